From an optimization exercise on the open Yosys and OpenROAD flow, aimed at small area; shortcuts taken in it are not production practice. Where RTL was checked, it was by simulation tests only, not by an equivalence proof against the original. Order is by start time. A run may have started before the one above it ended, and the first run may already hold edits. Some runs may be left out. An edit can pass the tests and still lose a function that they never use. For runs 10 to 12 and 18, only the layout was checked, not whether the RTL still works. The clock cells of runs 7 to 22 come from the design's own scripts or RTL, not from TritonCTS. The flow treats the clock pin as an ideal source. Dropping or thinning the clock tree relies on that and would not hold on a real chip. Power and IR drop assume default switching activity.

<file path="flow/constraint.sdc">
create_clock -name core_clock -period 10.0 [get_ports {clk}]
set_input_delay 2.0000 -clock core_clock [delete_from_list [all_inputs] [get_ports {clk}]]
set_output_delay 2.0000 -clock core_clock [all_outputs]
set_load 0.01 [all_outputs]
</file>
<file path="flow/run.sh">
#!/bin/bash
# synth_recipe.tcl (not shown) runs the flow's synth.tcl, then flattens the netlist and writes it again
# the make line also repeats each setting of config.mk as NAME=value (left out here)
make -C /OpenROAD-flow-scripts/flow DESIGN_CONFIG=/design/flow/config.mk WORK_HOME=/design/flow/orfs CLKGATE_MAP_FILE= SYNTH_SCRIPT=/design/flow/synth_recipe.tcl finish
</file>
<file path="flow/design.v">
module TinyMIPS(
    input wire clk,
    input wire rst,
    input wire [15:0] data_fromRAM,
    output reg wrEn,
    output reg [7:0] addr_toRAM,
    output reg [15:0] data_toRAM
);
    reg [2:0] st, stN;
    reg [7:0] PC, PCN;
    reg [15:0] IW, IWN;
    reg [15:0] T1, T1N, T2, T2N;
    reg [15:0] RF [7:0];
    reg rfWe;
    reg [2:0] rfWa;
    reg [15:0] rfWd;
    always @(posedge clk or posedge rst) begin
        if (rst) begin
            st <= 3'd0;
            PC <= 8'd0;
            IW <= 16'd0;
            T1 <= 16'd0;
            T2 <= 16'd0;
        end else begin
            st <= stN;
            PC <= PCN;
            IW <= IWN;
            T1 <= T1N;
            T2 <= T2N;
        end
    end
    always @(posedge clk) begin
        if (rfWe)
            RF[rfWa] <= rfWd;
    end
    always @* begin
        wrEn = 1'b0;
        PCN = PC;
        IWN = IW;
        stN = st;
        addr_toRAM = 8'd0;
        data_toRAM = 16'd0;
        T1N = T1;
        T2N = T2;
        rfWe = 1'b0;
        rfWa = 3'd0;
        rfWd = 16'd0;
        case (st)
            3'd0: begin  
                addr_toRAM = PC;
                stN = 3'd1;
            end
            3'd1: begin  
                IWN = data_fromRAM;
                case (data_fromRAM[15:12])
                    4'b0000: begin  
                        T1N = RF[data_fromRAM[8:6]];
                        stN = 3'd2;
                    end
                    4'b0001: begin  
                        T1N = RF[data_fromRAM[8:6]];
                        stN = 3'd2;
                    end
                    4'b0010: begin  
                        T1N = RF[data_fromRAM[8:6]];
                        stN = 3'd2;
                    end
                    4'b0011: begin  
                        T1N = RF[data_fromRAM[8:6]];
                        stN = 3'd2;
                    end
                    4'b0100: begin  
                        T1N = RF[data_fromRAM[8:6]];
                        stN = 3'd2;
                    end
                    4'b0101: begin  
                        T1N = RF[data_fromRAM[8:6]];
                        stN = 3'd2;
                    end
                    4'b0110: begin  
                        rfWe = 1'b1; rfWa = data_fromRAM[11:9]; rfWd = RF[data_fromRAM[8:6]];
                        PCN = PC + 8'd1;
                        stN = 3'd0;
                    end
                    4'b0111: begin  
                        rfWe = 1'b1; rfWa = data_fromRAM[11:9]; rfWd = {7'd0, data_fromRAM[8:0]};
                        PCN = PC + 8'd1;
                        stN = 3'd0;
                    end
                    4'b1000: begin  
                        T1N = RF[data_fromRAM[11:9]];
                        stN = 3'd2;
                    end
                    4'b1001: begin  
                        T1N = RF[data_fromRAM[11:9]];
                        stN = 3'd2;
                    end
                    4'b1010: begin  
                        T1N = RF[data_fromRAM[11:9]];
                        stN = 3'd2;
                    end
                    default: stN = 3'd0;
                endcase
            end
            3'd2: begin  
                case (IW[15:12])
                    4'b0000: begin  
                        T1N = T1;
                        T2N = RF[IW[5:3]];
                        stN = 3'd3;
                    end
                    4'b0001: begin  
                        rfWe = 1'b1; rfWa = IW[11:9]; rfWd = T1 + {{10{IW[5]}}, IW[5:0]};
                        PCN = PC + 8'd1;
                        stN = 3'd0;
                    end
                    4'b0010: begin  
                        T1N = T1;
                        T2N = RF[IW[5:3]];
                        stN = 3'd3;
                    end
                    4'b0011: begin  
                        T1N = T1;
                        T2N = RF[IW[5:3]];
                        stN = 3'd3;
                    end
                    4'b0100: begin  
                        addr_toRAM = T1 + IW[5:0];
                        stN = 3'd3;
                    end
                    4'b0101: begin  
                        addr_toRAM = T1 + IW[5:0];
                        data_toRAM = RF[IW[11:9]];
                        wrEn = 1'b1;
                        PCN = PC + 8'd1;
                        stN = 3'd0;
                    end
                    4'b1000: begin  
                        T2N = RF[IW[8:6]];
                        stN = 3'd3;
                    end
                    4'b1001: begin  
                        T2N = RF[IW[8:6]];
                        stN = 3'd3;
                    end
                    4'b1010: begin  
                        T2N = RF[IW[8:6]];
                        stN = 3'd3;
                    end
                    default: stN = 3'd0;
                endcase
            end
            3'd3: begin  
                case (IW[15:12])
                    4'b0000: begin  
                        rfWe = 1'b1; rfWa = IW[11:9]; rfWd = T1 + T2;
                        PCN = PC + 8'd1;
                        stN = 3'd0;
                    end
                    4'b0010: begin  
                        rfWe = 1'b1; rfWa = IW[11:9]; rfWd = T1 * T2;
                        PCN = PC + 8'd1;
                        stN = 3'd0;
                    end
                    4'b0011: begin  
                        rfWe = 1'b1; rfWa = IW[11:9]; rfWd = (T2 < 32) ? (T1 >> T2) : (T1 << (T2 - 32));
                        PCN = PC + 8'd1;
                        stN = 3'd0;
                    end
                    4'b0100: begin  
                        rfWe = 1'b1; rfWa = IW[11:9]; rfWd = data_fromRAM;
                        PCN = PC + 8'd1;
                        stN = 3'd0;
                    end
                    4'b1000: begin  
                        PCN = (T1 == T2) ? (PC + {{2{IW[5]}}, IW[5:0]}) : (PC + 8'd1);
                        stN = 3'd0;
                    end
                    4'b1001: begin  
                        PCN = (T1 < T2) ? (PC + {{2{IW[5]}}, IW[5:0]}) : (PC + 8'd1);
                        stN = 3'd0;
                    end
                    4'b1010: begin  
                        PCN = (T1 > T2) ? (PC + {{2{IW[5]}}, IW[5:0]}) : (PC + 8'd1);
                        stN = 3'd0;
                    end
                    default: stN = 3'd0;
                endcase
            end
            default: stN = 3'd0;
        endcase
    end
endmodule
</file>
<file path="flow/config.mk">
export PLATFORM = sky130hd
export DESIGN_NAME = TinyMIPS
export DESIGN_NICKNAME = TinyMIPS
export VERILOG_FILES = /design/flow/design.v
export SDC_FILE = /design/flow/constraint.sdc
export NUM_CORES = 8
export LEC_CHECK = 0
export CAP_MARGIN = 20
export CORE_MARGIN = 2
export CORE_UTILIZATION = 40
export SLEW_MARGIN = 20
</file>
==> results of run 1 <==
-- final timing paths --
check	end	slack, ns	cells past startpoint
max	RF[7][14]	2.65	20
min	IW[0]	0.57	1
max reg2reg	RF[7][14]	2.65	20
min reg2reg	IW[0]	0.57	1
max in group asynchronous	T2[1]	7.32	3
min in group asynchronous	IW[9]	2.09	3
-- final cells by class --
| cell class | instances | share of cell area |
|---|---|---|
| Multi-Input combinational cell | 1326 | 0.624 |
| Timing Repair Buffer | 79 | 0.0319 |
| Tap cell | 664 | 0.0390 |
| Clock inverter | 13 | 0.00905 |
| Inverter | 149 | 0.0263 |
| Clock buffer | 19 | 0.0208 |
| Sequential cell | 186 | 0.249 |
-- cell usage after synthesis, types with 11 or more instances --
cell,count,area share
mux4_2,181,0.21
nand2_1,174,0.033
inv_1,146,0.028
edfxtp_1,128,0.20
ha_1,105,0.067
clkbuf_1,97,0.019
o21ai_0,97,0.025
nor2_1,83,0.016
fa_1,82,0.083
mux2i_1,63,0.032
and2_1,60,0.019
dfrtp_1,58,0.074
a21oi_1,56,0.014
xnor2_1,56,0.025
mux2_2,52,0.030
o211ai_1,25,0.0095
nor3_1,21,0.0053
buf_2,20,0.0051
xor2_1,20,0.0089
a21o_1,17,0.0065
a22oi_1,15,0.0057
buf_1,14,0.0027
nand3_1,14,0.0036
a211oi_1,12,0.0046
a31oi_1,12,0.0038
o22ai_1,12,0.0038
a22o_1,11,0.0049
nand2b_1,11,0.0035
-- cell families (layout without fill, tap and decap cells) --
logic type / count (synthesis) / in the layout / share of synthesized area
and+or+nand+nor: 424 / 424 / 0.102
AOI/OAI and AO/OA: 342 / 342 / 0.117
muxes: 296 / 296 / 0.269
buffers and inverters: 285 / 260 / 0.0574
adders and majority gates: 187 / 187 / 0.150
DFF: 186 / 186 / 0.269
xor gates and xnor gates: 77 / 77 / 0.0350
-- per-layer routing --
metal  vias up  track usage
met4         0       0.0867
met1      7679        0.348
met5         -            0
met3       128       0.0518
met2       780        0.391
li1       6608            -
-- metrics by stage --
step,hold slack (ns),util,cells,cell area (um^2)
floorplan,0.512,-,1797,19700
global placement,0.555,0.423,2404,20600
detailed placement,0.550,0.424,2404,20600
CTS,0.569,0.437,2436,21300
global route,0.602,0.437,2436,21300
finish,0.567,0.437,2436,21300
-- registers in the layout, indices dropped and copies added (netlist names) --
name / flops
st: 2
IW: 16
T2: 16
RF: 128
PC: 8
T1: 16
==> flow_summary.toml, run 1 <==
[cells_and_area]
area_delta_synth_final_pct = 8.20
n_fill_cell = 4514
final_common_cell = "mux4_2"
seq_area_um2 = 5300
drive_above_1_share = 0.187
multi_input_area_um2 = 13300
nets = 1964
layout_common_cells = "mux4_2, nand2_1, inv_1"
diodes = 0

[clock_tree]
clk_pin_slew_ns = 0.08
cts-root-buf = "clkbuf_16"
cts_setup_buffers = 0
ctsHoldBuffers = 0
cts_resized = 0
cts_tree = "built"
cts-htree-levels = 4
cts_buffer_depth = 2
cts_buffers = 17
clk_latency_ns = 0.47
cts.sinks = 186

[synthesis]
synth_area_um2 = 19700
synth_ff_type = "edfxtp_1"
ys_async_sr_fraction = 0.312
ys_seq_area_frac = 0.269
yosysWarnings = 1
syn_nets = 2002
yosys.cell_types.count = 79
synth_area_per_cell_um2 = 10.9
syn_inst = 1797
synth_edf_count = 128
ys_seq_elements = 186

[worst_setup_path]
r2r-start = "T1[5]"
crit_family = "adder cells"
critPathKind = "reg2reg"
critPathMaxStageDelay_ns = 0.91
path_buf_inv = 3
start_kind = "flop"
path_common_cell = "fa_1"
crit_arrival_ns = 7.51
critPathRequiredTime_ns = 10.16
crit_chain = "ha_1 > xnor2_1 > ha_1 > a31oi_1 > fa_1 > fa_1 > fa_1 > inv_1 > fa_1 > inv_1 > fa_1 > inv_1 > ha_1 > and3_1 > a2111oi_0 > nand2_1 > o311a_1 > xor2_1 > a221oi_1 > o221ai_1"
cp_slowest_cell = "dfrtp_1"
cp-startpoint = "T1[5]"
cp-end-kind = "flop"
crit_path_max_fanout = 24

[flow_run]
maxCapViolCount = 0

[sta]
min_period_over_period = 0.735
fmax_mhz = 136
hold_viol_final = 0
max_slew_margin = 0.237
finalClockSkew_ns = 0.0202
tightest_slew_ns = 1.14
worst_slack_ns = 2.65
rsz0062_at_grt = "false"
finalCriticalPeriod_ns = 7.35
tns_ns = 0
maxSlewViolCount = 0
setup_viol = 0

[floorplan]
ios = 43
die_area_um2 = 51000
die_h_um = 226
core_um2 = 48700
start_util = 0.404
die_width_um = 226
core.rowCount = 81

[drt]
drtIter0Drc = 1791
first_pass_iters = 6
num_vias = 15195
wl_met3_mm = 6.08
wl_met1_mm = 25.9
drt.antenna.violating_nets = 0
dr.max_layer_used = "met4"
wire_per_inst_um = 25.6
routed_wl_mm = 62.5
wl_met2_mm = 28.6
drcViolationCount = 0
via_per_inst = 6.24

[place]
port_buffers = 42
pre_cts_ws_ns = 2.78
place.gp.congestion = 0.938
place_hpwl_mm = 43.2

[global_route]
grt_pass1_vias = 15382
grt_max_degree = 59
grt_pass1_wl_mm = 95.6
grt_usage = 0.251
overflow = 0
antenna_found_initial = 0

[hold_path]
min-delay-start = "IW[0]"
hp-class = "reg2reg"

[outcome]
status = "finished clean"
Power of run 1 is left out: the tool's default activity adds up to more than one toggle a clock period on the data nets, which glitch-free logic cannot reach.
==> run 2, diff against run 1 <==
==> flow/design.v (replaced) <==
module TinyMIPS(
    input wire clk,
    input wire rst,
    input wire [15:0] data_fromRAM,
    output wire wrEn,
    output wire [7:0] addr_toRAM,
    output wire [15:0] data_toRAM
);
    localparam S_WAIT = 3'd0, S_EX = 3'd1, S_PCUP = 3'd2, S_LDW = 3'd3,
               S_LDR = 3'd4, S_STW = 3'd5, S_LDX = 3'd6, S_STX = 3'd7;
    reg [3:0] ph;
    reg [2:0] st;
    reg [2:0] k;
    reg [7:0] AR;
    reg [15:0] T;
    reg [2:0] Ah;
    reg c1, c2, tdel, d0, d1;
    reg [3:0] n;
    reg zf, lf, neq, taken;
    reg [15:0] R [0:7];
    wire [15:0] I = data_fromRAM;
    wire [3:0] op = I[15:12];
    wire [2:0] fB = I[8:6];
    wire [2:0] fC = I[5:3];
    wire ex   = (st == S_EX);
    wire pcup = (st == S_PCUP);
    wire ldw  = (st == S_LDW);
    wire ldr  = (st == S_LDR);
    wire stw  = (st == S_STW);
    wire ldx  = (st == S_LDX);
    wire stx  = (st == S_STX);
    wire oADD = ex && op == 4'd0;
    wire oADDI= ex && op == 4'd1;
    wire oMUL = ex && op == 4'd2;
    wire oSRL = ex && op == 4'd3;
    wire oLD  = ex && op == 4'd4;
    wire oST  = ex && op == 4'd5;
    wire oCP  = ex && op == 4'd6;
    wire oCPI = ex && op == 4'd7;
    wire oBR  = ex && (op == 4'd8 || op == 4'd9 || op == 4'd10);
    wire oHLT = ex && op >= 4'd11;
    wire t0 = (ph == 4'd0);
    wire t15 = (ph == 4'd15);
    wire lo8 = ~ph[3];
    wire cA = (fC == Ah);
    wire bA = (fB == Ah);
    wire useA = oBR | oST | stx | stw | (oMUL & ((k != 3'd0) | cA));
    wire [2:0] selP = useA ? Ah : fB;
    wire useC = oADD | oSRL | (oMUL & ~cA);
    wire [2:0] selQ = useC ? fC : fB;
    wire P = R[selP][0];
    wire Q = R[selQ][0];
    wire dm = I[ph];
    wire sx6 = (ph >= 4'd5) ? I[5] : dm;
    wire zx6 = (ph < 4'd6) & dm;
    wire zx9 = (ph < 4'd9) & dm;
    wire mcopy = (oMUL | oSRL) & (k == 3'd0);
    wire ldst = oLD | oST;
    wire exch = ldx | stx;
    reg Tin;
    always @* begin
        if (mcopy) Tin = P;
        else if (ldst | exch) Tin = s1;
        else if (oBR) Tin = sx6;
        else Tin = T[0];
    end
    wire Tm = mcopy ? P : T[0];
    wire [3:0] s = oSRL ? (lf ? n : ~n) : {k, 1'b0};
    reg tap;
    always @* begin
        case (s)
            4'd0: tap = Tm;
            4'd1: tap = T[15];
            4'd2: tap = T[14];
            4'd3: tap = T[13];
            4'd4: tap = T[12];
            4'd5: tap = T[11];
            4'd6: tap = T[10];
            4'd7: tap = T[9];
            4'd8: tap = T[8];
            4'd9: tap = T[7];
            4'd10: tap = T[6];
            4'd11: tap = T[5];
            4'd12: tap = T[4];
            4'd13: tap = T[3];
            4'd14: tap = T[2];
            default: tap = T[1];
        endcase
    end
    wire D = (cA & bA) ? Tm : Q;
    wire kmatch = (ph[3:1] == k);
    wire d0n = (kmatch & ~ph[0]) ? D : (t0 ? 1'b0 : d0);
    wire d1n = (kmatch &  ph[0]) ? D : (t0 ? 1'b0 : d1);
    wire term0 = d0n & tap;
    wire term1 = d1n & tdel;
    reg a1, b1, ci1;
    always @* begin
        a1 = P; b1 = Q;
        if (oADDI) b1 = sx6;
        if (oBR) b1 = ~Q;
        if (ldst) begin a1 = Q; b1 = zx6; end
        if (exch | pcup) begin a1 = AR[0]; b1 = pcup & taken & T[0]; end
        if (oMUL) begin a1 = (k != 3'd0) & P; b1 = term0; end
        if (t0) ci1 = oBR | (pcup & ~taken);
        else if (exch & (ph == 4'd8)) ci1 = 1'b1;
        else ci1 = c1;
    end
    wire s1 = a1 ^ b1 ^ ci1;
    wire co1 = (a1 & b1) | (ci1 & (a1 ^ b1));
    wire ci2 = t0 ? 1'b0 : c2;
    wire s2 = s1 ^ term1 ^ ci2;
    wire co2 = (s1 & term1) | (ci2 & (s1 ^ term1));
    wire [4:0] tn = {1'b0, ph} + {1'b0, n};
    wire srl_bit = zf ? 1'b0 : (lf ? ((ph >= n) & tap) : (~tn[4] & tdel));
    wire swap = oST | stx | stw;
    reg wen, wdat;
    always @* begin
        wen = 1'b0; wdat = s1;
        if (oADD | oADDI) wen = 1'b1;
        if (oCP) begin wen = 1'b1; wdat = P; end
        if (oCPI) begin wen = 1'b1; wdat = zx9; end
        if (oMUL) begin wen = 1'b1; wdat = s2; end
        if (oSRL & (k == 3'd1)) begin wen = 1'b1; wdat = srl_bit; end
        if ((ldw & ~t0) | (ldr & t0)) begin wen = 1'b1; wdat = dm; end
        if (swap) begin wen = 1'b1; wdat = R[0][0]; end
    end
    integer i;
    always @(posedge clk) begin
        for (i = 0; i < 8; i = i + 1) begin
            if (i == 0)
                R[0] <= {swap ? P : (wen & (Ah == 3'd0)) ? wdat : R[0][0], R[0][15:1]};
            else
                R[i] <= {(wen & (Ah == i)) ? wdat : R[i][0], R[i][15:1]};
        end
        T <= {Tin, T[15:1]};
        c1 <= co1;
        c2 <= co2;
        tdel <= tap;
        d0 <= d0n;
        d1 <= d1n;
        if (oSRL & (k == 3'd0)) begin
            if (ph < 4'd4) n <= {Q, n[3:1]};
            if (ph == 4'd4) zf <= Q;
            else if (ph >= 4'd6) zf <= zf | Q;
            if (ph == 4'd5) lf <= Q;
        end
        if (oBR) neq <= (t0 ? 1'b0 : neq) | (P ^ Q);
    end
    wire arsh = ((pcup | ldr | stw) & lo8) | exch;
    wire arin = pcup ? s1 : T[8];
    wire ne_all = neq | (P ^ Q);
    wire cond = (op == 4'd8) ? ~ne_all : (op == 4'd9) ? ~co1 : (co1 & ne_all);
    always @(posedge clk or posedge rst) begin
        if (rst) begin
            ph <= 4'd14;
            st <= S_WAIT;
            k <= 3'd0;
            AR <= 8'd0;
            Ah <= 3'd0;
            taken <= 1'b0;
        end else begin
            ph <= ph + 4'd1;
            if (arsh) AR <= {arin, AR[7:1]};
            if (ph == 4'd7 && oLD) st <= S_LDX;
            if (ph == 4'd7 && oST) st <= S_STX;
            if (t15) begin
                if (st != S_EX && st != S_LDW && st != S_LDX && st != S_STX) Ah <= I[11:9];
                taken <= oBR & cond;
                case (st)
                    S_EX: begin
                        if ((oMUL & (k != 3'd7)) | (oSRL & (k == 3'd0))) k <= k + 3'd1;
                        else if (oHLT) k <= 3'd0;
                        else begin
                            k <= 3'd0;
                            st <= S_PCUP;
                        end
                    end
                    S_LDX: st <= S_LDW;
                    S_STX: st <= S_STW;
                    S_LDW: st <= S_LDR;
                    default: st <= S_EX;
                endcase
            end
        end
    end
    assign addr_toRAM = AR;
    assign wrEn = stw & t0;
    assign data_toRAM = R[0];
endmodule
==> run 2 against run 1 <==
Net effect:
- setup slack lost 0.43 ns
- clock skew shrank 0.012 ns
- sequential share of layout area rose by 25 points
- fmax down 5.5%
- global-route usage fell by 7.9 points
- first-iteration DRC count decreased by 80%
- via count fell by 72%
- final cell count is 66% lower
- critical path depth is 2 lower
- flip-flop and latch count decreased by 8
- synthesized cell count down 69%
- wire length decreased by 79%
- critical path type is now in2reg
==> flow_summary.toml, run 2 <==
[sta]
hold_viol_final = 0
fmax_mhz = 128
rsz0062_at_grt = "false"
finalCriticalPeriod_ns = 7.78
max_slew_margin = 0.365
tns_ns = 0
timing.hold.ws_ns = 0.323
min_period_over_period = 0.778
worst_slack_ns = 2.22
maxSlewViolCount = 0
tightest_slew_ns = 0.938
finalClockSkew_ns = 0.00835
setup_viol = 0

[clock_tree]
cts-htree-levels = 4
cts_resized = 0
cts.sinks = 178
cts_buffer_depth = 2
cts_buffers = 17
cts_setup_buffers = 0
ctsHoldBuffers = 0
clk_pin_slew_ns = 0.07
clk_latency_ns = 0.42
cts_tree = "built"
cts-root-buf = "clkbuf_16"

[synthesis]
synth_top_area_frac = 0.470
synth_edf_count = 7
ys_seq_elements = 178
syn_inst = 561
synth_area_per_cell_um2 = 11.3
ys_async_sr_fraction = 0.124
synth_most_common_cell = "dfxtp_1"
synth_ff_type = "dfxtp_1"
synthTopCellsByCount = "dfxtp_1, nand2_1, a21oi_1, nor2_1, inv_1"
synth_area_leader_cell = "dfxtp_1"
synth_area_leaders = "dfxtp_1, dfrtp_1, edfxtp_1"
yosysWarnings = 2
syn_nets = 597
ys_seq_area_frac = 0.591
yosys.cell_types.count = 72
synth_area_um2 = 6340

[worst_setup_path]
crit_path_max_fanout = 10
critPathRequiredTime_ns = 10.36
cp-end-kind = "flop"
critPathMaxStageDelay_ns = 0.84
crit_arrival_ns = 8.14
crit_chain = "clkdlybuf4s50_1 > or4b_4 > nor2_2 > nand4_1 > o311ai_4 > mux2_1 > mux4_2 > a211o_1 > a311oi_1 > nor2_1 > a31o_1 > fa_1 > inv_1 > fa_1 > a21oi_1 > a21oi_1 > o311ai_1 > o22a_1"
cp_slowest_cell = "o311ai_1"
critPathKind = "in2reg"
start_kind = "input pin"

[hold_path]
hp-class = "reg2reg"

[floorplan]
core_um2 = 15700
die_h_um = 130
start_util = 0.403
ios = 43
die_width_um = 130
die_area_um2 = 16900
core.rowCount = 46

[cells_and_area]
diodes = 0
largest_reg_flops = 128
largestRegisters = "R x128, T x16, AR x8"
final_area_um2 = 7540
area_delta_synth_final_pct = 19.0
largest-register = "R"
drive_above_1_share = 0.101
final_common_cell = "dfxtp_1"
n_fill_cell = 1409
layout_common_cells = "dfxtp_1, nand2_1, clkdlybuf4s50_1"
nets = 636

[global_route]
grt_max_degree = 23
grt_pass1_wl_mm = 22.1
antenna_found_initial = 0
grt_pass1_vias = 4180
grt_usage = 0.172
overflow = 0

[drt]
num_vias = 4290
drt.antenna.violating_nets = 0
routed_wl_mm = 13.4
wire_per_inst_um = 16.1
drcViolationCount = 0
first_pass_iters = 6
via_per_inst = 5.17
drtIter0Drc = 351

[power]
leakage_nw = 3.03
power.total_mw = 1.64
p_per_area_nw_per_um2 = 218
ir_worst_vdd_mv = 0.213

[flow_run]
maxCapViolCount = 0

[place]
port_buffers = 42
dpl_cell_area_um2 = 6930
pre_cts_ws_ns = 1.82
place_hpwl_mm = 9.59
place.gp.congestion = 0.934

[outcome]
status = "finished clean"
run 2: where the power goes:
group          switching, mW  internal, mW  leakage [nW]  total, mW
clock network          0.293         0.363         0.286      0.657
logic                 0.0805        0.0777          1.17      0.158
registers             0.0386         0.790          1.58      0.829
run 2: stage by stage:
stage,utilization,instances
floorplan,-,561
global placement,0.441,797
detailed placement,0.441,797
CTS,0.480,829
global route,0.480,829
finish,0.480,829
run 2: routing by layer:
metal / global-route usage / vias up / routed length (um)
li1: - / 2060 / -
met1: 0.229 / 2094 / 6240
met2: 0.260 / 106 / 6200
met3: 0.0472 / 30 / 595
met4: 0.0791 / 0 / 338
met5: 0 / - / 0
run 2: cell families (layout without fill, tap and decap cells):
logic type | count (synthesis) | in the layout | synth area share
AO/OA/AOI/OAI | 114 | 114 | 0.126
XOR/XNOR | 14 | 14 | 0.0193
adder cells (fa/ha/maj) | 18 | 18 | 0.0379
buffers and inverters | 44 | 96 | 0.0290
flip-flops | 178 | 178 | 0.591
multiplexers | 35 | 35 | 0.0701
AND/OR/NAND/NOR | 158 | 158 | 0.127
run 2: path summary, 6_finish.rpt:
kind | start | end | slack, ns | depth (start not counted)
worst min register to register | R[7][4] | R[7][3] | 0.32 | 0
worst min-delay path | R[7][4] | R[7][3] | 0.32 | 0
max in group asynchronous | rst | ph[0] | 7.38 | 2
worst max-delay path | data_fromRAM[15] | R[7][15] | 2.22 | 18
worst max register to register | st[1] | R[7][15] | 3.74 | 17
min in group asynchronous | rst | Ah[0] | 2.07 | 2
run 2: worst max-delay path: cells and delay by family:
family	cells	cell delay, ns
and+or+nand+nor	4	1.25
AOI/OAI and AO/OA	8	2.27
buffers and inverters	2	0.60
adders and majority gates	2	1.05
muxes	2	0.93
run 2: layout make-up:
| type | count | area, um^2 | area share |
|---|---|---|---|
| clock buffer | 18 | 439 | 0.0582 |
| clock inverter | 14 | 170 | 0.0226 |
| inverter | 21 | 78.8 | 0.0105 |
| multi-input combinational | 339 | 2410 | 0.319 |
| sequential | 178 | 3750 | 0.497 |
| tap | 216 | 270 | 0.0358 |
| timing repair buffer | 43 | 428 | 0.0567 |
==> run 3, diff against run 2 <==
--- a/flow/config.mk
+++ b/flow/config.mk
@@ -9,3 +9,4 @@
 export CORE_MARGIN = 2
 export CORE_UTILIZATION = 40
+export CTS_BUF_LIST = sky130_fd_sc_hd__clkbuf_8
 export SLEW_MARGIN = 20
==> run 3 against run 2 <==
Net effect:
- still clean on timing, DRC and antenna
- design area fell by 2.5%
- sequential power barely moved
- total power fell by 10%
- register-to-register slack got worse by 0.03 ns
- clock-buffer cell count did not move
- combinational power barely moved
- critical path depth did not move
- clock power fell by 26%
- final cell count did not move
- critical path type unchanged
==> flow_summary.toml, run 3 <==
[outcome]
status = "finished clean"

[synthesis]
synth-xor-area-share = 0.0193
yosys.cell_types.count = 72
synth_area_um2 = 6340
synthTopCellsByCount = "dfxtp_1, nand2_1, a21oi_1, nor2_1, inv_1"
synth_compound_area_frac = 0.126
ys_seq_elements = 178
synth-simple-area-share = 0.127
synth_fa_ha_area_frac = 0.0379
syn_inst = 561
synth_ff_type = "dfxtp_1"
synth_top_family_by_area = "simple AND/OR/NAND/NOR gates"
synthMuxAreaShare = 0.0701
synth_area_leaders = "dfxtp_1, dfrtp_1, edfxtp_1"
ys_seq_area_frac = 0.591
synth_top_area_frac = 0.470
yosysWarnings = 2
syn_nets = 597
synth_area_per_cell_um2 = 11.3
ys_async_sr_fraction = 0.124
synth_area_leader_cell = "dfxtp_1"
synth_most_common_cell = "dfxtp_1"
synth_edf_count = 7

[flow_run]
maxCapViolCount = 0

[drt]
first_pass_iters = 4
drt.antenna.violating_nets = 0
drtIter0Drc = 332
wire_per_inst_um = 16.0
via_per_inst = 5.13
routed_wl_mm = 13.3
drcViolationCount = 0
num_vias = 4252

[worst_setup_path]
cp_slowest_cell = "o311ai_1"
r2r-start = "st[1]"
cp-end-kind = "flop"
reg2reg_depth = 17
crit_chain = "clkdlybuf4s50_1 > or4b_4 > nor2_2 > nand4_1 > o311ai_4 > mux2_1 > mux4_2 > a211o_1 > a311oi_1 > nor2_1 > a31o_1 > fa_1 > inv_1 > fa_1 > a21oi_1 > a21oi_1 > o311ai_1 > o22a_1"
path_buf_inv = 2
start_kind = "input pin"
crit_family = "compound AO/OA/AOI/OAI gates"
critPathRequiredTime_ns = 10.39
critPathKind = "in2reg"
crit_arrival_ns = 8.16
reg2reg_slack_ns = 3.71
critPathMaxStageDelay_ns = 0.86
rr_endpoint = "R[7][15]"
crit_path_max_fanout = 10
cp_num_cells = 18

[clock_tree]
clk_latency_ns = 0.44
clk_pin_slew_ns = 0.09
cts_resized = 0
cts_setup_buffers = 0
cts_buffers = 17
cts.sinks = 178
ctsHoldBuffers = 0
cts-root-buf = "clkbuf_8"
cts-htree-levels = 4
cts_buffer_depth = 2
cts_tree = "built"

[global_route]
grt_pass1_wl_mm = 22.0
grt_usage = 0.169
overflow = 0
antenna_found_initial = 0
grt_pass1_vias = 4163
grt_max_degree = 23

[power]
p_per_area_nw_per_um2 = 201
ir_worst_vdd_mv = 0.182
leakage_nw = 2.95

[sta]
rsz0062_at_grt = "false"
max_slew_margin = 0.350
tns_ns = 0
tightest_slew_ns = 0.960
worst_slack_ns = 2.23
min_period_over_period = 0.777
setup_viol = 0
maxSlewViolCount = 0
finalClockSkew_ns = 0.0104
finalCriticalPeriod_ns = 7.77
hold_viol_final = 0
fmax_mhz = 129

[cells_and_area]
largestRegisters = "R x128, T x16, AR x8"
largest_reg_flops = 128
final_area_um2 = 7350
nets = 636
layout_common_cells = "dfxtp_1, nand2_1, clkdlybuf4s50_1"
final_common_cell = "dfxtp_1"
area_delta_synth_final_pct = 15.9
largest-register = "R"
final_util = 0.468
diodes = 0
layoutNonFillerInstCount = 829
drive_above_1_share = 0.101
n_fill_cell = 1447

[place]
port_buffers = 42
pre_cts_ws_ns = 1.82
place.gp.congestion = 0.934
placed_cells = 797
dpl_cell_area_um2 = 6930
place_hpwl_mm = 9.59

[floorplan]
core.rowCount = 46
die_area_um2 = 16900
start_util = 0.403
die_width_um = 130
ios = 43
core_um2 = 15700
die_h_um = 130

[hold_path]
min-delay-start = "R[7][4]"
hold_path_depth = 0
hold_end = "R[7][3]"
hp-class = "reg2reg"
==> run 3: cell counts after synthesis <==
No cell type changed its count.
==> run 3: cell type report <==
type / count / area [um^2] / share of cell area
Sequential cell: 178 / 3750 / 0.510
Multi-Input combinational cell: 339 / 2410 / 0.328
Timing Repair Buffer: 43 / 428 / 0.0582
Tap cell: 216 / 270 / 0.0368
Clock buffer: 18 / 248 / 0.0337
Clock inverter: 14 / 170 / 0.0231
Inverter: 21 / 78.8 / 0.0107
==> run 3: kinds of logic after synthesis <==
family | Yosys count
flops | 178
simple gates | 158
compound gates | 114
buf+inv | 44
mux | 35
fa+ha+maj | 18
xor+xnor | 14
==> run 3: metrics by stage <==
step	total power [mW]	hold WS, ns
4_1_cts	1.49	0.327
5_1_grt	1.54	0.324
6_report	1.48	0.326
2_1_floorplan	0.932	0.310
3_3_place_gp	0.999	0.313
3_5_place_dp	1.00	0.312
==> run 3: worst max path at each step <==
stage                                start       end  slack (ns)
after global placement    data_fromRAM[15]  R[6][15]        2.00
after floorplan           data_fromRAM[15]  R[1][15]        2.98
final                     data_fromRAM[15]  R[7][15]        2.23
after CTS                 data_fromRAM[15]  R[7][15]        2.29
after detailed placement  data_fromRAM[15]  R[7][15]        1.82
after global routing      data_fromRAM[12]  R[7][15]        1.70
==> run 3: metal layers <==
metal / vias up / global-route usage / share of wire / wire length (um)
met3: 27 / 0.0447 / 0.047 / 620
met1: 2062 / 0.228 / 0.47 / 6290
li1: 2060 / - / - / -
met2: 103 / 0.258 / 0.46 / 6110
met5: - / 0 / 0 / 0
met4: 0 / 0.0734 / 0.021 / 276
==> run 3: where the power goes <==
group	leakage, nW	internal, mW	switching [mW]
Combinational	1.17	0.0778	0.0809
Sequential	1.58	0.789	0.0388
Clock	0.199	0.217	0.272
==> run 4, diff against run 3 <==
==> flow/flow/run.sh (new file) <==
#!/bin/bash
# Standard ORFS layout with two changes: ports are buffered with the smallest
# buffer, and the clock tree is built from clkbuf_8 cells without dummy loads.
set -euo pipefail
export BUFFER_PORTS_ARGS="-buffer_cell sky130_fd_sc_hd__buf_1"
export CTS_ARGS="-sink_clustering_enable -repair_clock_nets -dont_use_dummy_load -buf_list sky130_fd_sc_hd__clkbuf_8"
bash standard.sh > standard_sh.log 2>&1
==> flow/standard.sh (new file) <==
#!/bin/bash
# synth_recipe.tcl (not shown) runs the flow's synth.tcl, then flattens the netlist and writes it again
# the make line also repeats each setting of config.mk as NAME=value (left out here)
make -C /OpenROAD-flow-scripts/flow DESIGN_CONFIG=/design/flow/config.mk WORK_HOME=/design/flow/orfs CLKGATE_MAP_FILE= SYNTH_SCRIPT=/design/flow/synth_recipe.tcl "${@:-finish}"
--- a/flow/config.mk
+++ b/flow/config.mk
@@ -9,4 +9,3 @@
 export CORE_MARGIN = 2
 export CORE_UTILIZATION = 40
-export CTS_BUF_LIST = sky130_fd_sc_hd__clkbuf_8
 export SLEW_MARGIN = 20
removed: flow/run.sh
==> run 4 against run 3 <==
Net effect:
- clock skew grew 0.017 ns
- synthesized cell count unchanged
- fmax increased by 4.4%
- first-iteration DRC count shrank 13%
- setup slack better by 0.33 ns
- core utilization down 2.8 points
- wire length up 1.6%
- global-route usage increased by 0.067 points
- total power is 10% lower
- still clean
==> flow_summary.toml, run 4 <==
[outcome]
status = "finished clean"

[drt]
first_pass_iters = 5
drcViolationCount = 0
drt.antenna.violating_nets = 0
num_vias = 4241
via_per_inst = 5.21
drtIter0Drc = 289
wire_per_inst_um = 16.6
routed_wl_mm = 13.5

[worst_setup_path]
critPathKind = "in2reg"
cp_slowest_cell = "o311ai_1"
crit_path_max_fanout = 16
crit_chain = "buf_1 > nand2_1 > a22oi_1 > o31ai_1 > nor2_1 > mux2i_1 > mux2i_1 > a221o_1 > o31ai_1 > a211o_1 > a31o_1 > fa_1 > inv_1 > fa_1 > a21oi_1 > a21oi_1 > o311ai_1 > o22a_1"
path_buf_inv = 2
cp-end-kind = "flop"
critPathRequiredTime_ns = 10.37
crit_family = "compound AO/OA/AOI/OAI gates"
critPathMaxStageDelay_ns = 0.82
crit_arrival_ns = 7.82
start_kind = "input pin"

[synthesis]
synth_area_um2 = 6340
synth_most_common_cell = "dfxtp_1"
synth_area_per_cell_um2 = 11.3
ys_seq_elements = 178
synth_edf_count = 7
yosys.cell_types.count = 72
syn_nets = 597
synth_area_leaders = "dfxtp_1, dfrtp_1, edfxtp_1"
ys_async_sr_fraction = 0.124
synth_ff_type = "dfxtp_1"
syn_inst = 561
synth_area_leader_cell = "dfxtp_1"
ys_seq_area_frac = 0.591
synthTopCellsByCount = "dfxtp_1, nand2_1, a21oi_1, nor2_1, inv_1"
synth_top_area_frac = 0.470
yosysWarnings = 2

[cells_and_area]
final_common_cell = "dfxtp_1"
n_fill_cell = 1501
layout_common_cells = "dfxtp_1, nand2_1, buf_1"
nets = 636
largest-register = "R"
largestRegisters = "R x128, T x16, AR x8"
diodes = 0
drive_above_1_share = 0.0786
largest_reg_flops = 128
area_delta_synth_final_pct = 8.90
final_area_um2 = 6900

[floorplan]
start_util = 0.403
die_h_um = 130
die_width_um = 130
ios = 43
core_um2 = 15700
core.rowCount = 46
die_area_um2 = 16900

[hold_path]
hp-class = "reg2reg"

[power]
power.total_mw = 1.33
ir_worst_vdd_mv = 0.127
p_per_area_nw_per_um2 = 192
leakage_nw = 2.76

[clock_tree]
cts_buffer_depth = 2
clk_pin_slew_ns = 0.09
cts_buffers = 17
cts-htree-levels = 4
cts_tree = "built"
cts_setup_buffers = 0
clk_latency_ns = 0.44
cts_resized = 0
cts-root-buf = "clkbuf_8"
ctsHoldBuffers = 0
cts.sinks = 178

[place]
pre_cts_ws_ns = 2.20
place_hpwl_mm = 9.78
place.gp.congestion = 0.905
port_buffers = 42
dpl_cell_area_um2 = 6670

[sta]
min_period_over_period = 0.745
tightest_slew_ns = 0.917
tns_ns = 0
fmax_mhz = 134
max_slew_margin = 0.379
finalClockSkew_ns = 0.0273
maxSlewViolCount = 0
worst_slack_ns = 2.55
setup_viol = 0
rsz0062_at_grt = "false"
hold_viol_final = 0
finalCriticalPeriod_ns = 7.45
timing.hold.ws_ns = 0.299

[global_route]
busiest_layer = "met2"
antenna_found_initial = 0
use_met3 = 0.0426
grt_pass1_vias = 4227
met2_usage = 0.269
grt_max_degree = 23
overflow = 0
grtUsageMet1 = 0.225
grt_pass1_wl_mm = 21.9
grt_usage = 0.170

[flow_run]
maxCapViolCount = 0
## run 4: layer usage
metal / vias to the layer above / wire [um]
met5: - / 0
met2: 91 / 6440
met4: 0 / 207
met1: 2093 / 6350
li1: 2039 / -
met3: 18 / 510
## run 4: through the flow
step | instances | util
after floorplan | 561 | -
after global placement | 797 | 0.425
after detailed placement | 797 | 0.425
after CTS | 814 | 0.439
after global routing | 814 | 0.439
final | 814 | 0.439
## run 4: cell type report
cell class,instances,area [um^2],area share
clock buffer,17,234,0.0339
inverter,21,78.8,0.0114
multi-input combinational,339,2410,0.349
sequential,178,3750,0.543
tap,216,270,0.0391
timing repair buffer,43,165,0.0239
## run 4: path summary, 6_finish.rpt
path                       cells after the start       end  slack (ns)             start
max in group asynchronous                      2      k[2]        7.78               rst
setup reg to reg                              17  R[1][15]        3.70             st[1]
hold reg to reg                                0   R[6][6]        0.30           R[6][7]
min in group asynchronous                      2     Ah[0]        1.68               rst
setup / recovery                              18  R[1][15]        2.55  data_fromRAM[12]
hold / removal                                 0   R[6][6]        0.30           R[6][7]
## run 4: cells by family (layout without fill, tap and decap cells)
logic type      after synthesis  count (layout)  share of synthesized area
compound gates              114             114                      0.126
mux                          35              35                     0.0701
xor+xnor                     14              14                     0.0193
simple gates                158             158                      0.127
fa+ha+maj                    18              18                     0.0379
buf+inv                      44              81                     0.0290
flops                       178             178                      0.591
## run 4: report_power, final
group / switching, mW / internal [mW]
Combinational: 0.0812 / 0.0586
Clock: 0.208 / 0.150
Sequential: 0.0390 / 0.790
Total: 0.328 / 0.999
==> run 5, diff against run 4 <==
==> flow/design.v (replaced) <==
module TinyMIPS(
    input wire clk,
    input wire rst,
    input wire [15:0] data_fromRAM,
    output wire wrEn,
    output wire [7:0] addr_toRAM,
    output wire [15:0] data_toRAM
);
    localparam S_WAIT = 3'd0, S_PCUP = 3'd1, S_LDR = 3'd2, S_STW = 3'd3,
               S_EX = 3'd4, S_LDW = 3'd5, S_LDX = 3'd6, S_STX = 3'd7;
    reg [3:0] ph;       
    reg [2:0] st;
    reg [2:0] k;        
    reg [7:0] AR;       
    reg [15:0] T;       
    reg [2:0] Ah;       
    reg c1, c2;         
    reg tdel;           
    reg d0, d1;         
    reg [3:0] n;        
    reg fz;             
    reg fl;             
    reg sp;             
    reg [15:0] R [0:7];
    wire [15:0] I = data_fromRAM;
    wire [3:0] op = I[15:12];
    wire [2:0] fB = I[8:6];
    wire [2:0] fC = I[5:3];
    wire g1   = ~st[2];
    wire ex   = (st == S_EX);
    wire pcup = (st == S_PCUP);
    wire wait0= (st == S_WAIT);
    wire ldw  = (st == S_LDW);
    wire ldr  = (st == S_LDR);
    wire stw  = (st == S_STW);
    wire exch = st[2] & st[1];
    wire swst = st[1] & st[0];
    wire oADD = ex & (op == 4'd0);
    wire oADDI= ex & (op == 4'd1);
    wire oMUL = ex & (op == 4'd2);
    wire oSRL = ex & (op == 4'd3);
    wire oLD  = ex & (op == 4'd4);
    wire oST  = ex & (op == 4'd5);
    wire oCP  = ex & (op == 4'd6);
    wire oCPI = ex & (op == 4'd7);
    wire oBR  = ex & (op[3:2] == 2'b10) & (op[1:0] != 2'b11);
    wire oHLT = ex & ((op[3:2] == 2'b11) | (op == 4'd11));
    wire t0 = (ph == 4'd0);
    wire t15 = (ph == 4'd15);
    wire k0 = (k == 3'd0);
    wire cA = (fC == Ah);
    wire bA = (fB == Ah);
    wire useA = oBR | oST | swst | (oMUL & (~k0 | cA));
    wire [2:0] selP = useA ? Ah : fB;
    wire useC = oADD | oSRL | (oMUL & ~cA);
    wire [2:0] selQ = useC ? fC : fB;
    wire P = R[selP][0];
    wire Q = R[selQ][0];
    wire dm = I[ph];
    wire sx6 = (ph >= 4'd5) ? I[5] : dm;
    wire zx6 = (ph < 4'd6) & dm;
    wire zx9 = (ph < 4'd9) & dm;
    wire mcopy = (oMUL & k0) | (oSRL & ~sp);
    wire Tm = mcopy ? P : T[0];
    reg tap;
    always @* begin
        case (k)
            3'd0: tap = Tm;
            3'd1: tap = T[14];
            3'd2: tap = T[12];
            3'd3: tap = T[10];
            3'd4: tap = T[8];
            3'd5: tap = T[6];
            3'd6: tap = T[4];
            default: tap = T[2];
        endcase
    end
    wire D = (cA & bA) ? Tm : Q;
    wire nz = (n == 4'd0);
    wire lft = fl | nz;
    wire sv = ~fz & oSRL;
    wire cap0v = oMUL ? D : (sv & lft & ~n[0]);
    wire cap1v = oMUL ? D : (sv & lft &  n[0]);
    wire pre0 = sv & ~lft & ~n[0];
    wire pre1 = sv & ~lft &  n[0];
    wire kmatch = (oMUL | oSRL) & (ph[3:1] == k);
    wire d0n = (kmatch & ~ph[0]) ? cap0v : t0 ? pre0 : d0;
    wire d1n = (kmatch &  ph[0]) ? cap1v : t0 ? pre1 : d1;
    wire term0 = d0n & tap;
    wire term1 = d1n & tdel;
    wire ldst = oLD | oST;
    wire a1 = ((oADD | oADDI | oBR | oCP | (oMUL & ~k0)) & P) | (ldst & Q) | ((exch | pcup) & AR[0]);
    wire b1 = (oADD & Q) | (oBR & ~Q) | (oADDI & sx6) | (ldst & zx6) | (oCPI & zx9) |
              ((ldw | ldr) & dm) | ((oMUL | oSRL) & term0) | (pcup & fl & T[0]);
    wire ci1 = t0 ? (oBR | (pcup & ~fl)) : ((exch & (ph == 4'd8)) | c1);
    wire s1 = a1 ^ b1 ^ ci1;
    wire co1 = (a1 & b1) | (ci1 & (a1 ^ b1));
    wire ci2 = ~t0 & c2;
    wire s2 = s1 ^ term1 ^ ci2;
    wire co2 = (s1 & term1) | (ci2 & (s1 ^ term1));
    wire Tin = mcopy ? P : (ldst | exch) ? s1 : oBR ? sx6 : T[0];
    wire swap = oST | swst;
    wire wen = oADD | oADDI | oCP | oCPI | oMUL | (oSRL & sp) | (ldw & ~t0) | (ldr & t0);
    wire wdat = swap ? R[0][0] : s2;
    integer i;
    always @(posedge clk) begin
        R[0] <= {swap ? P : (wen & (Ah == 3'd0)) ? wdat : R[0][0], R[0][15:1]};
        for (i = 1; i < 8; i = i + 1)
            R[i] <= {((wen | swap) & (Ah == i[2:0])) ? wdat : R[i][0], R[i][15:1]};
        T <= {Tin, T[15:1]};
        c1 <= co1;
        c2 <= co2;
        tdel <= tap;
        d0 <= d0n;
        d1 <= d1n;
        if (oSRL & ~sp) begin
            if (ph < 4'd4) n <= {Q, n[3:1]};
            if (ph == 4'd4) fz <= Q;
            else if (ph >= 4'd6) fz <= fz | Q;
            if (ph == 4'd5) fl <= Q;
        end
        if (oBR) fz <= ~t0 & fz | (P ^ Q);
        if (ex & t15 & ~(oSRL & ~sp)) fl <= oBR & cond;
        if (ex & t15) sp <= oSRL & ~sp;
        if (t15 & g1) Ah <= I[11:9];
        if (arsh) AR <= {arin, AR[7:1]};
        if (oSRL & ~sp & ph[3]) k <= lft ? n[3:1] : (~n[3:1] + {2'b00, ~n[0]});
        else if (ex & t15) begin
            if (oMUL & (k != 3'd7)) k <= k + 3'd1;
            else k <= 3'd0;
        end
    end
    wire ne_all = fz | (P ^ Q);
    wire cond = (op[1:0] == 2'd0) ? ~ne_all : (op[1:0] == 2'd1) ? ~co1 : (co1 & ne_all);
    wire arsh = (g1 & ~ph[3]) | exch;
    wire arin = pcup ? s1 : ~wait0 & T[8];
    always @(posedge clk or posedge rst) begin
        if (rst) begin
            ph <= 4'd0;
            st <= S_WAIT;
        end else begin
            ph <= ph + 4'd1;
            if (ph == 4'd7 && oLD) st <= S_LDX;
            if (ph == 4'd7 && oST) st <= S_STX;
            if (t15) begin
                case (st)
                    S_EX: if (~oHLT & ~(oMUL & (k != 3'd7)) & ~(oSRL & ~sp)) st <= S_PCUP;
                    S_LDX: st <= S_LDW;
                    S_STX: st <= S_STW;
                    S_LDW: st <= S_LDR;
                    default: st <= S_EX;
                endcase
            end
        end
    end
    assign addr_toRAM = AR;
    assign wrEn = stw & t0;
    assign data_toRAM = R[0];
endmodule
==> run 5 against run 4 <==
Net effect:
- register-to-register slack improved by 0.99 ns
- still clean on timing, DRC and antenna
- clock power is 2% lower
- total power shrank 3.1%
- die area shrank 2.4%
- synthesized area is 2.5% lower
- non-clock buffer count shrank 1
- clock skew up 0.011 ns
- sequential share of layout area increased by 2.3 points
- largest cell class unchanged
==> flow_summary.toml, run 5 <==
[power]
power.net_switching_mw = 0.317
ir_worst_vdd_mv = 0.104
power_frac_comb = 0.112
internal-power_mw = 0.969
p_per_area_nw_per_um2 = 192
power_frac_seq = 0.615
clkPwrFrac = 0.273
leakage_nw = 2.59
switching_share = 0.247

[global_route]
grt_usage = 0.165
use_met3 = 0.0392
overflow = 0
grt_pass1_vias = 3836
grt_max_degree = 20
grtUsageMet1 = 0.227
busiest_layer = "met2"
grt_pass1_wl_mm = 20.5
met2_usage = 0.252
antenna_found_initial = 0

[synthesis]
synth_most_common_cell = "dfxtp_1"
yosysWarnings = 2
synth-xor-area-share = 0.0170
ys_seq_elements = 177
synth_top_family_by_area = "compound AO/OA/AOI/OAI gates"
yosys.cell_types.count = 80
synth_ff_type = "dfxtp_1"
synth-simple-area-share = 0.124
syn_nets = 552
ys_seq_area_frac = 0.613
synth_area_um2 = 6180
ys_async_sr_fraction = 0.0395
synthTopCellsByCount = "dfxtp_1, nand2_1, nor2_1"
synth_area_leader_cell = "dfxtp_1"
synthMuxAreaShare = 0.0549
synth_top_area_frac = 0.483
synth_area_per_cell_um2 = 11.9
synth_fa_ha_area_frac = 0.0308
synth_edf_count = 21
synth_area_leaders = "dfxtp_1, edfxtp_1, dfrtp_1"
syn_inst = 520
synth_compound_area_frac = 0.129

[worst_setup_path]
r2r-start = "st[1]"
cp-end-kind = "flop"
crit_arrival_ns = 6.73
critPathKind = "in2reg"
crit_path_max_fanout = 17
cp-startpoint = "data_fromRAM[12]"
critPathRequiredTime_ns = 10.35
start_kind = "input pin"

[clock_tree]
cts.sinks = 177
cts-htree-levels = 4
clk_pin_slew_ns = 0.10
cts_setup_buffers = 0
cts_tree = "built"
cts_buffer_depth = 2
cts_resized = 0
ctsHoldBuffers = 0
clk_latency_ns = 0.44
cts-root-buf = "clkbuf_8"
cts_buffers = 17

[drt]
num_vias = 3969
drcViolationCount = 0
first_pass_iters = 5
drtIter0Drc = 256
via_per_inst = 5.33
drt.antenna.violating_nets = 0
wire_per_inst_um = 17.1
routed_wl_mm = 12.8

[cells_and_area]
largestRegisters = "R x128, T x16, AR x8"
drive_above_1_share = 0.0987
largest_reg_flops = 128
layout_common_cells = "dfxtp_1, buf_1, nand2_1, nor2_1, inv_1"
nets = 591
final_common_cell = "dfxtp_1"
diodes = 0
n_fill_cell = 1400
seq_area_um2 = 3790
final_area_um2 = 6700
area_delta_synth_final_pct = 8.40
multi_input_area_um2 = 2200
largest-register = "R"

[floorplan]
die_area_um2 = 16500
core.rowCount = 45
ios = 43
die_h_um = 128
core_um2 = 15100
start_util = 0.408
die_width_um = 128

[sta]
rsz0062_at_grt = "false"
finalClockSkew_ns = 0.0380
worst_slack_ns = 3.62
hold_viol_final = 0
setup_viol = 0
maxSlewViolCount = 0
tns_ns = 0
fmax_mhz = 157
finalCriticalPeriod_ns = 6.38
max_slew_margin = 0.421
tightest_slew_ns = 0.844
min_period_over_period = 0.638

[place]
dpl_cell_area_um2 = 6470
pre_cts_ws_ns = 3.29
port_buffers = 42
place.gp.congestion = 0.899
place_hpwl_mm = 9.47

[hold_path]
min-delay-start = "R[5][6]"
hp-class = "reg2reg"

[flow_run]
maxCapViolCount = 0

[outcome]
status = "finished clean"
-- run 5: cell count changes in the layout (fill, tap and decap cells not counted), sizes merged, moves of 5 or more --
cell    previous run  this run
nor3b              6         1
dfrtp             19         7
edfxtp             7        21
o211ai             1         6
mux2i             14         9
mux2              15         9
nor3               8        13
o22a               7         0
a21oi             29        18
nand2             52        35
nor2b             10         4
nor2              30        35
-- run 5: power by group through the flow --
stage / clock, mW / sequential, mW / combinational, mW
5_1_grt: 0.395 / 0.797 / 0.156
3_3_place_gp: 0 / 0.806 / 0.141
2_1_floorplan: 0 / 0.800 / 0.105
3_5_place_dp: 0 / 0.807 / 0.142
6_report: 0.351 / 0.791 / 0.143
4_1_cts: 0.369 / 0.792 / 0.143
-- run 5: per-stage QoR --
step	cells	hold WS [ns]	power, mW	utilization
after floorplan	520	0.310	0.905	-
after global placement	728	0.311	0.947	0.427
after detailed placement	728	0.312	0.949	0.427
after CTS	745	0.304	1.30	0.442
after global routing	745	0.310	1.35	0.442
final	745	0.306	1.29	0.442
-- run 5: layout make-up --
type	count	area share
clock buffers	17	0.0349
inverters	23	0.0129
multi-input cells	298	0.328
flip-flops and latches	177	0.565
well taps	188	0.0351
repair buffers	42	0.0235
-- run 5: critical path: stages --
cell and delay (ns):
buf_1 0.56, nor2b_1 0.15, nand3_1 0.26, a2bb2oi_1 0.41
nand3_1 0.23, a221oi_4 0.34, a22oi_4 0.12, a211oi_1 0.23
o21ai_1 0.12, o31a_1 0.26, fa_1 0.54, fa_1 0.55
o21ai_0 0.66, mux2_2 0.29
-- run 5: layer usage --
| layer | share of wire | vias to the layer above |
|---|---|---|
| met1 | 0.46 | 1932 |
| met5 | 0 | - |
| li1 | - | 1922 |
| met3 | 0.061 | 16 |
| met2 | 0.47 | 99 |
| met4 | 0.012 | 0 |
-- run 5: worst paths after layout --
check                           endpoint  slack (ns)  cells after the start
worst min register to register   R[5][5]        0.31                      0
worst max register to register  R[4][15]        4.69                     13
worst min-delay path             R[5][5]        0.31                      0
worst max-delay path            R[4][15]        3.62                     14
max in group asynchronous          ph[1]        8.32                      2
min in group asynchronous          st[2]        1.47                      2
-- run 5: logic make-up after synthesis --
family	after synthesis
AND/OR/NAND/NOR	146
XOR/XNOR	12
flip-flops	177
adder cells (fa/ha/maj)	14
buffers and inverters	45
multiplexers	24
AO/OA/AOI/OAI	102
==> run 6, diff against run 5 <==
--- a/flow/config.mk
+++ b/flow/config.mk
@@ -6,4 +6,5 @@
 export NUM_CORES = 8
 export LEC_CHECK = 0
+export ABC_AREA = 1
 export CAP_MARGIN = 20
 export CORE_MARGIN = 2
==> run 6 against run 5 <==
Net effect:
- still clean
- critical path depth increased by 15
- sequential power is 8.6% lower
- non-clock buffer count is the same
- synthesized cell count grew 7.5%
- flip-flop and latch count is the same
- total power fell by 12%
- via count shrank 3.5%
- wire length fell by 4.0%
- clock-buffer cell count is the same
- highest routed layer unchanged
==> flow_summary.toml, run 6 <==
[power]
switching_share = 0.214
leakage_nw = 2.67
clkPwrFrac = 0.313
power_frac_seq = 0.639
power.net_switching_mw = 0.242
p_per_area_nw_per_um2 = 176
power_frac_comb = 0.048
ir_worst_vdd_mv = 0.107
internal-power_mw = 0.889

[clock_tree]
clk_pin_slew_ns = 0.10
cts-root-buf = "clkbuf_8"
cts-htree-levels = 4
cts.sinks = 177
ctsHoldBuffers = 0
cts_setup_buffers = 0
cts_tree = "built"
clk_latency_ns = 0.45
cts_resized = 0
cts_buffer_depth = 2
cts_buffers = 17

[cells_and_area]
final_common_cell = "dfxtp_1"
drive_above_1_share = 0.0852
area_delta_synth_final_pct = 10.1
diodes = 0
largestRegisters = "R x128, T x16, AR x8"
nets = 644
n_fill_cell = 1395
multi_input_area_um2 = 1750
largest-register = "R"
layout_common_cells = "dfxtp_1, nand2_1, inv_1"
seq_area_um2 = 3790
largest_reg_flops = 128

[drt]
first_pass_iters = 5
wire_per_inst_um = 15.4
num_vias = 3830
drt.antenna.violating_nets = 0
via_per_inst = 4.82
drcViolationCount = 0
drtIter0Drc = 236
routed_wl_mm = 12.3

[synthesis]
yosysWarnings = 2
synth_area_per_cell_um2 = 10.4
synth_edf_count = 21
synthMuxAreaShare = 0
synth-simple-area-share = 0.157
synth_fa_ha_area_frac = 0.0326
ys_seq_elements = 177
synth_area_leaders = "dfxtp_1, edfxtp_1, nand2_1"
yosys.cell_types.count = 45
synth_area_um2 = 5830
ys_seq_area_frac = 0.650
syn_nets = 591
synth_area_leader_cell = "dfxtp_1"
ys_async_sr_fraction = 0.0395
synth_top_area_frac = 0.512
syn_inst = 559
synth_compound_area_frac = 0.0926
synth-xor-area-share = 0.0178
synth_ff_type = "dfxtp_1"
synth_top_family_by_area = "simple AND/OR/NAND/NOR gates"
synth_most_common_cell = "dfxtp_1"
synthTopCellsByCount = "dfxtp_1, nand2_1, inv_1"

[sta]
maxSlewViolCount = 0
max_slew_margin = 0.458
tns_ns = 0
finalCriticalPeriod_ns = 5.81
finalClockSkew_ns = 0.0408
rsz0062_at_grt = "false"
min_period_over_period = 0.581
hold_viol_final = 0
worst_slack_ns = 4.19
tightest_slew_ns = 0.793
fmax_mhz = 172
setup_viol = 0

[worst_setup_path]
critPathKind = "in2reg"
critPathMaxStageDelay_ns = 0.60
cp_slowest_cell = "fa_1"
path_common_cell = "nand2_1"
start_kind = "input pin"
reg2reg_depth = 30
cp-end-kind = "flop"
crit_path_max_fanout = 8
crit_arrival_ns = 6.12
critPathRequiredTime_ns = 10.31

[floorplan]
core.rowCount = 44
ios = 43
start_util = 0.405
die_width_um = 125
die_area_um2 = 15500
core_um2 = 14400
die_h_um = 125

[outcome]
status = "finished clean"

[place]
place.gp.congestion = 0.916
port_buffers = 42
place_hpwl_mm = 9.11
pre_cts_ws_ns = 3.79

[global_route]
grt_pass1_vias = 3897
grt_pass1_wl_mm = 20.1
grt_max_degree = 19
grt_usage = 0.167
antenna_found_initial = 0
overflow = 0

[hold_path]
hold_path_depth = 0
hp-class = "reg2reg"

[flow_run]
maxCapViolCount = 0
[run 6: cell types whose count changed in the layout (fill, tap and decap cells not counted), sizes merged, moves of 5 or more]
cell / delta
a22oi: -7
inv: +45
mux2: -9
mux2i: -9
mux4: -6
nand2: +57
nand2b: -11
nand3: +24
nor2: +10
o21ai: +19
or3: -5
[run 6: kinds of logic (layout without fill, tap and decap cells)]
| logic type | count (synthesis) | after routing |
|---|---|---|
| flip-flops | 177 | 177 |
| buffers and inverters | 76 | 127 |
| AO/OA/AOI/OAI | 86 | 86 |
| adder cells (fa/ha/maj) | 14 | 14 |
| XOR/XNOR | 11 | 11 |
| AND/OR/NAND/NOR | 195 | 195 |
[run 6: power groups by stage]
stage / sequential, mW / clock (mW) / combinational, mW
2_1_floorplan: 0.738 / 0 / 0.0378
5_1_grt: 0.723 / 0.395 / 0.0603
6_report: 0.723 / 0.354 / 0.0540
4_1_cts: 0.723 / 0.370 / 0.0536
3_3_place_gp: 0.739 / 0 / 0.0531
3_5_place_dp: 0.739 / 0 / 0.0534
[run 6: final cells by class]
| type | count | share of cell area |
|---|---|---|
| clock buffers | 17 | 0.0365 |
| multi-input cells | 306 | 0.273 |
| well taps | 184 | 0.0359 |
| flip-flops and latches | 177 | 0.591 |
| inverters | 68 | 0.0398 |
| repair buffers | 42 | 0.0246 |
[run 6: layer usage]
metal  up-vias  global-route usage  wire length (um)
li1       1927                   -                 -
met1      1796               0.231              6230
met2        97               0.257              5320
met3        10              0.0395               594
met4         0              0.0582               116
met5         -                   0                 0
[run 6: metrics by stage]
stage,utilization,cell area [um^2],power [mW],hold WS (ns),instances
after floorplan,-,5830,0.776,0.310,559
after global placement,0.430,6180,0.792,0.310,777
after detailed placement,0.430,6180,0.792,0.312,777
after CTS,0.446,6410,1.15,0.306,794
after global routing,0.446,6410,1.18,0.310,794
final,0.446,6410,1.13,0.299,794
[run 6: worst paths after layout]
check	startpoint	to	slack (ns)
max	data_fromRAM[12]	R[0][15]	4.19
min	R[2][9]	R[2][8]	0.30
max reg2reg	k[0]	R[0][15]	5.27
min reg2reg	R[2][9]	R[2][8]	0.30
max in group asynchronous	rst	st[2]	8.33
min in group asynchronous	rst	st[0]	1.44
[run 6: critical path: cells and delay by family]
family | cells | cell delay (ns)
AO/OA/AOI/OAI | 4 | 0.73
adder cells (fa/ha/maj) | 2 | 1.14
AND/OR/NAND/NOR | 20 | 1.93
buffers and inverters | 3 | 0.33
==> run 7, diff against run 6 <==
==> flow/flow/run.sh (replaced) <==
#!/bin/bash
# Standard ORFS layout (standard.sh) with two changes:
#  - ports are buffered with the smallest buffer (buf_1);
#  - the clock tree is a small two-level inverter tree built by
#    flow/cts_manual.tcl in place of TritonCTS (sourced through PRE_CTS_TCL,
#    so the rest of ORFS's CTS step - legalisation, timing repair - still runs).
set -euo pipefail
here=$(pwd)
export BUFFER_PORTS_ARGS="-buffer_cell sky130_fd_sc_hd__buf_1"
export PRE_CTS_TCL="$here/flow/cts_manual.tcl"
bash standard.sh > standard_sh.log 2>&1
==> flow/flow/cts_manual.tcl (new file) <==
# Sourced by ORFS's cts.tcl before CTS (PRE_CTS_TCL).  Replaces TritonCTS with a
# small two-level inverter tree: the clock port drives NROOT root inverters, each
# root drives NLEAF/NROOT leaf inverters, and each leaf drives one compact group
# of flip-flops.  Two inversions keep the clock polarity.
rename clock_tree_synthesis tritoncts_unused
proc clock_tree_synthesis {args} {
  set nroot 2
  set nleaf 8
  set root_cell sky130_fd_sc_hd__inv_12
  set leaf_cell sky130_fd_sc_hd__inv_8
  set db [ord::get_db]
  set block [ord::get_db_block]
  set clk_port_net [$block findNet clk]
  set sinks {}
  foreach it [$clk_port_net getITerms] {
    set inst [$it getInst]
    set xy [$inst getLocation]
    lappend sinks [list [lindex $xy 0] [lindex $xy 1] $it]
  }
  set n [llength $sinks]
  puts "manual CTS: $n sinks, $nroot roots, $nleaf leaves"
  # split by x into nroot columns, then each column by y into leaves
  set sinks [lsort -integer -index 0 $sinks]
  set per_root [expr {$nleaf / $nroot}]
  set groups {}
  for {set r 0} {$r < $nroot} {incr r} {
    set lo [expr {($r * $n) / $nroot}]
    set hi [expr {(($r + 1) * $n) / $nroot - 1}]
    set col [lsort -integer -index 1 [lrange $sinks $lo $hi]]
    set m [llength $col]
    set leaves {}
    for {set l 0} {$l < $per_root} {incr l} {
      set a [expr {($l * $m) / $per_root}]
      set b [expr {(($l + 1) * $m) / $per_root - 1}]
      lappend leaves [lrange $col $a $b]
    }
    lappend groups $leaves
  }
  set rm [$db findMaster $root_cell]
  set lm [$db findMaster $leaf_cell]
  for {set r 0} {$r < $nroot} {incr r} {
    set rnet [odb::dbNet_create $block "clknet_root_$r"]
    $rnet setSigType CLOCK
    set rinst [odb::dbInst_create $block $rm "clkinv_root_$r"]
    [$rinst findITerm A] connect $clk_port_net
    [$rinst findITerm Y] connect $rnet
    set rx 0; set ry 0; set rc 0
    set l 0
    foreach grp [lindex $groups $r] {
      set lnet [odb::dbNet_create $block "clknet_leaf_${r}_$l"]
      $lnet setSigType CLOCK
      set linst [odb::dbInst_create $block $lm "clkinv_leaf_${r}_$l"]
      [$linst findITerm A] connect $rnet
      [$linst findITerm Y] connect $lnet
      set sx 0; set sy 0
      foreach s $grp {
        set it [lindex $s 2]
        $it disconnect
        $it connect $lnet
        incr sx [lindex $s 0]; incr sy [lindex $s 1]
      }
      set k [llength $grp]
      set cx [expr {$sx / $k}]; set cy [expr {$sy / $k}]
      $linst setLocation $cx $cy
      $linst setPlacementStatus PLACED
      incr rx $cx; incr ry $cy; incr rc
      puts "  leaf ${r}_$l: $k sinks at $cx $cy"
      incr l
    }
    $rinst setLocation [expr {$rx / $rc}] [expr {$ry / $rc}]
    $rinst setPlacementStatus PLACED
  }
  set_propagated_clock [all_clocks]
}
==> run 7 against run 6 <==
Net effect:
- still clean
- register-to-register slack lost 0.04 ns
- critical path depth is the same
- synthesized area is the same
- design area shrank 1.7%
- clock skew shrank 0.026 ns
- synthesized cell count is the same
- largest power group unchanged
- highest routed layer unchanged
==> flow_summary.toml, run 7 <==
[outcome]
status = "finished clean"

[cells_and_area]
area_delta_synth_final_pct = 8.20
multi_input_area_um2 = 1750
largest_reg_flops = 128
n_fill_cell = 1402
layout_common_cells = "dfxtp_1, nand2_1, inv_1"
largest-register = "R"
drive_above_1_share = 0.0746
nets = 637
final_common_cell = "dfxtp_1"
seq_area_um2 = 3790
diodes = 0
largestRegisters = "R x128, T x16, AR x8"

[power]
clkPwrFrac = 0.255
switching_share = 0.249
internal-power_mw = 0.783
power_frac_seq = 0.693
power.total_mw = 1.04
power.net_switching_mw = 0.259
p_per_area_nw_per_um2 = 165
ir_worst_vdd_mv = 0.123
leakage_nw = 2.61
power_frac_comb = 0.052

[synthesis]
synth_most_common_cell = "dfxtp_1"
synth_ff_type = "dfxtp_1"
synth_area_um2 = 5830
yosysWarnings = 2
synthTopCellsByCount = "dfxtp_1, nand2_1, inv_1"
synth_area_leader_cell = "dfxtp_1"
syn_inst = 559
ys_seq_area_frac = 0.650
yosys.cell_types.count = 45
synth_top_area_frac = 0.512
synth_area_per_cell_um2 = 10.4
syn_nets = 591
synth_area_leaders = "dfxtp_1, edfxtp_1, nand2_1"
ys_seq_elements = 177
synth_edf_count = 21
ys_async_sr_fraction = 0.0395

[sta]
hold_viol_final = 0
tightest_slew_ns = 0.793
rsz0062_at_grt = "false"
maxSlewViolCount = 0
min_period_over_period = 0.610
fmax_mhz = 164
timing.hold.ws_ns = 0.325
tns_ns = 0
finalClockSkew_ns = 0.0147
max_slew_margin = 0.458
finalCriticalPeriod_ns = 6.10
setup_viol = 0

[worst_setup_path]
reg2reg_slack_ns = 5.23
start_kind = "input pin"
critPathRequiredTime_ns = 10.03
critPathKind = "in2reg"
cp-end-kind = "flop"
critPathMaxStageDelay_ns = 0.59
path_common_cell = "nand2_1"
cp_slowest_cell = "fa_1"
reg2reg_depth = 30
crit_path_max_fanout = 8
crit_arrival_ns = 6.13
rr_endpoint = "R[0][15]"
r2r-start = "k[0]"

[drt]
wire_per_inst_um = 15.3
first_pass_iters = 5
drcViolationCount = 0
via_per_inst = 4.81
num_vias = 3785
drt.antenna.violating_nets = 0
drtIter0Drc = 235
routed_wl_mm = 12.0

[floorplan]
start_util = 0.405
die_area_um2 = 15500
ios = 43
core.rowCount = 44
core_um2 = 14400
die_width_um = 125
die_h_um = 125

[clock_tree]
cts_setup_buffers = 0
cts_resized = 0
clk_pin_slew_ns = 0.10
clk_latency_ns = 0.15
ctsHoldBuffers = 0

[flow_run]
maxCapViolCount = 0

[hold_path]
hold_path_depth = 0
hold_end = "R[1][14]"
hp-class = "reg2reg"
min-delay-start = "R[1][15]"

[global_route]
grt_max_degree = 24
overflow = 0
grt_usage = 0.154
grt_pass1_vias = 3808
grt_pass1_wl_mm = 19.8
antenna_found_initial = 0

[place]
port_buffers = 42
place.gp.congestion = 0.916
place_hpwl_mm = 9.11
==> run 7: cell count changes in the layout (fill, tap and decap cells not counted) <==
cell / change
inv_8: +8
clkbuf_8: -17
inv_12: +2
==> run 7: metal layers <==
layer | GRT usage | vias to the layer above | share of wire | routed length, um
li1 | - | 1920 | - | -
met1 | 0.233 | 1768 | 0.52 | 6260
met2 | 0.249 | 83 | 0.43 | 5160
met3 | 0.0120 | 14 | 0.037 | 448
met4 | 0.0212 | 0 | 0.015 | 175
met5 | 0 | - | 0 | 0
==> run 7: worst max-delay path, delay by kind of cell <==
| family | cells | cell delay [ns] |
|---|---|---|
| AND/OR/NAND/NOR | 20 | 1.92 |
| adder cells (fa/ha/maj) | 2 | 1.13 |
| AO/OA/AOI/OAI | 4 | 0.73 |
| buffers and inverters | 3 | 0.34 |
==> run 7: power groups by stage <==
stage / Clock, mW / Sequential [mW] / Combinational [mW]
6_report: 0.266 / 0.723 / 0.0538
5_1_grt: 0.303 / 0.723 / 0.0603
4_1_cts: 0.279 / 0.723 / 0.0536
3_5_place_dp: 0 / 0.739 / 0.0534
3_3_place_gp: 0 / 0.739 / 0.0531
2_1_floorplan: 0 / 0.738 / 0.0378
==> run 7: cells by family after synthesis <==
group,share of synthesized area
AND/OR/NAND/NOR,0.157
flip-flops,0.650
AO/OA/AOI/OAI,0.0926
buffers and inverters,0.0494
adder cells (fa/ha/maj),0.0326
XOR/XNOR,0.0178
==> run 7: cell type report <==
type	instances	share of cell area
repair buffers	42	0.0250
well taps	184	0.0365
inverters	78	0.0599
flip-flops and latches	177	0.601
multi-input cells	306	0.277
==> run 7: per-stage QoR <==
stage / cells / setup WS [ns] / instance area, um^2 / util
6_report: 787 / 3.90 / 6300 / 0.439
5_1_grt: 787 / 3.45 / 6300 / 0.439
4_1_cts: 787 / 3.93 / 6300 / 0.439
3_5_place_dp: 777 / 3.79 / 6180 / 0.430
3_3_place_gp: 777 / 3.79 / 6180 / 0.430
2_1_floorplan: 559 / 4.68 / 5830 / -
==> run 7: how the worst max path moves through the flow <==
stage               slack (ns)              from  cells after the start        to
finish                    3.90  data_fromRAM[12]                     29  R[0][15]
global route              3.45  data_fromRAM[12]                     29  R[0][15]
CTS                       3.93  data_fromRAM[12]                     29  R[0][15]
detailed placement        3.79  data_fromRAM[12]                     29  R[0][15]
global placement          3.79  data_fromRAM[12]                     29  R[0][15]
floorplan                 4.68  data_fromRAM[15]                     26  R[0][15]
==> run 8, diff against run 7 <==
--- a/flow/design.v
+++ b/flow/design.v
@@ -18,5 +18,5 @@
     reg tdel;           
     reg d0, d1;         
-    reg [3:0] n;        
+    reg n0;             
     reg fz;             
     reg fl;             
@@ -77,11 +77,10 @@
     end
     wire D = (cA & bA) ? Tm : Q;
-    wire nz = (n == 4'd0);
-    wire lft = fl | nz;
+    wire nz = (k == 3'd0) & ~n0;
     wire sv = ~fz & oSRL;
-    wire cap0v = oMUL ? D : (sv & lft & ~n[0]);
-    wire cap1v = oMUL ? D : (sv & lft &  n[0]);
-    wire pre0 = sv & ~lft & ~n[0];
-    wire pre1 = sv & ~lft &  n[0];
+    wire cap0v = oMUL ? D : (sv & fl & ~n0);
+    wire cap1v = oMUL ? D : (sv & fl &  n0);
+    wire pre0 = sv & ~fl & ~n0;
+    wire pre1 = sv & ~fl &  n0;
     wire kmatch = (oMUL | oSRL) & (ph[3:1] == k);
     wire d0n = (kmatch & ~ph[0]) ? cap0v : t0 ? pre0 : d0;
@@ -115,8 +114,8 @@
         d1 <= d1n;
         if (oSRL & ~sp) begin
-            if (ph < 4'd4) n <= {Q, n[3:1]};
             if (ph == 4'd4) fz <= Q;
             else if (ph >= 4'd6) fz <= fz | Q;
             if (ph == 4'd5) fl <= Q;
+            if (ph == 4'd14) fl <= fl | nz;
         end
         if (oBR) fz <= ~t0 & fz | (P ^ Q);
@@ -125,6 +124,7 @@
         if (t15 & g1) Ah <= I[11:9];
         if (arsh) AR <= {arin, AR[7:1]};
-        if (oSRL & ~sp & ph[3]) k <= lft ? n[3:1] : (~n[3:1] + {2'b00, ~n[0]});
-        else if (ex & t15) begin
+        if (oSRL & ~sp & (ph < 4'd4)) {k, n0} <= {Q, k, n0} >> 1;
+        else if (oSRL & ~sp & (ph == 4'd14)) k <= (fl | nz) ? k : (~k + {2'b00, ~n0});
+        else if (ex & t15 & ~(oSRL & ~sp)) begin
             if (oMUL & (k != 3'd7)) k <= k + 3'd1;
             else k <= 3'd0;
==> flow/flow/run.sh (replaced) <==
#!/bin/bash
# The standard ORFS layout (standard.sh) with three changes:
#  - synthesis maps logic with an area-oriented ABC script (flow/synth_area.tcl,
#    flow/area.abc); registers are mapped before ABC, exactly as in the
#    standard synthesis;
#  - ports are buffered with the smallest buffer (buf_1);
#  - the clock tree is a small two-level inverter tree built by
#    flow/cts_manual.tcl in place of TritonCTS (sourced through PRE_CTS_TCL,
#    so the rest of ORFS's CTS step - legalisation, timing repair - still runs).
# Each make step's full output is in orfs/logs; make's own output is in
# standard_sh.log.
set -euo pipefail
here=$(pwd)
export FLOW_SYNTH_TCL="$here/synth_recipe.tcl"
export AREA_ABC_SCRIPT="$here/flow/area.abc"
export BUFFER_PORTS_ARGS="-buffer_cell sky130_fd_sc_hd__buf_1"
export PRE_CTS_TCL="$here/flow/cts_manual.tcl"
sed "s#SYNTH_SCRIPT=[^ ]*#SYNTH_SCRIPT=$here/flow/synth_area.tcl#" standard.sh > standard_area.sh
grep -q "SYNTH_SCRIPT=$here/flow/synth_area.tcl" standard_area.sh
bash standard_area.sh > standard_sh.log 2>&1
==> flow/flow/area.abc (new file) <==
&get -n
&st
&syn2
&dch -f
&nf -R 1000 -p
&put
==> flow/flow/synth_area.tcl (new file) <==
# The standard synthesis (synth_recipe.tcl, which runs ORFS's synth.tcl), with
# one change: ABC maps the logic with flow/area.abc, an area-oriented script,
# instead of ORFS's delay-oriented one.  Flip-flops are mapped before ABC runs,
# so the registers (names, count, cell types) are the standard synthesis's.
proc abc {args} {
  set i [lsearch -exact $args -script]
  if {$i >= 0} {
    set args [lreplace $args $i [expr {$i + 1}] -script $::env(AREA_ABC_SCRIPT)]
  }
  yosys abc {*}$args
}
source $::env(FLOW_SYNTH_TCL)
--- a/flow/config.mk
+++ b/flow/config.mk
@@ -6,5 +6,4 @@
 export NUM_CORES = 8
 export LEC_CHECK = 0
-export ABC_AREA = 1
 export CAP_MARGIN = 20
 export CORE_MARGIN = 2
==> run 8 against run 7 <==
Net effect:
- synthesized cell count down 24%
- fmax down 16%
- first-iteration DRC count up 5.1%
- largest power group unchanged
- still clean on timing, DRC and antenna
- clock skew up 0.012 ns
- total power up 7.8%
- die area down 7.0%
- sequential share of layout area up 2.5 points
- final cell count down 17%
- largest cell class unchanged
==> flow_summary.toml, run 8 <==
[sta]
setup_viol = 0
tightest_slew_ns = 0.777
max_slew_margin = 0.478
hold_viol_final = 0
finalClockSkew_ns = 0.0269
tns_ns = 0
maxSlewViolCount = 0
timing.hold.ws_ns = 0.303
finalCriticalPeriod_ns = 7.27
rsz0062_at_grt = "false"
min_period_over_period = 0.727
fmax_mhz = 138

[worst_setup_path]
critPathRequiredTime_ns = 10.03
crit_family = "multiplexers"
crit_chain = "buf_1 > nand2b_1 > nand2b_1 > a21oi_1 > nor2_1 > nand2_1 > mux2i_1 > mux4_2 > mux2i_1 > a21oi_1 > o21ai_0 > a31oi_1 > a221oi_1 > fa_1 > fa_1 > a21oi_1 > mux2_1"
path_buf_inv = 1
crit_path_max_fanout = 16
cp_slowest_cell = "fa_1"
critPathKind = "in2reg"
crit_arrival_ns = 7.29
start_kind = "input pin"
path_common_cell = "a21oi_1"
critPathMaxStageDelay_ns = 0.59
cp-end-kind = "flop"

[power]
leakage_nw = 2.20
ir_worst_vdd_mv = 0.141
p_per_area_nw_per_um2 = 190

[place]
place.gp.congestion = 0.880
dpl_cell_area_um2 = 5790
placed_cells = 645
port_buffers = 42
place_hpwl_mm = 7.39

[drt]
routed_wl_mm = 10.2
drt.antenna.violating_nets = 0
first_pass_iters = 4
num_vias = 3249
wire_per_inst_um = 15.5
via_per_inst = 4.96
drcViolationCount = 0
drtIter0Drc = 247

[cells_and_area]
final_common_cell = "dfxtp_1"
nets = 514
largest-register = "R"
final_area_um2 = 5910
diodes = 0
largest_reg_flops = 128
largestRegisters = "R x128, T x16, AR x8"
final_util = 0.448
layoutNonFillerInstCount = 655
layout_common_cells = "dfxtp_1, buf_1, nand2_1"
n_fill_cell = 1250
drive_above_1_share = 0.0334
area_delta_synth_final_pct = 9.40

[flow_run]
maxCapViolCount = 0

[synthesis]
synth-simple-area-share = 0.105
syn_inst = 426
ys_async_sr_fraction = 0.0402
syn_nets = 459
synth_edf_count = 18
synth_most_common_cell = "dfxtp_1"
synth_fa_ha_area_frac = 0.0375
synth_area_um2 = 5400
synth_compound_area_frac = 0.0857
synth_top_family_by_area = "simple AND/OR/NAND/NOR gates"
synth_ff_type = "dfxtp_1"
synth_top_area_frac = 0.552
ys_seq_elements = 174
synth_area_leader_cell = "dfxtp_1"
synthTopCellsByCount = "dfxtp_1, nand2_1, o21ai_0"
yosys.cell_types.count = 44
synthMuxAreaShare = 0.0561
ys_seq_area_frac = 0.685
synth_area_per_cell_um2 = 12.7
yosysWarnings = 2
synth_area_leaders = "dfxtp_1, edfxtp_1, dfrtp_1"
synth-xor-area-share = 0.0211

[global_route]
overflow = 0
antenna_found_initial = 0
grt_pass1_wl_mm = 16.4
grt_usage = 0.140
grt_pass1_vias = 3234
grt_max_degree = 23

[clock_tree]
ctsHoldBuffers = 0
cts_setup_buffers = 0
cts_resized = 0
clk_latency_ns = 0.16
clk_pin_slew_ns = 0.12

[floorplan]
ios = 43
die_width_um = 120
core_um2 = 13200
die_h_um = 120
die_area_um2 = 14400
core.rowCount = 42
start_util = 0.410

[outcome]
status = "finished clean"

[hold_path]
hp-class = "reg2reg"
[run 8: cell families after synthesis]
group | after synthesis
XOR/XNOR | 13
multiplexers | 23
AND/OR/NAND/NOR | 113
buffers and inverters | 14
adder cells (fa/ha/maj) | 15
flip-flops | 174
AO/OA/AOI/OAI | 74
[run 8: per-stage QoR]
step                      power [mW]  setup slack, ns
final                           1.12             2.73
after global routing            1.17             2.22
after CTS                       1.13             2.73
after detailed placement       0.874             2.59
after global placement         0.874             2.78
after floorplan                0.838             3.54
[run 8: path summary, 6_finish.rpt]
path	startpoint	endpoint	slack, ns	depth (start not counted)
setup / recovery	data_fromRAM[13]	R[7][15]	2.73	17
hold / removal	R[2][2]	R[2][1]	0.30	0
setup reg to reg	st[2]	R[7][15]	3.83	18
hold reg to reg	R[2][2]	R[2][1]	0.30	0
max in group asynchronous	rst	ph[1]	8.14	2
min in group asynchronous	rst	st[1]	1.70	2
[run 8: worst register-to-register path, cell delays in order, from the launching register on]
cell      delay [ns]
dfrtp_1         0.56
nor2b_1         0.30
nand2b_1        0.16
nor3_1          0.42
nand2b_1        0.33
a21oi_1         0.20
nor2_1          0.07
nand2_1         0.15
mux2i_1         0.42
mux4_2          0.55
mux2i_1         0.40
a21oi_1         0.16
o21ai_0         0.23
a31oi_1         0.16
a221oi_1        0.35
fa_1            0.55
fa_1            0.59
a21oi_1         0.15
mux2_1          0.32
[run 8: final cells by class]
type | count | area, um^2 | share of cell area
Timing Repair Buffer | 43 | 165 | 0.0279
Multi-Input combinational cell | 238 | 1650 | 0.279
Inverter | 24 | 175 | 0.0296
Sequential cell | 174 | 3700 | 0.626
Tap cell | 176 | 220 | 0.0373
[run 8: layer usage]
layer | wire length (um) | global-route usage
met4 | 449 | 0.0566
met2 | 4670 | 0.234
met3 | 421 | 0.00896
met1 | 4650 | 0.189
met5 | 0 | 0
[run 8: report_power, final]
| part | internal (mW) | switching, mW |
|---|---|---|
| Sequential | 0.746 | 0.0201 |
| Clock | 0.0443 | 0.220 |
| Combinational | 0.0351 | 0.0578 |
==> run 9, diff against run 8 <==
--- a/flow/flow/cts_manual.tcl
+++ b/flow/flow/cts_manual.tcl
@@ -4,4 +4,18 @@
 # of flip-flops.  Two inversions keep the clock polarity.
 rename clock_tree_synthesis tritoncts_unused
+proc bisect {pts parts} {
+  if {$parts <= 1} { return [list $pts] }
+  set xs {}; set ys {}
+  foreach p $pts { lappend xs [lindex $p 0]; lappend ys [lindex $p 1] }
+  set xs [lsort -integer $xs]; set ys [lsort -integer $ys]
+  set w [expr {[lindex $xs end] - [lindex $xs 0]}]
+  set h [expr {[lindex $ys end] - [lindex $ys 0]}]
+  set idx [expr {$w >= $h ? 0 : 1}]
+  set pts [lsort -integer -index $idx $pts]
+  set a [expr {$parts / 2}]
+  set cut [expr {([llength $pts] * $a) / $parts}]
+  return [concat [bisect [lrange $pts 0 [expr {$cut - 1}]] $a] \
+                 [bisect [lrange $pts $cut end] [expr {$parts - $a}]]]
+}
 proc clock_tree_synthesis {args} {
   set nroot 2
@@ -9,4 +23,5 @@
   set root_cell sky130_fd_sc_hd__inv_12
   set leaf_cell sky130_fd_sc_hd__inv_8
+  set big_leaf_cell sky130_fd_sc_hd__inv_12
   set db [ord::get_db]
   set block [ord::get_db_block]
@@ -20,20 +35,10 @@
   set n [llength $sinks]
   puts "manual CTS: $n sinks, $nroot roots, $nleaf leaves"
-  # split by x into nroot columns, then each column by y into leaves
-  set sinks [lsort -integer -index 0 $sinks]
+  # recursive bisection by count, always across the longer side of the
+  # group's bounding box, so that the groups come out compact
   set per_root [expr {$nleaf / $nroot}]
   set groups {}
-  for {set r 0} {$r < $nroot} {incr r} {
-    set lo [expr {($r * $n) / $nroot}]
-    set hi [expr {(($r + 1) * $n) / $nroot - 1}]
-    set col [lsort -integer -index 1 [lrange $sinks $lo $hi]]
-    set m [llength $col]
-    set leaves {}
-    for {set l 0} {$l < $per_root} {incr l} {
-      set a [expr {($l * $m) / $per_root}]
-      set b [expr {(($l + 1) * $m) / $per_root - 1}]
-      lappend leaves [lrange $col $a $b]
-    }
-    lappend groups $leaves
+  foreach half [bisect $sinks $nroot] {
+    lappend groups [bisect $half $per_root]
   }
   set rm [$db findMaster $root_cell]
@@ -54,16 +59,24 @@
       [$linst findITerm Y] connect $lnet
       set sx 0; set sy 0
+      set x0 1e9; set y0 1e9; set x1 -1e9; set y1 -1e9
       foreach s $grp {
         set it [lindex $s 2]
         $it disconnect
         $it connect $lnet
-        incr sx [lindex $s 0]; incr sy [lindex $s 1]
+        set px [lindex $s 0]; set py [lindex $s 1]
+        incr sx $px; incr sy $py
+        set x0 [expr {min($x0, $px)}]; set x1 [expr {max($x1, $px)}]
+        set y0 [expr {min($y0, $py)}]; set y1 [expr {max($y1, $py)}]
       }
       set k [llength $grp]
+      # a group spread over a large box has long wires: give it a stronger driver
+      if {($x1 - $x0) + ($y1 - $y0) > 60000} {
+        $linst swapMaster [$db findMaster $big_leaf_cell]
+      }
       set cx [expr {$sx / $k}]; set cy [expr {$sy / $k}]
       $linst setLocation $cx $cy
       $linst setPlacementStatus PLACED
       incr rx $cx; incr ry $cy; incr rc
-      puts "  leaf ${r}_$l: $k sinks at $cx $cy"
+      puts "  leaf ${r}_$l: $k sinks at $cx $cy, box [expr {($x1 - $x0) / 1000.0}] x [expr {($y1 - $y0) / 1000.0}] um, [[$linst getMaster] getName]"
       incr l
     }
==> run 9 against run 8 <==
Net effect:
- clock power grew 4%
- setup slack lost 0.0091 ns
- first-iteration DRC count unchanged
- clock skew decreased by 0.0050 ns
- critical endpoint unchanged
- die area is the same
- hold slack improved by 0.014 ns
- sequential share of layout area decreased by 0.16 points
- design area is 0.25% higher
- global-route usage unchanged
- register-to-register slack hardly changed
- fmax shrank 0.13%
- synthesized area stayed put
==> flow_summary.toml, run 9 <==
[synthesis]
syn_inst = 426
synth_area_per_cell_um2 = 12.7
synth_area_um2 = 5400
synth_edf_count = 18
ys_seq_area_frac = 0.685
ys_seq_elements = 174
synth_most_common_cell = "dfxtp_1"
yosys.cell_types.count = 44
synth_area_leader_cell = "dfxtp_1"
synth_area_leaders = "dfxtp_1, edfxtp_1, dfrtp_1"
syn_nets = 459
ys_async_sr_fraction = 0.0402
yosysWarnings = 2
synth_ff_type = "dfxtp_1"
synthTopCellsByCount = "dfxtp_1, nand2_1, o21ai_0"
synth_top_area_frac = 0.552

[floorplan]
ios = 43
die_h_um = 120
core_um2 = 13200
die_area_um2 = 14400
core.rowCount = 42
start_util = 0.410
die_width_um = 120

[sta]
fmax_mhz = 137
hold_viol_final = 0
finalClockSkew_ns = 0.0219
finalCriticalPeriod_ns = 7.28
max_slew_margin = 0.471
maxSlewViolCount = 0
rsz0062_at_grt = "false"
tightest_slew_ns = 0.787
tns_ns = 0
min_period_over_period = 0.728
setup_viol = 0

[power]
ir_worst_vdd_mv = 0.143
leakage_nw = 2.21
p_per_area_nw_per_um2 = 191

[cells_and_area]
nets = 514
diodes = 0
final_util = 0.449
drive_above_1_share = 0.0334
largest_reg_flops = 128
largestRegisters = "R x128, T x16, AR x8"
layout_common_cells = "dfxtp_1, buf_1, nand2_1"
area_delta_synth_final_pct = 9.68
largest-register = "R"
final_common_cell = "dfxtp_1"

[worst_setup_path]
cp-end-kind = "flop"
critPathKind = "in2reg"
r2r-start = "st[2]"
crit_path_max_fanout = 16
crit_arrival_ns = 7.30
rr_endpoint = "R[7][15]"
start_kind = "input pin"
cp-startpoint = "data_fromRAM[13]"
reg2reg_depth = 18
worstSetupEndpoint = "R[7][15]"
reg2reg_slack_ns = 3.84
critPathRequiredTime_ns = 10.03

[clock_tree]
ctsHoldBuffers = 0
cts_setup_buffers = 0
clk_latency_ns = 0.15
clk_pin_slew_ns = 0.09
cts_resized = 0

[drt]
num_vias = 3236
drt.antenna.violating_nets = 0
routed_wl_mm = 10.2
wire_per_inst_um = 15.5
via_per_inst = 4.94
drtIter0Drc = 247
drcViolationCount = 0
first_pass_iters = 4

[global_route]
grt_pass1_wl_mm = 16.4
antenna_found_initial = 0
grt_max_degree = 23
grt_pass1_vias = 3217
grt_usage = 0.140
overflow = 0

[place]
port_buffers = 42
place_hpwl_mm = 7.39
place.gp.congestion = 0.880

[outcome]
status = "finished clean"

[hold_path]
hp-class = "reg2reg"

[flow_run]
maxCapViolCount = 0
[run 9: final cells by class]
cell class	instances	area (um^2)
tap	176	220
timing repair buffer	43	165
fill	1245	7270
multi-input combinational	238	1650
inverter	24	190
sequential	174	3700
[run 9: worst min path at each step]
stage             start  slack, ns       end  cells after the start
2_1_floorplan   R[1][1]       0.31   R[1][0]                      0
3_3_place_gp    R[1][3]       0.31   R[1][2]                      0
3_5_place_dp   R[1][15]       0.31  R[1][14]                      0
4_1_cts         R[5][2]       0.31   R[5][1]                      0
5_1_grt         R[5][2]       0.32   R[5][1]                      0
6_report        R[5][2]       0.32   R[5][1]                      0
[run 9: routing by layer]
metal | GRT usage | vias to the layer above | wire (um)
met5 | 0 | - | 0
met4 | 0.0559 | 0 | 424
met3 | 0.0137 | 27 | 393
li1 | - | 1615 | -
met2 | 0.233 | 83 | 4690
met1 | 0.187 | 1511 | 4670
[run 9: worst max-delay path: stages]
cell	delay, ns
buf_1	0.47
nand2b_1	0.21
nand2b_1	0.35
a21oi_1	0.20
nor2_1	0.07
nand2_1	0.15
mux2i_1	0.41
mux4_2	0.55
mux2i_1	0.40
a21oi_1	0.16
o21ai_0	0.23
a31oi_1	0.15
a221oi_1	0.35
fa_1	0.55
fa_1	0.59
a21oi_1	0.15
mux2_1	0.32
[run 9: report_power, final]
part / internal, mW / switching [mW]
clock network: 0.0483 / 0.227
logic: 0.0350 / 0.0579
registers: 0.746 / 0.0201
total: 0.829 / 0.305
[run 9: logic make-up after synthesis]
group,count (synthesis),share of synthesized area
adder cells (fa/ha/maj),15,0.0375
multiplexers,23,0.0561
AND/OR/NAND/NOR,113,0.105
flip-flops,174,0.685
buffers and inverters,14,0.00973
AO/OA/AOI/OAI,74,0.0857
XOR/XNOR,13,0.0211
[run 9: metrics by stage]
stage	instances	hold slack (ns)	area, um^2	setup WS, ns	total power [mW]
2_1_floorplan	426	0.310	5400	3.54	0.838
3_3_place_gp	645	0.310	5790	2.78	0.874
3_5_place_dp	645	0.312	5790	2.59	0.874
4_1_cts	655	0.314	5920	2.73	1.15
5_1_grt	655	0.315	5920	2.22	1.19
6_report	655	0.317	5920	2.72	1.13
==> run 10, diff against run 9 <==
--- a/flow/design.v
+++ b/flow/design.v
@@ -113,22 +113,20 @@
         d0 <= d0n;
         d1 <= d1n;
-        if (oSRL & ~sp) begin
-            if (ph == 4'd4) fz <= Q;
-            else if (ph >= 4'd6) fz <= fz | Q;
-            if (ph == 4'd5) fl <= Q;
-            if (ph == 4'd14) fl <= fl | nz;
-        end
-        if (oBR) fz <= ~t0 & fz | (P ^ Q);
-        if (ex & t15 & ~(oSRL & ~sp)) fl <= oBR & cond;
+        if (oBR | srl0) fz <= (~t0 & fz) | (oBR ? (P ^ Q) : (Q & (ph[3] | (ph[2] & (ph[1] | ~ph[0])))));
+        if (srl0 & (ph == 4'd5)) fl <= Q | nz;
+        else if (ex & t15 & ~srl0) fl <= oBR & cond;
         if (ex & t15) sp <= oSRL & ~sp;
         if (t15 & g1) Ah <= I[11:9];
         if (arsh) AR <= {arin, AR[7:1]};
-        if (oSRL & ~sp & (ph < 4'd4)) {k, n0} <= {Q, k, n0} >> 1;
-        else if (oSRL & ~sp & (ph == 4'd14)) k <= (fl | nz) ? k : (~k + {2'b00, ~n0});
-        else if (ex & t15 & ~(oSRL & ~sp)) begin
-            if (oMUL & (k != 3'd7)) k <= k + 3'd1;
-            else k <= 3'd0;
-        end
+        if (kshift) {k, n0} <= {Q, k, n0} >> 1;
+        else if (kadd) k <= kx + {2'b00, kcin};
     end
+    wire srl0 = oSRL & ~sp;
+    wire kshift = srl0 & (ph < 4'd4);
+    wire kinv = srl0 & ~(fl | nz);
+    wire kclr = ~srl0 & ~(oMUL & (k != 3'd7));
+    wire kadd = (srl0 & (ph == 4'd14)) | (ex & t15 & ~srl0);
+    wire [2:0] kx = kclr ? 3'd0 : kinv ? ~k : k;
+    wire kcin = srl0 ? (kinv & ~n0) : ~kclr;
     wire ne_all = fz | (P ^ Q);
     wire cond = (op[1:0] == 2'd0) ? ~ne_all : (op[1:0] == 2'd1) ? ~co1 : (co1 & ne_all);
==> run 10 against run 9 <==
Net effect:
- final cell count decreased by 2.1%
- synthesized cell count is 3.3% lower
- combinational power down 1%
- synthesized area down 1.6%
- global-route usage grew 0.64 points
- die area fell by 1.5%
- hold slack better by 0.0038 ns
- sequential power grew 2%
- total power rose by 1.4%
- clock power hardly changed
- critical endpoint is now R[0][15]
- fmax decreased by 5.6%
- wire length increased by 3.7%
==> flow_summary.toml, run 10 <==
[floorplan]
die_area_um2 = 14200
ios = 43
core_um2 = 13100
die_width_um = 119
core.rowCount = 42
start_util = 0.406
die_h_um = 119

[global_route]
grt_pass1_vias = 3082
antenna_found_initial = 0
grt_pass1_wl_mm = 16.7
overflow = 0
grt_usage = 0.146
grt_max_degree = 23

[synthesis]
synth_ff_type = "dfxtp_1"
yosys.cell_types.count = 46
synth_top_area_frac = 0.561
synth_area_leader_cell = "dfxtp_1"
synth_most_common_cell = "dfxtp_1"
ys_seq_area_frac = 0.696
ys_seq_elements = 174
synth_edf_count = 18
yosysWarnings = 2
synth_area_per_cell_um2 = 12.9
syn_inst = 412
synth_area_leaders = "dfxtp_1, edfxtp_1, dfrtp_1"
synthTopCellsByCount = "dfxtp_1, nor2_1, nand2_1"
synth_area_um2 = 5320
syn_nets = 439
ys_async_sr_fraction = 0.0402

[drt]
via_per_inst = 4.97
num_vias = 3187
drt.antenna.violating_nets = 0
first_pass_iters = 4
drtIter0Drc = 190
routed_wl_mm = 10.6
drcViolationCount = 0
wire_per_inst_um = 16.5

[power]
power_frac_comb = 0.080
power_frac_seq = 0.679
p_per_area_nw_per_um2 = 197
switching_share = 0.270
internal-power_mw = 0.839
clkPwrFrac = 0.241
ir_worst_vdd_mv = 0.127
power.net_switching_mw = 0.311
leakage_nw = 2.23

[sta]
min_period_over_period = 0.771
fmax_mhz = 130
maxSlewViolCount = 0
tns_ns = 0
tightest_slew_ns = 0.747
finalClockSkew_ns = 0.0151
finalCriticalPeriod_ns = 7.71
rsz0062_at_grt = "false"
hold_viol_final = 0
max_slew_margin = 0.498
setup_viol = 0

[cells_and_area]
largest-register = "R"
nets = 494
diodes = 0
final_common_cell = "dfxtp_1"
layout_common_cells = "dfxtp_1, buf_1, nor2_1"
n_fill_cell = 1246
area_delta_synth_final_pct = 9.93
seq_area_um2 = 3700
final_area_um2 = 5840
largest_reg_flops = 128
largestRegisters = "R x128, T x16, AR x8"
multi_input_area_um2 = 1580
drive_above_1_share = 0.0323

[worst_setup_path]
start_kind = "input pin"
cp_num_cells = 20
cp_slowest_cell = "or4_1"
critPathMaxStageDelay_ns = 0.70
crit_family = "compound AO/OA/AOI/OAI gates"
cp-end-kind = "flop"
reg2reg_depth = 20
path_buf_inv = 1
crit_chain = "buf_1 > or4_1 > nor2_1 > o21ai_0 > nand3_1 > mux2i_1 > mux2_1 > a211oi_1 > a21oi_1 > mux2i_1 > mux2i_1 > nand2_1 > a31oi_1 > and3b_1 > a2111oi_0 > fa_1 > fa_1 > a21oi_1 > mux2i_1 > a21oi_1"
critPathRequiredTime_ns = 10.07
crit_path_max_fanout = 8
crit_arrival_ns = 7.77
critPathKind = "in2reg"
path_common_cell = "mux2i_1"

[place]
port_buffers = 42
place_hpwl_mm = 7.68
place.gp.congestion = 0.903
dpl_cell_area_um2 = 5700

[clock_tree]
ctsHoldBuffers = 0
cts_setup_buffers = 0
clk_latency_ns = 0.14
cts_resized = 0
clk_pin_slew_ns = 0.08

[hold_path]
hp-class = "reg2reg"
hold_path_depth = 0

[outcome]
status = "finished clean"

[flow_run]
maxCapViolCount = 0
[run 10: changes by cell type after synthesis, sizes merged, moves of 5 or more]
cell | before | now
mux2i | 10 | 15
nor3 | 13 | 8
nand2 | 28 | 23
ha | 13 | 7
nor2 | 20 | 31
a21oi | 20 | 15
o21ai | 21 | 16
[run 10: cell families (layout without fill, tap and decap cells)]
group	count (synthesis)	count (layout)	synth area share
DFF	174	174	0.696
buffers and inverters	10	63	0.00706
and+or+nand+nor	111	111	0.104
xor gates and xnor gates	15	15	0.0247
muxes	30	30	0.0685
adders and majority gates	9	9	0.0240
AOI/OAI and AO/OA	63	63	0.0758
[run 10: per-stage QoR]
stage	total power [mW]	utilization	instances	hold slack [ns]	setup slack, ns
after global placement	0.887	0.436	631	0.310	2.50
after floorplan	0.845	-	412	0.310	3.13
after CTS	1.17	0.447	641	0.323	2.32
final	1.15	0.447	641	0.321	2.29
after detailed placement	0.889	0.436	631	0.312	2.20
after global routing	1.20	0.447	641	0.331	1.83
[run 10: final cells by class]
type / instances / share of cell area
inverters: 20 / 0.0308
multi-input cells: 228 / 0.270
flip-flops and latches: 174 / 0.633
well taps: 176 / 0.0377
repair buffers: 43 / 0.0283
[run 10: power by group through the flow]
stage	registers (mW)	clock network, mW	logic [mW]
after global routing	0.787	0.314	0.102
after detailed placement	0.797	0	0.0919
after global placement	0.797	0	0.0902
after CTS	0.782	0.291	0.0925
after floorplan	0.794	0	0.0510
final	0.781	0.277	0.0918
[run 10: routing by layer]
metal / GRT usage / vias to the layer above / part of all wire
li1: - / 1570 / -
met1: 0.202 / 1549 / 0.47
met2: 0.247 / 56 / 0.47
met3: 0.0153 / 12 / 0.033
met4: 0.0342 / 0 / 0.020
met5: 0 / - / 0
[run 10: path summary, 6_finish.rpt]
check                            startpoint        to  slack [ns]
setup / recovery           data_fromRAM[15]  R[0][15]        2.29
hold / removal                        T[13]     T[12]        0.32
setup reg to reg                      st[1]  R[0][15]        3.59
hold reg to reg                       T[13]     T[12]        0.32
max in group asynchronous               rst     ph[2]        8.12
min in group asynchronous               rst     ph[3]        1.71
==> run 11, diff against run 10 <==
--- a/flow/design.v
+++ b/flow/design.v
@@ -83,5 +83,5 @@
     wire pre0 = sv & ~fl & ~n0;
     wire pre1 = sv & ~fl &  n0;
-    wire kmatch = (oMUL | oSRL) & (ph[3:1] == k);
+    wire kmatch = (ph[3:1] == k);
     wire d0n = (kmatch & ~ph[0]) ? cap0v : t0 ? pre0 : d0;
     wire d1n = (kmatch &  ph[0]) ? cap1v : t0 ? pre1 : d1;
@@ -100,5 +100,5 @@
     wire Tin = mcopy ? P : (ldst | exch) ? s1 : oBR ? sx6 : T[0];
     wire swap = oST | swst;
-    wire wen = oADD | oADDI | oCP | oCPI | oMUL | (oSRL & sp) | (ldw & ~t0) | (ldr & t0);
+    wire wen = oADD | oADDI | oCP | oCPI | oMUL | (oSRL & sp) | ldw | (ldr & t0);
     wire wdat = swap ? R[0][0] : s2;
     integer i;
@@ -116,17 +116,17 @@
         if (srl0 & (ph == 4'd5)) fl <= Q | nz;
         else if (ex & t15 & ~srl0) fl <= oBR & cond;
-        if (ex & t15) sp <= oSRL & ~sp;
+        if (ex & t15) sp <= srl0;
         if (t15 & g1) Ah <= I[11:9];
         if (arsh) AR <= {arin, AR[7:1]};
-        if (kshift) {k, n0} <= {Q, k, n0} >> 1;
+        if (g1) k <= 3'd0;
+        else if (kshift) {k, n0} <= {Q, k, n0} >> 1;
         else if (kadd) k <= kx + {2'b00, kcin};
     end
     wire srl0 = oSRL & ~sp;
     wire kshift = srl0 & (ph < 4'd4);
-    wire kinv = srl0 & ~(fl | nz);
-    wire kclr = ~srl0 & ~(oMUL & (k != 3'd7));
-    wire kadd = (srl0 & (ph == 4'd14)) | (ex & t15 & ~srl0);
-    wire [2:0] kx = kclr ? 3'd0 : kinv ? ~k : k;
-    wire kcin = srl0 ? (kinv & ~n0) : ~kclr;
+    wire kinv = srl0 & ~fl;
+    wire kadd = (srl0 & (ph == 4'd14)) | (oMUL & t15);
+    wire [2:0] kx = kinv ? ~k : k;
+    wire kcin = ~srl0 | (kinv & ~n0);
     wire ne_all = fz | (P ^ Q);
     wire cond = (op[1:0] == 2'd0) ? ~ne_all : (op[1:0] == 2'd1) ? ~co1 : (co1 & ne_all);
==> run 11 against run 10 <==
Net effect:
- fmax rose by 4.8%
- still clean
- synthesized area fell by 0.38%
- via count fell by 0.60%
- first-iteration DRC count rose by 5.3%
- clock power rose by 2%
- sequential power barely moved
- critical path depth rose by 1
- register-to-register slack improved by 0.50 ns
- synthesized cell count fell by 0.73%
- critical path type unchanged
- flip-flop and latch count did not move
==> flow_summary.toml, run 11 <==
[clock_tree]
ctsHoldBuffers = 0
cts_setup_buffers = 0
clk_pin_slew_ns = 0.09
clk_latency_ns = 0.15
cts_resized = 0

[worst_setup_path]
reg2reg_depth = 23
cp-end-kind = "flop"
worstSetupEndpoint = "R[2][15]"
cp-startpoint = "data_fromRAM[13]"
reg2reg_slack_ns = 4.09
rr_endpoint = "R[2][15]"
crit_path_max_fanout = 16
start_kind = "input pin"
r2r-start = "st[0]"
crit_arrival_ns = 7.38
critPathRequiredTime_ns = 10.02
critPathKind = "in2reg"

[floorplan]
core_um2 = 13100
start_util = 0.405
ios = 43
die_area_um2 = 14200
core.rowCount = 42
die_width_um = 119
die_h_um = 119

[global_route]
grt_pass1_vias = 3028
grt_usage = 0.138
grt_max_degree = 23
grt_pass1_wl_mm = 16.1
overflow = 0
antenna_found_initial = 0

[synthesis]
synth_most_common_cell = "dfxtp_1"
ys_seq_area_frac = 0.693
synth-xor-area-share = 0.0265
synth_area_leader_cell = "dfxtp_1"
yosysWarnings = 2
synth_area_um2 = 5300
synth_compound_area_frac = 0.0787
synthTopCellsByCount = "dfxtp_1, nand2_1, nor2_1"
synth-simple-area-share = 0.0990
synth_top_family_by_area = "simple AND/OR/NAND/NOR gates"
synth_edf_count = 15
ys_seq_elements = 174
synth_ff_type = "dfxtp_1"
yosys.cell_types.count = 46
synth_top_area_frac = 0.575
synthMuxAreaShare = 0.0721
syn_inst = 409
syn_nets = 436
synth_fa_ha_area_frac = 0.0241
ys_async_sr_fraction = 0.0402
synth_area_leaders = "dfxtp_1, edfxtp_1, dfrtp_1"
synth_area_per_cell_um2 = 12.9

[place]
place_hpwl_mm = 7.13
port_buffers = 42
pre_cts_ws_ns = 2.54
dpl_cell_area_um2 = 5680
place.gp.congestion = 0.872

[cells_and_area]
nets = 491
largest_reg_flops = 128
final_area_um2 = 5830
drive_above_1_share = 0.0390
diodes = 0
layout_common_cells = "dfxtp_1, buf_1, nand2_1"
largest-register = "R"
area_delta_synth_final_pct = 10.1
largestRegisters = "R x128, T x16, AR x8"
final_common_cell = "dfxtp_1"

[sta]
fmax_mhz = 136
setup_viol = 0
finalClockSkew_ns = 0.0213
tns_ns = 0
min_period_over_period = 0.736
tightest_slew_ns = 0.698
rsz0062_at_grt = "false"
finalCriticalPeriod_ns = 7.36
maxSlewViolCount = 0
hold_viol_final = 0
worst_slack_ns = 2.64
max_slew_margin = 0.531

[drt]
num_vias = 3168
routed_wl_mm = 9.96
drt.antenna.violating_nets = 0
wire_per_inst_um = 15.6
drcViolationCount = 0
via_per_inst = 4.97
first_pass_iters = 4
drtIter0Drc = 200

[power]
p_per_area_nw_per_um2 = 199
ir_worst_vdd_mv = 0.130
power.total_mw = 1.16
leakage_nw = 2.23

[hold_path]
hp-class = "reg2reg"
min-delay-start = "R[3][7]"

[flow_run]
maxCapViolCount = 0

[outcome]
status = "finished clean"
run 11: changes by cell type in the layout (fill, tap and decap cells not counted), sizes merged, moves of 3 or more:
cell,delta
mux2i,-5
nand3,+3
nand2,+7
a21oi,+4
nand3b,-3
edfxtp,-3
o211a,+3
dfxtp,+3
o22ai,-4
nor2,-10
mux4,+3
run 11: cells by family after synthesis:
family                   after synthesis
flip-flops                           174
adder cells (fa/ha/maj)                9
buffers and inverters                 10
AND/OR/NAND/NOR                      107
multiplexers                          28
XOR/XNOR                              16
AO/OA/AOI/OAI                         65
run 11: final cells by class:
| cell class | count | area [um^2] |
|---|---|---|
| fill | 1251 | 7260 |
| sequential | 174 | 3670 |
| multi-input combinational | 225 | 1590 |
| tap | 176 | 220 |
| inverter | 20 | 185 |
| timing repair buffer | 43 | 165 |
run 11: worst min-delay path by stage:
| stage | endpoint | slack [ns] | cells after the start |
|---|---|---|---|
| after floorplan | R[1][0] | 0.31 | 0 |
| after global placement | R[2][6] | 0.31 | 0 |
| after detailed placement | R[5][9] | 0.31 | 0 |
| after CTS | R[3][6] | 0.31 | 0 |
| after global routing | R[1][12] | 0.32 | 0 |
| final | R[3][6] | 0.31 | 0 |
run 11: stage by stage:
step                cells  utilization  hold WS [ns]
finish                638        0.445         0.309
global route          638        0.445         0.320
CTS                   638        0.445         0.310
detailed placement    628        0.434         0.312
global placement      628        0.434         0.311
floorplan             409            -         0.310
run 11: routing by layer:
metal	vias up	track usage	wire length, um	share of wire
li1	1553	-	-	-
met1	1516	0.212	5060	0.51
met2	83	0.212	4170	0.42
met3	16	0.0168	528	0.053
met4	0	0.0246	199	0.020
met5	-	0	0	0
run 11: worst max-delay path, cell delays in order:
cell	delay, ns
buf_1	0.46
nand2b_1	0.26
nor2_1	0.09
a21oi_1	0.40
nand3_1	0.26
mux2_1	0.42
mux4_2	0.44
mux2i_1	0.37
nand2_1	0.09
o21ai_0	0.11
mux2i_1	0.09
and2_0	0.18
o21ai_0	0.15
o21ai_0	0.12
nand4_1	0.11
nand2_1	0.06
a21oi_1	0.17
fa_1	0.51
fa_1	0.60
a21oi_1	0.16
mux2_1	0.35
run 11: power by group:
part | switching, mW | total, mW | internal [mW]
sequential | 0.0256 | 0.778 | 0.753
clock | 0.231 | 0.283 | 0.0510
combinational | 0.0633 | 0.102 | 0.0386
==> run 12, diff against run 11 <==
==> flow/flow/area.abc (replaced) <==
&get -n
&st
&syn2
&dch -f
&nf -R 1000 -p -C 32 -E 50
&put
==> run 12 against run 11 <==
Net effect:
- sequential power about the same
- register-to-register slack got worse by 0.23 ns
- clock skew about the same
- via count increased by 0.28%
- die area decreased by 0.28%
- flip-flop and latch count unchanged
- largest power group unchanged
==> flow_summary.toml, run 12 <==
[worst_setup_path]
crit_arrival_ns = 7.54
reg2reg_depth = 22
crit_path_max_fanout = 16
cp_slowest_cell = "fa_1"
cp-end-kind = "flop"
critPathRequiredTime_ns = 10.02
critPathMaxStageDelay_ns = 0.60
critPathKind = "in2reg"
start_kind = "input pin"
crit_chain = "buf_1 > nand2b_1 > nor2_1 > a21oi_1 > nand3_1 > mux2i_1 > mux4_2 > mux2i_1 > nand2_1 > o21ai_0 > mux2_1 > nor2_1 > o21ai_0 > o21ai_0 > nand4_1 > nand3_1 > a21oi_1 > fa_1 > fa_1 > a21oi_1 > mux2_1"

[place]
port_buffers = 42
place.gp.congestion = 0.938
placed_cells = 620
place_hpwl_mm = 7.12

[sta]
tns_ns = 0
finalClockSkew_ns = 0.0213
min_period_over_period = 0.752
max_slew_margin = 0.294
setup_viol = 0
tightest_slew_ns = 1.05
rsz0062_at_grt = "false"
maxSlewViolCount = 0
hold_viol_final = 0
fmax_mhz = 133
finalCriticalPeriod_ns = 7.52

[synthesis]
ys_seq_elements = 174
synth_ff_type = "dfxtp_1"
yosys.cell_types.count = 40
ys_seq_area_frac = 0.695
yosysWarnings = 2
synthTopCellsByCount = "dfxtp_1, nand2_1, nor2_1"
syn_inst = 405
synth_most_common_cell = "dfxtp_1"
syn_nets = 432
synth_area_um2 = 5280
synth_edf_count = 15
synth_area_per_cell_um2 = 13.0
ys_async_sr_fraction = 0.0402
synth_area_leader_cell = "dfxtp_1"
synth_area_leaders = "dfxtp_1, edfxtp_1, mux4_2"
synth_top_area_frac = 0.576

[drt]
drtIter0Drc = 213
first_pass_iters = 4
drcViolationCount = 0
via_per_inst = 5.04
routed_wl_mm = 10.0
wire_per_inst_um = 15.9
drt.antenna.violating_nets = 0
num_vias = 3177

[clock_tree]
cts_setup_buffers = 0
cts_resized = 0
ctsHoldBuffers = 0
clk_latency_ns = 0.15
clk_pin_slew_ns = 0.09

[floorplan]
die_width_um = 119
ios = 43
core_um2 = 12800
die_h_um = 119
core.rowCount = 41
die_area_um2 = 14100
start_util = 0.413

[cells_and_area]
final_util = 0.454
final_common_cell = "dfxtp_1"
largest-register = "R"
layoutNonFillerInstCount = 630
area_delta_synth_final_pct = 9.90
diodes = 0
layout_common_cells = "dfxtp_1, buf_1, nand2_1"
largestRegisters = "R x128, T x16, AR x8"
nets = 487
drive_above_1_share = 0.0459
largest_reg_flops = 128

[global_route]
overflow = 0
grt_usage = 0.141
grt_pass1_vias = 3036
antenna_found_initial = 0
grt_max_degree = 23
grt_pass1_wl_mm = 16.4

[outcome]
status = "finished clean"

[hold_path]
hp-class = "reg2reg"
hold_path_depth = 0

[flow_run]
maxCapViolCount = 0

[power]
ir_worst_vdd_mv = 0.145
leakage_nw = 2.18
p_per_area_nw_per_um2 = 198
==> run 12: cell count changes after synthesis, sizes merged, moves of 3 or more <==
cell / previous run / this run
a21oi: 19 / 14
a31oi: 2 / 6
nor2: 21 / 28
o211ai: 5 / 2
mux4: 7 / 10
==> run 12: routing by layer <==
layer  part of all wire  GRT usage
met3              0.045     0.0144
met5                  0          0
met2               0.46      0.226
met1               0.46      0.202
met4              0.027     0.0394
==> run 12: metrics by stage <==
step	power (mW)	hold slack, ns	setup slack [ns]	area (um^2)
detailed placement	0.887	0.312	2.39	5660
floorplan	0.847	0.310	3.62	5280
global placement	0.886	0.310	2.65	5660
finish	1.15	0.322	2.48	5800
global route	1.21	0.334	1.98	5800
CTS	1.16	0.326	2.55	5800
==> run 12: area by class of cell <==
cell class / count / area (um^2)
inverter: 20 / 180
sequential: 174 / 3670
multi-input combinational: 221 / 1580
timing repair buffer: 43 / 165
tap: 172 / 215
fill: 1183 / 6970
==> run 12: kinds of logic (layout without fill, tap and decap cells) <==
logic type | after synthesis | count (layout) | synth area share
compound gates | 62 | 62 | 0.0739
xor+xnor | 16 | 16 | 0.0265
fa+ha+maj | 9 | 9 | 0.0242
buf+inv | 10 | 63 | 0.00711
flops | 174 | 174 | 0.695
mux | 28 | 28 | 0.0791
simple gates | 106 | 106 | 0.0945
==> run 12: path summary, 6_finish.rpt <==
path / from / endpoint / slack [ns]
max: data_fromRAM[13] / R[7][15] / 2.48
min in group asynchronous: rst / st[1] / 1.70
max reg2reg: st[2] / R[7][15] / 3.86
min reg2reg: T[1] / T[0] / 0.32
min: T[1] / T[0] / 0.32
max in group asynchronous: rst / st[0] / 8.14
==> run 12: critical path: cells and delay by family <==
family / cells / cell delay (ns)
buffers and inverters: 1 / 0.51
adders and majority gates: 2 / 1.11
and+or+nand+nor: 7 / 0.93
AOI/OAI and AO/OA: 6 / 1.12
muxes: 5 / 1.85
==> run 12: report_power, final <==
| part | internal (mW) | switching [mW] | total [mW] |
|---|---|---|---|
| Combinational | 0.0376 | 0.0588 | 0.0964 |
| Sequential | 0.750 | 0.0255 | 0.775 |
| Clock | 0.0497 | 0.228 | 0.277 |
==> run 13, diff against run 12 <==
--- a/flow/design.v
+++ b/flow/design.v
@@ -116,5 +116,6 @@
         if (srl0 & (ph == 4'd5)) fl <= Q | nz;
         else if (ex & t15 & ~srl0) fl <= oBR & cond;
-        if (ex & t15) sp <= srl0;
+        if (g1) sp <= 1'b0;
+        else if (ex & t15) sp <= srl0;
         if (t15 & g1) Ah <= I[11:9];
         if (arsh) AR <= {arin, AR[7:1]};
==> run 13 against run 12 <==
Net effect:
- largest power group unchanged
- setup slack improved by 0.46 ns
- hold slack improved by 0.0052 ns
- design area fell by 0.43%
- flip-flop and latch count did not move
- synthesized area fell by 0.47%
- wire length rose by 2.6%
- final cell count fell by 1.7%
- register-to-register slack improved by 0.19 ns
- via count fell by 2.2%
- core utilization barely moved
- clock power barely moved
- total power fell by 8.6%
==> flow_summary.toml, run 13 <==
[outcome]
status = "finished clean"

[sta]
finalCriticalPeriod_ns = 7.07
rsz0062_at_grt = "false"
finalClockSkew_ns = 0.0215
max_slew_margin = 0.534
tightest_slew_ns = 0.694
fmax_mhz = 142
maxSlewViolCount = 0
tns_ns = 0
timing.hold.ws_ns = 0.328
setup_viol = 0
hold_viol_final = 0
min_period_over_period = 0.707

[global_route]
use_met3 = 0.0101
overflow = 0
antenna_found_initial = 0
busiest_layer = "met2"
met2_usage = 0.242
grtUsageMet1 = 0.200
grt_pass1_vias = 3041
grt_max_degree = 23
grt_pass1_wl_mm = 16.4
grt_usage = 0.143

[synthesis]
synthTopCellsByCount = "dfxtp_1, nand2_1, nor2_1"
syn_inst = 394
synth_area_leaders = "dfxtp_1, edfxtp_1, mux4_2"
synth_most_common_cell = "dfxtp_1"
yosysWarnings = 2
synth_area_um2 = 5260
synth_top_area_frac = 0.583
ys_seq_elements = 174
synth_area_leader_cell = "dfxtp_1"
synth_area_per_cell_um2 = 13.3
ys_seq_area_frac = 0.696
synth_ff_type = "dfxtp_1"
synth-simple-area-share = 0.0900
synth_compound_area_frac = 0.0764
synth_top_family_by_area = "simple AND/OR/NAND/NOR gates"
synthMuxAreaShare = 0.0788
synth_edf_count = 14
ys_async_sr_fraction = 0.0402
yosys.cell_types.count = 49
synth_fa_ha_area_frac = 0.0243
syn_nets = 421
synth-xor-area-share = 0.0267

[cells_and_area]
drive_above_1_share = 0.0470
largest_reg_flops = 128
layout_common_cells = "dfxtp_1, buf_1, nand2_1"
diodes = 0
final_common_cell = "dfxtp_1"
nets = 476
area_delta_synth_final_pct = 9.95
n_fill_cell = 1223
largest-register = "R"
largestRegisters = "R x128, T x16, AR x8"

[power]
power_frac_comb = 0.042
power_frac_seq = 0.692
switching_share = 0.251
ir_worst_vdd_mv = 0.140
clkPwrFrac = 0.267
power.net_switching_mw = 0.263
leakage_nw = 2.19
p_per_area_nw_per_um2 = 182
internal-power_mw = 0.787

[flow_run]
maxCapViolCount = 0

[hold_path]
hp-class = "reg2reg"
hold_path_depth = 0
min-delay-start = "T[5]"
hold_end = "T[4]"

[floorplan]
start_util = 0.413
die_area_um2 = 14100
die_h_um = 119
core_um2 = 12700
core.rowCount = 41
ios = 43
die_width_um = 119

[worst_setup_path]
critPathMaxStageDelay_ns = 0.57
crit_chain = "buf_1 > a21oi_1 > and4_1 > nand3b_1 > mux2i_1 > mux4_2 > mux2i_1 > nand2_1 > o21ai_0 > mux2i_1 > nor2_1 > a21oi_1 > a31o_1 > a41oi_1 > fa_1 > fa_1 > a21oi_1 > mux2_1"
crit_path_max_fanout = 14
cp_slowest_cell = "fa_1"
critPathKind = "in2reg"
r2r-start = "st[2]"
start_kind = "input pin"
reg2reg_depth = 19
rr_endpoint = "R[3][15]"
reg2reg_slack_ns = 4.05
crit_arrival_ns = 7.09
critPathRequiredTime_ns = 10.03
cp-end-kind = "flop"

[drt]
routed_wl_mm = 10.3
drt.antenna.violating_nets = 0
drcViolationCount = 0
first_pass_iters = 5
wire_per_inst_um = 16.6
num_vias = 3106
drtIter0Drc = 183
via_per_inst = 5.02

[clock_tree]
ctsHoldBuffers = 0
cts_setup_buffers = 0
cts_resized = 0
clk_pin_slew_ns = 0.10
clk_latency_ns = 0.15

[place]
place.gp.congestion = 0.866
place_hpwl_mm = 7.34
port_buffers = 42
## run 13: changes by cell type in the layout (fill, tap and decap cells not counted), moves of 3 or more
cell / before / now
mux2_1: 10 / 7
mux2i_1: 8 / 11
nand3_1: 11 / 7
nor2_1: 28 / 20
o21ai_0: 18 / 13
## run 13: layer usage
layer,vias to the layer above,routed length [um]
li1,1518,-
met2,63,4950
met3,16,363
met4,0,253
met5,-,0
met1,1509,4690
## run 13: kinds of logic after synthesis
family / count (synthesis)
flops: 174
simple gates: 95
compound gates: 61
mux: 28
xor+xnor: 16
buf+inv: 11
fa+ha+maj: 9
## run 13: worst max-delay path, delay by kind of cell
family                     cells  cell delay [ns]
muxes                          5             1.69
adders and majority gates      2             1.09
AOI/OAI and AO/OA              6             1.00
and+or+nand+nor                4             0.87
buffers and inverters          1             0.43
## run 13: per-stage QoR
stage,std cells,power (mW),worst slack (ns),utilization,instance area [um^2]
floorplan,394,0.768,3.54,-,5260
global placement,609,0.786,2.91,0.443,5640
detailed placement,609,0.786,2.74,0.443,5640
CTS,619,1.06,2.90,0.454,5780
global route,619,1.09,2.46,0.454,5780
finish,619,1.05,2.93,0.454,5780
## run 13: how the worst max path moves through the flow
stage	startpoint	end	slack, ns	cells past startpoint
floorplan	data_fromRAM[15]	R[2][15]	3.54	18
global placement	data_fromRAM[13]	R[3][15]	2.91	18
detailed placement	data_fromRAM[13]	R[3][15]	2.74	18
CTS	data_fromRAM[13]	R[3][15]	2.90	18
global route	data_fromRAM[13]	R[3][15]	2.46	18
finish	data_fromRAM[13]	R[3][15]	2.93	18
## run 13: final cells by class
cell class	instances	area, um^2	share of cell area
sequential	174	3660	0.633
timing repair buffer	43	165	0.0286
tap	172	215	0.0372
inverter	21	184	0.0318
multi-input combinational	209	1560	0.269
## run 13: power groups by stage
stage | Clock (mW) | Combinational [mW] | Sequential [mW]
after floorplan | 0 | 0.0282 | 0.740
after global placement | 0 | 0.0433 | 0.743
after detailed placement | 0 | 0.0437 | 0.742
after CTS | 0.290 | 0.0439 | 0.727
after global routing | 0.314 | 0.0488 | 0.728
final | 0.280 | 0.0436 | 0.727
==> run 14, diff against run 13 <==
--- a/flow/config.mk
+++ b/flow/config.mk
@@ -8,4 +8,4 @@
 export CAP_MARGIN = 20
 export CORE_MARGIN = 2
-export CORE_UTILIZATION = 40
+export CORE_UTILIZATION = 75
 export SLEW_MARGIN = 20
==> run 14 against run 13 <==
Net effect:
- highest routed layer unchanged
- sequential power is essentially flat
- largest power group unchanged
- critical endpoint is now R[1][15]
- final cell count decreased by 12%
- die area is 45% lower
- flip-flop and latch count unchanged
- fmax decreased by 8.4%
- critical path type unchanged
==> flow_summary.toml, run 14 <==
[clock_tree]
clk_latency_ns = 0.15
clk_pin_slew_ns = 0.10
cts_setup_buffers = 0
ctsHoldBuffers = 0
cts_resized = 0

[drt]
wire_per_inst_um = 23.2
routed_wl_mm = 12.6
drcViolationCount = 0
drt.antenna.violating_nets = 0
num_vias = 3522
via_per_inst = 6.49
drtIter0Drc = 535
first_pass_iters = 8

[synthesis]
synth_edf_count = 14
synth_area_um2 = 5260
synth_area_leaders = "dfxtp_1, edfxtp_1, mux4_2"
ys_async_sr_fraction = 0.0402
yosysWarnings = 2
syn_nets = 421
synth_area_per_cell_um2 = 13.3
ys_seq_area_frac = 0.696
synth_area_leader_cell = "dfxtp_1"
syn_inst = 394
synth_ff_type = "dfxtp_1"
synth_most_common_cell = "dfxtp_1"
ys_seq_elements = 174
synthTopCellsByCount = "dfxtp_1, nand2_1, nor2_1"
synth_top_area_frac = 0.583
yosys.cell_types.count = 49

[worst_setup_path]
critPathRequiredTime_ns = 10.08
crit_family = "multiplexers"
cp-end-kind = "flop"
crit_arrival_ns = 7.79
critPathKind = "in2reg"
path_buf_inv = 1
cp_slowest_cell = "fa_1"
crit_path_max_fanout = 14
start_kind = "input pin"
crit_chain = "buf_1 > a21oi_1 > and4_1 > nand3b_1 > mux2i_1 > mux4_2 > mux2i_1 > nand2_1 > o21ai_0 > mux2i_1 > nor2_1 > a21oi_1 > a31o_1 > a41oi_1 > fa_1 > fa_1 > a21oi_1 > mux2_1"
critPathMaxStageDelay_ns = 0.56

[place]
pre_cts_ws_ns = 2.54
port_buffers = 42
place.gp.congestion = 0.906
place_hpwl_mm = 7.96

[floorplan]
die_h_um = 87.7
ios = 43
die_width_um = 87.7
core.rowCount = 30
die_area_um2 = 7690
core_um2 = 6790
start_util = 0.774

[cells_and_area]
drive_above_1_share = 0.0470
layout_common_cells = "dfxtp_1, buf_1, nand2_1"
final_common_cell = "dfxtp_1"
largest-register = "R"
largestRegisters = "R x128, T x16, AR x8"
largest_reg_flops = 128
nets = 476
area_delta_synth_final_pct = 7.95
diodes = 0

[outcome]
status = "finished clean"

[power]
ir_worst_vdd_mv = 0.265
leakage_nw = 2.19
p_per_area_nw_per_um2 = 185

[sta]
setup_viol = 0
worst_slack_ns = 2.29
max_slew_margin = 0.450
finalClockSkew_ns = 0.0165
tns_ns = 0
hold_viol_final = 0
min_period_over_period = 0.771
finalCriticalPeriod_ns = 7.71
rsz0062_at_grt = "false"
tightest_slew_ns = 0.802
fmax_mhz = 130
maxSlewViolCount = 0

[hold_path]
hp-class = "reg2reg"

[flow_run]
maxCapViolCount = 0

[global_route]
antenna_found_initial = 1
grt_pass1_vias = 3523
grt_usage = 0.337
grt_pass1_wl_mm = 19.4
overflow = 0
grt_max_degree = 23
## run 14: stage by stage
step	total power [mW]	hold WS (ns)	util	area, um^2	std cells
final	1.05	0.321	0.835	5670	543
after global routing	1.08	0.331	0.835	5670	543
after CTS	1.05	0.324	0.835	5670	543
after detailed placement	0.788	0.312	0.816	5540	533
after global placement	0.784	0.310	0.816	5540	533
after floorplan	0.768	0.310	-	5260	394
## run 14: routing by layer
metal | up-vias | track usage | routed length [um]
met5 | - | 0 | 0
met4 | 0 | 0.161 | 826
met3 | 96 | 0.0688 | 1400
met2 | 317 | 0.550 | 5890
met1 | 1602 | 0.434 | 4500
li1 | 1507 | - | -
## run 14: where the power goes
part | internal, mW | leakage, nW | switching [mW]
clock network | 0.0471 | 0.0655 | 0.225
logic | 0.0179 | 0.658 | 0.0313
registers | 0.719 | 1.46 | 0.00897
total | 0.784 | 2.19 | 0.266
## run 14: worst paths after layout
check	start	slack (ns)	cells past startpoint	endpoint
max in group asynchronous	rst	8.13	2	st[2]
worst max-delay path	data_fromRAM[13]	2.29	18	R[1][15]
worst max register to register	st[2]	3.38	19	R[1][15]
worst min-delay path	T[1]	0.32	0	T[0]
min in group asynchronous	rst	1.70	2	ph[1]
worst min register to register	T[1]	0.32	0	T[0]
## run 14: worst register-to-register path, delay by kind of cell, from the launching register on
kind	cells	cell delay, ns
and+or+nand+nor	6	1.53
AOI/OAI and AO/OA	6	1.50
DFF	1	0.70
adders and majority gates	2	1.09
muxes	5	1.72
## run 14: final cells by class
cell class / instances / area [um^2]
Fill cell: 309 / 1120
Timing Repair Buffer: 43 / 165
Tap cell: 96 / 120
Multi-Input combinational cell: 209 / 1560
Sequential cell: 174 / 3660
Inverter: 21 / 174
## run 14: cells by family after synthesis
logic type / Yosys count / share of synthesized area
AOI/OAI and AO/OA: 61 / 0.0764
and+or+nand+nor: 95 / 0.0900
DFF: 174 / 0.696
buffers and inverters: 11 / 0.00786
muxes: 28 / 0.0788
xor gates and xnor gates: 16 / 0.0267
adders and majority gates: 9 / 0.0243
==> run 15, diff against run 14 <==
--- a/flow/config.mk
+++ b/flow/config.mk
@@ -8,4 +8,4 @@
 export CAP_MARGIN = 20
 export CORE_MARGIN = 2
-export CORE_UTILIZATION = 75
+export CORE_UTILIZATION = 60
 export SLEW_MARGIN = 20
==> run 15 against run 14 <==
Net effect:
- via count down 9.6%
- synthesized cell count is the same
- global-route usage shrank 11 points
- combinational power fell by 9.6%
- hold slack got worse by 0.0039 ns
- fmax increased by 8.0%
- register-to-register slack improved by 0.58 ns
- first-iteration DRC count is 68% lower
- flip-flop and latch count stayed put
- clock power barely moved
- wire length shrank 18%
- clock skew rose by 0.0058 ns
- critical endpoint is now R[4][15]
- largest power group unchanged
- highest routed layer unchanged
==> flow_summary.toml, run 15 <==
[drt]
wire_per_inst_um = 18.7
first_pass_iters = 5
routed_wl_mm = 10.4
drt.antenna.violating_nets = 0
num_vias = 3185
drtIter0Drc = 172
drcViolationCount = 0
via_per_inst = 5.74

[synthesis]
synth_ff_type = "dfxtp_1"
ys_async_sr_fraction = 0.0402
syn_nets = 421
yosys.cell_types.count = 49
synth_area_leaders = "dfxtp_1, edfxtp_1, mux4_2"
synthTopCellsByCount = "dfxtp_1, nand2_1, nor2_1"
yosysWarnings = 2
synth_edf_count = 14
synth_top_area_frac = 0.583
synth_area_per_cell_um2 = 13.3
syn_inst = 394
synth_area_leader_cell = "dfxtp_1"
ys_seq_area_frac = 0.696
ys_seq_elements = 174
synth_most_common_cell = "dfxtp_1"
synth_area_um2 = 5260

[clock_tree]
clk_pin_slew_ns = 0.10
cts_resized = 0
cts_setup_buffers = 0
ctsHoldBuffers = 0
clk_latency_ns = 0.15

[sta]
fmax_mhz = 140
setup_viol = 0
tns_ns = 0
maxSlewViolCount = 0
finalCriticalPeriod_ns = 7.14
max_slew_margin = 0.502
finalClockSkew_ns = 0.0223
min_period_over_period = 0.714
tightest_slew_ns = 0.742
timing.hold.ws_ns = 0.317
hold_viol_final = 0
rsz0062_at_grt = "false"

[power]
internal-power_mw = 0.786
switching_share = 0.246
clkPwrFrac = 0.259
ir_worst_vdd_mv = 0.173
leakage_nw = 2.19
power.net_switching_mw = 0.256
power_frac_comb = 0.043
p_per_area_nw_per_um2 = 183
power_frac_seq = 0.698
power.total_mw = 1.04

[worst_setup_path]
cp-end-kind = "flop"
rr_endpoint = "R[4][15]"
r2r-start = "st[2]"
reg2reg_depth = 19
worstSetupEndpoint = "R[4][15]"
critPathRequiredTime_ns = 10.03
crit_arrival_ns = 7.17
critPathKind = "in2reg"
reg2reg_slack_ns = 3.96
start_kind = "input pin"
cp-startpoint = "data_fromRAM[13]"
crit_path_max_fanout = 14

[cells_and_area]
drive_above_1_share = 0.0470
area_delta_synth_final_pct = 8.33
layoutNonFillerInstCount = 555
layout_common_cells = "dfxtp_1, buf_1, nand2_1"
largest_reg_flops = 128
nets = 476
largestRegisters = "R x128, T x16, AR x8"
largest-register = "R"
diodes = 0
final_util = 0.663
n_fill_cell = 641
final_common_cell = "dfxtp_1"

[place]
placed_cells = 545
port_buffers = 42
place.gp.congestion = 0.897
place_hpwl_mm = 7.38

[flow_run]
maxCapViolCount = 0

[global_route]
grt_pass1_vias = 3118
antenna_found_initial = 0
grt_max_degree = 23
grt_usage = 0.223
overflow = 0
grt_pass1_wl_mm = 17.0

[floorplan]
start_util = 0.612
core.rowCount = 34
die_area_um2 = 9520
die_h_um = 97.6
core_um2 = 8590
die_width_um = 97.6
ios = 43

[hold_path]
hp-class = "reg2reg"

[outcome]
status = "finished clean"
-- run 15: cell counts after synthesis --
No cell type changed its count.
-- run 15: power groups by stage --
stage	Sequential [mW]	Clock, mW	Combinational (mW)
2_1_floorplan	0.740	0	0.0282
3_3_place_gp	0.742	0	0.0432
3_5_place_dp	0.743	0	0.0441
4_1_cts	0.727	0.281	0.0443
5_1_grt	0.729	0.303	0.0492
6_report	0.727	0.270	0.0445
-- run 15: final cells by class --
class / count / area [um^2] / share of cell area
well taps: 108 / 135 / 0.0237
repair buffers: 43 / 165 / 0.0290
flip-flops and latches: 174 / 3660 / 0.642
inverters: 21 / 179 / 0.0314
multi-input cells: 209 / 1560 / 0.273
-- run 15: worst min-delay path by stage --
stage	startpoint	end	slack (ns)	cells past startpoint
finish	T[7]	T[6]	0.32	0
global route	R[2][5]	R[2][4]	0.32	0
CTS	T[15]	T[14]	0.32	0
detailed placement	R[5][7]	R[5][6]	0.31	0
global placement	T[9]	T[8]	0.31	0
floorplan	R[1][1]	R[1][0]	0.31	0
-- run 15: cells by family after synthesis --
logic type / share of synthesized area
xor gates and xnor gates: 0.0267
adders and majority gates: 0.0243
muxes: 0.0788
AOI/OAI and AO/OA: 0.0764
buffers and inverters: 0.00786
DFF: 0.696
and+or+nand+nor: 0.0900
-- run 15: metal layers --
metal  wire, um  up-vias  track usage
met2       5040      111        0.375
met3        621       21       0.0281
met4        254        0       0.0491
li1           -     1516            -
met1       4470     1537        0.313
met5          0        -            0
-- run 15: worst max-delay path, cell delays in order --
cell and delay (ns):
buf_1 0.42, a21oi_1 0.16, and4_1 0.35, nand3b_1 0.29, mux2i_1 0.34, mux4_2 0.54
mux2i_1 0.38, nand2_1 0.12, o21ai_0 0.13, mux2i_1 0.15, nor2_1 0.11, a21oi_1 0.05
a31o_1 0.23, a41oi_1 0.26, fa_1 0.52, fa_1 0.60, a21oi_1 0.15, mux2_1 0.35
-- run 15: stage by stage --
stage | setup slack, ns | cell area [um^2]
CTS | 2.86 | 5690
global placement | 2.97 | 5560
finish | 2.86 | 5690
floorplan | 3.54 | 5260
global route | 2.45 | 5690
detailed placement | 2.71 | 5560
==> run 16, diff against run 15 <==
--- a/flow/design.v
+++ b/flow/design.v
@@ -18,5 +18,5 @@
     reg tdel;           
     reg d0, d1;         
-    reg n0;             
+    reg n0b;            
     reg fz;             
     reg fl;             
@@ -49,9 +49,8 @@
     wire t15 = (ph == 4'd15);
     wire k0 = (k == 3'd0);
-    wire cA = (fC == Ah);
-    wire bA = (fB == Ah);
-    wire useA = oBR | oST | swst | (oMUL & (~k0 | cA));
+    wire k7 = (k == 3'd7);
+    wire useA = oBR | oST | swst | (oMUL & ~k0);
     wire [2:0] selP = useA ? Ah : fB;
-    wire useC = oADD | oSRL | (oMUL & ~cA);
+    wire useC = oADD | oSRL | oMUL;
     wire [2:0] selQ = useC ? fC : fB;
     wire P = R[selP][0];
@@ -66,16 +65,17 @@
     always @* begin
         case (k)
-            3'd0: tap = Tm;
-            3'd1: tap = T[14];
-            3'd2: tap = T[12];
-            3'd3: tap = T[10];
-            3'd4: tap = T[8];
-            3'd5: tap = T[6];
-            3'd6: tap = T[4];
-            default: tap = T[2];
+            3'd0: tap = T[2];
+            3'd1: tap = T[4];
+            3'd2: tap = T[6];
+            3'd3: tap = T[8];
+            3'd4: tap = T[10];
+            3'd5: tap = T[12];
+            3'd6: tap = T[14];
+            default: tap = Tm;
         endcase
     end
-    wire D = (cA & bA) ? Tm : Q;
-    wire nz = (k == 3'd0) & ~n0;
+    wire D = Q;
+    wire n0 = ~n0b;
+    wire nz = k7 & n0b;
     wire sv = ~fz & oSRL;
     wire cap0v = oMUL ? D : (sv & fl & ~n0);
@@ -83,5 +83,5 @@
     wire pre0 = sv & ~fl & ~n0;
     wire pre1 = sv & ~fl &  n0;
-    wire kmatch = (ph[3:1] == k);
+    wire kmatch = (ph[3:1] == ~k);
     wire d0n = (kmatch & ~ph[0]) ? cap0v : t0 ? pre0 : d0;
     wire d1n = (kmatch &  ph[0]) ? cap1v : t0 ? pre1 : d1;
@@ -89,5 +89,5 @@
     wire term1 = d1n & tdel;
     wire ldst = oLD | oST;
-    wire a1 = ((oADD | oADDI | oBR | oCP | (oMUL & ~k0)) & P) | (ldst & Q) | ((exch | pcup) & AR[0]);
+    wire a1 = ((oADD | oADDI | oBR | oCP | (oMUL & ~k0 & ~kmatch)) & P) | ((ldst | (oMUL & k0 & ~kmatch)) & Q) | ((exch | pcup) & AR[0]);
     wire b1 = (oADD & Q) | (oBR & ~Q) | (oADDI & sx6) | (ldst & zx6) | (oCPI & zx9) |
               ((ldw | ldr) & dm) | ((oMUL | oSRL) & term0) | (pcup & fl & T[0]);
@@ -121,13 +121,11 @@
         if (arsh) AR <= {arin, AR[7:1]};
         if (g1) k <= 3'd0;
-        else if (kshift) {k, n0} <= {Q, k, n0} >> 1;
-        else if (kadd) k <= kx + {2'b00, kcin};
+        else if (kshift) {k, n0b} <= {~Q, k};
+        else if (kadd) k <= oMUL ? ky : ~ky;
     end
     wire srl0 = oSRL & ~sp;
     wire kshift = srl0 & (ph < 4'd4);
-    wire kinv = srl0 & ~fl;
-    wire kadd = (srl0 & (ph == 4'd14)) | (oMUL & t15);
-    wire [2:0] kx = kinv ? ~k : k;
-    wire kcin = ~srl0 | (kinv & ~n0);
+    wire kadd = (srl0 & ~fl & (ph == 4'd14)) | (oMUL & t15);
+    wire [2:0] ky = k + {2'b00, oMUL | n0b};
     wire ne_all = fz | (P ^ Q);
     wire cond = (op[1:0] == 2'd0) ? ~ne_all : (op[1:0] == 2'd1) ? ~co1 : (co1 & ne_all);
@@ -144,5 +142,5 @@
             if (t15) begin
                 case (st)
-                    S_EX: if (~oHLT & ~(oMUL & (k != 3'd7)) & ~(oSRL & ~sp)) st <= S_PCUP;
+                    S_EX: if (~oHLT & ~(oMUL & ~k7) & ~(oSRL & ~sp)) st <= S_PCUP;
                     S_LDX: st <= S_LDW;
                     S_STX: st <= S_STW;
--- a/flow/config.mk
+++ b/flow/config.mk
@@ -8,4 +8,4 @@
 export CAP_MARGIN = 20
 export CORE_MARGIN = 2
-export CORE_UTILIZATION = 60
+export CORE_UTILIZATION = 40
 export SLEW_MARGIN = 20
==> run 16 against run 15 <==
Net effect:
- hold slack got worse by 0.0030 ns
- still clean
- core utilization fell by 21 points
- clock skew fell by 0.0053 ns
- wire length fell by 7.8%
- critical path type unchanged
- highest routed layer unchanged
- clock power rose by 3%
- largest cell class unchanged
==> flow_summary.toml, run 16 <==
[synthesis]
synth_area_per_cell_um2 = 13.3
synth_most_common_cell = "dfxtp_1"
ys_async_sr_fraction = 0.0402
ys_seq_elements = 174
yosysWarnings = 2
synth_edf_count = 14
synth_top_area_frac = 0.588
syn_nets = 419
synth_ff_type = "dfxtp_1"
synth_area_leader_cell = "dfxtp_1"
ys_seq_area_frac = 0.703
yosys.cell_types.count = 43
synth_area_um2 = 5210
synth_area_leaders = "dfxtp_1, edfxtp_1, mux4_2"
syn_inst = 392
synthTopCellsByCount = "dfxtp_1, nand2_1, nor2_1"

[cells_and_area]
drive_above_1_share = 0.0472
largest_reg_flops = 128
largestRegisters = "R x128, T x16, AR x8"
layoutNonFillerInstCount = 617
nets = 474
final_common_cell = "dfxtp_1"
diodes = 0
largest-register = "R"
final_area_um2 = 5730
layout_common_cells = "dfxtp_1, buf_1, nand2_1"
area_delta_synth_final_pct = 10.1
final_util = 0.453

[drt]
drtIter0Drc = 154
routed_wl_mm = 9.58
wire_per_inst_um = 15.5
via_per_inst = 4.92
first_pass_iters = 5
drt.antenna.violating_nets = 0
num_vias = 3038
drcViolationCount = 0

[clock_tree]
clk_latency_ns = 0.14
cts_setup_buffers = 0
clk_pin_slew_ns = 0.09
ctsHoldBuffers = 0
cts_resized = 0

[power]
ir_worst_vdd_mv = 0.138
p_per_area_nw_per_um2 = 196
power.total_mw = 1.12
leakage_nw = 2.18

[global_route]
overflow = 0
antenna_found_initial = 0
grt_usage = 0.138
grt_max_degree = 23
grt_pass1_vias = 3042
grt_pass1_wl_mm = 15.8

[worst_setup_path]
critPathKind = "in2reg"
cp-end-kind = "flop"
path_buf_inv = 1
critPathRequiredTime_ns = 10.08
crit_arrival_ns = 7.33
crit_chain = "buf_1 > nand2b_1 > nand2b_1 > nor2_1 > nor3_1 > mux2i_1 > mux4_2 > mux2i_1 > nand2_1 > o21ai_0 > a21oi_1 > a41oi_1 > fa_1 > fa_1 > o21ai_0 > mux2_1 > nor2_1 > a21oi_1"
crit_family = "multiplexers"
crit_path_max_fanout = 11
critPathMaxStageDelay_ns = 0.57
start_kind = "input pin"
cp_slowest_cell = "o21ai_0"

[floorplan]
start_util = 0.411
die_h_um = 118
core.rowCount = 41
die_area_um2 = 13900
core_um2 = 12700
die_width_um = 118
ios = 43

[sta]
finalClockSkew_ns = 0.0170
fmax_mhz = 138
finalCriticalPeriod_ns = 7.25
hold_viol_final = 0
tightest_slew_ns = 0.941
max_slew_margin = 0.366
worst_slack_ns = 2.75
rsz0062_at_grt = "false"
timing.hold.ws_ns = 0.314
maxSlewViolCount = 0
min_period_over_period = 0.725
tns_ns = 0
setup_viol = 0

[hold_path]
hp-class = "reg2reg"

[place]
place.gp.congestion = 0.887
placed_cells = 607
pre_cts_ws_ns = 2.58
port_buffers = 42
dpl_cell_area_um2 = 5590
place_hpwl_mm = 7.02

[outcome]
status = "finished clean"

[flow_run]
maxCapViolCount = 0
## run 16: cell count changes in the layout (fill, tap and decap cells not counted), moves of 4 or more
cell      before  now
nor2b_1        1    5
o21ai_0       13   19
xor2_1        11    5
nand2b_1       5    9
and3_1         1    5
a21oi_1       15   19
## run 16: layout make-up
class                      instances  area (um^2)
fill                            1188         6940
sequential                       174         3660
multi-input combinational        208         1510
tap                              172          215
inverter                          20          185
timing repair buffer              43          165
## run 16: kinds of logic (layout without fill, tap and decap cells)
| family | after synthesis | count (layout) | synth area share |
|---|---|---|---|
| buffers and inverters | 10 | 63 | 0.00721 |
| and+or+nand+nor | 99 | 99 | 0.0949 |
| adders and majority gates | 9 | 9 | 0.0245 |
| DFF | 174 | 174 | 0.703 |
| muxes | 29 | 29 | 0.0820 |
| xor gates and xnor gates | 9 | 9 | 0.0151 |
| AOI/OAI and AO/OA | 62 | 62 | 0.0735 |
## run 16: routing by layer
layer | share of wire | vias to the layer above | GRT usage
li1 | - | 1487 | -
met1 | 0.47 | 1467 | 0.189
met2 | 0.47 | 68 | 0.236
met3 | 0.037 | 16 | 0.0170
met4 | 0.022 | 0 | 0.0279
met5 | 0 | - | 0
## run 16: worst paths after layout
path | cells past startpoint | from | endpoint | slack, ns
max in group asynchronous | 2 | rst | ph[1] | 8.13
max reg2reg | 17 | st[2] | R[0][15] | 3.65
min in group asynchronous | 2 | rst | st[0] | 1.71
min | 0 | R[5][1] | R[5][0] | 0.31
max | 18 | data_fromRAM[12] | R[0][15] | 2.75
min reg2reg | 0 | R[5][1] | R[5][0] | 0.31
## run 16: worst reg2reg max path: stages, from the launching register on
cell and delay, ns:
dfrtp_1 0.75, nor3b_1 0.63, nand3b_1 0.24, o21ai_0 0.56, nor3_1 0.24, mux2i_1 0.33
mux4_2 0.54, mux2i_1 0.36, nand2_1 0.13, o21ai_0 0.10, a21oi_1 0.12, a41oi_1 0.28
fa_1 0.53, fa_1 0.49, o21ai_0 0.57, mux2_1 0.23, nor2_1 0.04, a21oi_1 0.14
## run 16: where the power goes
part	leakage [nW]	internal (mW)	switching [mW]	total, mW
logic	0.650	0.0299	0.0458	0.0758
clock network	0.0692	0.0512	0.227	0.278
registers	1.46	0.747	0.0223	0.769
total	2.18	0.828	0.295	1.12
==> run 17, diff against run 16 <==
--- a/flow/design.v
+++ b/flow/design.v
@@ -92,5 +92,5 @@
     wire b1 = (oADD & Q) | (oBR & ~Q) | (oADDI & sx6) | (ldst & zx6) | (oCPI & zx9) |
               ((ldw | ldr) & dm) | ((oMUL | oSRL) & term0) | (pcup & fl & T[0]);
-    wire ci1 = t0 ? (oBR | (pcup & ~fl)) : ((exch & (ph == 4'd8)) | c1);
+    wire ci1 = t0 ? (oBR | (pcup & ~fl)) : c1;
     wire s1 = a1 ^ b1 ^ ci1;
     wire co1 = (a1 & b1) | (ci1 & (a1 ^ b1));
@@ -108,5 +108,5 @@
             R[i] <= {((wen | swap) & (Ah == i[2:0])) ? wdat : R[i][0], R[i][15:1]};
         T <= {Tin, T[15:1]};
-        c1 <= co1;
+        c1 <= co1 | (ldst & (ph == 4'd7));    
         c2 <= co2;
         tdel <= tap;
@@ -126,5 +126,5 @@
     wire srl0 = oSRL & ~sp;
     wire kshift = srl0 & (ph < 4'd4);
-    wire kadd = (srl0 & ~fl & (ph == 4'd14)) | (oMUL & t15);
+    wire kadd = (srl0 & ~(Q | nz) & (ph == 4'd5)) | (oMUL & t15);
     wire [2:0] ky = k + {2'b00, oMUL | n0b};
     wire ne_all = fz | (P ^ Q);
==> run 17 against run 16 <==
Net effect:
- still clean on timing, DRC and antenna
- clock skew up 0.0039 ns
- wire length fell by 0.57%
- first-iteration DRC count grew 14%
- register-to-register slack worse by 0.05 ns
- clock power is essentially flat
- hold slack got worse by 0.0044 ns
- synthesized area is 0.79% lower
- die area is 0.77% lower
- largest power group unchanged
==> flow_summary.toml, run 17 <==
[outcome]
status = "finished clean"

[power]
leakage_nw = 2.20
power.net_switching_mw = 0.295
power_frac_comb = 0.067
ir_worst_vdd_mv = 0.121
internal-power_mw = 0.828
switching_share = 0.263
p_per_area_nw_per_um2 = 197
clkPwrFrac = 0.248
power_frac_seq = 0.685

[sta]
min_period_over_period = 0.701
tightest_slew_ns = 0.773
max_slew_margin = 0.481
tns_ns = 0
finalClockSkew_ns = 0.0209
worst_slack_ns = 2.99
rsz0062_at_grt = "false"
fmax_mhz = 143
setup_viol = 0
hold_viol_final = 0
maxSlewViolCount = 0
finalCriticalPeriod_ns = 7.01

[synthesis]
synthTopCellsByCount = "dfxtp_1, nand2_1, nor2_1"
syn_nets = 411
synth_ff_type = "dfxtp_1"
synth_top_area_frac = 0.593
synth_area_leader_cell = "dfxtp_1"
syn_inst = 386
synth_edf_count = 14
ys_seq_area_frac = 0.708
synth_area_leaders = "dfxtp_1, edfxtp_1, mux4_2"
synth_area_per_cell_um2 = 13.4
ys_seq_elements = 174
synth_most_common_cell = "dfxtp_1"
yosys.cell_types.count = 46
ys_async_sr_fraction = 0.0402
yosysWarnings = 2
synth_area_um2 = 5160

[cells_and_area]
final_area_um2 = 5690
nets = 466
final_common_cell = "dfxtp_1"
area_delta_synth_final_pct = 10.2
largestRegisters = "R x128, T x16, AR x8"
layout_common_cells = "dfxtp_1, buf_1, nand2_1"
drive_above_1_share = 0.0478
largest_reg_flops = 128
diodes = 0
n_fill_cell = 1178
largest-register = "R"

[drt]
num_vias = 2996
first_pass_iters = 4
drt.antenna.violating_nets = 0
via_per_inst = 4.90
drtIter0Drc = 175
wl_met1_mm = 4.26
routed_wl_mm = 9.52
drcViolationCount = 0
wl_met2_mm = 4.68
dr.max_layer_used = "met4"
wl_met3_um = 367
wire_per_inst_um = 15.6

[flow_run]
maxCapViolCount = 0

[clock_tree]
clk_pin_slew_ns = 0.09
cts_resized = 0
ctsHoldBuffers = 0
clk_latency_ns = 0.15
cts_setup_buffers = 0

[worst_setup_path]
path_common_cell = "o21ai_0"
cp_slowest_cell = "mux4_2"
critPathKind = "in2reg"
critPathMaxStageDelay_ns = 0.54
crit_path_max_fanout = 12
start_kind = "input pin"
critPathRequiredTime_ns = 10.07
cp-end-kind = "flop"
crit_chain = "buf_1 > nand2b_1 > o21ai_0 > or3_1 > mux2i_1 > mux4_2 > mux2i_1 > nand2_1 > o21ai_0 > a21oi_1 > nand4b_1 > nand3_1 > a41oi_1 > fa_1 > fa_1 > o21ai_0 > mux2_1"
crit_arrival_ns = 7.08

[place]
place.gp.congestion = 0.876
place_hpwl_mm = 7.02
dpl_cell_area_um2 = 5550
port_buffers = 42
pre_cts_ws_ns = 2.82

[floorplan]
core.rowCount = 41
core_um2 = 12600
ios = 43
die_h_um = 118
die_area_um2 = 13800
start_util = 0.409
die_width_um = 118

[global_route]
overflow = 0
antenna_found_initial = 0
grt_usage = 0.136
grt_pass1_vias = 3001
grt_pass1_wl_mm = 15.6
grt_max_degree = 23

[hold_path]
hp-class = "reg2reg"
## run 17: worst max-delay path, delay by kind of cell
kind	cells	cell delay, ns
AO/OA/AOI/OAI	5	1.44
adder cells (fa/ha/maj)	2	1.03
buffers and inverters	1	0.38
multiplexers	4	1.45
AND/OR/NAND/NOR	5	0.77
## run 17: routing by layer
| layer | GRT usage | vias to the layer above |
|---|---|---|
| met5 | 0 | - |
| met4 | 0.0361 | 0 |
| met3 | 0.0145 | 21 |
| met2 | 0.240 | 76 |
| met1 | 0.178 | 1433 |
| li1 | - | 1466 |
## run 17: cell families (layout without fill, tap and decap cells)
group,after synthesis,count (layout),synth area share
and+or+nand+nor,98,98,0.0937
muxes,28,28,0.0804
DFF,174,174,0.708
buffers and inverters,10,63,0.00727
AOI/OAI and AO/OA,59,59,0.0734
adders and majority gates,7,7,0.0199
xor gates and xnor gates,10,10,0.0170
## run 17: power by group through the flow
stage          sequential, mW  clock (mW)  combinational (mW)
2_1_floorplan           0.782           0              0.0441
3_3_place_gp            0.786           0              0.0760
3_5_place_dp            0.786           0              0.0757
4_1_cts                 0.771       0.294              0.0759
5_1_grt                 0.775       0.316              0.0838
6_report                0.770       0.278              0.0751
## run 17: cell type report
cell class              instances  area, um^2  area share
well taps                     172         215      0.0378
multi-input cells             202        1470       0.258
inverters                      20         185      0.0325
flip-flops and latches        174        3660       0.643
repair buffers                 43         165      0.0290
## run 17: worst paths after layout
path / slack [ns] / startpoint / cells past startpoint / end
max: 2.99 / data_fromRAM[12] / 17 / R[5][15]
min: 0.31 / R[4][1] / 0 / R[4][0]
max reg2reg: 3.60 / st[2] / 17 / R[5][15]
min reg2reg: 0.31 / R[4][1] / 0 / R[4][0]
max in group asynchronous: 8.13 / rst / 2 / st[0]
min in group asynchronous: 1.70 / rst / 2 / ph[3]
## run 17: per-stage QoR
stage | util | hold slack (ns) | power [mW] | std cells
floorplan | - | 0.310 | 0.826 | 386
global placement | 0.439 | 0.310 | 0.862 | 601
global route | 0.451 | 0.321 | 1.17 | 611
CTS | 0.451 | 0.314 | 1.14 | 611
finish | 0.451 | 0.309 | 1.12 | 611
detailed placement | 0.439 | 0.312 | 0.861 | 601
==> run 18, diff against run 17 <==
--- a/flow/design.v
+++ b/flow/design.v
@@ -50,7 +50,7 @@
     wire k0 = (k == 3'd0);
     wire k7 = (k == 3'd7);
-    wire useA = oBR | oST | swst | (oMUL & ~k0);
+    wire useA = ~ex | op[3] | (op[2:0] == 3'b101) | ((op[2:0] == 3'b010) & ~k0);
     wire [2:0] selP = useA ? Ah : fB;
-    wire useC = oADD | oSRL | oMUL;
+    wire useC = ~op[3] & ~op[2];
     wire [2:0] selQ = useC ? fC : fB;
     wire P = R[selP][0];
@@ -98,5 +98,5 @@
     wire s2 = s1 ^ term1 ^ ci2;
     wire co2 = (s1 & term1) | (ci2 & (s1 ^ term1));
-    wire Tin = mcopy ? P : (ldst | exch) ? s1 : oBR ? sx6 : T[0];
+    wire Tin = exch ? s1 : ~ex ? T[0] : op[3] ? sx6 : (op[2] & ~op[1]) ? s1 : Tm;
     wire swap = oST | swst;
     wire wen = oADD | oADDI | oCP | oCPI | oMUL | (oSRL & sp) | ldw | (ldr & t0);
--- a/flow/flow/cts_manual.tcl
+++ b/flow/flow/cts_manual.tcl
@@ -24,4 +24,5 @@
   set leaf_cell sky130_fd_sc_hd__inv_8
   set big_leaf_cell sky130_fd_sc_hd__inv_12
+  set slew_limit 0.100
   set db [ord::get_db]
   set block [ord::get_db_block]
@@ -70,13 +71,9 @@
       }
       set k [llength $grp]
-      # a group spread over a large box has long wires: give it a stronger driver
-      if {($x1 - $x0) + ($y1 - $y0) > 60000} {
-        $linst swapMaster [$db findMaster $big_leaf_cell]
-      }
       set cx [expr {$sx / $k}]; set cy [expr {$sy / $k}]
       $linst setLocation $cx $cy
       $linst setPlacementStatus PLACED
       incr rx $cx; incr ry $cy; incr rc
-      puts "  leaf ${r}_$l: $k sinks at $cx $cy, box [expr {($x1 - $x0) / 1000.0}] x [expr {($y1 - $y0) / 1000.0}] um, [[$linst getMaster] getName]"
+      puts "  leaf ${r}_$l: $k sinks at $cx $cy, box [expr {($x1 - $x0) / 1000.0}] x [expr {($y1 - $y0) / 1000.0}] um"
       incr l
     }
@@ -85,3 +82,19 @@
   }
   set_propagated_clock [all_clocks]
+  # a leaf whose flip-flop clock pins see a slow edge (estimated from the
+  # placement) gets the stronger inverter
+  estimate_parasitics -placement
+  foreach net [get_nets clknet_leaf_*] {
+    set worst 0
+    foreach pin [get_pins -of_objects $net -filter "direction==input"] {
+      set sl [get_property $pin slew_max]
+      if {$sl > $worst} { set worst $sl }
+    }
+    set name [get_full_name $net]
+    set inst [$block findInst [string map {clknet_leaf_ clkinv_leaf_} $name]]
+    if {$worst > $slew_limit} {
+      $inst swapMaster [$db findMaster $big_leaf_cell]
+    }
+    puts "  $name: estimated slew [format %.3f $worst] ns, [[$inst getMaster] getName]"
+  }
 }
==> run 18 against run 17 <==
Net effect:
- still clean on timing, DRC and antenna
- setup slack better by 0.0046 ns
- final cell count up 2.0%
- clock power increased by 3%
- clock skew increased by 0.0070 ns
- synthesized cell count up 2.8%
- die area rose by 0.47%
- first-iteration DRC count up 1.1%
- combinational power increased by 37%
- total power up 4.2%
- sequential power is 2% higher
- via count increased by 4.6%
- critical endpoint is now R[1][15]
- largest cell class unchanged
==> flow_summary.toml, run 18 <==
[worst_setup_path]
cp-end-kind = "flop"
critPathKind = "in2reg"
r2r-start = "st[2]"
start_kind = "input pin"
crit_path_max_fanout = 11
reg2reg_depth = 14
rr_endpoint = "R[1][15]"
critPathRequiredTime_ns = 10.02
crit_arrival_ns = 7.02
reg2reg_slack_ns = 4.24

[synthesis]
synth_area_per_cell_um2 = 13.1
synth_area_leaders = "dfxtp_1, edfxtp_1, mux4_2"
ys_seq_elements = 174
synth_most_common_cell = "dfxtp_1"
ys_seq_area_frac = 0.705
synthTopCellsByCount = "dfxtp_1, nand2_1, nor2_1"
syn_inst = 397
syn_nets = 422
yosys.cell_types.count = 45
yosysWarnings = 2
synth_ff_type = "dfxtp_1"
synth_edf_count = 14
ys_async_sr_fraction = 0.0402
synth_top_area_frac = 0.590
synth_area_leader_cell = "dfxtp_1"
synth_area_um2 = 5190

[floorplan]
die_width_um = 118
ios = 43
start_util = 0.411
die_area_um2 = 13900
die_h_um = 118
core_um2 = 12600
core.rowCount = 41

[clock_tree]
ctsHoldBuffers = 0
cts_setup_buffers = 0
clk_latency_ns = 0.15
cts_resized = 0
clk_pin_slew_ns = 0.10

[sta]
finalClockSkew_ns = 0.0278
setup_viol = 0
fmax_mhz = 143
tns_ns = 0
tightest_slew_ns = 0.766
min_period_over_period = 0.700
finalCriticalPeriod_ns = 7.00
maxSlewViolCount = 0
worst_slack_ns = 3.00
rsz0062_at_grt = "false"
hold_viol_final = 0
max_slew_margin = 0.489

[global_route]
antenna_found_initial = 0
grt_pass1_wl_mm = 16.5
grt_usage = 0.145
grt_max_degree = 23
grt_pass1_vias = 3056
overflow = 0

[cells_and_area]
layout_common_cells = "dfxtp_1, buf_1, nand2_1"
final_common_cell = "dfxtp_1"
largest_reg_flops = 128
final_area_um2 = 5730
nets = 478
n_fill_cell = 1190
largest-register = "R"
drive_above_1_share = 0.0466
area_delta_synth_final_pct = 10.3
diodes = 0
largestRegisters = "R x128, T x16, AR x8"

[drt]
drcViolationCount = 0
drtIter0Drc = 177
first_pass_iters = 5
num_vias = 3133
routed_wl_mm = 10.1
drt.antenna.violating_nets = 0
wire_per_inst_um = 16.2
via_per_inst = 5.03

[power]
ir_worst_vdd_mv = 0.0943
p_per_area_nw_per_um2 = 204
leakage_nw = 2.15

[place]
dpl_cell_area_um2 = 5580
pre_cts_ws_ns = 2.79
place_hpwl_mm = 7.20
place.gp.congestion = 0.888
port_buffers = 42

[outcome]
status = "finished clean"

[hold_path]
hp-class = "reg2reg"
hold_end = "R[5][2]"
min-delay-start = "R[5][3]"
hold_path_depth = 0

[flow_run]
maxCapViolCount = 0
run 18: worst max path at each step:
stage | from | to | slack, ns
after floorplan | data_fromRAM[15] | R[3][15] | 3.72
after global placement | data_fromRAM[12] | R[2][15] | 3.05
after detailed placement | data_fromRAM[12] | R[1][15] | 2.79
after CTS | data_fromRAM[12] | R[1][15] | 2.96
after global routing | data_fromRAM[12] | R[4][15] | 2.59
final | data_fromRAM[12] | R[1][15] | 3.00
run 18: cell families (layout without fill, tap and decap cells):
kind of cell,count (synthesis),after routing,synth area share
buffers and inverters,7,61,0.00506
xor gates and xnor gates,10,10,0.0169
adders and majority gates,7,7,0.0198
muxes,26,26,0.0735
AOI/OAI and AO/OA,70,70,0.0829
DFF,174,174,0.705
and+or+nand+nor,103,103,0.0969
run 18: worst max-delay path, stage by stage:
cell	delay (ns)
buf_1	0.35
nand2b_1	0.24
nor3_1	0.07
a211oi_1	0.52
mux2i_1	0.40
mux4_2	0.54
mux2i_1	0.40
a21o_1	0.19
a21oi_1	0.08
a2111oi_0	0.56
fa_1	0.59
fa_1	0.60
a21oi_1	0.15
mux2_1	0.34
run 18: final cells by class:
class | instances | area (um^2) | area share
flip-flops and latches | 174 | 3660 | 0.639
repair buffers | 44 | 173 | 0.0302
inverters | 17 | 174 | 0.0304
multi-input cells | 216 | 1510 | 0.263
well taps | 172 | 215 | 0.0376
run 18: per-layer routing:
metal | routed length (um) | GRT usage
met4 | 138 | 0.0218
met3 | 633 | 0.0228
met2 | 4260 | 0.221
met1 | 5050 | 0.221
met5 | 0 | 0
run 18: through the flow:
| step | util | hold WS [ns] | power (mW) | instances |
|---|---|---|---|---|
| 6_report | 0.454 | 0.309 | 1.17 | 623 |
| 5_1_grt | 0.454 | 0.323 | 1.23 | 623 |
| 4_1_cts | 0.454 | 0.316 | 1.18 | 623 |
| 3_5_place_dp | 0.442 | 0.312 | 0.902 | 613 |
| 3_3_place_gp | 0.442 | 0.311 | 0.899 | 613 |
| 2_1_floorplan | - | 0.310 | 0.857 | 397 |
run 18: power by group:
group	total (mW)	internal [mW]	switching [mW]
Sequential	0.782	0.755	0.0271
Combinational	0.103	0.0406	0.0626
Clock	0.285	0.0512	0.234
Total	1.17	0.847	0.324
==> run 19, diff against run 18 <==
--- a/flow/design.v
+++ b/flow/design.v
@@ -50,7 +50,7 @@
     wire k0 = (k == 3'd0);
     wire k7 = (k == 3'd7);
-    wire useA = ~ex | op[3] | (op[2:0] == 3'b101) | ((op[2:0] == 3'b010) & ~k0);
+    wire useA = oBR | oST | swst | (oMUL & ~k0);
     wire [2:0] selP = useA ? Ah : fB;
-    wire useC = ~op[3] & ~op[2];
+    wire useC = oADD | oSRL | oMUL;
     wire [2:0] selQ = useC ? fC : fB;
     wire P = R[selP][0];
@@ -98,5 +98,5 @@
     wire s2 = s1 ^ term1 ^ ci2;
     wire co2 = (s1 & term1) | (ci2 & (s1 ^ term1));
-    wire Tin = exch ? s1 : ~ex ? T[0] : op[3] ? sx6 : (op[2] & ~op[1]) ? s1 : Tm;
+    wire Tin = mcopy ? P : (ldst | exch) ? s1 : oBR ? sx6 : T[0];
     wire swap = oST | swst;
     wire wen = oADD | oADDI | oCP | oCPI | oMUL | (oSRL & sp) | ldw | (ldr & t0);
--- a/flow/flow/cts_manual.tcl
+++ b/flow/flow/cts_manual.tcl
@@ -20,8 +20,8 @@
 proc clock_tree_synthesis {args} {
   set nroot 2
-  set nleaf 8
-  set root_cell sky130_fd_sc_hd__inv_12
-  set leaf_cell sky130_fd_sc_hd__inv_8
-  set big_leaf_cell sky130_fd_sc_hd__inv_12
+  set nleaf 6
+  set root_cell sky130_fd_sc_hd__inv_8
+  set leaf_cell sky130_fd_sc_hd__inv_12
+  set big_leaf_cell sky130_fd_sc_hd__inv_16
   set slew_limit 0.100
   set db [ord::get_db]
==> run 19 against run 18 <==
Net effect:
- still clean
- register-to-register slack got worse by 0.65 ns
- clock power decreased by 7.0%
- combinational power decreased by 27%
- hold slack improved by 0.016 ns
- fmax decreased by 0.38%
- synthesized cell count decreased by 2.8%
- wire length decreased by 5.3%
- final cell count decreased by 2.2%
- largest power group unchanged
==> flow_summary.toml, run 19 <==
[clock_tree]
clk_pin_slew_ns = 0.10
cts_setup_buffers = 0
clk_latency_ns = 0.16
ctsHoldBuffers = 0
cts_resized = 0

[drt]
dr.max_layer_used = "met4"
drcViolationCount = 0
num_vias = 2976
wl_met2_mm = 4.64
wl_met1_mm = 4.28
first_pass_iters = 4
routed_wl_mm = 9.54
wire_per_inst_um = 15.7
via_per_inst = 4.89
drtIter0Drc = 167
wl_met3_um = 357
drt.antenna.violating_nets = 0

[synthesis]
synth_ff_type = "dfxtp_1"
syn_inst = 386
ys_seq_area_frac = 0.708
synth_area_leaders = "dfxtp_1, edfxtp_1, mux4_2"
synth_most_common_cell = "dfxtp_1"
ys_seq_elements = 174
yosys.cell_types.count = 46
synth_area_leader_cell = "dfxtp_1"
synthTopCellsByCount = "dfxtp_1, nand2_1, nor2_1"
synth_area_per_cell_um2 = 13.4
synth_top_area_frac = 0.593
synth_area_um2 = 5160
syn_nets = 411
ys_async_sr_fraction = 0.0402
yosysWarnings = 2
synth_edf_count = 14

[worst_setup_path]
critPathRequiredTime_ns = 10.10
rr_endpoint = "R[2][15]"
reg2reg_depth = 17
critPathKind = "in2reg"
reg2reg_slack_ns = 3.59
crit_arrival_ns = 7.13
path_common_cell = "o21ai_0"
path_buf_inv = 1
cp_slowest_cell = "mux4_2"
crit_path_max_fanout = 14
start_kind = "input pin"
crit_chain = "buf_1 > nand2b_1 > o21ai_0 > or3_1 > mux2i_1 > mux4_2 > mux2i_1 > nand2_1 > o21ai_0 > a21oi_1 > nand4b_1 > nand3_1 > a41oi_1 > fa_1 > fa_1 > o21ai_0 > mux2_1"
crit_family = "multiplexers"
critPathMaxStageDelay_ns = 0.54
cp-end-kind = "flop"
r2r-start = "st[2]"

[floorplan]
die_width_um = 118
start_util = 0.409
die_h_um = 118
core.rowCount = 41
die_area_um2 = 13800
core_um2 = 12600
ios = 43

[flow_run]
maxCapViolCount = 0

[sta]
tightest_slew_ns = 0.792
finalClockSkew_ns = 0.0106
setup_viol = 0
rsz0062_at_grt = "false"
timing.hold.ws_ns = 0.325
maxSlewViolCount = 0
hold_viol_final = 0
fmax_mhz = 142
max_slew_margin = 0.468
min_period_over_period = 0.703
finalCriticalPeriod_ns = 7.03
tns_ns = 0

[hold_path]
hold_end = "R[7][1]"
hold_path_depth = 0
hp-class = "reg2reg"
min-delay-start = "R[7][2]"

[global_route]
overflow = 0
grt_max_degree = 30
grt_usage = 0.136
grt_pass1_vias = 2960
antenna_found_initial = 0
grt_pass1_wl_mm = 15.5

[power]
ir_worst_vdd_mv = 0.179
p_per_area_nw_per_um2 = 196
power.total_mw = 1.11
leakage_nw = 2.19

[place]
placed_cells = 601
port_buffers = 42
place_hpwl_mm = 7.02
place.gp.congestion = 0.876

[cells_and_area]
area_delta_synth_final_pct = 9.84
largest_reg_flops = 128
n_fill_cell = 1178
largest-register = "R"
final_common_cell = "dfxtp_1"
diodes = 0
nets = 464
drive_above_1_share = 0.0435
largestRegisters = "R x128, T x16, AR x8"
layout_common_cells = "dfxtp_1, buf_1, nand2_1"
layoutNonFillerInstCount = 609

[outcome]
status = "finished clean"
## run 19: cells by family (layout without fill, tap and decap cells)
| group | after synthesis | count (layout) | synth area share |
|---|---|---|---|
| flip-flops | 174 | 174 | 0.708 |
| XOR/XNOR | 10 | 10 | 0.0170 |
| adder cells (fa/ha/maj) | 7 | 7 | 0.0199 |
| multiplexers | 28 | 28 | 0.0804 |
| AND/OR/NAND/NOR | 98 | 98 | 0.0937 |
| buffers and inverters | 10 | 61 | 0.00727 |
| AO/OA/AOI/OAI | 59 | 59 | 0.0734 |
## run 19: area by class of cell
class                           count  area (um^2)  area share
Multi-Input combinational cell    202         1470       0.259
Inverter                           18          165      0.0291
Sequential cell                   174         3660       0.645
Tap cell                          172          215      0.0379
Timing Repair Buffer               43          165      0.0291
## run 19: worst max path at each step
stage / startpoint / to / slack [ns] / cells past startpoint
final: data_fromRAM[13] / R[2][15] / 2.97 / 17
after global routing: data_fromRAM[12] / R[2][15] / 2.34 / 17
after CTS: data_fromRAM[12] / R[2][15] / 2.96 / 17
after detailed placement: data_fromRAM[12] / R[2][15] / 2.82 / 17
after global placement: data_fromRAM[12] / R[2][15] / 2.94 / 17
after floorplan: data_fromRAM[14] / R[2][15] / 3.70 / 19
## run 19: per-layer routing
layer / up-vias / global-route usage
met2: 65 / 0.239
met4: 0 / 0.0377
met5: - / 0
met3: 23 / 0.0150
met1: 1421 / 0.177
li1: 1467 / -
## run 19: where the power goes
group | internal (mW) | switching (mW) | total [mW]
registers | 0.747 | 0.0222 | 0.769
clock network | 0.0437 | 0.221 | 0.265
logic | 0.0294 | 0.0460 | 0.0755
## run 19: worst reg2reg max path, cell delays in order (launching register included)
cell	delay (ns)
dfrtp_1	0.71
nor3b_1	0.71
nand3_1	0.30
o21ai_0	0.56
or3_1	0.29
mux2i_1	0.34
mux4_2	0.54
mux2i_1	0.35
nand2_1	0.14
o21ai_0	0.09
a21oi_1	0.10
nand4b_1	0.09
nand3_1	0.09
a41oi_1	0.23
fa_1	0.52
fa_1	0.52
o21ai_0	0.53
mux2_1	0.24
## run 19: stage by stage
step	worst slack, ns	area [um^2]	util
floorplan	3.70	5160	-
global placement	2.94	5550	0.439
detailed placement	2.82	5550	0.439
CTS	2.96	5670	0.450
global route	2.34	5670	0.450
finish	2.97	5670	0.450
==> run 20, diff against run 19 <==
--- a/flow/flow/cts_manual.tcl
+++ b/flow/flow/cts_manual.tcl
@@ -1,6 +1,11 @@
 # Sourced by ORFS's cts.tcl before CTS (PRE_CTS_TCL).  Replaces TritonCTS with a
-# small two-level inverter tree: the clock port drives NROOT root inverters, each
-# root drives NLEAF/NROOT leaf inverters, and each leaf drives one compact group
-# of flip-flops.  Two inversions keep the clock polarity.
+# small two-level inverter tree: the clock port drives nroot root inverters, each
+# root drives nleaf/nroot leaf inverters, and each leaf drives one compact group
+# of flip-flops (groups of equal size, from recursive bisection of the placed
+# flip-flops).  Two inversions keep the clock polarity, and every flip-flop is
+# two inverters from the clock port.  A leaf whose flip-flops would see a clock
+# edge slower than slew_limit (estimated from the placement) gets a bigger
+# inverter.  ORFS's cts.tcl then legalises the placement and repairs timing as
+# usual.
 rename clock_tree_synthesis tritoncts_unused
 proc bisect {pts parts} {
==> run 20 against run 19 <==
Net effect:
- clock skew did not move
- synthesized area is the same
- critical path depth stayed put
- global-route usage unchanged
- still clean on timing, DRC and antenna
- sequential share of layout area unchanged
- fmax stayed put
- largest cell class unchanged
==> flow_summary.toml, run 20 <==
[outcome]
status = "finished clean"

[hold_path]
hp-class = "reg2reg"

[synthesis]
synth-xor-area-share = 0.0170
synth_area_leaders = "dfxtp_1, edfxtp_1, mux4_2"
synth_area_um2 = 5160
synth_top_area_frac = 0.593
yosysWarnings = 2
synth_top_family_by_area = "simple AND/OR/NAND/NOR gates"
ys_seq_elements = 174
synth_edf_count = 14
synth_area_leader_cell = "dfxtp_1"
synth_area_per_cell_um2 = 13.4
yosys.cell_types.count = 46
syn_nets = 411
synth_fa_ha_area_frac = 0.0199
synth_compound_area_frac = 0.0734
ys_seq_area_frac = 0.708
syn_inst = 386
synth-simple-area-share = 0.0938
ys_async_sr_fraction = 0.0402
synthMuxAreaShare = 0.0804
synth_ff_type = "dfxtp_1"
synth_most_common_cell = "dfxtp_1"
synthTopCellsByCount = "dfxtp_1, nand2_1, nor2_1"

[sta]
setup_viol = 0
finalCriticalPeriod_ns = 7.03
tns_ns = 0
max_slew_margin = 0.468
hold_viol_final = 0
timing.hold.ws_ns = 0.325
rsz0062_at_grt = "false"
min_period_over_period = 0.703
tightest_slew_ns = 0.792
finalClockSkew_ns = 0.0106
fmax_mhz = 142
maxSlewViolCount = 0

[cells_and_area]
largest-register = "R"
layout_common_cells = "dfxtp_1, buf_1, nand2_1"
layoutNonFillerInstCount = 609
n_fill_cell = 1178
area_delta_synth_final_pct = 9.84
final_util = 0.450
largestRegisters = "R x128, T x16, AR x8"
largest_reg_flops = 128
multi_input_area_um2 = 1470
drive_above_1_share = 0.0435
final_common_cell = "dfxtp_1"
nets = 464
diodes = 0
seq_area_um2 = 3660

[power]
power.total_mw = 1.11
ir_worst_vdd_mv = 0.179
leakage_nw = 2.19
p_per_area_nw_per_um2 = 196

[floorplan]
core_um2 = 12600
core.rowCount = 41
die_h_um = 118
start_util = 0.409
die_width_um = 118
ios = 43
die_area_um2 = 13800

[global_route]
grt_pass1_vias = 2960
grt_max_degree = 30
overflow = 0
grt_pass1_wl_mm = 15.5
grt_usage = 0.136
antenna_found_initial = 0

[flow_run]
maxCapViolCount = 0

[drt]
wire_per_inst_um = 15.7
num_vias = 2976
drtIter0Drc = 167
drt.antenna.violating_nets = 0
routed_wl_mm = 9.54
drcViolationCount = 0
via_per_inst = 4.89
first_pass_iters = 4

[clock_tree]
ctsHoldBuffers = 0
clk_latency_ns = 0.16
cts_setup_buffers = 0
cts_resized = 0
clk_pin_slew_ns = 0.10

[worst_setup_path]
critPathKind = "in2reg"
start_kind = "input pin"
crit_arrival_ns = 7.13
crit_path_max_fanout = 14
critPathRequiredTime_ns = 10.10
cp-end-kind = "flop"

[place]
place.gp.congestion = 0.876
placed_cells = 601
place_hpwl_mm = 7.02
port_buffers = 42
## run 20: cell counts in the layout (fill, tap and decap cells not counted)
Identical to the previous run, type by type.
## run 20: kinds of logic after synthesis
logic type	count (synthesis)
DFF	174
and+or+nand+nor	98
AOI/OAI and AO/OA	59
muxes	28
xor gates and xnor gates	10
buffers and inverters	10
adders and majority gates	7
## run 20: stage by stage
step | instance area, um^2 | setup WS, ns
finish | 5670 | 2.97
global route | 5670 | 2.34
CTS | 5670 | 2.96
detailed placement | 5550 | 2.82
global placement | 5550 | 2.94
floorplan | 5160 | 3.70
## run 20: cell type report
class,instances,share of cell area
sequential,174,0.645
timing repair buffer,43,0.0291
inverter,18,0.0291
tap,172,0.0379
multi-input combinational,202,0.259
## run 20: layer usage
metal  vias to the layer above  track usage  routed length (um)
met2                        65        0.239                4640
met3                        23       0.0150                 357
met1                      1421        0.177                4280
li1                       1467            -                   -
met4                         0       0.0377                 257
met5                         -            0                   0
## run 20: worst paths after layout
path,from,to,slack [ns],cells after the start
worst max-delay path,data_fromRAM[13],R[2][15],2.97,17
worst max register to register,st[2],R[2][15],3.59,17
max in group asynchronous,rst,ph[1],8.15,2
worst min-delay path,R[7][2],R[7][1],0.33,0
worst min register to register,R[7][2],R[7][1],0.33,0
min in group asynchronous,rst,st[2],1.69,2
## run 20: worst max-delay path, stage by stage
cell and delay [ns]:
buf_1 0.42, nand2b_1 0.22, o21ai_0 0.22, or3_1 0.51, mux2i_1 0.31, mux4_2 0.54
mux2i_1 0.35, nand2_1 0.14, o21ai_0 0.09, a21oi_1 0.10, nand4b_1 0.09, nand3_1 0.09
a41oi_1 0.23, fa_1 0.52, fa_1 0.52, o21ai_0 0.53, mux2_1 0.24
## run 20: power breakdown
| part | internal [mW] | total (mW) | switching [mW] |
|---|---|---|---|
| clock network | 0.0437 | 0.265 | 0.221 |
| registers | 0.747 | 0.769 | 0.0222 |
| logic | 0.0294 | 0.0755 | 0.0460 |
==> run 21, diff against run 20 <==
--- a/flow/config.mk
+++ b/flow/config.mk
@@ -9,3 +9,4 @@
 export CORE_MARGIN = 2
 export CORE_UTILIZATION = 40
+export PLACE_DENSITY = 0.8
 export SLEW_MARGIN = 20
==> run 21 against run 20 <==
Net effect:
- still clean
- core utilization fell by 0.060 points
- wire length barely moved
- combinational power fell by 0.7%
- die area did not move
- final cell count fell by 0.16%
- critical path type unchanged
- highest routed layer unchanged
==> flow_summary.toml, run 21 <==
[hold_path]
hp-class = "reg2reg"

[clock_tree]
cts_resized = 0
ctsHoldBuffers = 0
clk_pin_slew_ns = 0.09
cts_setup_buffers = 0
clk_latency_ns = 0.16

[synthesis]
ys_async_sr_fraction = 0.0402
yosysWarnings = 2
synthTopCellsByCount = "dfxtp_1, nand2_1, nor2_1"
ys_seq_elements = 174
ys_seq_area_frac = 0.708
synth_most_common_cell = "dfxtp_1"
synth_edf_count = 14
syn_nets = 411
synth_ff_type = "dfxtp_1"
synth_area_leader_cell = "dfxtp_1"
synth_area_leaders = "dfxtp_1, edfxtp_1, mux4_2"
synth_area_per_cell_um2 = 13.4
yosys.cell_types.count = 46
synth_top_area_frac = 0.593
synth_area_um2 = 5160
syn_inst = 386

[worst_setup_path]
crit_chain = "buf_1 > nand2b_1 > o21ai_0 > or3_1 > mux2i_1 > mux4_2 > mux2i_1 > nand2_1 > o21ai_0 > a21oi_1 > nand4b_1 > nand3_1 > a41oi_1 > fa_1 > fa_1 > o21ai_0 > mux2_1"
cp_slowest_cell = "mux4_2"
critPathKind = "in2reg"
start_kind = "input pin"
crit_path_max_fanout = 12
crit_arrival_ns = 7.25
critPathMaxStageDelay_ns = 0.54
path_common_cell = "o21ai_0"
cp-end-kind = "flop"
critPathRequiredTime_ns = 10.10

[cells_and_area]
layout_common_cells = "dfxtp_1, buf_1, nand2_1"
drive_above_1_share = 0.0413
nets = 463
largest-register = "R"
layoutNonFillerInstCount = 608
final_area_um2 = 5670
final_util = 0.449
final_common_cell = "dfxtp_1"
diodes = 0
largestRegisters = "R x128, T x16, AR x8"
n_fill_cell = 1191
seq_area_um2 = 3660
largest_reg_flops = 128
multi_input_area_um2 = 1470
area_delta_synth_final_pct = 9.69

[drt]
first_pass_iters = 4
drcViolationCount = 0
num_vias = 2992
routed_wl_mm = 9.54
drtIter0Drc = 225
via_per_inst = 4.92
wire_per_inst_um = 15.7
drt.antenna.violating_nets = 0

[power]
power.total_mw = 1.11
power_frac_comb = 0.068
power_frac_seq = 0.695
power.net_switching_mw = 0.288
clkPwrFrac = 0.238
leakage_nw = 2.18
internal-power_mw = 0.820
p_per_area_nw_per_um2 = 196
ir_worst_vdd_mv = 0.146
switching_share = 0.260

[global_route]
grt_pass1_wl_mm = 15.6
grt_pass1_vias = 3000
antenna_found_initial = 0
grt_usage = 0.138
grt_max_degree = 30
overflow = 0

[sta]
worst_slack_ns = 2.84
max_slew_margin = 0.325
rsz0062_at_grt = "false"
tns_ns = 0
hold_viol_final = 0
min_period_over_period = 0.716
fmax_mhz = 140
setup_viol = 0
finalCriticalPeriod_ns = 7.16
finalClockSkew_ns = 0.00729
maxSlewViolCount = 0
tightest_slew_ns = 1.01
timing.hold.ws_ns = 0.332

[place]
place_hpwl_mm = 7.00
place.gp.congestion = 0.849
placed_cells = 600
dpl_cell_area_um2 = 5540
port_buffers = 42
pre_cts_ws_ns = 2.66

[floorplan]
core_um2 = 12600
start_util = 0.409
die_h_um = 118
die_area_um2 = 13800
ios = 43
die_width_um = 118
core.rowCount = 41

[outcome]
status = "finished clean"

[flow_run]
maxCapViolCount = 0
==> run 21: cells by family after synthesis <==
| group | synth area share |
|---|---|
| flip-flops | 0.708 |
| AND/OR/NAND/NOR | 0.0937 |
| AO/OA/AOI/OAI | 0.0734 |
| multiplexers | 0.0804 |
| XOR/XNOR | 0.0170 |
| buffers and inverters | 0.00727 |
| adder cells (fa/ha/maj) | 0.0199 |
==> run 21: layout make-up <==
type / instances / share of cell area
well taps: 172 / 0.0380
repair buffers: 42 / 0.0278
multi-input cells: 202 / 0.259
flip-flops and latches: 174 / 0.646
inverters: 18 / 0.0292
==> run 21: path summary, 6_finish.rpt <==
kind                       slack (ns)             start  cells after the start        to
setup / recovery                 2.84  data_fromRAM[12]                     17  R[1][15]
hold / removal                   0.33           R[5][3]                      0   R[5][2]
setup reg to reg                 3.41             st[2]                     17  R[1][15]
hold reg to reg                  0.33           R[5][3]                      0   R[5][2]
max in group asynchronous        8.14               rst                      2     ph[3]
min in group asynchronous        1.70               rst                      2     st[2]
==> run 21: power by group through the flow <==
stage               clock [mW]  combinational, mW  sequential, mW
finish                   0.263             0.0750           0.769
global route             0.302             0.0837           0.775
CTS                      0.274             0.0755           0.771
detailed placement           0             0.0752           0.785
global placement             0             0.0749           0.784
floorplan                    0             0.0441           0.782
==> run 21: worst max-delay path: cells and delay by family <==
family | cells | cell delay (ns)
and+or+nand+nor | 5 | 0.76
muxes | 4 | 1.51
AOI/OAI and AO/OA | 5 | 1.52
buffers and inverters | 1 | 0.39
adders and majority gates | 2 | 1.05
==> run 21: metal layers <==
metal / up-vias / routed length (um) / GRT usage
li1: 1472 / - / -
met1: 1441 / 4460 / 0.186
met2: 68 / 4560 / 0.242
met3: 11 / 392 / 0.0179
met4: 0 / 125 / 0.0173
met5: - / 0 / 0
==> run 22, diff against run 21 <==
--- a/flow/config.mk
+++ b/flow/config.mk
@@ -8,5 +8,5 @@
 export CAP_MARGIN = 20
 export CORE_MARGIN = 2
-export CORE_UTILIZATION = 40
+export CORE_UTILIZATION = 60
 export PLACE_DENSITY = 0.8
 export SLEW_MARGIN = 20
==> run 22 against run 21 <==
Net effect:
- still clean
- hold slack improved by 0.00058 ns
- setup slack got worse by 0.22 ns
- die area fell by 32%
- sequential share of layout area rose by 0.88 points
- flip-flop and latch count did not move
- design area fell by 1.3%
- critical endpoint is now R[4][15]
- largest cell class unchanged
- largest power group unchanged
==> flow_summary.toml, run 22 <==
[outcome]
status = "finished clean"

[power]
p_per_area_nw_per_um2 = 200
ir_worst_vdd_mv = 0.205
power.total_mw = 1.12
leakage_nw = 2.19

[drt]
dr.max_layer_used = "met4"
drt.antenna.violating_nets = 0
routed_wl_mm = 10.5
num_vias = 3075
wl_met2_mm = 5.40
first_pass_iters = 5
wl_met3_um = 697
wl_met1_mm = 4.20
drcViolationCount = 0
wire_per_inst_um = 19.4
via_per_inst = 5.67
drtIter0Drc = 147

[floorplan]
core_um2 = 8300
die_h_um = 96.8
die_width_um = 96.8
start_util = 0.622
die_area_um2 = 9370
ios = 43
core.rowCount = 33

[place]
place.gp.congestion = 0.914
place_hpwl_mm = 7.58
port_buffers = 42
dpl_cell_area_um2 = 5460

[sta]
hold_viol_final = 0
finalCriticalPeriod_ns = 7.38
min_period_over_period = 0.738
maxSlewViolCount = 0
setup_viol = 0
max_slew_margin = 0.432
tightest_slew_ns = 0.843
timing.hold.ws_ns = 0.332
finalClockSkew_ns = 0.00923
fmax_mhz = 136
rsz0062_at_grt = "false"
tns_ns = 0

[clock_tree]
cts_setup_buffers = 0
ctsHoldBuffers = 0
clk_pin_slew_ns = 0.10
clk_latency_ns = 0.16
cts_resized = 0

[cells_and_area]
nets = 464
final_util = 0.673
seq_area_um2 = 3660
drive_above_1_share = 0.0435
final_area_um2 = 5590
final_common_cell = "dfxtp_1"
largest_reg_flops = 128
largestRegisters = "R x128, T x16, AR x8"
largest-register = "R"
multi_input_area_um2 = 1470
layout_common_cells = "dfxtp_1, buf_1, nand2_1"
area_delta_synth_final_pct = 8.21
n_fill_cell = 577
diodes = 0

[worst_setup_path]
cp-startpoint = "data_fromRAM[12]"
crit_arrival_ns = 7.47
crit_chain = "buf_1 > nand2b_1 > o21ai_0 > or3_1 > mux2i_1 > mux4_2 > mux2i_1 > nand2_1 > o21ai_0 > a21oi_1 > nand4b_1 > nand3_1 > a41oi_1 > fa_1 > fa_1 > o21ai_0 > mux2_1"
critPathKind = "in2reg"
crit_path_max_fanout = 12
cp-end-kind = "flop"
cp_slowest_cell = "o21ai_0"
start_kind = "input pin"
critPathRequiredTime_ns = 10.10
path_common_cell = "o21ai_0"
critPathMaxStageDelay_ns = 0.70
r2r-start = "st[2]"

[global_route]
grt_pass1_vias = 3166
grt_usage = 0.230
antenna_found_initial = 0
grt_pass1_wl_mm = 17.3
grt_max_degree = 30
overflow = 0

[synthesis]
synth_top_area_frac = 0.593
yosysWarnings = 2
ys_async_sr_fraction = 0.0402
synth_area_leaders = "dfxtp_1, edfxtp_1, mux4_2"
synth_area_leader_cell = "dfxtp_1"
synth_edf_count = 14
synth_most_common_cell = "dfxtp_1"
synthTopCellsByCount = "dfxtp_1, nand2_1, nor2_1"
synth_area_um2 = 5160
yosys.cell_types.count = 46
synth_area_per_cell_um2 = 13.4
syn_inst = 386
ys_seq_area_frac = 0.708
syn_nets = 411
ys_seq_elements = 174
synth_ff_type = "dfxtp_1"

[hold_path]
min-delay-start = "R[1][3]"
hp-class = "reg2reg"

[flow_run]
maxCapViolCount = 0
run 22: path summary, 6_finish.rpt:
check / end / slack [ns] / cells after the start
worst max-delay path: R[4][15] / 2.62 / 17
worst min-delay path: R[1][2] / 0.33 / 0
worst max register to register: R[4][15] / 3.16 / 17
worst min register to register: R[1][2] / 0.33 / 0
max in group asynchronous: ph[3] / 8.13 / 2
min in group asynchronous: st[1] / 1.70 / 2
run 22: power breakdown:
part / switching, mW / total (mW) / internal, mW / leakage (nW)
clock network: 0.222 / 0.266 / 0.0437 / 0.0609
registers: 0.0251 / 0.772 / 0.747 / 1.47
logic: 0.0482 / 0.0776 / 0.0294 / 0.663
total: 0.295 / 1.12 / 0.820 / 2.19
run 22: cells by family (layout without fill, tap and decap cells):
group | Yosys count | in the layout | synth area share
AOI/OAI and AO/OA | 59 | 59 | 0.0734
xor gates and xnor gates | 10 | 10 | 0.0170
adders and majority gates | 7 | 7 | 0.0199
buffers and inverters | 10 | 61 | 0.00727
DFF | 174 | 174 | 0.708
muxes | 28 | 28 | 0.0804
and+or+nand+nor | 98 | 98 | 0.0937
run 22: layout make-up:
type,count,area share
sequential,174,0.655
multi-input combinational,202,0.263
timing repair buffer,43,0.0295
inverter,18,0.0295
tap,105,0.0235
run 22: through the flow:
stage | std cells | worst slack (ns)
finish | 542 | 2.62
global route | 542 | 2.15
CTS | 542 | 2.67
detailed placement | 534 | 2.62
global placement | 534 | 2.97
floorplan | 386 | 3.70
run 22: routing by layer:
metal  GRT usage  vias up
li1            -     1466
met1       0.303     1477
met2       0.409      119
met3      0.0282       13
met4      0.0531        0
met5           0        -
run 22: critical path, delay by kind of cell:
family,cells,cell delay [ns]
simple gates,5,0.77
compound gates,5,1.78
fa+ha+maj,2,1.05
buf+inv,1,0.39
mux,4,1.49

## what the ideal ports hide
No port has a modelled driver above. Below, the same layouts with a new extraction and two added sets of constraints.
Step 1 (the two cells are an assumption about what drives the block):
set clk [get_ports {clk}]
set_driving_cell -lib_cell sky130_fd_sc_hd__clkbuf_16 $clk
set_driving_cell -lib_cell sky130_fd_sc_hd__buf_2 [delete_from_list [all_inputs] $clk]
Step 2 adds t to the input delays and takes it off the output delays; t is the mean of the earliest and latest rising clock arrival at the registers after step 1. Input paths then give back, and output paths get back, about the clock's delay inside the block.
Slacks: ideal ports / drivers / drivers and shift; pairs: ideal ports / drivers.
run | shift t [ns] | setup WS [ns] | worst setup path at the end
run 1 | 0.520 | 2.648 / 2.648 / 2.648 | register to register
run 2 | 0.457 | 2.217 / 2.234 / 1.778 | input to register
run 3 | 0.474 | 2.228 / 2.240 / 1.766 | input to register
run 4 | 0.464 | 2.554 / 2.557 / 2.093 | input to register
run 5 | 0.457 | 3.618 / 3.625 / 3.169 | input to register
run 6 | 0.469 | 4.190 / 4.203 / 3.734 | input to register
run 7 | 0.235 | 3.904 / 3.976 / 3.741 | input to register
run 8 | 0.238 | 2.731 / 2.793 / 2.555 | input to register
run 9 | 0.235 | 2.722 / 2.784 / 2.549 | input to register
run 10 | 0.226 | 2.292 / 2.364 / 2.137 | input to register
run 11 | 0.238 | 2.643 / 2.681 / 2.442 | input to register
run 12 | 0.233 | 2.479 / 2.539 / 2.305 | input to register
run 13 | 0.233 | 2.935 / 3.001 / 2.768 | input to register
run 14 | 0.229 | 2.289 / 2.354 / 2.124 | input to register
run 15 | 0.230 | 2.860 / 2.929 / 2.698 | input to register
run 16 | 0.225 | 2.752 / 2.816 / 2.591 | input to register
run 17 | 0.225 | 2.993 / 3.053 / 2.828 | input to register
run 18 | 0.235 | 2.998 / 3.067 / 2.831 | input to register
run 19 | 0.228 | 2.971 / 3.020 / 2.793 | input to register
run 20 | 0.228 | 2.971 / 3.020 / 2.793 | input to register
run 21 | 0.224 | 2.843 / 2.881 / 2.657 | input to register
run 22 | 0.226 | 2.624 / 2.669 / 2.443 | input to register
After both steps every run listed still meets setup and hold. The setup slack of run 3, which loses most, moves by +0.012 ns with the drivers and by -0.462 ns with both steps.
